From an optimization exercise on the open Yosys and OpenROAD flow, aimed at small area, a short achievable clock period and few clock cycles per item; shortcuts taken in it are not production practice. At most, simulation tests tie the RTL to the original design; equivalence was not proved. The runs stand in the order in which they began. Some may have run side by side, so a run need not build on the results above it, and the first need not be the original design. Not every run is shown, and edits may drop behaviour that the tests do not exercise. Only the layout flow was run in run 2; the RTL was not checked for function there.

File: design/flow/run.sh
#!/bin/bash
# synth_recipe.tcl (not shown) runs the flow's synth.tcl, then flattens the netlist and writes it again
# the make line also repeats each setting of config.mk as NAME=value (left out here)
make -C /OpenROAD-flow-scripts/flow DESIGN_CONFIG=/design/flow/config.mk WORK_HOME=/design/flow/orfs CLKGATE_MAP_FILE= SYNTH_SCRIPT=/design/flow/synth_recipe.tcl finish
File: design/flow/config.mk
export PLATFORM = sky130hd
export DESIGN_NAME = div_top
export DESIGN_NICKNAME = div_top
export VERILOG_FILES = /design/flow/design.v
export SDC_FILE = /design/flow/constraint.sdc
export NUM_CORES = 4
export LEC_CHECK = 0
export CAP_MARGIN = 20
export CORE_MARGIN = 2
export CORE_UTILIZATION = 40
export SLEW_MARGIN = 20
File: design/flow/constraint.sdc
create_clock -name core_clock -period 8.0 [get_ports {clk}]
set_input_delay 1.6000 -clock core_clock [delete_from_list [all_inputs] [get_ports {clk}]]
set_output_delay 1.6000 -clock core_clock [all_outputs]
set_load 0.01 [all_outputs]
File: design/flow/design.v
package types;
typedef struct packed {
    logic [15:0] opid;
    logic [4:0] fu;
    logic [7:0] funct;
    logic [1:0][63:0] prsv;
} iss_bundle_t;
typedef struct packed {
    logic [15:0] opid;           
    logic [63:0] prdv;           
} exe_bundle_t;
typedef struct packed {
    logic [15:0] opid, topid;      
} red_bundle_t;
typedef struct packed {
    logic remuw, remw, divuw, divw, remu, rem, divu, div;
} div_funct_t;
endpackage
module firstk #(
    parameter width = 64,  
    parameter k     = 4    
)(
    input  logic [width-1:0] bits,
    output logic [k:1][$clog2(width):0] pos  
);
    localparam iw = $clog2(width);  
    logic [iw:0][width-1:0][k:1][iw:0] sel;
    always_comb begin
        sel = 0;
        for (int i = 0; i < width; i++) if (bits[i]) sel[0][i][1] = {1'b1, iw'(i)};
        for (int d = 1; d <= iw; d++)
            for (int i = 0; i < width / 2; i++)
                for (int j = 1; j <= k; j++) begin
                    sel[d][i][j] = sel[d-1][2*i+1][j];
                    for (int l = 1; l < k; l++)
                        if (l < j & sel[d-1][2*i][l][iw])  
                            sel[d][i][j] = sel[d-1][2*i+1][j-l];
                    if (sel[d-1][2*i][j][iw]) sel[d][i][j] = sel[d-1][2*i][j];
                end
    end
    always_comb pos = sel[iw][0];
endmodule
module mwpram #(parameter width = 64, parameter depth = 64,
    parameter rports = 2, parameter wports = 1) (
    input  logic clk,
    input  logic rst,
    input  logic [rports-1:0][$clog2(depth)-1:0] raddr,   
    output logic [rports-1:0]        [width-1:0] rvalue,  
    input  logic [wports-1:0][$clog2(depth)-1:0] waddr,   
    input  logic [wports-1:0]        [width-1:0] wvalue,  
    input  logic [wports-1:0]                    wena     
);
    localparam selwd = wports == 1 ? 1 : $clog2(wports);
    logic [selwd-1:0] sel[depth-1:0];  
    always_ff @(posedge clk)
        for (int i = 0; i < wports; i++) if (wena[i]) sel[waddr[i]] <= (selwd)'(i);
    for (genvar i = 0; i < wports; i++) begin : dupregs
        logic [width-1:0] regs[depth-1:0];  
        always_ff @(posedge clk)
            if (wena[i]) regs[waddr[i]] <= wvalue[i];  
    end
    for (genvar i = 0; i < rports; i++) begin
        logic [width-1:0] dupval[wports-1:0];
        for (genvar j = 0; j < wports; j++)
            always_comb dupval[j] = dupregs[j].regs[raddr[i]];
        always_comb rvalue[i] = dupval[sel[raddr[i]]];  
    end
endmodule
import types::*;
module div #(
    parameter ewd,   
    parameter opsz   
)(
    input  logic clk,
    input  logic rst,
    input  types::red_bundle_t redir,            
    output logic ready,                   
    input  types::iss_bundle_t req,             
    input  logic        claim,            
    output types::exe_bundle_t resp        
);
    function logic succeed(input logic [15:0] opid);
        succeed = redir.opid[15] & opid[15] &
            $clog2(opsz)'(opid)       - $clog2(opsz)'(redir.topid) >=
            $clog2(opsz)'(redir.opid) - $clog2(opsz)'(redir.topid) + $clog2(opsz)'(1);
    endfunction
    localparam eqsz = (1 << $clog2(3 * ewd));
    logic [$clog2(eqsz)-1:0] rr_front;
    logic [$clog2(eqsz):0] rr_num, rr_in, rr_out;
    logic [eqsz-1:0][15:0] rr_opid;
    logic [eqsz-1:0]       rr_bubble;
    types::iss_bundle_t           rr_rvalue;
    logic        [ewd-1:0][$clog2(eqsz)-1:0] rr_waddr;
    types::iss_bundle_t                             rr_wvalue;
    logic        [ewd-1:0]                   rr_wena;
    mwpram #(.width($bits(rr_rvalue)), .depth(eqsz), .rports(1), .wports(ewd))
        rr_inst(.clk(clk), .rst(rst),
            .raddr(rr_front), .rvalue(rr_rvalue),
            .waddr(rr_waddr), .wvalue(rr_wvalue), .wena(rr_wena));
    always_comb begin
        rr_in = 0; rr_wvalue = 0;
        if (req.opid[15] & req.fu[4]) begin  
            rr_wvalue = req;
            rr_in++;
        end
    end
    always_comb for (int i = 0; i < ewd; i++) rr_waddr[i] = rr_front + $clog2(eqsz)'(rr_num) + $clog2(eqsz)'(i);
    always_comb for (int i = 0; i < ewd; i++) rr_wena [i] = i < 32'(rr_in);
    always_ff @(posedge clk) if (rst) rr_opid <= 0;
        else for (int i = 0; i < ewd; i++) if (rr_wena[i]) rr_opid[rr_waddr[i]] <= rr_wvalue.opid;
    always_ff @(posedge clk) if (rst) rr_bubble <= 0; else begin
        for (int i = 0; i < eqsz; i++) if (succeed(rr_opid[i])) rr_bubble[i] <= 1;
        for (int i = 0; i < ewd; i++) if (rr_wena[i]) rr_bubble[rr_waddr[i]] <= 0;
    end
    always_ff @(posedge clk) if (rst) rr_front <= 0; else rr_front <= rr_front + $clog2(eqsz)'(rr_out);
    always_ff @(posedge clk) if (rst) rr_num   <= 0; else rr_num   <= rr_num + rr_in - rr_out;
    types::exe_bundle_t bundle;
    logic [63:0] a, b, r;  
    logic  [6:0] c;        
    logic ov, dz, an, bn;  
    logic d, u, w;         
    logic [1:0][63:0] o;   
    types::div_funct_t f;         
    logic  [6:0] topone;   
    logic [63:0] a_rev;    
    firstk #(.width(64), .k(1)) firstk_inst(.bits(a_rev), .pos(topone));
    always_comb o = rr_rvalue.prsv;
    always_comb f = rr_rvalue.funct[7:0];
    always_comb rr_out = c == 64 & |rr_num ? 1 : 0;
    always_comb for (int i = 0; i < 64; i++) a_rev[i] = a[63 - i];
    always_ff @(posedge clk) if (rst) begin bundle <= 0; a <= 0; b <= 0; r <= 0; c <= 64; end
        else if (|rr_out) begin
            bundle        <= 0;
            bundle.opid   <= rr_rvalue.opid;
            if (f.divw | f.remw | f.divuw | f.remuw) begin
                a[31:0] <= (f.divw | f.remw) & o[0][31] ? -o[0][31:0] : o[0][31:0];
                b[31:0] <= (f.divw | f.remw) & o[1][31] ? -o[1][31:0] : o[1][31:0];
                a[63:32] <= 0;
                b[63:32] <= 0;
                c <= 31;
            end else begin
                a <= (f.div | f.rem) & o[0][63] ? -o[0] : o[0];
                b <= (f.div | f.rem) & o[1][63] ? -o[1] : o[1];
                c <= 63;
            end
            r <= 0;
            if (f.divw | f.remw | f.divuw | f.remuw) begin an <= o[0][31]; bn <= o[1][31]; end
            else                                     begin an <= o[0][63]; bn <= o[1][63]; end
            d <= f.div  | f.divu | f.divw  | f.divuw;
            u <= f.divu | f.remu | f.divuw | f.remuw;
            w <= f.divw | f.remw | f.divuw | f.remuw;
            ov <= 0;
            dz <= 0;
            if ((f.divw | f.remw) & o[0][31:0] == 32'h80000000   & o[1][31:0] == 32'hffffffff |
                (f.div  | f.rem)  & o[0] == 64'h8000000000000000 & o[1] == 64'hffffffffffffffff) begin
                ov <= 1;
                a <= o[0];
                c <= -7'd2;
            end
            if ((f.divw | f.remw | f.divuw | f.remuw) & ~|o[1][31:0] |
               ~(f.divw | f.remw | f.divuw | f.remuw) & ~|o[1][63:0]) begin
                dz <= 1;
                a <= o[0];
                c <= -7'd2;
            end
            if (succeed(rr_opid[rr_front]) | rr_bubble[rr_front]) c <= 64;
        end else if (succeed(bundle.opid)) c <= 64;
        else if (~c[6]) begin
            if      (~topone[6])                       c <= -7'd1;
            else if (c > 0 & 63 - topone[5:0] < c - 1) c <= 63 - topone[5:0];
            else                                       c <= c - 1;
            if ((a >> c[5:0]) >= b) begin
                r[c[5:0]] <= 1;
                a <= a - (b << c[5:0]);
            end
        end else if (c == -7'd1) begin
            case ({w, u, d})
                3'b000: r <= an      ? -a : a;                                             
                3'b001: r <= an ^ bn ? -r : r;                                             
                3'b010: r <= a;                                                            
                3'b011: r <= r;                                                            
                3'b100: r <= an      ? {{32{~a[31]}}, -a[31:0]} : {{32{a[31]}}, a[31:0]};  
                3'b101: r <= an ^ bn ? {{32{~r[31]}}, -r[31:0]} : {{32{r[31]}}, r[31:0]};  
                3'b110: r <= {{32{a[31]}}, a[31:0]};                                       
                3'b111: r <= {{32{r[31]}}, r[31:0]};                                       
            endcase
            c <= -2;
        end else if (c == -7'd2)
            if (claim) c <= 7'd64;
    always_comb ready = ewd <= eqsz - 32'(rr_num);  
    always_comb begin
        resp      = bundle;
        resp.prdv = w ? {{32{r[31]}}, r[31:0]} : r;
        if (ov &  d) resp.prdv = w ? {{32{a[31]}}, a[31:0]} : a;
        if (ov & ~d) resp.prdv = 0;
        if (dz &  d) resp.prdv = -64'd1;
        if (dz & ~d) resp.prdv = w ? {{32{a[31]}}, a[31:0]} : a;
        if (c != -7'd2) resp.opid = 0;
    end
endmodule
import types::*;
module div_top (
    input  logic        clk,
    input  logic        rst,
    input  logic        in_valid,
    output logic        in_ready,
    input  logic  [2:0] in_op,
    input  logic [63:0] in_a,
    input  logic [63:0] in_b,
    output logic        out_valid,
    input  logic        out_ready,
    output logic [63:0] out_result
);
    types::red_bundle_t    redir;
    types::iss_bundle_t    req;
    types::exe_bundle_t    resp;
    logic           ready;
    always_comb redir = 0;  
    always_comb begin
        req          = 0;
        req.opid     = {in_valid & ready, 15'd0};
        req.fu       = 5'b10000;
        req.funct    = 8'd1 << in_op;
        req.prsv[0]  = in_a;
        req.prsv[1]  = in_b;
    end
    div #(.ewd(1), .opsz(64)) div_inst(
        .clk(clk), .rst(rst), .redir(redir), .ready(ready),
        .req(req), .claim(out_ready), .resp(resp));
    always_comb in_ready   = ready;
    always_comb out_valid  = resp.opid[15];
    always_comb out_result = resp.prdv;
endmodule
==> notes.md, run 1 <==
Setup path
STA puts the critical path data required time at 8.55 ns. The worst setup path is captured at a flip-flop. The top fanout value on the critical path is 77. The length in cells of the worst reg-to-reg path is 21. The kind of critical path is flip-flop to flip-flop.

The nature of the critical path startpoint is a flip-flop. The data arrival time of the critical path is around 7.3 ns.

Timing
The tightest hold path in the finished design has a slack of 0.453 ns. Setup slack on the critical path of the routed design comes to 1.26 ns. The number of slew-limit violations in the final report is 0.

Subtracting the final worst setup slack from the clock period gives ~6.7 ns. The worst max-slew margin expressed relative to the limit is 0.254. The clock skew after layout is 0.0404 ns. The final count of hold timing violations was 0.

Setup violations remaining at the end of the flow were counted as 0. Of the available clock period, the critical path in the final layout requires 0.843. Setup repair after global routing left no endpoint under its margin. The actual transition at the worst max-transition pin is 1.11 ns. The highest clock frequency the design can meet is 0.148 GHz.

Synth
For this run, asynchronously set or reset flops after synthesis account for 0. The commonest cells after synthesis are nand2_1, nor2_1, edfxtp_1. The total nets after synthesis is 5665.

Synthesis handed over a netlist of 5376 instances. Sorting the synthesized cells by area gives the leading types as edfxtp_1, mux4_2, dfxtp_1, nand2_1, a21oi_1. The number of enable-type register cells in the synthesized netlist is 555.

The sequential cell area fraction in the yosys report is 0.407. The number of distinct standard cells referenced by the synthesized netlist is about 100. The most frequently used cell type in the post-synthesis netlist is nand2_1. For this run, the number of Yosys warnings is 5. The share of Yosys cell area claimed by the top area cell type is 0.325.

The most used flip-flop cell after synthesis is edfxtp_1. The average instance in the mapped netlist occupies approximately 9.5 µm². Synthesis inferred 764 register bits. The cell area that synthesis handed to floorplanning was 51300 µm².

edfxtp_1 takes more of the synthesized area than any other cell.

Placement
Once detailed placement completed, the half-perimeter wirelength came to 136 mm. The post-placement worst setup slack is about 1.4 ns. Routability-driven placement finished with a final weighted congestion of about 1.0. In this run the tool buffered the top-level ports with 200 buffer cells.

Final layout
Fill cells in the final layout number between 10000 and 15000. At the end of the flow, the number of nets in the layout was 5634. Relative to the synthesized area, the layout overhead comes to 12.1%. Of the cells placed in the final design, the portion with a size suffix greater than 1 is 0.107. The number of antenna diodes in the final layout is 0.

Clock network
The total clock buffers created by CTS is 85. After clock tree synthesis, the repair step resized 0 gates. The H-tree was split into 3 levels. The number of clock sinks seen by CTS is between 700 and 800. The quantity of hold-fixing buffers added after cts is 0. The longest clock path from root to sink contains 3 buffers. Once the clock tree was built, the setup fixing pass inserted 0 buffers. The root buffer cell is clkbuf_16. The clock-pin slew reported for the worst setup and hold paths after clock tree synthesis is around 0.06 ns. TritonCTS built the clock tree. The clock latency reported for the late side of the worst-skew pair is around 0.71 ns.

Global routing
The residual overflow from global routing is 0. The global routing usage summed across all routing layers is 0.278. The first global-routing pass estimated 276 mm of wire. The layer with the highest usage is met2. The met2 track demand over resource in global routing is 0.419. The global routing met1 resource utilization is 0.389. The number of global-route vias before repair is 42100. Entering global routing, the biggest net connects approximately 120 pins. The met3 capacity usage during global routing is 0.0479. The number of antenna violations at the first check in global routing came to 1.

Floorplanning
The number of standard-cell rows in the floorplan is roughly 130. The die footprint is roughly 130000 µm². In this run the vertical extent of the chip is ~360 µm.

The area of the placeable core is 127000 µm². For this configuration, the core starts out at a cell density of 0.403. The number of top-level pins is around 200.

The chip width is 362 µm.

Routing
The routed design has 188 mm of wire. The number of detailed-route iterations in the first pass is 8. In this run the remaining antenna-violating nets after routing total 0. For this run, design rule violations remaining after detail routing come to 0. The routed wire length per instance is 26.6 µm. The number of violations reported at the end of detailed-routing iteration 0 is between 5000 and 6000. In the routed layout, each cell is associated on average with a via count of between 6 and 7. The routed layout has between 40000 and 50000 vias.

Run
Across the run, the number of max-cap violations was 0.

Worst hold path
The number of cells traversed by the worst hold path is 2. The worst min-delay path class is flip-flop to flip-flop.

Run status
The run finished with no timing, DRC or antenna violations.
registers in the layout, summed over array words and instances (netlist names):
register                       cells
div_inst.r                        64
div_inst.w                         1
div_inst.u                         1
div_inst.rr_inst.dupregs.regs    548
div_inst.d                         1
div_inst.c                         7
div_inst.a                        64
div_inst.an                        1
div_inst.bundle                    1
div_inst.dz                        1
div_inst.rr_num                    3
div_inst.rr_front                  2
div_inst.rr_bubble                 4
div_inst.bn                        1
div_inst.b                        64
div_inst.ov                        1
layout make-up:
class | instances | area [µm²] | share of cell area
clock buffer | 115 | 2320 | 0.0404
inverter | 157 | 592 | 0.0103
sequential | 764 | 20900 | 0.363
multi-input combinational | 4014 | 28100 | 0.490
timing repair buffer | 323 | 3000 | 0.0521
tap | 1662 | 2080 | 0.0362
clock inverter | 40 | 479 | 0.00834
cell families after synthesis:
group | Yosys count | share of synthesized area
AOI/OAI and AO/OA | 1385 | 0.169
xor gates and xnor gates | 248 | 0.0424
adders and majority gates | 154 | 0.0379
buffers and inverters | 598 | 0.0462
DFF | 764 | 0.407
muxes | 358 | 0.127
and+or+nand+nor | 1869 | 0.171
stage by stage:
step	utilization	area, µm²	cells	setup TNS, ns
5_1_grt	0.451	57500	7075	0
4_1_cts	0.451	57500	7075	0
6_report	0.451	57500	7075	0
3_3_place_gp	0.429	54700	6920	0
3_5_place_dp	0.429	54700	6920	0
2_1_floorplan	-	51300	5376	-92.27
routing by layer:
layer | part of all wire | vias to the layer above
met1 | 0.42 | 21900
met4 | 0.050 | 2
li1 | - | 20100
met5 | 0.000043 | -
met3 | 0.089 | 462
met2 | 0.44 | 2290
path summary, 6_finish.rpt:
check / from / end / slack, ns
worst max-delay path: div_inst.c[1]$_SDFFE_PP0P_ / div_inst.a[48]$_SDFFE_PP0P_ / 1.26
worst min-delay path: div_inst.bundle[79]$_SDFFE_PP0P_ / div_inst.bundle[79]$_SDFFE_PP0P_ / 0.45
worst max register to register: div_inst.c[1]$_SDFFE_PP0P_ / div_inst.a[48]$_SDFFE_PP0P_ / 1.26
worst min register to register: div_inst.bundle[79]$_SDFFE_PP0P_ / div_inst.bundle[79]$_SDFFE_PP0P_ / 0.45
critical path, stage by stage, from the launching register on:
cell and delay [ns]:
dfxtp_4 0.97, mux2i_1 0.46, a21oi_1 0.18, a21oi_1 0.48, nand2_1 0.09, o21ai_0 0.30, mux2i_1 0.29, and2_1 0.24
ha_1 0.27, nand3_1 0.08, nor3_1 0.24, nand3_1 0.15, a2111oi_0 0.79, a21oi_1 0.17, o211ai_1 0.18, a31oi_4 0.15
buf_4 0.42, buf_4 0.37, nand2_1 0.28, o21ai_0 0.13, a21oi_1 0.15, nor3_1 0.06
placed cells by master (no fill, tap or decap), types with 53 or more instances in the layout:
| master | count |
|---|---|
| nand4_1 | 60 |
| inv_1 | 150 |
| edfxtp_1 | 555 |
| a21oi_1 | 425 |
| ha_1 | 152 |
| nor3_1 | 132 |
| nand3_1 | 53 |
| buf_4 | 119 |
| o21ai_0 | 313 |
| nor2_1 | 563 |
| clkdlybuf4s50_1 | 198 |
| nand2_1 | 597 |
| dfxtp_1 | 200 |
| a21o_1 | 61 |
| xnor2_1 | 155 |
| a31oi_1 | 58 |
| xor2_1 | 93 |
| and3_1 | 144 |
| a211oi_1 | 106 |
| mux4_2 | 232 |
| o22ai_1 | 93 |
| mux2i_1 | 119 |
| clkbuf_16 | 87 |
Testbench counts, summed over its fixed seeds: cycles 65,419, divs 2,048.
Power of run 1 is not shown: the default activity estimate is doubtful for this run.
==> run 2: changes to the inputs <==
==> design/flow/design.v (replaced) <==
module div_top (
    input  logic        clk,
    input  logic        rst,
    input  logic        in_valid,
    output logic        in_ready,
    input  logic  [2:0] in_op,
    input  logic [63:0] in_a,
    input  logic [63:0] in_b,
    output logic        out_valid,
    input  logic        out_ready,
    output logic [63:0] out_result
);
    localparam [2:0] S_IDLE = 3'd0, S_P1 = 3'd1, S_P2 = 3'd2, S_ITER = 3'd3, S_POST = 3'd4;
    logic  [2:0] st;
    logic [64:0] R, V;      
    logic [63:0] Q;         
    logic  [6:0] cnt;       
    logic        w, rm, un;  
    logic        sa;        
    logic        cin;       
    logic        neg;       
    logic        zq;        
    logic        fst;       
    logic        ovld;
    function automatic [6:0] blen(input logic [63:0] x);
        logic [63:0] v [0:6];
        logic [5:0]  p [0:6][0:63];
        for (int i = 0; i < 64; i++) begin v[0][i] = x[i]; p[0][i] = 6'd0; end
        for (int l = 1; l <= 6; l++) begin
            for (int i = 0; i < 64; i++) begin v[l][i] = 1'b0; p[l][i] = 6'd0; end
            for (int i = 0; i < (64 >> l); i++) begin
                v[l][i] = v[l-1][2*i+1] | v[l-1][2*i];
                p[l][i] = v[l-1][2*i+1] ? (p[l-1][2*i+1] | (6'd1 << (l-1))) : p[l-1][2*i];
            end
        end
        blen = v[6][0] ? {1'b0, p[6][0]} + 7'd1 : 7'd0;
    endfunction
    logic [64:0] ea, eb;
    logic        sb, opadd;
    logic  [6:0] ma, mb;
    logic  [7:0] s;
    always_comb begin
        ea = w ? {{33{~un & R[31]}}, R[31:0]} : {~un & R[63], R[63:0]};
        eb = w ? {{33{~un & V[31]}}, V[31:0]} : {~un & V[63], V[63:0]};
        sb = eb[64];
        opadd = ea[64] ^ sb;
        ma = blen(ea[63:0] ^ {64{ea[64]}});
        mb = blen(eb[63:0] ^ {64{sb}});
        s  = {1'b0, ma} + {7'd0, ea[64]} - {1'b0, mb};
    end
    wire dz = (mb == 7'd0) & ~sb;
    logic [64:0] S;
    logic        zs, c;
    always_comb begin
        S  = R + V + {64'd0, cin};
        zs = &((R ^ V) ~^ {R[63:0] | V[63:0], cin});
        c  = sa ? (S[64] | zs) : ~S[64];
    end
    logic [64:0] Vsh;
    always_comb Vsh = (V << cnt) | (cin ? ~({65{1'b1}} << cnt) : 65'd0);
    logic [63:0] qv, r;
    always_comb begin
        qv = zq ? 64'd0 : Q;
        r  = rm ? R[63:0] : (neg ? ~qv : qv);
        if (w) r[63:32] = {32{r[31]}};
    end
    wire take = in_valid & in_ready;
    always_ff @(posedge clk) begin
        if (rst) begin
            st   <= S_IDLE;
            ovld <= 1'b0;
        end else begin
            if (ovld & out_ready) ovld <= 1'b0;
            case (st)
                S_IDLE: if (in_valid) st <= S_P1;
                S_P1: begin
                    if (dz | s[7]) st <= S_POST;
                    else           st <= S_P2;
                end
                S_P2: st <= c ? S_ITER : S_POST;
                S_ITER: if (~ovld && cnt == 7'd0) st <= S_POST;
                S_POST: if (~ovld) begin
                    ovld <= 1'b1;
                    st   <= in_valid ? S_P1 : S_IDLE;
                end
                default: st <= S_IDLE;
            endcase
        end
    end
    always_ff @(posedge clk) begin
        case (st)
            S_IDLE, S_POST: if (in_ready) begin
                R  <= {1'b0, in_a};
                V  <= {1'b0, in_b};
                w  <= in_op[2];
                rm <= in_op[1];
                un <= in_op[0];
            end
            S_P1: begin
                R   <= ea;
                V   <= opadd ? eb : ~eb;
                cin <= ~opadd;
                sa  <= ea[64];
                cnt <= s[6:0];
                neg <= dz | (opadd & ~rm & ~s[7]);
                zq  <= dz | s[7];
                fst <= 1'b1;
            end
            S_P2: begin
                V <= Vsh;
                if (c & neg) R <= S;
                if (~c) begin zq <= 1'b1; neg <= 1'b0; end
            end
            S_ITER: if (~ovld) begin
                if (c) R <= S;
                Q   <= {Q[62:0] & {63{~fst}}, c};
                fst <= 1'b0;
                V   <= {V[64], V[64:1]};
                cnt <= cnt - 7'd1;
            end
            default: ;
        endcase
        if (st == S_POST && ~ovld) Q <= r;
    end
    always_comb in_ready   = (st == S_IDLE) | (st == S_POST & ~ovld);
    always_comb out_valid  = ovld;
    always_comb out_result = Q;
endmodule
==> notes.md, run 2 <==
Synth
The commonest cells after synthesis are nand2_1, o21ai_0, a21oi_1. Summing every instance area after synthesis gives 26900 µm². The number of nets handed over by synthesis was 3781. Synthesis handed over a netlist of 3496 instances. The sequential cell area fraction in the yosys report is 0.236. The synthesized design contains 213 register bits. The most used flip-flop cell after synthesis is edfxtp_1. The library cell occupying the most area in the post-synthesis netlist is edfxtp_1. Counting flops with a built-in enable in the synthesized netlist gives 209.

The share of synthesized registers carrying an async set or reset is 0. The number of warnings issued by yosys is 5. Yosys instantiated no cell more often than nand2_1. After synthesis, the netlist uses 98 different library cells.

By area the synthesized netlist is led by edfxtp_1, o21ai_0, ha_1, nand2_1, a21oi_1. A synthesized cell averages 7.69 µm². The share of Yosys cell area claimed by the top area cell type is 0.233.

Setup path
The critical path in this run is classified as flip-flop to flip-flop. The worst setup path is captured at a flip-flop. The worst setup path is launched from a flip-flop. The worst reg2reg path endpoint is neg$_SDFFCE_PP0P_.

For the worst setup path, the data arrival time is 6.74 ns. The required arrival time at the worst endpoint is between 8 and 9 ns. For the worst flop-to-flop path, the logic depth is 22.

In this run the critical register-to-register path is launched from un$_DFFE_PP_. The top fanout value on the critical path is 22. For flop-to-flop paths, the worst setup slack is around 1.6 ns.

Routing
The antenna violation net count after detailed routing is 0. The number of violations reported at the end of detailed-routing iteration 0 is 3918. After detailed routing, the total wire length is 115 mm. The total DRC errors in the routed layout is 0.

The number of detailed-route iterations in the first pass is 8. The met3 routed wirelength is between 9 and 10 mm. The highest signal layer in the routed design is met4. For this block, wires on met1 add up to 47.5 mm. The routed design uses 51.4 mm of met2 wire. Dividing the detail-routed wire length by the instance count gives around 26 µm. In the routed layout, each cell is associated on average with a via count of 6.48. The routed layout has 28200 vias.

Final layout
Leaving out fill and tap cells, the most frequent cell in the layout is nand2_1. The net count of the finished layout is 3734. Of the cells placed in the final design, the portion with a size suffix greater than 1 is 0.0608. The largest registers in the layout are R (65), V (65), Q (64).

Leaving out fill and tap cells, the most frequent cells in the layout are nand2_1, o21ai_0, a21oi_1. The area growth from synthesis to final layout is 11.8%. The final design instance area without fill is around 30000 µm².

Timing
The final count of hold timing violations is 0. For the finished layout, the period the worst path requires is 6.39 ns. Of the available clock period, the critical path in the final layout requires 0.798. The clock skew after layout is 0.0228 ns. The worst max-slew margin expressed relative to the limit is 0.282.

The actual transition at the worst max-transition pin is 1.07 ns. The setup violation total in the final timing report is 0. Setup repair after global routing left no endpoint under its margin. The sum of negative setup slack is 0 ns. The highest clock frequency the design can meet is 0.157 GHz. The number of slew-limit violations in the final report is 0.

The post-route worst hold slack is 0.603 ns.

Worst hold path
The worst hold path belongs to the class flip-flop to flip-flop. Along the worst hold path, the cell count comes to 2. The critical hold path startpoint is Q[33]$_DFFE_PP_.

The path with the worst hold slack has its endpoint at Q[34]$_DFFE_PP_.

Floorplanning
The die is 263 µm wide. After floorplanning, the core was divided into 95 placement rows. The total area inside the core boundary comes to 66800 µm². The die extent in y is 263 µm. The die covers a little under 70000 µm².

For this configuration, the core starts out at a cell density of 0.402. The number of top-level pins is 201.

Clock network
For this design, the CTS-stage hold fixing added 0 buffers. The number of setup buffers added after CTS is 0. The root buffer cell is clkbuf_16. The clock net in this run drives a total of 213 sinks. The maximum root-to-sink buffer count is 3. CTS built an H-tree with a depth of 1.

After clock tree synthesis, the clock-pin slew on the worst setup and hold paths is 0.06 ns. For the worst-skew pair, the clock arrives at the later sink with an insertion delay of 0.61 ns. The total clock buffers created by CTS is 29. The number of gates resized after CTS was 0. The TritonCTS clock tree is done.

Global routing
For this run the aggregate overflow at the end of global routing stands at 0. The number of global-route vias before repair is 26000. The number of antenna violations at the first check in global routing is 1.

Entering global routing, the biggest net connects 85 pins. The first-pass GRT wire length is 170 mm. The global routing usage summed across all routing layers is 0.317.

Placement
The HPWL after detailed placement is 84.8 mm. Once placement finished, the instance area stood at 29200 µm². The congestion estimate from routability-driven global placement came to 1.00.

Input and output buffers added on the ports amount to 200.

Run status
The run finished with no timing, DRC or antenna violations.

Run
The count of maximum capacitance violations is 0.
-- run 2: cell count changes in the layout (fill, tap and decap cells not counted), sizes merged, moves of 60 or more --
cell / before / now
a211oi: 106 / 45
a21oi: 426 / 283
and3: 144 / 14
buf: 125 / 54
clkbuf: 115 / 34
dfxtp: 209 / 4
edfxtp: 555 / 209
mux4: 232 / 54
nand2: 599 / 422
nand3b: 6 / 66
nor2: 573 / 253
nor3: 140 / 52
-- run 2: worst max path at each step --
stage	slack, ns	endpoint	from
after floorplan	2.17	R[32]$_DFFE_PP_	V[39]$_DFFE_PP_
after global placement	1.88	neg$_SDFFCE_PP0P_	un$_DFFE_PP_
after detailed placement	1.77	neg$_SDFFCE_PP0P_	un$_DFFE_PP_
after CTS	1.74	neg$_SDFFCE_PP0P_	un$_DFFE_PP_
after global routing	1.19	neg$_SDFFCE_PP0P_	un$_DFFE_PP_
final	1.61	neg$_SDFFCE_PP0P_	un$_DFFE_PP_
-- run 2: cell type report --
class / count / area [µm²]
timing repair buffer: 254 / 2410
fill: 6738 / 36800
antenna: 2 / 5.00
multi-input combinational: 2770 / 18600
tap: 873 / 1090
clock buffer: 34 / 744
clock inverter: 20 / 140
sequential: 213 / 6360
inverter: 181 / 679
-- run 2: critical path: stages (launching register included) --
cell and delay, ns:
edfxtp_1 0.80, inv_2 0.25, nand2_2 0.48, inv_2 0.36, nor3_1 0.32, o21ai_0 0.17
or2_2 0.33, nor2_1 0.31, a31oi_1 0.22, o21ai_1 0.26, ha_1 0.27, and2_1 0.14
ha_1 0.32, ha_1 0.28, a21o_1 0.18, a21oi_1 0.25, o21bai_1 0.11, a21oi_1 0.23
o21bai_1 0.10, a21oi_1 0.19, xor2_1 0.29, nor3_1 0.08, o21a_1 0.19
-- run 2: kinds of logic after synthesis --
kind of cell             after synthesis  synth area share
AO/OA/AOI/OAI                       1143             0.269
XOR/XNOR                             220            0.0717
multiplexers                         137            0.0770
buffers and inverters                513            0.0742
AND/OR/NAND/NOR                     1120             0.201
flip-flops                           213             0.236
adder cells (fa/ha/maj)              150            0.0707
-- run 2: metal layers --
metal	GRT usage	vias up
met4	0.143	0
li1	-	12800
met1	0.430	13600
met2	0.503	1581
met3	0.0419	290
met5	0	-
-- run 2: stage by stage --
stage | utilization | instances | setup slack [ns]
after global routing | 0.450 | 4345 | 1.19
after floorplan | - | 3496 | 2.17
after CTS | 0.450 | 4345 | 1.74
final | 0.450 | 4347 | 1.61
after detailed placement | 0.437 | 4291 | 1.77
after global placement | 0.437 | 4291 | 1.88
Power of run 2 is not shown: the default activity estimate is doubtful for this run.
==> run 3: changes to the inputs <==
==> design/flow/design.v (replaced) <==
module div_top (
    input  logic        clk,
    input  logic        rst,
    input  logic        in_valid,
    output logic        in_ready,
    input  logic  [2:0] in_op,
    input  logic [63:0] in_a,
    input  logic [63:0] in_b,
    output logic        out_valid,
    input  logic        out_ready,
    output logic [63:0] out_result
);
    localparam [2:0] S_IDLE = 3'd0, S_P1 = 3'd1, S_P2 = 3'd2, S_ITER = 3'd3, S_POST = 3'd4;
    logic  [2:0] st;
    logic [64:0] R, V;      
    logic [63:0] Q;         
    logic  [5:0] cnt;       
    logic  [6:0] ma, mb;    
    logic        w, rm;     
    logic        sa;        
    logic        cin;       
    logic        neg;       
    logic        zq;        
    logic        fst;       
    logic        ovld;
    function automatic [6:0] blen(input logic [63:0] x);
        logic [63:0] v [0:6];
        logic [5:0]  p [0:6][0:63];
        for (int i = 0; i < 64; i++) begin v[0][i] = x[i]; p[0][i] = 6'd0; end
        for (int l = 1; l <= 6; l++) begin
            for (int i = 0; i < 64; i++) begin v[l][i] = 1'b0; p[l][i] = 6'd0; end
            for (int i = 0; i < (64 >> l); i++) begin
                v[l][i] = v[l-1][2*i+1] | v[l-1][2*i];
                p[l][i] = v[l-1][2*i+1] ? (p[l-1][2*i+1] | (6'd1 << (l-1))) : p[l-1][2*i];
            end
        end
        blen = v[6][0] ? {1'b0, p[6][0]} + 7'd1 : 7'd0;
    endfunction
    logic [64:0] ia, ib;
    logic        iadd;
    always_comb begin
        ia = in_op[2] ? {{33{~in_op[0] & in_a[31]}}, in_a[31:0]} : {~in_op[0] & in_a[63], in_a};
        ib = in_op[2] ? {{33{~in_op[0] & in_b[31]}}, in_b[31:0]} : {~in_op[0] & in_b[63], in_b};
        iadd = ia[64] ^ ib[64];
    end
    logic [65:0] sum;
    logic [64:0] S;
    logic        zs, c;
    always_comb begin
        sum = {R, 1'b1} + {V, cin};
        S   = sum[65:1];
        zs  = &((R ^ V) ~^ {R[63:0] | V[63:0], cin});
        c   = sa ? (S[64] | zs) : ~S[64];
    end
    logic  [6:0] la, lb;
    logic        dz;
    always_comb begin
        la = blen(R[63:0] ^ {64{R[64]}});
        lb = blen(V[63:0] ^ {64{V[64]}});
        dz = (V == {65{cin}});
    end
    logic  [7:0] s;
    logic  [5:0] sh;
    always_comb begin
        s  = {1'b0, ma} + {7'd0, sa} - {1'b0, mb};
        sh = s[6] ? 6'd63 : s[5:0];
    end
    logic [64:0] Vsh;
    always_comb begin
        Vsh = V;
        for (int k = 0; k < 6; k++)
            if (sh[k]) Vsh = (Vsh << (1 << k)) | (cin ? ~({65{1'b1}} << (1 << k)) : 65'd0);
    end
    logic [63:0] qv, r;
    always_comb begin
        qv = zq ? 64'd0 : Q;
        r  = rm ? R[63:0] : (neg ? ~qv : qv);
        if (w) r[63:32] = {32{r[31]}};
    end
    always_ff @(posedge clk) begin
        if (rst) begin
            st   <= S_IDLE;
            ovld <= 1'b0;
        end else begin
            if (ovld & out_ready) ovld <= 1'b0;
            case (st)
                S_IDLE: if (in_valid) st <= S_P1;
                S_P1: begin
                    if (dz | ~c) st <= S_POST;
                    else         st <= S_P2;
                end
                S_P2: st <= S_ITER;
                S_ITER: if (~ovld && cnt == 6'd0) st <= S_POST;
                S_POST: if (~ovld) begin
                    ovld <= 1'b1;
                    st   <= in_valid ? S_P1 : S_IDLE;
                end
                default: st <= S_IDLE;
            endcase
        end
    end
    always_ff @(posedge clk) begin
        case (st)
            S_IDLE, S_POST: if (in_ready) begin
                R   <= ia;
                V   <= iadd ? ib : ~ib;
                cin <= ~iadd;
                sa  <= ia[64];
                neg <= iadd & ~in_op[1];
                w   <= in_op[2];
                rm  <= in_op[1];
            end
            S_P1: begin
                ma  <= la;
                mb  <= lb;
                fst <= 1'b1;
                zq  <= dz | ~c;
                if (dz | ~c) neg <= dz;
                else if (neg) R <= S;
            end
            S_P2: begin
                V   <= Vsh;
                cnt <= sh;
            end
            S_ITER: if (~ovld) begin
                if (c) R <= S;
                Q   <= {Q[62:0] & {63{~fst}}, c};
                fst <= 1'b0;
                V   <= {V[64], V[64:1]};
                cnt <= cnt - 6'd1;
            end
            default: ;
        endcase
        if (st == S_POST && ~ovld) Q <= r;
    end
    always_comb in_ready   = (st == S_IDLE) | (st == S_POST & ~ovld);
    always_comb out_valid  = ovld;
    always_comb out_result = Q;
endmodule
--- a/design/flow/config.mk
+++ b/design/flow/config.mk
@@ -8,4 +8,5 @@
 export CAP_MARGIN = 20
 export CORE_MARGIN = 2
 export CORE_UTILIZATION = 40
+export SETUP_SLACK_MARGIN = 4.0
 export SLEW_MARGIN = 20
==> notes.md, run 3 <==
Synth
The number of warnings issued by yosys is 5. The library cell occupying the most area in the post-synthesis netlist is edfxtp_1. The netlist area before placement is 28500 µm². The sequential cell area fraction in the yosys report is 0.236. The synthesized flop and latch total is 225. Averaged over all synthesized cells, the footprint is 7.76 µm².

The number of enable-type register cells in the synthesized netlist is 221. By count the netlist is led by nor2_1, o21ai_0, nand2_1. The most frequently used cell type in the post-synthesis netlist is nor2_1.

Ranked by total cell area, the synthesized netlist is headed by edfxtp_1, ha_1, o21ai_0, xnor2_1, nor2_1. The total nets after synthesis is 3950. The synthesized instance count is 3670. The share of synthesized registers carrying an async set or reset is 0. The synthesized netlist contains 98 unique library cells. The most used flip-flop cell after synthesis is edfxtp_1. Of the post-synthesis cell area, the dominant cell type holds 0.233.

Final layout
Leaving out fill and tap cells, the most frequent cells in the layout are buf_4, nor2_1, nand2_1. The final layout contains around 4300 nets. Relative to the synthesized area, the layout overhead comes to 32.9%. In the final layout, the registers with the most flip-flops are R (65), V (65), Q (64). The share of layout cells above drive strength 1 is 0.222. The layout filler cell count is 6548. The register area is 6720 µm². The most frequent standard cell in the layout excluding fill and tap cells is buf_4.

The total area of multi-input combinational cells is 22100 µm².

Floorplanning
Pin placement for this block handled approximately 200 I/O pins. The number of standard-cell rows in the floorplan is 97. The area of the placeable core is 70300 µm². The initial utilization of the core area, before any placement, comes to 0.405.

Measured along the y axis, the die boundary spans 271 µm. The chip width is about 270 µm. The die covers 73300 µm².

Timing
The worst max-slew margin expressed relative to the limit is 0.239. Setup repair after global routing could not meet its margin everywhere. The final count of hold timing violations is 0. For this run, the top clock speed supported by timing is 0.229 GHz.

The number of slew-limit violations in the final report is 0. The post-route minimum period is 4.36 ns. The sum of negative setup slack is 0 ns.

In the finished design, the share of the clock period the worst path needs comes to 0.545. The actual transition at the worst max-transition pin is around 1.1 ns. For the final database, setup skew stands at about 0.039 ns. Setup violations remaining at the end of the flow were counted as 0.

Global routing
Entering global routing, the biggest net connects 90 pins. The number of antenna violations at the first check in global routing is 6. The number of global-route vias before repair came to 30200. The first-pass GRT wire length is roughly 210 mm. The global routing usage summed across all routing layers is 0.382. The residual overflow from global routing is 0.

Clock network
Counting the buffers created by CTS gives 31. At the later pin of the worst-skew pair, clock insertion delay measures 0.65 ns. CTS built an H-tree with a depth of 1. The maximum root-to-sink buffer count is 3. The TritonCTS clock tree is done. The clock-pin slew reported for the worst setup and hold paths after clock tree synthesis is 0.07 ns. CTS placed an instance of clkbuf_16 at the clock tree root. The number of clock sinks seen by CTS is 225.

Worst hold path
The worst min-delay path class is flip-flop to flip-flop.

Setup path
The nature of the critical path startpoint is a flip-flop. The kind of critical path is flip-flop to flip-flop. The top fanout value on the critical path is 12. The required arrival time at the worst endpoint is 8.37 ns. The worst setup path is captured at a flip-flop. The maximum cell stage delay along the critical path is 0.82 ns. The cell at the slowest stage of the critical path is o31ai_1. Data on the critical path arrives at its endpoint at around 4.7 ns. The critical path goes through inv_2, ha_4, inv_4, ha_4, inv_2, fa_2, nand2b_4, a21oi_4, o21ai_4, buf_12, nand3_4, buf_12, buf_4, nor2_1, o31ai_1, o21ai_2, o21ai_2, o211ai_1.

Run status
The run finished with no timing, DRC or antenna violations.

Routing
The final layout contains routed wiring with a total length of between 150 and 200 mm. The total DRC errors in the routed layout is 0. For this block, the via count after detailed routing is 34000. The antenna violation net count after detailed routing is 0. The number of violations reported at the end of detailed-routing iteration 0 is 5628. The number of detailed-route iterations in the first pass is 9. Dividing the detail-routed via count by the number of cells gives 6.85. The routed wire length per instance is 30.9 µm.

Placement
The total of buffers placed on input and output ports is 200. Routability-driven placement finished with a final weighted congestion of about 1.1. The wire-length estimate of the detail-placed layout is a little over 100 mm.

Run
The count of maximum capacitance violations is 0.
-- run 3: changes by cell type after synthesis, moves of 53 or more --
| cell | before | now |
|---|---|---|
| a211oi_1 | 43 | 101 |
| a21oi_1 | 283 | 230 |
| a31oi_1 | 33 | 91 |
| nand2_1 | 421 | 263 |
| nand3_1 | 48 | 114 |
| nor2_1 | 252 | 339 |
| o21ai_0 | 369 | 268 |
-- run 3: path summary, 6_finish.rpt --
| kind | end | slack, ns | cells past startpoint | start |
|---|---|---|---|---|
| max | V[59]$_DFFE_PP_ | 3.64 | 18 | sa$_DFFE_PP_ |
| min | Q[17]$_DFFE_PP_ | 0.61 | 2 | Q[16]$_DFFE_PP_ |
| max reg2reg | V[59]$_DFFE_PP_ | 3.64 | 18 | sa$_DFFE_PP_ |
| min reg2reg | Q[17]$_DFFE_PP_ | 0.61 | 2 | Q[16]$_DFFE_PP_ |
-- run 3: cells by family after synthesis --
kind of cell             Yosys count  synth area share
AND/OR/NAND/NOR                 1232             0.218
multiplexers                     117            0.0536
XOR/XNOR                         244            0.0764
buffers and inverters            517            0.0727
flip-flops                       225             0.236
AO/OA/AOI/OAI                   1190             0.280
adder cells (fa/ha/maj)          145            0.0642
-- run 3: area by class of cell --
class / count / share of cell area
multi-input combinational: 2937 / 0.583
sequential: 225 / 0.178
clock inverter: 16 / 0.00410
timing repair inverter: 1 / 0.000132
clock buffer: 41 / 0.0220
tap: 940 / 0.0311
timing repair buffer: 624 / 0.163
antenna: 2 / 0.000132
inverter: 174 / 0.0186
-- run 3: what timing repair did --
item | in CTS | in global routing
endpoints found under the hold margin | 0 | 0
hold buffers | 0 | 0
setup buffers | 148 | 162
resized for setup | 253 | 279
setup endpoints to repair | 170 | 206
gates cloned | 17 | 21
pin swaps | 33 | 89
-- run 3: metal layers --
layer	wire length (µm)	up-vias	part of all wire	GRT usage
met3	20200	766	0.13	0.105
met5	134	-	0.00087	0
met1	58000	16100	0.38	0.501
met2	62100	2750	0.40	0.557
met4	13000	10	0.085	0.225
li1	-	14400	-	-
-- run 3: worst max-delay path, delay by kind of cell (launching register included) --
family | cells | cell delay, ns
compound gates | 6 | 1.77
buf+inv | 6 | 0.78
fa+ha+maj | 3 | 0.69
flops | 1 | 0.40
simple gates | 3 | 0.43
-- run 3: stage by stage --
step | std cells | setup slack [ns] | instance area, µm² | util | hold slack (ns)
after floorplan | 3670 | 2.57 | 28900 | - | 0.569
after global placement | 4553 | 2.57 | 31100 | 0.443 | 0.591
after detailed placement | 4553 | 2.47 | 31100 | 0.443 | 0.597
after CTS | 4775 | 3.83 | 34900 | 0.496 | 0.614
after global routing | 4958 | 3.64 | 37800 | 0.538 | 0.641
final | 4960 | 3.64 | 37800 | 0.538 | 0.605
Testbench counts for the RTL of run 3, summed over its fixed seeds: cycles 22,095, divs 2,048.
Power of run 3 is not shown: default switching activity piles up to over one toggle a cycle in this logic, so the estimate is an artifact.
==> run 4: changes to the inputs <==
--- a/design/flow/config.mk
+++ b/design/flow/config.mk
@@ -5,8 +5,9 @@
 export SDC_FILE = /design/flow/constraint.sdc
 export NUM_CORES = 4
 export LEC_CHECK = 0
+export ABC_AREA = 1
 export CAP_MARGIN = 20
 export CORE_MARGIN = 2
 export CORE_UTILIZATION = 40
-export SETUP_SLACK_MARGIN = 4.0
+export SETUP_SLACK_MARGIN = 4.5
 export SLEW_MARGIN = 20
==> notes.md, run 4 <==
Synth
The number of distinct standard cells referenced by the synthesized netlist is 60. The xor/xnor cell area share of the yosys netlist is 0.0621. The number of nets in the synthesized netlist is about 4500. In the synthesized netlist the dominant register cell turns out to be edfxtp_1. By area the synthesized netlist is led by edfxtp_1, nand2_1, nand3_1, ha_1, o21ai_0. The sequential cell area fraction in the yosys report is 0.252.

Yosys instantiated no cell more often than nand2_1. The share of Yosys cell area claimed by the top area cell type is 0.249. The synthesized design spends more area on one cell type than any other, namely edfxtp_1. Of the post-synthesis cell area, the part taken by muxes is 0. The number of enable-type register cells in the synthesized netlist is 221. Of the total synthesized cell area, the portion taken by AND, OR, NAND and NOR gates is 0.357. A synthesized cell averages ~6.4 µm². Of the total synthesized cell area, the portion taken by full adders, half adders and majority gates is 0.0686. The Yosys step of the flow raised 5 warnings.

The share of synthesized registers carrying an async set or reset is 0. The largest family of logic cells by synthesized area is simple AND/OR/NAND/NOR gates. The synthesized instance count is about 4200. The synthesized flop and latch total is 225. Sorting the synthesized cells by how often they occur yields nand2_1, nand3_1, inv_1. The netlist area before placement is about 27000 µm².

The synthesized-area fraction occupied by ao, oa, aoi and oai cells was 0.167.

Global routing
The number of antenna violations at the first check in global routing is 6. The maximum number of pins on one net before global-route repair is 100. The first-pass GRT wire length is 192 mm.

The number of global-route vias before repair is 29000. The global routing usage summed across all routing layers is 0.369. For this run the aggregate overflow at the end of global routing stands at 0.

Floorplanning
The floorplan step set the die height to ~260 µm. The initial utilization of the core area, before any placement, comes to 0.405. In this run the horizontal extent of the chip is 262 µm. Pin placement for this block handled 201 I/O pins. The area of the placeable core is between 60000 and 70000 µm².

The floorplan has 94 rows. The die covers 68800 µm².

Final layout
The final layout contains 4722 nets. The layout filler cell count is 6322. The largest registers in the layout are R (65), V (65), Q (64). In the layout the commonest cells are nand2_1, nand3_1, inv_1. The finished cells cover 35900 µm². The library cell used most frequently in the layout, excluding fill and tap cells, is nand2_1. The area growth from synthesis to final layout is 34.5%. The multi-input combinational cells in the finished layout cover a total of between 20000 and 25000 µm². Summing all flip-flop and latch instances after layout gives 6720 µm². The share of layout cells above drive strength 1 is 0.219.

Routing
After detailed routing, the number of remaining DRC violations is 0. The first detailed-routing pass took 12 iterations. The routed wire length per instance is 26.7 µm. The ratio of routed vias to standard cells is ~6.3.

Summed over all layers, the routed wires come to 143 mm. The number of violations reported at the end of detailed-routing iteration 0 is 5654. For this block, the via count after detailed routing is 33500. The antenna violation net count after detailed routing is 0.

Setup path
The critical path runs through a total of 21 cells. Among all stages on the critical path, the largest delay is contributed by edfxtp_1. The worst reg2reg path endpoint is V[39]$_DFFE_PP_.

For the worst setup path, the data arrival time is 4.49 ns. The critical path is of the flip-flop to flip-flop type. The length in cells of the worst reg-to-reg path is 21. Following the worst setup path forward leads to its endpoint at V[39]$_DFFE_PP_. The worst register-to-register path begins at sa$_DFFE_PP_. The critical path endpoint category is a flip-flop. The signal on the critical path passes through inv_2, ha_4, inv_4, ha_4, inv_2, fa_2, inv_2, nand4_1, nand2_1, nand2_2, nand2_4, buf_4, bufbuf_16, nand3_1, nand3_1, nand3_1, nand3_1, nand3_1, nand3_1, nand3_2, nand2_1.

For this run, the slowest stage of the critical path takes slightly above 0.5 ns. Counting stages on the worst path, the most repeated cell is nand3_1. In this run the worst path has a maximum fanout of 16. The critical path startpoint is sa$_DFFE_PP_. The kind of cell adding the most delay to the critical path is simple AND/OR/NAND/NOR gates. The nature of the critical path startpoint is a flip-flop. The setup slack on the worst flop-to-flop path is 4.00 ns. The critical path contains buffers and inverters numbering 6 combined. For the worst setup path, the data required time is 8.49 ns.

Timing
The final worst slack is 4.00 ns. The clock arrives with 0.0261 ns of skew. The highest clock frequency the design can meet is 0.250 GHz.

The number of slew-limit violations in the final report is 0. In this run the tightest slew margin relative to its limit is 0.389. The fraction of the cycle the final worst path needs is 0.500.

Setup repair after global routing could not meet its margin everywhere. The final count of hold timing violations is 0. The post-route minimum period is between 4 and 5 ns.

The tightest hold path in the finished design has a slack of 0.597 ns. The sum of negative setup slack is 0 ns. The actual transition at the worst max-transition pin is 0.917 ns. The setup violation total in the final timing report is 0.

Worst hold path
The worst hold path belongs to the class flip-flop to flip-flop.

Placement
Routability-driven placement finished with a final weighted congestion of 0.992. The post-placement worst setup slack is about 2.1 ns. After detailed placement, the total cell area comes to 29300 µm². Input and output buffers added on the ports amount to 200.

The HPWL after detailed placement is 91.9 mm.

Clock network
TritonCTS built the clock tree. The total clock buffers created by CTS is 29. For the worst-skew pair, the clock arrives at the later sink with an insertion delay of 0.63 ns.

The maximum root-to-sink buffer count is 3. The root buffer cell is clkbuf_16. The number of clock sinks seen by CTS is 225. The clock-pin slew reported for the worst setup and hold paths after clock tree synthesis is around 0.070 ns.

In this run the number of H-tree levels came out at 1.

Run status
The flow ran to the end and the layout has no timing, DRC or antenna violations.

Run
Across the run, the number of max-cap violations was 0.
[run 4: cell types whose count changed after synthesis, sizes merged, moves of 51 or more]
cell	delta
nand3	+563
clkbuf	-108
o21ai	+64
nand3b	-57
inv	+214
a31oi	-75
mux2i	-76
a211oi	-96
nand2b	-51
nand4	-57
xnor2	-100
nand2	+848
a21oi	+66
[run 4: kinds of logic (layout without fill, tap and decap cells)]
logic type      after synthesis  count (layout)
xor+xnor                    189             189
flops                       225             225
compound gates              801             802
buf+inv                     625             895
fa+ha+maj                   145             145
other cells                   0               8
simple gates               2206            2208
[run 4: layout make-up]
type | count | area share
tap | 864 | 0.0301
sequential | 225 | 0.187
clock buffer | 30 | 0.0203
inverter | 391 | 0.0465
antenna | 8 | 0.000558
timing repair inverter | 12 | 0.00495
timing repair buffer | 439 | 0.137
multi-input combinational | 3344 | 0.566
clock inverter | 23 | 0.00704
[run 4: what timing repair did]
action | 4_1_cts | 5_1_grt
gates cloned | 25 | 19
setup endpoints to repair | 239 | 214
hold buffers | 0 | 0
gates resized for setup | 278 | 534
pin swaps | 39 | 84
setup buffers | 101 | 62
[run 4: how the worst min path moves through the flow]
stage                        from                 end  slack (ns)  depth (start not counted)
5_1_grt          cnt[0]$_DFFE_PP_    cnt[0]$_DFFE_PP_        0.62                          1
3_5_place_dp      Q[26]$_DFFE_PP_     Q[27]$_DFFE_PP_        0.59                          2
6_report         cnt[0]$_DFFE_PP_    cnt[0]$_DFFE_PP_        0.60                          1
2_1_floorplan  st[0]$_SDFFE_PP0P_  st[0]$_SDFFE_PP0P_        0.55                          3
4_1_cts          cnt[0]$_DFFE_PP_    cnt[0]$_DFFE_PP_        0.60                          1
3_3_place_gp     cnt[0]$_DFFE_PP_    cnt[0]$_DFFE_PP_        0.59                          1
[run 4: routing by layer]
layer / vias up / GRT usage / share of wire
li1: 14700 / - / -
met4: 6 / 0.229 / 0.086
met2: 2541 / 0.518 / 0.39
met5: - / 0.0159 / 0.0015
met1: 15600 / 0.496 / 0.38
met3: 726 / 0.101 / 0.14
[run 4: metrics by stage]
step,utilization,instances
2_1_floorplan,-,4191
3_3_place_gp,0.444,5067
3_5_place_dp,0.444,5067
4_1_cts,0.498,5246
5_1_grt,0.545,5332
6_report,0.545,5336
Power of run 4 is left out for the same reason.
==> run 5: changes to the inputs <==
--- a/design/flow/design.v
+++ b/design/flow/design.v
@@ -15,15 +15,14 @@
     logic [64:0] R, V;      
     logic [63:0] Q;         
     logic  [5:0] cnt;       
-    logic  [6:0] ma, mb;    
+    logic  [5:0] pa, pb;    
     logic        w, rm;     
     logic        sa;        
     logic        cin;       
     logic        neg;       
     logic        zq;        
-    logic        fst;       
     logic        ovld;
-    function automatic [6:0] blen(input logic [63:0] x);
+    function automatic [5:0] hpos(input logic [63:0] x);
         logic [63:0] v [0:6];
         logic [5:0]  p [0:6][0:63];
         for (int i = 0; i < 64; i++) begin v[0][i] = x[i]; p[0][i] = 6'd0; end
@@ -34,7 +33,7 @@
                 p[l][i] = v[l-1][2*i+1] ? (p[l-1][2*i+1] | (6'd1 << (l-1))) : p[l-1][2*i];
             end
         end
-        blen = v[6][0] ? {1'b0, p[6][0]} + 7'd1 : 7'd0;
+        hpos = p[6][0];
     endfunction
     logic [64:0] ia, ib;
     logic        iadd;
@@ -52,19 +51,15 @@
         zs  = &((R ^ V) ~^ {R[63:0] | V[63:0], cin});
         c   = sa ? (S[64] | zs) : ~S[64];
     end
-    logic  [6:0] la, lb;
+    logic  [5:0] ha, hb;
     logic        dz;
     always_comb begin
-        la = blen(R[63:0] ^ {64{R[64]}});
-        lb = blen(V[63:0] ^ {64{V[64]}});
+        ha = hpos(sa ? {~R[62:0], 1'b1} : R[63:0]);
+        hb = hpos(V[63:0] ^ {64{V[64]}});
         dz = (V == {65{cin}});
     end
-    logic  [7:0] s;
     logic  [5:0] sh;
-    always_comb begin
-        s  = {1'b0, ma} + {7'd0, sa} - {1'b0, mb};
-        sh = s[6] ? 6'd63 : s[5:0];
-    end
+    always_comb sh = pa - pb;
     logic [64:0] Vsh;
     always_comb begin
         Vsh = V;
@@ -89,8 +84,8 @@
                     if (dz | ~c) st <= S_POST;
                     else         st <= S_P2;
                 end
-                S_P2: st <= S_ITER;
-                S_ITER: if (~ovld && cnt == 6'd0) st <= S_POST;
+                S_P2: if (~ovld) st <= S_ITER;
+                S_ITER: if (cnt == 6'd0) st <= S_POST;
                 S_POST: if (~ovld) begin
                     ovld <= 1'b1;
                     st   <= in_valid ? S_P1 : S_IDLE;
@@ -111,21 +106,20 @@
                 rm  <= in_op[1];
             end
             S_P1: begin
-                ma  <= la;
-                mb  <= lb;
-                fst <= 1'b1;
+                pa  <= ha;
+                pb  <= hb;
                 zq  <= dz | ~c;
                 if (dz | ~c) neg <= dz;
                 else if (neg) R <= S;
             end
-            S_P2: begin
+            S_P2: if (~ovld) begin
                 V   <= Vsh;
                 cnt <= sh;
+                Q   <= 64'd0;
             end
-            S_ITER: if (~ovld) begin
+            S_ITER: begin
                 if (c) R <= S;
-                Q   <= {Q[62:0] & {63{~fst}}, c};
-                fst <= 1'b0;
+                Q   <= {Q[62:0], c};
                 V   <= {V[64], V[64:1]};
                 cnt <= cnt - 6'd1;
             end
==> notes.md, run 5 <==
Final layout
The largest registers in the layout are R (65), V (65), Q (64). Leaving out fill and tap cells, the most frequent cell in the layout is nand2_1. In the final layout, the share of cells above drive strength 1 is 0.137. The net count of the finished layout is 4231. In the layout the commonest cells are nand2_1, o21ai_0, a21oi_1.

The finished layout holds 4820 standard cells, fillers aside. The area growth from synthesis to final layout is 23.3%.

Routing
Dividing the detail-routed wire length by the instance count gives 24.6 µm. Before antenna repair, the detailed router went through 9 iterations. The antenna violation net count after detailed routing is 0. The ratio of routed vias to standard cells is between 5 and 6. The total DRC errors in the routed layout is 0.

The final wirelength is 118 mm. The vias after detailed routing is 28500. The number of violations reported at the end of detailed-routing iteration 0 is approximately 3600.

Clock network
Clock-pin slew was measured on the worst setup and hold paths at 0.06 ns. TritonCTS built the clock tree. CTS built an H-tree with a depth of 1. The clock net in this run drives a total of 222 sinks. The longest clock path from root to sink contains 3 buffers.

The clock latency reported for the late side of the worst-skew pair is 0.61 ns. The root buffer cell is clkbuf_16. The total clock buffers created by CTS is 30.

Run status
The flow ran to the end and the layout has no timing, DRC or antenna violations.

Timing
The worst pin sits at a relative slew slack of 0.213. Setup violations remaining at the end of the flow were counted as 0. The number of slew-limit violations in the final report is 0. Clock skew on the completed layout was measured at 0.0240 ns.

Dividing the final minimum period by the clock period gives 0.434. The post-route worst hold slack is between 0.5 and 0.6 ns. The clock period could shrink to 3.47 ns. Setup repair after global routing could not meet its margin everywhere. The highest clock frequency the design can meet is 0.288 GHz.

The final count of hold timing violations was 0. The sum of negative setup slack is 0 ns. The actual transition at the worst max-transition pin is 1.17 ns. The final worst slack is 4.53 ns.

Synth
The number of distinct standard cells referenced by the synthesized netlist is 61. The netlist area before placement is between 20000 and 30000 µm². The commonest cells after synthesis are nand2_1, o21ai_0, inv_1. Synthesis produced a netlist with a net count of 4024. The most common cell in the synthesized netlist is nand2_1. The library cell occupying the most area in the post-synthesis netlist is edfxtp_1. By area the synthesized netlist is led by edfxtp_1, nand2_1, o21ai_0, ha_1, a21oi_1.

The share of synthesized area in the top cell type comes to 0.260. Synthesis produced 3752 cells. The share of synthesized registers carrying an async set or reset is 0. The most used flip-flop cell after synthesis is edfxtp_1. During synthesis, Yosys emitted a total of 5 warnings. Synthesis inferred 222 register bits. The sequential cell area fraction in the yosys report is 0.263. The synthesized design contains around 220 enable-type register cells. After synthesis, the mean cell area works out to 6.71 µm².

Placement
Before CTS, the worst setup slack after placement is 2.26 ns. Port buffering added 200 buffers. The last weighted congestion value of the routability-driven placer is 0.994. Summed over all nets, the half-perimeter wirelength after detailed placement is 88.1 mm. Including well taps, the total number of placed cells is 4615.

Worst hold path
The min-delay analysis places its worst path in the category flip-flop to flip-flop. The number of cells traversed by the worst hold path is 2. For hold timing, the worst endpoint is st[1]$_SDFFE_PP0P_.

The critical hold path startpoint is st[1]$_SDFFE_PP0P_.

Setup path
The worst reg2reg path endpoint is R[63]$_DFFE_PP_. The setup slack on the worst flop-to-flop path is about 4.5 ns. The startpoint of the worst register-to-register path is cin$_DFFE_PP_. The setup path with the least slack is of type flip-flop to flip-flop. The nature of the critical path startpoint is a flip-flop.

The data arrival time of the critical path is roughly 3.8 ns. The top fanout value on the critical path is 10. Data on the critical path is required at its endpoint by 8.36 ns. STA classifies the critical path endpoint as a flip-flop. The length in cells of the worst reg-to-reg path is 14.

Global routing
After global routing the overflow that remains totals 0. In the global route stage, overall resource usage came out at 0.347. The first-pass GRT wire length is 166 mm. The number of antenna violations at the first check in global routing came to 0. The maximum number of pins on one net before global-route repair is 85. The number of global-route vias before repair was 25400.

Floorplanning
The floorplan has 91 rows. The area of the placeable core is 61900 µm². The die is 255 µm tall. The number of top-level pins is ~200. The floorplan step defined a die boundary enclosing ~65000 µm². The chip width is 255 µm. For this configuration, the core starts out at a cell density of 0.407.

Run
The count of maximum capacitance violations is 0.
-- run 5: cell families (layout without fill, tap and decap cells) --
group / Yosys count / after routing / share of synthesized area
AO/OA/AOI/OAI: 1058 / 1058 / 0.240
XOR/XNOR: 172 / 172 / 0.0604
AND/OR/NAND/NOR: 1542 / 1542 / 0.253
flip-flops: 222 / 222 / 0.263
buffers and inverters: 563 / 792 / 0.0917
other: 0 / 2 / 0
multiplexers: 58 / 58 / 0.0231
adder cells (fa/ha/maj): 137 / 137 / 0.0687
-- run 5: worst max-delay path by stage --
stage,from,to,cells after the start,slack [ns]
4_1_cts,V[42]$_DFFE_PP_,R[53]$_DFFE_PP_,14,4.50
2_1_floorplan,V[1]$_DFFE_PP_,R[0]$_DFFE_PP_,20,3.95
6_report,cin$_DFFE_PP_,R[63]$_DFFE_PP_,14,4.53
5_1_grt,V[19]$_DFFE_PP_,R[54]$_DFFE_PP_,18,4.47
3_3_place_gp,in_op[2],V[8]$_DFFE_PP_,13,2.33
3_5_place_dp,in_op[2],V[17]$_DFFE_PP_,13,2.26
-- run 5: cell type report --
class | instances | area [µm²]
Antenna cell | 2 | 5.00
Clock buffer | 34 | 787
Clock inverter | 20 | 145
Fill cell | 6444 | 30900
Inverter | 357 | 1420
Multi-Input combinational cell | 2967 | 17300
Sequential cell | 222 | 6630
Tap cell | 837 | 1050
Timing Repair Buffer | 379 | 3740
Timing Repair inverter | 2 | 12.5
-- run 5: what timing repair did --
action,CTS,global route
hold buffers,0,0
endpoints found under the setup margin,156,182
pin swaps,3,15
resized for setup,102,193
setup buffers,57,79
cloned,4,9
-- run 5: per-layer routing --
| layer | GRT usage | routed length (µm) |
|---|---|---|
| met1 | 0.502 | 50800 |
| met2 | 0.520 | 50100 |
| met3 | 0.0431 | 11700 |
| met4 | 0.141 | 5840 |
| met5 | 0 | 0 |
-- run 5: metrics by stage --
step	util	cell area [µm²]
global route	0.501	31000
global placement	0.451	28000
detailed placement	0.451	28000
CTS	0.479	29700
floorplan	-	25600
finish	0.501	31000
-- run 5: critical path, cell delays in order (launching register included) --
cell,delay (ns)
edfxtp_1,0.41
buf_12,0.17
clkinvlp_4,0.09
buf_4,0.25
nand4_1,0.14
o41ai_1,0.95
nand2_1,0.12
nor2_1,0.19
nand2_1,0.12
nand3_2,0.12
nand2_4,0.08
o21ai_2,0.09
nor3_4,0.07
buf_12,0.20
clkbuf_16,0.19
Testbench counts for the RTL of run 5, summed over its fixed seeds: cycles 22,091, divs 2,048.
Power of run 5 is left out for the same reason.
==> run 6: changes to the inputs <==
--- a/design/flow/design.v
+++ b/design/flow/design.v
@@ -72,26 +72,32 @@
         r  = rm ? R[63:0] : (neg ? ~qv : qv);
         if (w) r[63:32] = {32{r[31]}};
     end
+    logic  [2:0] st_n;
+    logic        ovld_n, rdy;
+    always_comb begin
+        st_n   = st;
+        ovld_n = ovld & ~out_ready;
+        case (st)
+            S_IDLE: if (in_valid) st_n = S_P1;
+            S_P1:   st_n = (dz | ~c) ? S_POST : S_P2;
+            S_P2:   if (~ovld) st_n = S_ITER;
+            S_ITER: if (cnt == 6'd0) st_n = S_POST;
+            S_POST: if (~ovld) begin
+                ovld_n = 1'b1;
+                st_n   = in_valid ? S_P1 : S_IDLE;
+            end
+            default: st_n = S_IDLE;
+        endcase
+    end
     always_ff @(posedge clk) begin
         if (rst) begin
             st   <= S_IDLE;
             ovld <= 1'b0;
+            rdy  <= 1'b1;
         end else begin
-            if (ovld & out_ready) ovld <= 1'b0;
-            case (st)
-                S_IDLE: if (in_valid) st <= S_P1;
-                S_P1: begin
-                    if (dz | ~c) st <= S_POST;
-                    else         st <= S_P2;
-                end
-                S_P2: if (~ovld) st <= S_ITER;
-                S_ITER: if (cnt == 6'd0) st <= S_POST;
-                S_POST: if (~ovld) begin
-                    ovld <= 1'b1;
-                    st   <= in_valid ? S_P1 : S_IDLE;
-                end
-                default: st <= S_IDLE;
-            endcase
+            st   <= st_n;
+            ovld <= ovld_n;
+            rdy  <= (st_n == S_IDLE) | (st_n == S_POST & ~ovld_n);
         end
     end
     always_ff @(posedge clk) begin
@@ -127,7 +133,7 @@
         endcase
         if (st == S_POST && ~ovld) Q <= r;
     end
-    always_comb in_ready   = (st == S_IDLE) | (st == S_POST & ~ovld);
+    always_comb in_ready   = rdy;
     always_comb out_valid  = ovld;
     always_comb out_result = Q;
 endmodule
==> design/flow/flow/run.sh (new file) <==
#!/bin/bash
set -euo pipefail
bash standard.sh SETUP_SLACK_MARGIN=4.5 cts > run_cts.log 2>&1
bash standard.sh SETUP_SLACK_MARGIN=4.3 finish > run_finish.log 2>&1
==> design/flow/standard.sh (new file) <==
#!/bin/bash
# synth_recipe.tcl (not shown) runs the flow's synth.tcl, then flattens the netlist and writes it again
# the make line also repeats each setting of config.mk as NAME=value (left out here)
make -C /OpenROAD-flow-scripts/flow DESIGN_CONFIG=/design/flow/config.mk WORK_HOME=/design/flow/orfs CLKGATE_MAP_FILE= SYNTH_SCRIPT=/design/flow/synth_recipe.tcl "${@:-finish}"
--- a/design/flow/config.mk
+++ b/design/flow/config.mk
@@ -9,5 +9,4 @@
 export CAP_MARGIN = 20
 export CORE_MARGIN = 2
 export CORE_UTILIZATION = 40
-export SETUP_SLACK_MARGIN = 4.5
 export SLEW_MARGIN = 20
removed: design/flow/run.sh
==> notes.md, run 6 <==
Global routing
The maximum number of pins on one net before global-route repair is 104. The first-pass GRT wire length is between 150 and 200 mm. The number of global-route vias before repair is about 26000. In the global route stage, overall resource usage came out at 0.350. The residual overflow from global routing is 0.

The number of antenna violations at the first check in global routing came to 1.

Routing
The ratio of routed vias to standard cells is 5.82. The first routing iteration left 3494 violations. In this run the remaining antenna-violating nets after routing total 0. After detailed routing, the number of remaining DRC violations is 0. In this run the top signal layer used is met4. The met2 wire length is just under 50 mm.

The number of detailed-route iterations in the first pass is 7. The vias after detailed routing is about 28000. The final layout contains routed wiring with a total length of 117 mm. In the final routed layout, each cell accounts on average for 24.0 µm.

The met3 routed wirelength is 11.9 mm. The met1 layer wirelength in the final routing is 50.5 mm.

Placement
Prior to clock tree synthesis, the placed netlist has a worst setup slack of 2.44 ns. The HPWL after detailed placement is roughly 84 mm. The total of buffers placed on input and output ports is 200.

The last weighted congestion value of the routability-driven placer is 1.02.

Floorplanning
The starting utilization of the core area is 0.406. The area of the placeable core is 61900 µm². Row generation in the floorplan step produced 91 rows. 201 I/O pins were placed. The chip width is 255 µm. The floorplan step defined a die boundary enclosing 64900 µm².

The die is 255 µm tall.

Setup path
The startpoint identified for the worst register-to-register timing path is V[28]$_DFFE_PP_. Broken down by cell family, the worst path's largest delay share belongs to simple AND/OR/NAND/NOR gates. Traced cell by cell, the critical path runs through inv_1, ha_1, nand2_1, nor2_1, nand2_1, inv_1, a21oi_1, nand2_2, nand2_4, nand2_1, nand2_1, nand3_2, nand2_4, nand2_2, nand2_2, nor3b_4, buf_6, bufbuf_16. Along the worst path, the maximum fanout reaches 16.

The nature of the critical path startpoint is a flip-flop. The maximum cell stage delay along the critical path is 0.48 ns. The cell that appears most often on the critical path is nand2_1.

The worst register-to-register path has a depth of 18. The cell at the slowest stage of the critical path is edfxtp_1. The data arrival time of the critical path is about 3.9 ns. The endpoint identified for the worst register-to-register timing path is R[8]$_DFFE_PP_. The required arrival time at the worst endpoint is 8.29 ns. The combined buffer and inverter count along the critical path is 4.

The setup slack on the worst flop-to-flop path is roughly 4.4 ns. The worst setup path is captured at a flip-flop. The worst setup path is of the flip-flop to flip-flop kind.

Synth
The synthesized flop and latch total is approximately 220. The synthesized design contains 218 enable-type register cells. Of the total synthesized cell area, the portion taken by AND, OR, NAND and NOR gates is 0.263. Ranked by total cell area, the synthesized netlist is headed by edfxtp_1, nand2_1, o21ai_0, ha_1, a21oi_1. The number of distinct standard cells referenced by the synthesized netlist is 66. In the post-synthesis netlist, the cell with the most instances is nand2_1.

By count the netlist is led by nand2_1, o21ai_0, inv_1. The share of the Yosys chip area taken by registers is 0.264. The mux contribution to synthesized area is 0.0199.

The cell area that synthesis handed to floorplanning was 25200 µm². The synthesized instance count is 3805. Of the total synthesized cell area, the portion taken by XOR and XNOR cells is 0.0651. The most used flip-flop cell after synthesis is edfxtp_1.

Yosys printed 5 warnings. The synthesized design spends more area on one cell type than any other, namely edfxtp_1. After synthesis, the largest family of logic cells by area is simple AND/OR/NAND/NOR gates. The number of nets in the synthesized netlist is 4077.

After synthesis, the share of flip-flops with an asynchronous set or reset is 0. The average instance in the mapped netlist occupies 6.61 µm². The share of Yosys cell area claimed by the top area cell type is 0.260. The adder-cell area share of the yosys netlist is 0.0687. The synthesized-area fraction occupied by ao, oa, aoi and oai cells is 0.227.

Timing
The worst max-slew margin expressed relative to the limit is 0.287. The final count of hold timing violations was 0. Clock skew on the completed layout was measured at ~0.041 ns. The smallest clock period supported by the final layout is computed as 3.60 ns. Setup repair after global routing left no endpoint under its margin. Of the available clock period, the critical path in the final layout requires 0.450. The sum of negative setup slack is 0 ns. Once routing completed, OpenROAD measured the worst setup slack at 4.40 ns. For the pin with the worst max-slew slack, the measured transition is 1.07 ns. For this run, the top clock speed supported by timing is 0.278 GHz. The setup violation total in the final timing report is 0. The number of slew-limit violations in the final report was 0.

Worst hold path
The worst hold path terminates at Q[22]$_DFFE_PP_. The critical hold path startpoint is Q[21]$_DFFE_PP_. Counting instances, the worst hold path has a depth of 2.

The worst hold path belongs to the class flip-flop to flip-flop.

Clock network
The clock latency reported for the late side of the worst-skew pair is 0.62 ns. The total clock buffers created by CTS is 29. CTS built an H-tree with a depth of 1. CTS placed an instance of clkbuf_16 at the clock tree root. The quantity of hold-fixing buffers added after cts is 0. The number of clock sinks seen by CTS is 223. TritonCTS built the clock tree. In this run the deepest clock path goes through 3 buffers. Clock-pin slew was measured on the worst setup and hold paths at 0.06 ns.

Final layout
The largest registers in the layout are R (65), V (65), Q (64). The layout filler cell count is 6528. In the final layout, the multi-input gates occupy 16800 µm². The library cells used most frequently in the layout, excluding fill and tap cells, are nand2_1, o21ai_0, inv_1.

The register area is 6650 µm². The net count of the finished layout is between 4000 and 5000. The library cell used most frequently in the layout, excluding fill and tap cells, is nand2_1.

From synthesis to final layout, the design area changed by 21.4%. In the final layout, the share of cells above drive strength 1 is 0.114.

Run status
The run finished with no timing, DRC or antenna violations.

Run
The count of maximum capacitance violations is 0.
[run 6: cell types whose count changed in the layout (fill, tap and decap cells not counted), moves of 14 or more]
| cell | change |
|---|---|
| nand2_1 | +110 |
| a21o_1 | -40 |
| a21oi_1 | -34 |
| o21ai_0 | +25 |
| ha_4 | -21 |
| ha_1 | +16 |
| inv_1 | +16 |
| o21ai_1 | +16 |
| buf_4 | -15 |
| or2_2 | -14 |
| xor2_1 | +14 |
[run 6: cell type report]
| class | count | area share |
|---|---|---|
| well taps | 837 | 0.0343 |
| flip-flops and latches | 223 | 0.217 |
| clock inverters | 20 | 0.00614 |
| multi-input cells | 3005 | 0.550 |
| diodes | 1 | 0.0000819 |
| clock buffers | 34 | 0.0244 |
| repair buffers | 364 | 0.119 |
| inverters | 371 | 0.0490 |
| repair inverters | 2 | 0.000491 |
[run 6: logic make-up (layout without fill, tap and decap cells)]
kind of cell / after synthesis / count (layout)
simple gates: 1621 / 1621
compound gates: 1012 / 1012
buf+inv: 577 / 791
flops: 223 / 223
xor+xnor: 185 / 185
fa+ha+maj: 137 / 137
mux: 50 / 50
other cells: 0 / 1
[run 6: worst max-delay path by stage]
stage / from / endpoint / depth (start not counted)
2_1_floorplan: V[2]$_DFFE_PP_ / R[0]$_DFFE_PP_ / 21
3_3_place_gp: in_op[2] / V[11]$_DFFE_PP_ / 14
3_5_place_dp: in_op[2] / V[11]$_DFFE_PP_ / 14
4_1_cts: pa[2]$_DFFE_PP_ / V[53]$_DFFE_PP_ / 14
5_1_grt: V[48]$_DFFE_PP_ / R[26]$_DFFE_PP_ / 17
6_report: V[28]$_DFFE_PP_ / R[8]$_DFFE_PP_ / 18
[run 6: through the flow]
stage / hold WS [ns] / instances / utilization / instance area (µm²)
3_3_place_gp: 0.566 / 4668 / 0.448 / 27700
4_1_cts: 0.577 / 4840 / 0.489 / 30300
6_report: 0.581 / 4857 / 0.493 / 30600
2_1_floorplan: 0.566 / 3805 / - / 25300
5_1_grt: 0.613 / 4856 / 0.493 / 30600
3_5_place_dp: 0.561 / 4668 / 0.448 / 27700
[run 6: what timing repair did]
item / 4_1_cts / 5_1_grt
endpoints found under the setup margin: 283 / 89
resized for setup: 206 / 38
hold endpoints to repair: 0 / 0
pin swaps: 10 / 3
buffers inserted: 108 / 14
gates cloned: 10 / 2
[run 6: worst reg2reg max path: stages (launching register included)]
cell and delay, ns:
edfxtp_1 0.48, inv_1 0.29, ha_1 0.37, nand2_1 0.14
nor2_1 0.09, nand2_1 0.09, inv_1 0.04, a21oi_1 0.16
nand2_2 0.15, nand2_4 0.15, nand2_1 0.09, nand2_1 0.11
nand3_2 0.09, nand2_4 0.13, nand2_2 0.07, nand2_2 0.10
nor3b_4 0.19, buf_6 0.18, bufbuf_16 0.35
[run 6: per-layer routing]
metal / global-route usage / up-vias
met4: 0.125 / 0
met5: 0 / -
met1: 0.505 / 13400
met3: 0.0545 / 196
met2: 0.528 / 1487
li1: - / 13200
Testbench counts for the RTL of run 6, summed over its fixed seeds: cycles 22,091, divs 2,048.
Power of run 6 is left out for the same reason.
==> run 7: changes to the inputs <==
--- a/design/flow/design.v
+++ b/design/flow/design.v
@@ -15,14 +15,14 @@
     logic [64:0] R, V;      
     logic [63:0] Q;         
     logic  [5:0] cnt;       
-    logic  [5:0] pa, pb;    
+    logic  [5:0] pb;        
     logic        w, rm;     
     logic        sa;        
     logic        cin;       
     logic        neg;       
     logic        zq;        
     logic        ovld;
-    function automatic [5:0] hpos(input logic [63:0] x);
+    function automatic [6:0] hpos(input logic [63:0] x);
         logic [63:0] v [0:6];
         logic [5:0]  p [0:6][0:63];
         for (int i = 0; i < 64; i++) begin v[0][i] = x[i]; p[0][i] = 6'd0; end
@@ -33,7 +33,7 @@
                 p[l][i] = v[l-1][2*i+1] ? (p[l-1][2*i+1] | (6'd1 << (l-1))) : p[l-1][2*i];
             end
         end
-        hpos = p[6][0];
+        hpos = {v[6][0], p[6][0]};    
     endfunction
     logic [64:0] ia, ib;
     logic        iadd;
@@ -51,15 +51,19 @@
         zs  = &((R ^ V) ~^ {R[63:0] | V[63:0], cin});
         c   = sa ? (S[64] | zs) : ~S[64];
     end
-    logic  [5:0] ha, hb;
+    logic  [6:0] ha, hb;
     logic        dz;
     always_comb begin
         ha = hpos(sa ? {~R[62:0], 1'b1} : R[63:0]);
         hb = hpos(V[63:0] ^ {64{V[64]}});
-        dz = (V == {65{cin}});
+        dz = ~hb[6] & (V[64] == cin);
     end
     logic  [5:0] sh;
-    always_comb sh = pa - pb;
+    logic        sh0;       
+    always_comb begin
+        sh  = cnt - pb;
+        sh0 = cnt == pb;
+    end
     logic [64:0] Vsh;
     always_comb begin
         Vsh = V;
@@ -80,7 +84,7 @@
         case (st)
             S_IDLE: if (in_valid) st_n = S_P1;
             S_P1:   st_n = (dz | ~c) ? S_POST : S_P2;
-            S_P2:   if (~ovld) st_n = S_ITER;
+            S_P2:   if (~ovld) st_n = sh0 ? S_POST : S_ITER;
             S_ITER: if (cnt == 6'd0) st_n = S_POST;
             S_POST: if (~ovld) begin
                 ovld_n = 1'b1;
@@ -112,16 +116,21 @@
                 rm  <= in_op[1];
             end
             S_P1: begin
-                pa  <= ha;
-                pb  <= hb;
+                cnt <= ha[5:0];
+                pb  <= hb[5:0];
                 zq  <= dz | ~c;
                 if (dz | ~c) neg <= dz;
                 else if (neg) R <= S;
             end
             S_P2: if (~ovld) begin
-                V   <= Vsh;
-                cnt <= sh;
-                Q   <= 64'd0;
+                if (sh0) begin
+                    if (c) R <= S;
+                    Q <= {63'd0, c};
+                end else begin
+                    V   <= Vsh;
+                    cnt <= sh;
+                    Q   <= 64'd0;
+                end
             end
             S_ITER: begin
                 if (c) R <= S;
==> design/flow/run.sh (new file) <==
#!/bin/bash
# synth_recipe.tcl (not shown) runs the flow's synth.tcl, then flattens the netlist and writes it again
# the make line also repeats each setting of config.mk as NAME=value (left out here)
make -C /OpenROAD-flow-scripts/flow DESIGN_CONFIG=/design/flow/config.mk WORK_HOME=/design/flow/orfs CLKGATE_MAP_FILE= SYNTH_SCRIPT=/design/flow/synth_recipe.tcl finish
--- a/design/flow/config.mk
+++ b/design/flow/config.mk
@@ -9,4 +9,5 @@
 export CAP_MARGIN = 20
 export CORE_MARGIN = 2
 export CORE_UTILIZATION = 40
+export SETUP_SLACK_MARGIN = 4.5
 export SLEW_MARGIN = 20
removed: design/flow/flow/run.sh
removed: design/flow/standard.sh
==> notes.md, run 7 <==
Placement
At the end of routability-driven placement, the weighted congestion stood at 1.08. The HPWL after detailed placement is slightly above 90 mm. The total of buffers placed on input and output ports is 200.

Final layout
Leaving out fill and tap cells, the most frequent cells in the layout are nand2_1, o21ai_0, a21oi_1. Relative to the synthesized area, the layout overhead comes to 21.6%. At the end of the flow, the number of nets in the layout was 4185.

Leaving out fill and tap cells, the most frequent cell in the layout is nand2_1. The share of layout cells above drive strength 1 is 0.121. The largest registers in the layout are R (65), V (65), Q (64).

Worst hold path
The number of cells traversed by the worst hold path is 1. The worst hold path terminates at Q[58]$_DFFE_PP_. The critical hold path startpoint is Q[57]$_DFFE_PP_.

The tightest min-delay check is of the flip-flop to flip-flop type.

Global routing
The maximum number of pins on one net before global-route repair is 78. Global routing finished with a remaining overflow of 0. The global routing met1 resource utilization is 0.506. The number of global-route vias before repair was 25200. The met2 track demand over resource in global routing is 0.576.

The number of antenna violations at the first check in global routing is 11. The met3 capacity usage during global routing is 0.0728. The global routing usage summed across all routing layers is 0.378. The layer flagged by global routing as most heavily used is met2. The first global-routing pass estimated 176 mm of wire.

Timing
Setup repair after global routing could not meet its margin everywhere. The setup violation total in the final timing report is 0. The sum of negative setup slack is 0 ns. The highest clock frequency the design can meet is between 0.2 and 0.3 GHz. The worst max-slew margin expressed relative to the limit is 0.254. The clock skew after layout is 0.0170 ns. The final count of hold timing violations is 0. The worst path needs about 3.6 ns of the cycle, external delays included. The fraction of the cycle the final worst path needs is 0.449.

The number of slew-limit violations in the final report is 0. The actual transition at the worst max-transition pin is 1.12 ns.

Setup path
The cell at the slowest stage of the critical path is edfxtp_1. STA classifies the critical path startpoint as a flip-flop. The length in cells of the worst reg-to-reg path is 15. The setup slack on the worst flop-to-flop path is 4.41 ns. The worst reg2reg path endpoint is R[55]$_DFFE_PP_.

The signal on the critical path passes through inv_4, ha_2, nand2_2, nand4_1, nor2_1, nand2_1, nor2_1, nand3_1, nor2_1, nor2_1, nand3_2, nand2_1, nand2_2, and3_4, buf_12. For this run, the slowest stage of the critical path takes between 0.4 and 0.5 ns. The data arrival time of the critical path is 3.91 ns.

The critical path endpoint category is a flip-flop. The worst register-to-register path begins at R[61]$_DFFE_PP_. The kind of critical path is flip-flop to flip-flop. The top fanout value on the critical path is 14. In this design, the critical path's most frequently occurring cell is nor2_1. Data on the critical path is required at its endpoint by 8.31 ns.

Routing
Using the TritonRoute via totals, the vias-per-cell ratio works out to 5.89. The number of violations reported at the end of detailed-routing iteration 0 is 3869. The routed design has around 130 mm of wire. The total DRC errors in the routed layout is 0. The routed wire length per instance is 26.4 µm. The vias after detailed routing is 28200. The number of detailed-route iterations in the first pass is 10. Once detail routing completed, the nets flagged for antenna violations numbered 0.

Run
The count of maximum capacitance violations is 0.

Synth
Ranked by instance count, the synthesized netlist is headed by nand2_1, o21ai_0, inv_1. The most used flip-flop cell after synthesis is edfxtp_1. Of all flip-flops after synthesis, the portion carrying an async set or reset was 0. The total nets after synthesis is 3988. After synthesis, the cell types taking the most area are edfxtp_1, nand2_1, o21ai_0, ha_1, a21oi_1.

The synthesized design contains 212 enable-type register cells. The most frequently used cell type in the post-synthesis netlist is nand2_1. The library cell occupying the most area in the post-synthesis netlist is edfxtp_1. The sequential cell area fraction in the yosys report is 0.260. The share of synthesized area in the top cell type comes to 0.256. Yosys printed 5 warnings. The netlist area before placement is 24900 µm². The number of distinct standard cells referenced by the synthesized netlist is 65. The mean post-synth cell area is 6.70 µm². The synthesized instance count is 3716. The synthesized flop and latch total is between 200 and 250.

Clock network
The number of clock sinks seen by CTS is 217. The maximum root-to-sink buffer count is 3. After clock tree synthesis, the clock-pin slew on the worst setup and hold paths is 0.06 ns. In this run the clock root is driven by a clkbuf_16.

The clock latency reported for the late side of the worst-skew pair is 0.63 ns. The H-tree depth reported by CTS is 1. The total clock buffers created by CTS is 30. TritonCTS built the clock tree.

Floorplanning
From bottom edge to top edge, the die measures 253 µm. From left edge to right edge, the die measures roughly 250 µm. The floorplan step defined a die boundary enclosing 64200 µm². The number of standard-cell rows in the floorplan is a little over 90. The starting utilization of the core area is 0.404. The area of the placeable core is approximately 62000 µm². The number of top-level pins is about 200.

Run status
The run finished with no timing, DRC or antenna violations.
[run 7: changes by cell type after synthesis, moves of 11 or more]
cell / before / now
nand2_1: 1087 / 979
a21o_1: 11 / 45
or2_2: 35 / 46
o22ai_1: 14 / 33
a21oi_1: 271 / 319
or2_1: 14 / 3
nor4_1: 16 / 2
nor2_1: 259 / 229
nand3_1: 148 / 116
o211ai_1: 61 / 49
o21ai_0: 475 / 506
[run 7: stage by stage]
| step | area [µm²] | util | hold slack (ns) | setup WS [ns] | std cells |
|---|---|---|---|---|---|
| detailed placement | 27300 | 0.443 | 0.571 | 2.98 | 4583 |
| floorplan | 24900 | - | 0.606 | 4.54 | 3716 |
| CTS | 29400 | 0.477 | 0.585 | 4.46 | 4715 |
| finish | 30300 | 0.492 | 0.584 | 4.41 | 4776 |
| global placement | 27300 | 0.443 | 0.570 | 3.02 | 4583 |
| global route | 30300 | 0.492 | 0.605 | 4.42 | 4774 |
[run 7: how the worst max path moves through the flow]
stage	startpoint	end	slack, ns
global placement	in_op[2]	V[62]$_DFFE_PP_	3.02
CTS	cnt[2]$_DFFE_PP_	V[64]$_DFFE_PP_	4.46
detailed placement	in_op[2]	V[62]$_DFFE_PP_	2.98
global route	pb[0]$_DFFE_PP_	V[24]$_DFFE_PP_	4.42
floorplan	cnt[0]$_DFFE_PP_	V[0]$_DFFE_PP_	4.54
finish	R[61]$_DFFE_PP_	R[55]$_DFFE_PP_	4.41
[run 7: final cells by class]
| type | count | area (µm²) |
|---|---|---|
| diodes | 2 | 5.00 |
| clock buffers | 35 | 769 |
| clock inverters | 21 | 145 |
| fillers | 6370 | 31300 |
| inverters | 360 | 1450 |
| multi-input cells | 2940 | 16800 |
| flip-flops and latches | 217 | 6470 |
| well taps | 837 | 1050 |
| repair buffers | 362 | 3560 |
| repair inverters | 2 | 15.0 |
[run 7: what timing repair did]
item                       4_1_cts  5_1_grt
cloned                          11        2
buffers inserted                65       57
resized for setup              153      125
hold buffers                     0        0
pin swaps                        7       12
setup endpoints to repair      172      161
[run 7: cells by family after synthesis]
group	share of synthesized area
simple gates	0.239
buf+inv	0.0934
compound gates	0.251
xor+xnor	0.0682
flops	0.260
fa+ha+maj	0.0695
mux	0.0189
[run 7: worst max-delay path, delay by kind of cell, from the launching register on]
kind	cells	cell delay (ns)
adder cells (fa/ha/maj)	1	0.37
buffers and inverters	2	0.36
AND/OR/NAND/NOR	12	2.05
flip-flops	1	0.47
[run 7: routing by layer]
metal  routed length (µm)  vias up
met4                 8060       10
met3                14600      374
met1                49600    13000
met5                   76        -
met2                53900     1766
li1                     -    13000
Testbench counts for the RTL of run 7, summed over its fixed seeds: cycles 22,018, divs 2,048.
Power of run 7 is left out for the same reason.
==> run 8: changes to the inputs <==
--- a/design/flow/design.v
+++ b/design/flow/design.v
@@ -70,10 +70,9 @@
         for (int k = 0; k < 6; k++)
             if (sh[k]) Vsh = (Vsh << (1 << k)) | (cin ? ~({65{1'b1}} << (1 << k)) : 65'd0);
     end
-    logic [63:0] qv, r;
+    logic [63:0] r;
     always_comb begin
-        qv = zq ? 64'd0 : Q;
-        r  = rm ? R[63:0] : (neg ? ~qv : qv);
+        r = rm ? R[63:0] : (zq ? {64{neg}} : Q);
         if (w) r[63:32] = {32{r[31]}};
     end
     logic  [2:0] st_n;
@@ -125,16 +124,16 @@
             S_P2: if (~ovld) begin
                 if (sh0) begin
                     if (c) R <= S;
-                    Q <= {63'd0, c};
+                    Q <= {{63{neg}}, c ^ neg};
                 end else begin
                     V   <= Vsh;
                     cnt <= sh;
-                    Q   <= 64'd0;
+                    Q   <= {64{neg}};
                 end
             end
             S_ITER: begin
                 if (c) R <= S;
-                Q   <= {Q[62:0], c};
+                Q   <= {Q[62:0], c ^ neg};
                 V   <= {V[64], V[64:1]};
                 cnt <= cnt - 6'd1;
             end
==> notes.md, run 8 <==
Setup path
In this design, the stage delay of the slowest critical-path cell is 0.57 ns. STA classifies the critical path startpoint as a flip-flop. The critical path goes through buf_6, inv_4, nor3_1, o21ai_0, nor2_1, nand2_1, or2_2, o2111ai_1, o21ai_1, nand2_1. For the worst setup path, the data arrival time is about 3.9 ns. The number of cells on the worst reg-to-reg path is 10.

The worst setup path is captured at a flip-flop. Among all stages on the critical path, the largest delay is contributed by o21ai_1. Counting stages on the worst path, the most repeated cell is nand2_1. The critical path is of the flip-flop to flip-flop type. Data on the critical path is required at its endpoint by 8.32 ns. Along the worst path, the maximum fanout reaches 59.

Routing
The antenna violation net count after detailed routing is 0. In the routed design, unresolved DRC markers number 0. The final wirelength is 118 mm. The ratio of routed vias to standard cells is around 6.

The number of violations reported at the end of detailed-routing iteration 0 is 4083. The number of detailed-route iterations in the first pass is 9. Dividing the detail-routed wire length by the instance count gives 25.7 µm. The final route contains 27400 vias.

Timing
The setup violation total in the final timing report is 0. The sum of negative setup slack is 0 ns. In the finished design, the share of the clock period the worst path needs comes to 0.441.

In this run the tightest slew margin relative to its limit is 0.328. The actual transition at the worst max-transition pin is 1.00 ns. The highest clock frequency the design can meet is 0.283 GHz. The clock skew after layout is between 0.015 and 0.02 ns. The final count of hold timing violations was 0. Setup repair after global routing could not meet its margin everywhere. The post-route minimum period is 3.53 ns. The number of slew-limit violations in the final report is 0.

Floorplanning
For this configuration, the core starts out at a cell density of 0.402. The die footprint is slightly above 60000 µm². The core region is 58700 µm². The die is 247 µm wide.

The floorplan has 89 rows. From bottom edge to top edge, the die measures 247 µm. During I/O placement, the number of pins put on the boundary was 201.

Run status
The flow ran to the end and the layout has no timing, DRC or antenna violations.

Synth
The share of Yosys cell area claimed by the top area cell type is 0.270. Synthesis handed over a netlist of 3526 instances. For this run, the leading register cell type out of synthesis is edfxtp_1. The most frequently used cell type in the post-synthesis netlist is nand2_1. After synthesis, the share of flip-flops with an asynchronous set or reset is 0. Dividing the synthesized area by the synthesized cell count gives ~6.7 µm². The number of warnings issued by yosys is 5. Counting distinct cell types in the post-synthesis netlist gives slightly above 60. The share of the Yosys chip area taken by registers is 0.274. Counting flops with a built-in enable in the synthesized netlist gives around 210. The number of nets handed over by synthesis was 3798.

In the synthesized netlist, the cells that appear most often are nand2_1, o21ai_0, a21oi_1. The synthesized flop and latch total is 217. Ranked by total cell area, the synthesized netlist is headed by edfxtp_1, nand2_1, o21ai_0, a21oi_1, ha_1. edfxtp_1 takes more of the synthesized area than any other cell. The netlist area before placement is between 20000 and 25000 µm².

Final layout
The area growth from synthesis to final layout is 26.5%. In the layout the commonest cells are nand2_1, o21ai_0, a21oi_1. The most frequent standard cell in the layout excluding fill and tap cells is nand2_1.

Of the cells placed in the final design, the portion with a size suffix greater than 1 is 0.141. The largest registers in the layout are R (65), V (65), Q (64). The net count of the finished layout is roughly 4100.

Fill cells in the final layout number about 6000.

Clock network
The maximum root-to-sink buffer count is 3. The clock latency reported for the late side of the worst-skew pair is 0.61 ns. The tree is rooted in a clkbuf_16.

The H-tree depth reported by CTS is 1. The clock-pin slew reported for the worst setup and hold paths after clock tree synthesis is 0.06 ns. The number of clock sinks seen by CTS is 217. Counting the buffers created by CTS gives 29. The TritonCTS clock tree is done. The quantity of hold-fixing buffers added after cts is 0.

Worst hold path
Along the worst hold path, the cell count comes to 2. The worst hold path belongs to the class flip-flop to flip-flop.

Placement
The last weighted congestion value of the routability-driven placer is ~1.0. Input and output buffers added on the ports amount to 200. The HPWL after detailed placement is 85.1 mm.

Global routing
The first-pass GRT wire length is roughly 160 mm. The number of global-route vias before repair is ~25000. The global routing usage summed across all routing layers is 0.369.

The number of antenna violations at the first check in global routing is 9. The maximum number of pins on one net before global-route repair is 76. Summed over all layers, the global routing overflow is 0.

Run
The count of maximum capacitance violations is 0.
[run 8: worst paths after layout]
kind | start | endpoint | slack [ns]
worst max register to register | sa$_DFFE_PP_ | cnt[1]$_DFFE_PP_ | 4.47
worst min register to register | Q[58]$_DFFE_PP_ | Q[59]$_DFFE_PP_ | 0.62
worst min-delay path | Q[58]$_DFFE_PP_ | Q[59]$_DFFE_PP_ | 0.62
worst max-delay path | sa$_DFFE_PP_ | cnt[1]$_DFFE_PP_ | 4.47
[run 8: final cells by class]
cell class                 instances  area [µm²]  area share
tap                              773         967      0.0324
inverter                         347        1380      0.0463
clock buffer                      33         741      0.0248
sequential                       217        6470       0.217
timing repair inverter             2        15.0    0.000503
multi-input combinational       2775       15900       0.533
timing repair buffer             419        4190       0.140
antenna                            2        5.00    0.000168
clock inverter                    20         189     0.00633
[run 8: critical path, delay by kind of cell (launching register included)]
kind / cells / cell delay [ns]
simple gates: 5 / 0.87
buf+inv: 2 / 0.64
compound gates: 3 / 1.30
flops: 1 / 0.38
[run 8: what timing repair did]
action	4_1_cts	5_1_grt
gates cloned	12	4
setup endpoints to repair	203	274
resized for setup	190	166
pin swaps	5	11
setup buffers	83	89
[run 8: cells by family after synthesis]
group	synth area share
simple gates	0.232
compound gates	0.255
buf+inv	0.0910
flops	0.274
xor+xnor	0.0537
fa+ha+maj	0.0732
mux	0.0212
[run 8: metrics by stage]
stage	instance area, µm²	hold slack (ns)	utilization	cells	setup WS [ns]
3_3_place_gp	26200	0.604	0.446	4345	2.72
4_1_cts	28500	0.619	0.486	4493	4.50
6_report	29900	0.623	0.509	4588	4.47
2_1_floorplan	23700	0.616	-	3526	4.50
5_1_grt	29900	0.648	0.509	4586	4.46
3_5_place_dp	26200	0.603	0.446	4345	2.66
[run 8: layer usage]
layer	part of all wire	vias up	GRT usage	wire, µm
met4	0.068	2	0.201	8010
li1	-	12600	-	-
met5	0.000093	-	0	11
met2	0.43	1933	0.570	51000
met1	0.38	12600	0.487	45300
met3	0.12	381	0.0650	13800
Testbench counts for the RTL of run 8, summed over its fixed seeds: cycles 22,018, divs 2,048.
Power of run 8 is left out for the same reason.
==> run 9: changes to the inputs <==
==> design/flow/flow/run.sh (new file) <==
#!/bin/bash
# Layout: the standard flow (standard.sh) with one change: the port
# buffers that global placement inserts on every input and output are
# sky130_fd_sc_hd__buf_2 cells instead of the default pick,
# sky130_fd_sc_hd__clkdlybuf4s50_1 (a delay buffer: larger and about 0.4 ns
# slower on every path from an input or to an output).  Timing repair aims
# at 4.5 ns of setup slack, as SETUP_SLACK_MARGIN does in config.mk.
# The whole make output goes to run_flow.log in this folder; ORFS keeps each
# step's own log under orfs/logs/.
set -euo pipefail
bash standard.sh SETUP_SLACK_MARGIN=4.5 "BUFFER_PORTS_ARGS=-buffer_cell sky130_fd_sc_hd__buf_2" finish > run_flow.log 2>&1
==> design/flow/standard.sh (new file) <==
#!/bin/bash
# synth_recipe.tcl (not shown) runs the flow's synth.tcl, then flattens the netlist and writes it again
# the make line also repeats each setting of config.mk as NAME=value (left out here)
make -C /OpenROAD-flow-scripts/flow DESIGN_CONFIG=/design/flow/config.mk WORK_HOME=/design/flow/orfs CLKGATE_MAP_FILE= SYNTH_SCRIPT=/design/flow/synth_recipe.tcl "${@:-finish}"
--- a/design/flow/config.mk
+++ b/design/flow/config.mk
@@ -9,5 +9,4 @@
 export CAP_MARGIN = 20
 export CORE_MARGIN = 2
 export CORE_UTILIZATION = 40
-export SETUP_SLACK_MARGIN = 4.5
 export SLEW_MARGIN = 20
removed: design/flow/run.sh
==> notes.md, run 9 <==
Global routing
The number of antenna violations at the first check in global routing is 8. The number of global-route vias before repair came to 24600. The maximum number of pins on one net before global-route repair is 76. The residual overflow from global routing is 0. The global routing usage summed across all routing layers is 0.363. The layer with the highest usage is met2. For met3 alone, demand over resource in global routing was 0.0672. The global routing met1 resource utilization is 0.464. For met2 alone, demand over resource in global routing was 0.566. The first-pass GRT wire length is roughly 160 mm.

Final layout
The final non-filler cell total is roughly 4600. The final cell utilization of the core is 0.487. The top cell types in the final layout, fill and taps aside, are nand2_1, o21ai_0, a21oi_1.

The largest registers in the layout are R (65), V (65), Q (64). The library cell used most frequently in the layout, excluding fill and tap cells, is nand2_1. The area growth from synthesis to final layout is 21.1%. The share of layout cells above drive strength 1 is 0.189. After the last flow step, the layout net total stands at 4034.

Setup path
The signal on the critical path passes through inv_2, ha_4, inv_1, fa_2, buf_12, clkinvlp_4, buf_12, or2_1, o21ai_0, mux2i_1, nand2_1, o21ai_0, o21ai_1, nand2_1, nand2_1, o211ai_1. The startpoint of the worst register-to-register path is cnt[0]$_DFFE_PP_. The most prevalent standard cell on the critical path is nand2_1. The worst register-to-register path has a depth of 16. The largest individual stage delay along the critical path comes from the cell fa_2. STA classifies the critical path endpoint as a flip-flop. The kind of cell adding the most delay to the critical path is compound AO/OA/AOI/OAI gates.

In this design, the stage delay of the slowest critical-path cell is 0.57 ns. For the worst setup path, the data required time is 8.34 ns. The kind of critical path is flip-flop to flip-flop. The critical path contains buffers and inverters numbering 5 combined. The setup slack on the worst flop-to-flop path is roughly 4.5 ns. The data arrival time of the critical path is 3.85 ns. The worst reg2reg path endpoint is V[15]$_DFFE_PP_. The nature of the critical path startpoint is a flip-flop. The critical path starts at cnt[0]$_DFFE_PP_.

The top fanout value on the critical path is 25.

Run status
The flow ran to the end and the layout has no timing, DRC or antenna violations.

Timing
For the pin with the worst max-slew slack, the measured transition is 1.06 ns. The setup violation total in the final timing report is 0. The final worst slack is 4.50 ns.

The final count of hold timing violations is 0. The post-route minimum period is around 3.5 ns. The clock skew after layout is 0.0233 ns. The sum of negative setup slack is 0 ns. The highest clock frequency the design can meet is 0.285 GHz.

Dividing the final minimum period by the clock period gives 0.438. The number of slew-limit violations in the final report is 0. The worst pin sits at a relative slew slack of 0.293. Setup repair after global routing left no endpoint under its margin.

Routing
The number of violations reported at the end of detailed-routing iteration 0 is between 3000 and 4000. The routed wire length per instance is 25.5 µm. The antenna violation net count after detailed routing is 0.

In the routed layout, each cell is associated on average with a via count of 6.00. The pre-antenna-repair detailed-routing pass consisted of 9 iterations. In the routed design, unresolved DRC markers number 0.

The vias after detailed routing is 27400. The final wirelength is 116 mm.

Synth
The most common cell in the synthesized netlist is nand2_1. Counting instances in the post-synthesis netlist gives the leading cell types as nand2_1, o21ai_0, a21oi_1. The number of warnings issued by yosys is 5. By area the synthesized netlist is led by edfxtp_1, nand2_1, o21ai_0, a21oi_1, ha_1. The netlist area before placement is approximately 24000 µm². Counting every net in the synthesized netlist gives 3798. The share of synthesized registers carrying an async set or reset is 0. Summed over all instances, the cell type with the most area after synthesis is edfxtp_1. The share of synthesized area in the top cell type comes to 0.270. The sequential cell area fraction in the yosys report is 0.274. Synthesis produced a netlist whose cell count is 3526. The number of enable-type register cells in the synthesized netlist is 212. The most used flip-flop cell after synthesis is edfxtp_1. The synthesized flop and latch total is 217.

The mean post-synth cell area is 6.70 µm². The synthesized netlist contains 61 unique library cells.

Floorplanning
The core region is 58700 µm². 201 I/O pins were placed. The die extent in y is 247 µm. The floorplan has 89 rows. The chip width is 247 µm.

The die footprint is 61000 µm². The starting utilization of the core area is 0.402.

Placement
The last weighted congestion value of the routability-driven placer is 1.08. Input and output buffers added on the ports amount to 200. The post-placement worst setup slack is 2.76 ns. The number of cells after detailed placement is ~4300. The wire-length estimate of the detail-placed layout is 84.9 mm.

Clock network
In this run, CTS created clock tree buffers numbering 28. Clock latency on the worst-skew pair, taken at its later pin, is around 0.62 ns. Clock-pin slew was measured on the worst setup and hold paths at ~0.07 ns. TritonCTS built the clock tree. CTS saw 217 sinks. The maximum root-to-sink buffer count is 3. In this run the clock root is driven by a clkbuf_16. The number of hold buffers added after CTS was 0. The H-tree depth reported by CTS is 1.

Worst hold path
The critical hold path startpoint is Q[57]$_DFFE_PP_. Counting instances, the worst hold path has a depth of 2. For hold timing, the worst endpoint is Q[58]$_DFFE_PP_. The worst min-delay path class is flip-flop to flip-flop.

Run
The count of maximum capacitance violations is 0.
==> run 9: tightest hold or removal path, delay by kind of cell, from the launching register on <==
kind | cells | cell delay [ns]
DFF | 1 | 0.33
AOI/OAI and AO/OA | 2 | 0.16
==> run 9: logic make-up after synthesis <==
kind of cell | synth area share
DFF | 0.274
xor gates and xnor gates | 0.0537
and+or+nand+nor | 0.232
AOI/OAI and AO/OA | 0.255
buffers and inverters | 0.0910
muxes | 0.0212
adders and majority gates | 0.0732
==> run 9: timing repair <==
action | 4_1_cts | 5_1_grt
setup endpoints to repair | 204 | 180
pin swaps | 4 | 9
gates cloned | 9 | 4
buffers inserted | 84 | 66
resized for setup | 178 | 156
endpoints found under the hold margin | 0 | 0
==> run 9: layout make-up <==
cell class,instances,area [µm²]
antenna,2,5.00
clock buffer,32,716
clock inverter,19,255
fill,6083,30100
inverter,347,1410
multi-input combinational,2773,15900
sequential,217,6470
tap,773,967
timing repair buffer,392,2850
timing repair inverter,3,20.0
==> run 9: worst max-delay path by stage <==
stage                                  to  slack, ns  depth (start not counted)
after floorplan            R[0]$_DFFE_PP_       4.50                         16
after global placement    V[35]$_DFFE_PP_       2.88                         15
after detailed placement  V[49]$_DFFE_PP_       2.76                         15
after CTS                 V[53]$_DFFE_PP_       4.49                         14
after global routing      V[15]$_DFFE_PP_       4.47                         16
final                     V[15]$_DFFE_PP_       4.50                         16
==> run 9: layer usage <==
layer  wire length [µm]  vias up
met5                  0        -
met4               8900        0
met3              12700      378
met2              50000     1825
met1              44900    12700
li1                   -    12500
==> run 9: stage by stage <==
step,instance area [µm²],hold WS (ns)
2_1_floorplan,23700,0.616
3_3_place_gp,25100,0.595
3_5_place_dp,25100,0.597
4_1_cts,27400,0.616
5_1_grt,28600,0.652
6_report,28600,0.615
Power of run 9 is left out for the same reason.
==> run 10: changes to the inputs <==
==> design/flow/flow/run.sh (replaced) <==
#!/bin/bash
# Layout: the standard flow (standard.sh) with one change: the port
# buffers that global placement inserts on every input and output are
# sky130_fd_sc_hd__buf_2 cells instead of the default pick,
# sky130_fd_sc_hd__clkdlybuf4s50_1 (a delay buffer: larger and about 0.4 ns
# slower on every path from an input or to an output).  Timing repair aims
# at 4.75 ns of setup slack, as SETUP_SLACK_MARGIN does in config.mk.
# The whole make output goes to run_flow.log in this folder; ORFS keeps each
# step's own log under orfs/logs/.
set -euo pipefail
bash standard.sh SETUP_SLACK_MARGIN=4.75 "BUFFER_PORTS_ARGS=-buffer_cell sky130_fd_sc_hd__buf_2" finish > run_flow.log 2>&1
==> notes.md, run 10 <==
Run status
The run finished with no timing, DRC or antenna violations.

Global routing
The number of antenna violations at the first check in global routing was 9. In the global route stage, overall resource usage came out at 0.368. The residual overflow from global routing is 0. The maximum number of pins on one net before global-route repair is 67. The number of global-route vias before repair is ~24000. The first global-routing pass estimated 165 mm of wire.

Floorplanning
The core region is around 59000 µm². The number of top-level pins is 201. The starting utilization of the core area is 0.402. The number of standard-cell rows in the floorplan is 89.

The chip width is 247 µm. The die footprint is 61000 µm². The die is 247 µm tall.

Final layout
Leaving out fill and tap cells, the most frequent cell in the layout is nand2_1. Leaving out fill and tap cells, the most frequent cells in the layout are nand2_1, o21ai_0, a21oi_1. The layout filler cell count is about 5900. In the final layout, the share of cells above drive strength 1 is 0.233. The largest registers in the layout are R (65), V (65), Q (64). The net count of the finished layout is 4084. The area growth from synthesis to final layout is 26.9%.

Run
The count of maximum capacitance violations is 0.

Timing
The actual transition at the worst max-transition pin is a little over 1 ns. The post-route minimum period is 3.57 ns. Derived from the worst setup path, the maximum achievable clock frequency is approximately 0.28 GHz. Setup repair after global routing could not meet its margin everywhere. The fraction of the cycle the final worst path needs is 0.446. The final worst slack is roughly 4.4 ns. The final count of hold timing violations is 0. The worst max-slew margin expressed relative to the limit is 0.307.

Across the routed clock network, the largest skew measured is 0.0414 ns. The setup violation total in the final timing report is 0. The sum of negative setup slack is 0 ns. The number of slew-limit violations in the final report is 0.

Setup path
The critical path goes through inv_1, ha_2, a21oi_2, o21ai_0, a21oi_1, nand2_1, a21oi_4, nand2_1, nand2_1, nand3b_1, nand2_4, o21ai_2, a21oi_4, buf_12, buf_12, clkbuf_16. The kind of critical path is flip-flop to flip-flop. The combined buffer and inverter count along the critical path is 4. The data arrival time of the critical path is 3.91 ns. The most prevalent standard cell on the critical path is nand2_1. The critical path endpoint category is a flip-flop.

Broken down by cell family, the worst path's largest delay share belongs to compound AO/OA/AOI/OAI gates. The nature of the critical path startpoint is a flip-flop. On the worst path, the slowest cell contributes a delay of 0.47 ns.

The cell at the slowest stage of the critical path is edfxtp_1. The top fanout value on the critical path is 8. The required arrival time at the worst endpoint is 8.34 ns.

Routing
The detailed router placed 27700 vias in this run. After detailed routing, the number of vias per cell comes to 6.02. The number of detailed-route iterations in the first pass is 7.

The routed wire length per instance is 26.2 µm. Once detail routing completed, the nets flagged for antenna violations numbered 0. The final wirelength is 121 mm. After detailed routing, the number of remaining DRC violations is 0. The number of violations reported at the end of detailed-routing iteration 0 is 4034.

Clock network
The clock latency reported for the late side of the worst-skew pair is 0.63 ns. The H-tree depth reported by CTS is 1. The TritonCTS clock tree is done. For this design, the sink count on the clock tree is 217. The number of hold buffers added after CTS was 0. The clock-pin slew reported for the worst setup and hold paths after clock tree synthesis is around 0.060 ns.

Buffers inserted during clock tree synthesis total 28. The cell sitting at the root of the clock tree is a clkbuf_16. The clock passes through at most 3 buffers.

Synth
Counting every instance in the synthesized netlist gives 3526. The share of the Yosys chip area taken by registers is 0.274. The total nets after synthesis is 3798. The mean post-synth cell area is between 6 and 7 µm².

The synthesized flop and latch total is between 200 and 250. In the synthesized netlist, the cells that appear most often are nand2_1, o21ai_0, a21oi_1. Among all flip-flop cells after synthesis, the most frequent one is edfxtp_1. Sorting the synthesized cells by area gives the leading types as edfxtp_1, nand2_1, o21ai_0, a21oi_1, ha_1. The most frequently used cell type in the post-synthesis netlist is nand2_1. The number of distinct standard cells referenced by the synthesized netlist is 61. The netlist area before placement is 23600 µm². The library cell occupying the most area in the post-synthesis netlist is edfxtp_1. The number of warnings issued by yosys is 5. Of the post-synthesis cell area, the dominant cell type holds 0.270.

The number of enable-type register cells in the synthesized netlist is 212. After synthesis, the share of flip-flops with an asynchronous set or reset is 0.

Placement
The last weighted congestion value of the routability-driven placer is 1.06. At the placement stage, the worst setup path has a slack of 2.67 ns. Summed over all nets, the half-perimeter wirelength after detailed placement is about 86 mm. The count of buffers added on input and output ports is 200.

Worst hold path
The tightest min-delay check is of the flip-flop to flip-flop type.
==> run 10: cell counts after synthesis <==
Identical to the previous run, type by type.
==> run 10: per-layer routing <==
metal / wire (µm) / track usage / vias to the layer above
li1: - / - / 12600
met1: 46200 / 0.482 / 12800
met2: 51800 / 0.568 / 1888
met3: 14600 / 0.0814 / 406
met4: 8020 / 0.189 / 8
met5: 49 / 0 / -
==> run 10: what timing repair did <==
action                                  4_1_cts  5_1_grt
buffers inserted                             86      102
endpoints found under the setup margin      236      232
gates cloned                                 13       10
resized for setup                           216      329
pin swaps                                    10       74
==> run 10: layout make-up <==
class / count / area [µm²] / share of cell area
sequential: 217 / 6470 / 0.216
inverter: 347 / 1400 / 0.0469
multi-input combinational: 2773 / 16500 / 0.552
clock inverter: 19 / 258 / 0.00860
timing repair inverter: 5 / 38.8 / 0.00129
clock buffer: 32 / 716 / 0.0239
timing repair buffer: 440 / 3550 / 0.119
tap: 773 / 967 / 0.0323
antenna: 1 / 2.50 / 0.0000835
==> run 10: logic make-up after synthesis <==
logic type | Yosys count | share of synthesized area
adders and majority gates | 137 | 0.0732
and+or+nand+nor | 1357 | 0.232
DFF | 217 | 0.274
muxes | 50 | 0.0212
AOI/OAI and AO/OA | 1086 | 0.255
xor gates and xnor gates | 143 | 0.0537
buffers and inverters | 536 | 0.0910
==> run 10: through the flow <==
| step | utilization | instance area (µm²) | hold WS, ns | instances |
|---|---|---|---|---|
| global placement | 0.431 | 25300 | 0.599 | 4344 |
| detailed placement | 0.431 | 25300 | 0.605 | 4344 |
| CTS | 0.474 | 27800 | 0.592 | 4494 |
| floorplan | - | 23900 | 0.616 | 3526 |
| finish | 0.510 | 30000 | 0.611 | 4607 |
| global route | 0.510 | 30000 | 0.647 | 4606 |
==> run 10: worst paths after layout <==
check | startpoint | endpoint | slack [ns] | cells past startpoint
hold / removal | Q[48]$_DFFE_PP_ | Q[49]$_DFFE_PP_ | 0.61 | 2
setup / recovery | V[57]$_DFFE_PP_ | R[4]$_DFFE_PP_ | 4.43 | 16
hold reg to reg | Q[48]$_DFFE_PP_ | Q[49]$_DFFE_PP_ | 0.61 | 2
setup reg to reg | V[57]$_DFFE_PP_ | R[4]$_DFFE_PP_ | 4.43 | 16
==> run 10: worst min-delay path: cells and delay by family (launching register included) <==
family,cells,cell delay [ns]
compound gates,2,0.18
flops,1,0.35
Power of run 10 is left out for the same reason.
==> run 11: changes to the inputs <==
--- a/design/flow/design.v
+++ b/design/flow/design.v
@@ -35,12 +35,14 @@
         end
         hpos = {v[6][0], p[6][0]};    
     endfunction
-    logic [64:0] ia, ib;
-    logic        iadd;
+    logic [64:0] ia, ib;    
+    logic        isa, isb, iinv;
     always_comb begin
-        ia = in_op[2] ? {{33{~in_op[0] & in_a[31]}}, in_a[31:0]} : {~in_op[0] & in_a[63], in_a};
-        ib = in_op[2] ? {{33{~in_op[0] & in_b[31]}}, in_b[31:0]} : {~in_op[0] & in_b[63], in_b};
-        iadd = ia[64] ^ ib[64];
+        isa  = ~in_op[0] & (in_op[2] ? in_a[31] : in_a[63]);
+        isb  = ~in_op[0] & (in_op[2] ? in_b[31] : in_b[63]);
+        iinv = ~(isa ^ isb);
+        ia   = {isa, in_op[2] ? {32{isa}} : in_a[63:32], in_a[31:0]};
+        ib   = {~isa, in_op[2] ? {32{~isa}} : in_b[63:32] ^ {32{iinv}}, in_b[31:0] ^ {32{iinv}}};
     end
     logic [65:0] sum;
     logic [64:0] S;
@@ -107,10 +109,10 @@
         case (st)
             S_IDLE, S_POST: if (in_ready) begin
                 R   <= ia;
-                V   <= iadd ? ib : ~ib;
-                cin <= ~iadd;
-                sa  <= ia[64];
-                neg <= iadd & ~in_op[1];
+                V   <= ib;
+                cin <= iinv;
+                sa  <= isa;
+                neg <= ~iinv & ~in_op[1];
                 w   <= in_op[2];
                 rm  <= in_op[1];
             end
==> design/flow/flow/run.sh (replaced) <==
#!/bin/bash
# Layout: the standard flow (standard.sh) with one change: the port
# buffers that global placement inserts on every input and output are
# sky130_fd_sc_hd__buf_2 cells instead of the default pick,
# sky130_fd_sc_hd__clkdlybuf4s50_1 (a delay buffer: larger and about 0.4 ns
# slower on every path from an input or to an output).  Timing repair aims
# at 4.5 ns of setup slack, as SETUP_SLACK_MARGIN does in config.mk.
# The whole make output goes to run_flow.log in this folder; ORFS keeps each
# step's own log under orfs/logs/.
set -euo pipefail
bash standard.sh SETUP_SLACK_MARGIN=4.5 "BUFFER_PORTS_ARGS=-buffer_cell sky130_fd_sc_hd__buf_2" finish > run_flow.log 2>&1
==> notes.md, run 11 <==
Run status
The flow ran to the end and the layout has no timing, DRC or antenna violations.

Clock network
CTS placed an instance of clkbuf_16 at the clock tree root. In this run the deepest clock path goes through 3 buffers. The clock-pin slew reported for the worst setup and hold paths after clock tree synthesis is 0.06 ns. The H-tree depth reported by CTS is 1. CTS saw 217 sinks.

In this run, CTS created clock tree buffers numbering 29. TritonCTS built the clock tree. For the worst-skew pair, the clock arrives at the later sink with an insertion delay of about 0.62 ns.

Worst hold path
The worst min-delay path class is flip-flop to flip-flop.

Synth
By count the netlist is led by nand2_1, o21ai_0, a21oi_1. The biggest area contributor in the post-synthesis netlist is edfxtp_1. When the netlist entered floorplanning its net count stood at between 3000 and 4000. Synthesis inferred 217 register bits. The number of enable-type register cells in the synthesized netlist is roughly 210. The number of distinct standard cells referenced by the synthesized netlist is 62. Ranked by total cell area, the synthesized netlist is headed by edfxtp_1, nand2_1, o21ai_0, a21oi_1, ha_1. The sequential cell area fraction in the yosys report is 0.273.

The number of warnings issued by yosys is 5. The most frequently used cell type in the post-synthesis netlist is nand2_1. The share of synthesized registers carrying an async set or reset is 0. In the synthesized netlist, the number of instances is roughly 3500. The netlist area before placement is 23700 µm².

The mean post-synth cell area is 6.74 µm². The share of Yosys cell area claimed by the top area cell type is 0.269. The most used flip-flop cell after synthesis is edfxtp_1.

Placement
Detailed placement ended at an HPWL of ~88 mm. Before CTS, the worst setup slack after placement is 3.00 ns. The total of buffers placed on input and output ports is 200. In this run the cell area measured after placement is 25100 µm². The last weighted congestion value of the routability-driven placer is 1.10.

Setup path
STA classifies the critical path endpoint as a flip-flop. For the worst setup path, the data required time is around 8.3 ns. Walking the worst path, the cells encountered are clkbuf_8, clkinvlp_4, buf_4, buf_4, nand2_1, o22ai_1, o21ai_0, nor3_2, nand2_1, inv_2, o211ai_1, nand3_1, o221ai_1.

The critical path is of the flip-flop to flip-flop type. The data arrival time of the critical path is 3.86 ns. The setup slack on the worst flop-to-flop path is 4.46 ns. Along the worst path, the maximum fanout reaches 70. For this run, the slowest stage of the critical path takes 0.46 ns. For this design, the slowest cell found on the critical path is nor3_2. The nature of the critical path startpoint is a flip-flop.

Final layout
The most frequent standard cell in the layout excluding fill and tap cells is nand2_1. Of the cells placed in the final design, the portion with a size suffix greater than 1 is 0.185. For this run, the post-layout net count is between 4000 and 5000. Measured on the finished design, the core utilization comes to 0.481. Relative to the synthesized area, the layout overhead comes to 19.3%. With fillers left out, the area of the finished cells amounts to 28300 µm². The top cell types in the final layout, fill and taps aside, are nand2_1, o21ai_0, a21oi_1. In the final layout, the registers with the most flip-flops are R (65), V (65), Q (64).

Run
The count of maximum capacitance violations is 0.

Timing
The clock skew after layout is 0.0245 ns. The number of slew-limit violations in the final report is 0. The post-route minimum period is 3.54 ns.

Setup slack on the critical path of the routed design comes to 4.46 ns. The highest clock frequency the design can meet is 0.283 GHz. Of the available clock period, the critical path in the final layout requires 0.442. Setup repair after global routing left no endpoint under its margin. The actual transition at the worst max-transition pin is 1.01 ns. The worst pin sits at a relative slew slack of 0.327.

The sum of negative setup slack is 0 ns. Setup violations remaining at the end of the flow were counted as 0. The final count of hold timing violations is 0.

Global routing
The first-pass GRT wire length is 165 mm. Entering global routing, the biggest net connects 130 pins. The number of antenna violations at the first check in global routing is 8.

After global routing the overflow that remains totals 0. The global routing usage summed across all routing layers is 0.370. The number of global-route vias before repair is approximately 24000.

Floorplanning
The number of standard-cell rows in the floorplan is 89. The area of the placeable core is 58800 µm². The chip width is 247 µm. The die covers 61200 µm².

The number of top-level pins is 201. The die extent in y is 247 µm. The starting utilization of the core area is 0.403.

Routing
Dividing the detail-routed via count by the number of cells gives between 5 and 6. The total DRC errors in the routed layout is 0. The final wirelength is ~120 mm.

The number of detailed-route iterations in the first pass is 6. The number of violations reported at the end of detailed-routing iteration 0 is a little under 4000. The vias after detailed routing is between 20000 and 30000.

Dividing the detail-routed wire length by the instance count gives 26.0 µm. The antenna violation net count after detailed routing is 0.
==> run 11: cell count changes after synthesis, moves of 14 or more <==
| cell | previous run | this run |
|---|---|---|
| o22ai_1 | 29 | 15 |
| buf_2 | 50 | 71 |
| o21ai_0 | 459 | 440 |
| nor2_1 | 244 | 212 |
| a21oi_1 | 381 | 412 |
| xnor2_1 | 45 | 30 |
| clkbuf_1 | 119 | 94 |
==> run 11: what timing repair did <==
item | 4_1_cts | 5_1_grt
pin swaps | 3 | 9
gates cloned | 4 | 1
endpoints found under the hold margin | 0 | 0
hold buffers | 0 | 0
resized for setup | 131 | 160
setup buffers | 65 | 93
setup endpoints to repair | 205 | 255
==> run 11: through the flow <==
| stage | hold slack [ns] | cells |
|---|---|---|
| global placement | 0.598 | 4324 |
| global route | 0.651 | 4539 |
| CTS | 0.625 | 4445 |
| finish | 0.621 | 4541 |
| floorplan | 0.593 | 3516 |
| detailed placement | 0.606 | 4324 |
==> run 11: final cells by class <==
type	count	area, µm²
sequential	217	6470
clock buffer	35	748
fill	6211	30500
multi-input combinational	2769	16000
inverter	336	1340
timing repair buffer	391	2650
antenna	2	5.00
clock inverter	17	133
tap	773	967
timing repair inverter	1	7.51
==> run 11: worst paths after layout <==
path	from	end	cells past startpoint
max	sa$_DFFE_PP_	cnt[2]$_DFFE_PP_	13
min	Q[40]$_DFFE_PP_	Q[41]$_DFFE_PP_	2
max reg2reg	sa$_DFFE_PP_	cnt[2]$_DFFE_PP_	13
min reg2reg	Q[40]$_DFFE_PP_	Q[41]$_DFFE_PP_	2
==> run 11: cell families after synthesis <==
logic type                 synth area share
and+or+nand+nor                       0.231
AOI/OAI and AO/OA                     0.264
buffers and inverters                0.0921
DFF                                   0.273
adders and majority gates            0.0730
xor gates and xnor gates             0.0484
muxes                                0.0190
==> run 11: layer usage <==
metal	wire (µm)	part of all wire	up-vias	track usage
met1	46600	0.40	12500	0.492
li1	-	-	12400	-
met4	8170	0.069	4	0.198
met5	23	0.00019	-	0
met3	13600	0.11	382	0.0819
met2	49600	0.42	1824	0.558
==> run 11: critical path, delay by kind of cell (launching register included) <==
family / cells / cell delay, ns
buffers and inverters: 5 / 1.03
AND/OR/NAND/NOR: 4 / 0.98
AO/OA/AOI/OAI: 4 / 0.77
flip-flops: 1 / 0.37
Testbench counts for the RTL of run 11, summed over its fixed seeds: cycles 22,018, divs 2,048.
Power of run 11 is left out for the same reason.
==> run 12: changes to the inputs <==
--- a/design/flow/config.mk
+++ b/design/flow/config.mk
@@ -8,5 +8,5 @@
 export ABC_AREA = 1
 export CAP_MARGIN = 20
 export CORE_MARGIN = 2
-export CORE_UTILIZATION = 40
+export CORE_UTILIZATION = 55
 export SLEW_MARGIN = 20
==> notes.md, run 12 <==
Clock network
After clock tree synthesis, the clock-pin slew on the worst setup and hold paths is 0.06 ns. Counting the buffers created by CTS gives 27. The maximum root-to-sink buffer count is 3.

The root buffer cell is clkbuf_16. Buffers inserted to repair hold after CTS numbered 0. The H-tree depth reported by CTS is 1. At the later pin of the worst-skew pair, clock insertion delay measures 0.60 ns.

The number of clock sinks seen by CTS is about 220. TritonCTS built the clock tree.

Synth
Synthesis produced 3516 cells. Yosys mapped the design onto 62 distinct sky130hd cell types. The number of warnings issued by yosys is 5. The number of nets in the synthesized netlist is around 3800. The adder-cell area share of the yosys netlist is 0.0730.

The share of Yosys cell area claimed by the top area cell type is 0.269. In this run, synthesis inferred 212 flip-flops with an integrated enable. By count the netlist is led by nand2_1, o21ai_0, a21oi_1.

Ranked by total cell area, the synthesized netlist is headed by edfxtp_1, nand2_1, o21ai_0, a21oi_1, ha_1. The synthesized design contains 217 register bits. The xor/xnor cell area share of the yosys netlist is 0.0484. Of the total synthesized cell area, the portion taken by AND, OR, NAND and NOR gates is 0.231. The mapped netlist covers between 20000 and 25000 µm². The most used flip-flop cell after synthesis is edfxtp_1. The synthesized-area fraction occupied by ao, oa, aoi and oai cells is 0.264. The mean post-synth cell area is ~6.7 µm². Summed over all instances, the cell type with the most area after synthesis is edfxtp_1.

In the post-synthesis netlist, the cell with the most instances is nand2_1. After synthesis, the largest family of logic cells by area is compound AO/OA/AOI/OAI gates. The sequential cell area fraction in the yosys report is 0.273. The share of synthesized registers carrying an async set or reset is 0.

Of the post-synthesis cell area, the part taken by muxes is 0.0190.

Setup path
For this design, the slowest cell found on the critical path is nor3_1. Traced cell by cell, the critical path runs through ha_1, nand2_1, nand2_1, a31oi_1, or2_1, nand2_1, a21oi_4, xor2_4, buf_4, nand2_1, nor3_1, nor3_1. Counting stages on the worst path, the most repeated cell is nand2_1.

The critical path is of the flip-flop to flip-flop type. The data arrival time of the critical path is 3.95 ns. STA classifies the critical path startpoint as a flip-flop. The worst setup path is captured at a flip-flop. STA puts the critical path data required time at 8.21 ns. For this run, the slowest stage of the critical path takes 0.85 ns.

In this run the worst path has a maximum fanout of 12.

Timing
The setup violation total in the final timing report is 0. At the pin with the least slew margin, the transition time is 1.09 ns. The final count of hold timing violations is 0. Counting I/O delays and the setup requirement, the final critical path takes approximately 3.7 ns. The clock skew after layout is 0.0165 ns. The highest clock frequency the design can meet is 0.268 GHz. After routing, the total negative slack on setup checks comes to 0 ns. The worst max-slew margin expressed relative to the limit is 0.267. Setup repair after global routing could not meet its margin everywhere.

Setup slack closes at 4.26 ns. Dividing the final minimum period by the clock period gives 0.467. The number of slew-limit violations in the final report came to 0.

Floorplanning
After floorplanning, the core was divided into 76 placement rows. The area of the placeable core is about 43000 µm². The die footprint is ~45000 µm². The die is 212 µm wide. The die extent in y is 212 µm.

The number of top-level pins is 201. The starting utilization of the core area is 0.554.

Final layout
The register area is 6470 µm². The largest registers in the layout are R (65), V (65), Q (64). The final cell utilization of the core is 0.660. The top cell types in the final layout, fill and taps aside, are nand2_1, o21ai_0, a21oi_1.

Leaving out filler cells and counting taps, the final layout contains around 4300. The area growth from synthesis to final layout is 19.2%. The layout filler cell count is 3677. In the final layout, the multi-input gates occupy 16100 µm². At the end of the flow, the number of nets in the layout was 4006. The most frequent standard cell in the layout excluding fill and tap cells is nand2_1. In the final layout, the share of cells above drive strength 1 is 0.186.

Placement
The congestion estimate from routability-driven global placement came to 1.12. Including well taps, the total number of placed cells is 4088. Buffers placed on the I/O ports in this run total 200. At the placement stage, the worst setup path has a slack of approximately 2.5 ns. Detailed placement finished with a half-perimeter wire length of approximately 85 mm.

Routing
The antenna violation net count after detailed routing is 0. For this block, the routed nets add up to 119 mm of wire. The number of detailed-route iterations in the first pass is 12. The routed wire length per instance is 27.7 µm. The ratio of routed vias to standard cells is 6.71. The total DRC errors in the routed layout is 0. The vias after detailed routing is 28900. In this run, the number of DRC markers left after iteration 0 of detailed routing was 5166.

Global routing
For met2 alone, demand over resource in global routing was 0.756. After global routing, the most crowded layer is met2. The number of antenna violations at the first check in global routing is 14. The residual overflow from global routing is 0. The number of global-route vias before repair is 25600. The first global-routing pass estimated 166 mm of wire. For met3 alone, demand over resource in global routing was 0.182.

The maximum number of pins on one net before global-route repair is 71. The global routing usage summed across all routing layers is 0.509. For this run, global-route usage on met1 was measured as 0.617.

Run
The count of maximum capacitance violations is 0.

Run status
The flow ran to the end and the layout has no timing, DRC or antenna violations.

Worst hold path
The worst min-delay path class is flip-flop to flip-flop.
-- run 12: final timing paths --
kind	start	end	slack, ns	depth (start not counted)
hold / removal	Q[60]$_DFFE_PP_	Q[61]$_DFFE_PP_	0.62	2
setup reg to reg	cnt[2]$_DFFE_PP_	V[63]$_DFFE_PP_	4.26	12
hold reg to reg	Q[60]$_DFFE_PP_	Q[61]$_DFFE_PP_	0.62	2
setup / recovery	cnt[2]$_DFFE_PP_	V[63]$_DFFE_PP_	4.26	12
-- run 12: routing by layer --
metal | routed length (µm) | vias up
li1 | - | 12500
met1 | 41000 | 13100
met2 | 48400 | 2641
met3 | 18600 | 671
met4 | 11000 | 14
met5 | 210 | -
-- run 12: cell families after synthesis --
group	after synthesis
buf+inv	531
xor+xnor	127
fa+ha+maj	137
compound gates	1121
mux	45
simple gates	1338
flops	217
-- run 12: layout make-up --
class                      count  share of cell area
clock inverter                18             0.00797
clock buffer                  31              0.0244
timing repair buffer         380              0.0957
sequential                   217               0.229
timing repair inverter         2            0.000443
tap                          546              0.0242
inverter                     336              0.0482
antenna                        3            0.000266
multi-input combinational   2770               0.570
-- run 12: through the flow --
| step | area [µm²] | hold WS [ns] |
|---|---|---|
| floorplan | 23700 | 0.593 |
| global placement | 24700 | 0.598 |
| detailed placement | 24700 | 0.604 |
| CTS | 27300 | 0.621 |
| global route | 28300 | 0.647 |
| finish | 28300 | 0.617 |
-- run 12: worst max-delay path, delay by kind of cell, from the launching register on --
family	cells	cell delay, ns
buffers and inverters	1	0.24
AOI/OAI and AO/OA	2	0.53
and+or+nand+nor	7	1.48
DFF	1	0.46
xor gates and xnor gates	1	0.18
adders and majority gates	1	0.47
-- run 12: repair_timing --
action	in CTS	in global routing
resized for setup	208	109
setup buffers	98	49
pin swaps	6	12
gates cloned	8	6
setup endpoints to repair	256	184
Power of run 12 is left out for the same reason.
==> run 13: changes to the inputs <==
--- a/design/flow/design.v
+++ b/design/flow/design.v
@@ -14,7 +14,7 @@
     logic  [2:0] st;
     logic [64:0] R, V;      
     logic [63:0] Q;         
-    logic  [5:0] cnt;       
+    logic  [6:0] cnt;       
     logic  [5:0] pb;        
     logic        w, rm;     
     logic        sa;        
@@ -53,18 +53,23 @@
         zs  = &((R ^ V) ~^ {R[63:0] | V[63:0], cin});
         c   = sa ? (S[64] | zs) : ~S[64];
     end
-    logic  [6:0] ha, hb;
+    logic  [6:0] ha, hb, ht;
+    logic [64:0] ta;
     logic        dz;
     always_comb begin
-        ha = hpos(sa ? {~R[62:0], 1'b1} : R[63:0]);
-        hb = hpos(V[63:0] ^ {64{V[64]}});
+        ta = R ^ {R[63:0], 1'b0};
+        ht = hpos(ta[63:0]);
+        ha = ta[64] ? 7'd64 : {1'b0, ht[5:0]};
+        hb = hpos(V[64:1] ^ V[63:0]);
         dz = ~hb[6] & (V[64] == cin);
     end
+    logic  [6:0] s7;
     logic  [5:0] sh;
     logic        sh0;       
     always_comb begin
-        sh  = cnt - pb;
-        sh0 = cnt == pb;
+        s7  = cnt + {1'b1, ~pb} + {6'd0, sa};
+        sh  = s7[5:0];
+        sh0 = sh == 6'd0;
     end
     logic [64:0] Vsh;
     always_comb begin
@@ -86,7 +91,7 @@
             S_IDLE: if (in_valid) st_n = S_P1;
             S_P1:   st_n = (dz | ~c) ? S_POST : S_P2;
             S_P2:   if (~ovld) st_n = sh0 ? S_POST : S_ITER;
-            S_ITER: if (cnt == 6'd0) st_n = S_POST;
+            S_ITER: if (cnt == 7'd0) st_n = S_POST;
             S_POST: if (~ovld) begin
                 ovld_n = 1'b1;
                 st_n   = in_valid ? S_P1 : S_IDLE;
@@ -117,7 +122,7 @@
                 rm  <= in_op[1];
             end
             S_P1: begin
-                cnt <= ha[5:0];
+                cnt <= ha;
                 pb  <= hb[5:0];
                 zq  <= dz | ~c;
                 if (dz | ~c) neg <= dz;
@@ -129,7 +134,7 @@
                     Q <= {{63{neg}}, c ^ neg};
                 end else begin
                     V   <= Vsh;
-                    cnt <= sh;
+                    cnt <= {1'b0, sh};
                     Q   <= {64{neg}};
                 end
             end
@@ -137,7 +142,7 @@
                 if (c) R <= S;
                 Q   <= {Q[62:0], c ^ neg};
                 V   <= {V[64], V[64:1]};
-                cnt <= cnt - 6'd1;
+                cnt <= cnt - 7'd1;
             end
             default: ;
         endcase
--- a/design/flow/config.mk
+++ b/design/flow/config.mk
@@ -8,5 +8,5 @@
 export ABC_AREA = 1
 export CAP_MARGIN = 20
 export CORE_MARGIN = 2
-export CORE_UTILIZATION = 55
+export CORE_UTILIZATION = 40
 export SLEW_MARGIN = 20
==> notes.md, run 13 <==
Run status
The run finished with no timing, DRC or antenna violations.

Timing
Setup violations remaining at the end of the flow were counted as 0. The worst pin sits at a relative slew slack of 0.232. The actual transition at the worst max-transition pin is around 1.2 ns. The clock skew after layout is 0.0132 ns.

The final count of hold timing violations is 0. The fraction of the cycle the final worst path needs is 0.429. The final worst slack is 4.57 ns. Timing would allow up to 0.291 GHz. The number of slew-limit violations in the final report was 0. Setup repair after global routing could not meet its margin everywhere. After routing, the total negative slack on setup checks comes to 0 ns.

The post-route minimum period is 3.43 ns.

Setup path
In this design, the stage delay of the slowest critical-path cell is just over 0.5 ns. The worst register-to-register path has a setup slack of roughly 4.6 ns. Traced cell by cell, the critical path runs through inv_1, fa_4, inv_2, fa_2, buf_12, buf_4, mux2i_1, mux2i_1, o21ai_0, nand2_1, o21ai_4, nand2_1, nand2_1, o211ai_1. The kind of cell adding the most delay to the critical path is adder cells. The most prevalent standard cell on the critical path is nand2_1. The required arrival time at the worst endpoint is 8.33 ns. Together, buffers and inverters on the worst path number 4. STA classifies the critical path endpoint as a flip-flop. The largest individual stage delay along the critical path comes from the cell fa_2. The critical path is of the flip-flop to flip-flop type. The data arrival time of the critical path is 3.77 ns.

Of all nets on the critical path, the largest fanout is 6. STA classifies the critical path startpoint as a flip-flop.

Global routing
The first global-routing pass estimated 154 mm of wire. Entering global routing, the biggest net connects between 80 and 90 pins. The residual overflow from global routing is 0. In the global route stage, met2 resource usage came out at 0.524.

In this run the most used layer during global routing was met2. The met3 capacity usage during global routing is 0.0587. In the global route stage, met1 resource usage came out at 0.452.

The number of global-route vias before repair came to approximately 25000. The number of antenna violations at the first check in global routing is 1. The global routing usage summed across all routing layers is 0.335.

Synth
The average instance in the mapped netlist occupies roughly 6.7 µm². By instance count, the leading cell after synthesis is nand2_1. The library cell occupying the most area in the post-synthesis netlist is edfxtp_1.

The number of enable-type register cells in the synthesized netlist is 213. For this run, the register share of the synthesized area comes to 0.273. The share of synthesized registers carrying an async set or reset is 0.

For this run, the leading register cell type out of synthesis is edfxtp_1. The cell count after synthesis came out at 3548. Sorting the synthesized cells by how often they occur yields nand2_1, o21ai_0, a21oi_1. The cell area that synthesis handed to floorplanning was 23800 µm².

By area the synthesized netlist is led by edfxtp_1, nand2_1, o21ai_0, a21oi_1, ha_1. The number of nets in the synthesized netlist is 3820. The number of warnings issued by yosys is 5. The number of distinct standard cells referenced by the synthesized netlist is 68. The synthesized flop and latch total is 218. Of the post-synthesis cell area, the dominant cell type holds 0.269.

Floorplanning
The chip width is around 250 µm. The die extent in y is 248 µm. In this run the standard cell core region covers slightly below 60000 µm².

Row generation in the floorplan step produced 89 rows. The number of top-level pins is 201. The starting utilization of the core area is 0.404. The die covers about 61000 µm².

Placement
The number of cells after detailed placement is around 4400. The total of buffers placed on input and output ports is 200. The HPWL after detailed placement is 79.4 mm. The last weighted congestion value of the routability-driven placer is 1.03. The post-placement worst setup slack is around 2.7 ns.

Final layout
After the last flow step, the layout net total stands at about 4000. The library cell used most frequently in the layout, excluding fill and tap cells, is nand2_1. Of the cells placed in the final design, the portion with a size suffix greater than 1 is 0.205. In the final layout, the multi-input gates occupy between 15000 and 20000 µm².

For this run, the number of standard cells in the final layout without fillers is 4644. Measured on the finished design, the core utilization comes to 0.495. The count of inserted antenna diode cells is 0. The register area is 6500 µm². In the final layout, the registers with the most flip-flops are R (65), V (65), Q (64).

The layout has 6094 filler cells. Compared with the post-synthesis result, the final layout area differs by 22.6%. The library cells used most frequently in the layout, excluding fill and tap cells, are nand2_1, o21ai_0, a21oi_1.

Worst hold path
The tightest min-delay check is of the flip-flop to flip-flop type.

Routing
The first routing iteration left 3535 violations. In the final routed layout, each cell accounts on average for roughly 24 µm. The detail route stage leaves a number of antenna-violating nets equal to 0. After detailed routing, the number of vias per cell comes to ~5.9.

After detailed routing, the number of remaining DRC violations is 0. The final wirelength is 109 mm. The first TritonRoute pass finished after 6 iterations. The vias after detailed routing is 27200.

Clock network
The root buffer cell is clkbuf_16. The total clock buffers created by CTS is 29. The TritonCTS clock tree is done. In this run the number of H-tree levels came out at 1. The maximum root-to-sink buffer count is 3. The clock latency reported for the late side of the worst-skew pair is 0.61 ns. After clock tree synthesis, the clock-pin slew on the worst setup and hold paths is 0.06 ns. The number of clock sinks seen by CTS is 218.

Run
The count of maximum capacitance violations is 0.
==> run 13: per-layer routing <==
metal | share of wire | vias up
met5 | 0.00012 | -
met4 | 0.055 | 2
met3 | 0.11 | 274
met2 | 0.43 | 1467
met1 | 0.40 | 12800
li1 | - | 12700
==> run 13: what timing repair did <==
| action | CTS | global route |
|---|---|---|
| setup endpoints to repair | 306 | 267 |
| buffers inserted | 63 | 149 |
| gates resized for setup | 98 | 248 |
| pin swaps | 6 | 23 |
| gates cloned | 7 | 6 |
| hold buffers | 0 | 0 |
| endpoints found under the hold margin | 0 | 0 |
==> run 13: logic make-up after synthesis <==
family | count (synthesis) | synth area share
XOR/XNOR | 149 | 0.0560
multiplexers | 47 | 0.0198
adder cells (fa/ha/maj) | 137 | 0.0730
AND/OR/NAND/NOR | 1388 | 0.238
AO/OA/AOI/OAI | 1081 | 0.253
flip-flops | 218 | 0.273
buffers and inverters | 528 | 0.0877
==> run 13: layout make-up <==
class                   count  share of cell area
well taps                 773              0.0331
repair inverters            4             0.00111
flip-flops and latches    218               0.223
repair buffers            445               0.110
clock buffers              31              0.0251
inverters                 348              0.0482
multi-input cells        2804               0.555
clock inverters            21             0.00476
==> run 13: path summary, 6_finish.rpt <==
path	from	to	cells past startpoint
worst max-delay path	sa$_DFFE_PP_	V[21]$_DFFE_PP_	14
worst min-delay path	Q[30]$_DFFE_PP_	Q[31]$_DFFE_PP_	2
worst max register to register	sa$_DFFE_PP_	V[21]$_DFFE_PP_	14
worst min register to register	Q[30]$_DFFE_PP_	Q[31]$_DFFE_PP_	2
==> run 13: metrics by stage <==
stage | cell area [µm²] | hold WS [ns]
3_3_place_gp | 25400 | 0.594
3_5_place_dp | 25400 | 0.599
6_report | 29200 | 0.613
4_1_cts | 27200 | 0.614
5_1_grt | 29200 | 0.644
2_1_floorplan | 24000 | 0.618
==> run 13: tightest hold or removal path, cell delays in order (launching register included) <==
cell	delay (ns)
edfxtp_1	0.34
a21oi_1	0.08
nor2_1	0.08
Testbench counts for the RTL of run 13, summed over its fixed seeds: cycles 22,018, divs 2,048.
Power of run 13 is left out for the same reason.
==> run 14: changes to the inputs <==
--- a/design/flow/design.v
+++ b/design/flow/design.v
@@ -63,12 +63,12 @@
         hb = hpos(V[64:1] ^ V[63:0]);
         dz = ~hb[6] & (V[64] == cin);
     end
-    logic  [6:0] s7;
-    logic  [5:0] sh;
+    logic  [5:0] sh, d0, d1;
     logic        sh0;       
     always_comb begin
-        s7  = cnt + {1'b1, ~pb} + {6'd0, sa};
-        sh  = s7[5:0];
+        d0  = cnt[5:0] + ~pb;   
+        d1  = cnt[5:0] - pb;
+        sh  = sa ? d1 : d0;
         sh0 = sh == 6'd0;
     end
     logic [64:0] Vsh;
==> notes.md, run 14 <==
Setup path
The worst setup path is captured at a flip-flop. Of all nets on the critical path, the largest fanout is 8. The slowest stage of the critical path belongs to the cell edfxtp_1.

For this run, the slowest stage of the critical path takes between 0.4 and 0.5 ns. Together, buffers and inverters on the worst path number 4. The most prevalent standard cell on the critical path is nor2_1. The critical path is of the flip-flop to flip-flop type. The critical path goes through inv_2, ha_2, nand2_1, o21ai_0, nor2_1, nand4_1, nor2_1, nand3_1, nor2_1, nor2_1, nand3_1, nand3_2, a21oi_4, buf_6, buf_6, clkbuf_16.

The data arrival time of the critical path is 3.98 ns. Grouping stages by cell kind, the critical path spends the most delay in simple AND/OR/NAND/NOR gates. STA classifies the critical path startpoint as a flip-flop. At the worst endpoint, the required time is 8.32 ns.

Final layout
In the final layout, the share of cells above drive strength 1 is 0.186. The most frequent standard cell in the layout excluding fill and tap cells is nand2_1. The total area of multi-input combinational cells is 16200 µm². Relative to the synthesized area, the layout overhead comes to 25.1%.

The layout filler cell count is 5951. The finished layout holds 4604 standard cells, fillers aside. The net count of the finished layout is 4088. Leaving out fill and tap cells, the most frequent cells in the layout are nand2_1, o21ai_0, a21oi_1. The final cell utilization of the core is 0.508.

Across the whole layout, storage elements account for ~6500 µm². The largest registers in the layout are R (65), V (65), Q (64).

Clock network
The number of hold buffers added after CTS was 0. Counting along the longest clock path gives a buffer depth of 3. In this run the number of H-tree levels came out at 1.

The number of clock sinks seen by CTS is 218. The root buffer cell is clkbuf_16. The total clock buffers created by CTS is 29. Clock-pin slew was measured on the worst setup and hold paths at ~0.06 ns. The TritonCTS clock tree is done. For the worst-skew pair, the clock arrives at the later sink with an insertion delay of approximately 0.61 ns.

Global routing
The number of antenna violations at the first check in global routing is 4. The maximum number of pins on one net before global-route repair is 83. For this run the aggregate overflow at the end of global routing stands at 0. The number of global-route vias before repair came to 24700. The first global-routing pass estimated around 160 mm of wire. The global routing usage summed across all routing layers is 0.361.

Synth
Counting flops with a built-in enable in the synthesized netlist gives between 200 and 250. The sequential cell area fraction in the yosys report is 0.276. The most frequently used cell type in the post-synthesis netlist is nand2_1. After synthesis the cells add up to ~24000 µm². The share of synthesized registers carrying an async set or reset is 0.

Among all flip-flop cells after synthesis, the most frequent one is edfxtp_1. Sorting the synthesized cells by area gives the leading types as edfxtp_1, nand2_1, o21ai_0, a21oi_1, ha_1. When the netlist entered floorplanning its net count stood at 3794. The share of Yosys cell area claimed by the top area cell type is 0.271. The mean post-synth cell area is 6.70 µm². The number of distinct standard cells referenced by the synthesized netlist is 59. The synthesized instance count is roughly 3500. Ranked by instance count, the synthesized netlist is headed by nand2_1, o21ai_0, a21oi_1.

Yosys printed 5 warnings. The synthesized flop and latch total is 218. The largest total area in the synthesized netlist belongs to edfxtp_1.

Placement
In this run the tool buffered the top-level ports with 200 buffer cells. The last weighted congestion value of the routability-driven placer is 1.01. Including well taps, the total number of placed cells is 4343. The HPWL after detailed placement is about 84 mm. The post-placement worst setup slack is 2.78 ns.

Routing
For this block, the via count after detailed routing is around 28000. The number of detailed-route iterations in the first pass is 9. The number of violations reported at the end of detailed-routing iteration 0 is approximately 3700. The total DRC errors in the routed layout is 0. Dividing the detail-routed via count by the number of cells gives 6.02. The final wirelength is 118 mm. The routed wire length per instance is 25.7 µm. The antenna violation net count after detailed routing is 0.

Floorplanning
The die extent in y is 247 µm. The initial utilization of the core area, before any placement, comes to 0.406. For this design the top-level I/O count stands at 201.

After floorplanning, the core was divided into 88 placement rows. The die is around 250 µm wide. The die footprint is 60900 µm². The area of the placeable core is a little under 60000 µm².

Run status
The flow ran to the end and the layout has no timing, DRC or antenna violations.

Run
The tool flagged a number of max-cap violations equal to 0.

Timing
The worst max-slew margin expressed relative to the limit is 0.257. The sum of negative setup slack is 0 ns. The final worst slack is 4.34 ns. The actual transition at the worst max-transition pin is 1.11 ns.

The fraction of the cycle the final worst path needs is 0.458. Setup violations remaining at the end of the flow were counted as 0. The post-route minimum period is 3.66 ns.

Setup repair after global routing could not meet its margin everywhere. The final count of hold timing violations is 0. The number of slew-limit violations in the final report was 0. Derived from the worst setup path, the maximum achievable clock frequency is 0.273 GHz. For the final database, setup skew stands at 0.0206 ns.

Worst hold path
The worst min-delay path class is flip-flop to flip-flop.
## run 14: cell types whose count changed in the layout (fill, tap and decap cells not counted), moves of 12 or more
| cell | change |
|---|---|
| nor2_1 | +47 |
| buf_4 | -46 |
| o311ai_1 | -16 |
| o211ai_1 | -14 |
| inv_1 | +33 |
| nand2_1 | -32 |
| o21ai_0 | -12 |
| o221ai_1 | +29 |
| inv_2 | -35 |
## run 14: logic make-up (layout without fill, tap and decap cells)
family                     count (synthesis)  after routing  synth area share
and+or+nand+nor                         1380           1383             0.236
AOI/OAI and AO/OA                       1088           1089             0.256
adders and majority gates                138            138            0.0739
other                                      0              1                 0
buffers and inverters                    503            816            0.0828
DFF                                      218            218             0.276
muxes                                     46             46            0.0195
xor gates and xnor gates                 148            148            0.0567
## run 14: what timing repair did
| action | CTS | global route |
|---|---|---|
| gates resized for setup | 146 | 198 |
| gates cloned | 14 | 19 |
| setup endpoints to repair | 298 | 274 |
| pin swaps | 7 | 30 |
| setup buffers | 91 | 82 |
## run 14: cell type report
| type | count | share of cell area |
|---|---|---|
| timing repair inverter | 3 | 0.00123 |
| tap | 765 | 0.0325 |
| antenna | 1 | 0.0000849 |
| multi-input combinational | 2804 | 0.551 |
| inverter | 337 | 0.0457 |
| clock buffer | 33 | 0.0251 |
| sequential | 218 | 0.220 |
| timing repair buffer | 422 | 0.117 |
| clock inverter | 21 | 0.00755 |
## run 14: worst register-to-register path: stages (launching register included)
cell       delay (ns)
edfxtp_1         0.49
inv_2            0.18
ha_2             0.35
nand2_1          0.18
o21ai_0          0.15
nor2_1           0.12
nand4_1          0.13
nor2_1           0.21
nand3_1          0.10
nor2_1           0.22
nor2_1           0.11
nand3_1          0.20
nand3_2          0.18
a21oi_4          0.30
buf_6            0.17
buf_6            0.13
clkbuf_16        0.16
## run 14: path summary, 6_finish.rpt
check / start / endpoint / slack, ns / cells past startpoint
max: V[25]$_DFFE_PP_ / R[16]$_DFFE_PP_ / 4.34 / 16
min: Q[10]$_DFFE_PP_ / Q[11]$_DFFE_PP_ / 0.62 / 2
max reg2reg: V[25]$_DFFE_PP_ / R[16]$_DFFE_PP_ / 4.34 / 16
min reg2reg: Q[10]$_DFFE_PP_ / Q[11]$_DFFE_PP_ / 0.62 / 2
## run 14: metal layers
layer / vias up / track usage / share of wire
met5: - / 0 / 0.00014
met2: 1716 / 0.581 / 0.44
met3: 368 / 0.0509 / 0.099
met4: 4 / 0.188 / 0.067
li1: 12600 / - / -
met1: 13000 / 0.469 / 0.39
## run 14: stage by stage
step / hold WS, ns / area (µm²)
floorplan: 0.605 / 23600
global placement: 0.601 / 25200
detailed placement: 0.606 / 25200
CTS: 0.619 / 27600
global route: 0.655 / 29500
finish: 0.616 / 29500
Testbench counts for the RTL of run 14, summed over its fixed seeds: cycles 22,018, divs 2,048.
Power of run 14 is left out for the same reason.
==> run 15: changes to the inputs <==
==> design/flow/flow/run.sh (replaced) <==
#!/bin/bash
# Layout: the standard flow (standard.sh) with one change: the port
# buffers that global placement inserts on every input and output are
# sky130_fd_sc_hd__buf_2 cells instead of the default pick,
# sky130_fd_sc_hd__clkdlybuf4s50_1 (a delay buffer: larger and about 0.4 ns
# slower on every path from an input or to an output).  Timing repair aims
# at 4.75 ns of setup slack, as SETUP_SLACK_MARGIN does in config.mk.
# The whole make output goes to run_flow.log in this folder; ORFS keeps each
# step's own log under orfs/logs/.
set -euo pipefail
bash standard.sh SETUP_SLACK_MARGIN=4.75 "BUFFER_PORTS_ARGS=-buffer_cell sky130_fd_sc_hd__buf_2" finish > run_flow.log 2>&1
==> notes.md, run 15 <==
Synth
After synthesis the netlist holds a flip-flop and latch count of 218. When the netlist entered floorplanning its net count stood at 3794. Counting instances in the post-synthesis netlist gives the leading cell types as nand2_1, o21ai_0, a21oi_1. The number of enable-type register cells in the synthesized netlist is 213. The number of distinct standard cells referenced by the synthesized netlist is 59.

A synthesized cell averages approximately 6.7 µm². Ranked by total cell area, the synthesized netlist is headed by edfxtp_1, nand2_1, o21ai_0, a21oi_1, ha_1. The most used flip-flop cell after synthesis is edfxtp_1. Yosys printed 5 warnings. Summed over all instances, the cell type with the most area after synthesis is edfxtp_1.

Counting flops with an async set or reset pin after synthesis yields a share of 0. Summing every instance area after synthesis gives 23600 µm². The share of Yosys cell area claimed by the top area cell type is 0.271. The synthesized instance count is 3521. In the post-synthesis netlist, the cell with the most instances is nand2_1. The sequential cell area fraction in the yosys report is 0.276.

Clock network
The total clock buffers created by CTS is 29. The H-tree depth reported by CTS is 1. The quantity of hold-fixing buffers added after cts is 0. After clock tree synthesis, the clock-pin slew on the worst setup and hold paths is 0.06 ns. The cell sitting at the root of the clock tree is a clkbuf_16.

The clock latency reported for the late side of the worst-skew pair is 0.60 ns. For this design, the sink count on the clock tree is 218. The TritonCTS clock tree is done. The maximum root-to-sink buffer count is 3.

Placement
Input and output buffers added on the ports amount to 200. The congestion estimate from routability-driven global placement came to 1.03. Once detailed placement completed, the half-perimeter wirelength came to 84.3 mm.

Routing
The antenna violation net count after detailed routing is 0. After detailed routing, the total wire length is 121 mm. The first detailed-routing pass ran for 6 iterations. Dividing the detail-routed wire length by the instance count gives ~26 µm. In the routed design, unresolved DRC markers number 0.

For this block, the via count after detailed routing is between 20000 and 30000. For this block, the initial DRC count from the detailed router was about 3700. The ratio of routed vias to standard cells is roughly 6.

Final layout
Counting the fill cells in the layout gives between 5000 and 6000. The final cell utilization of the core is 0.538. Compared with the post-synthesis result, the final layout area differs by 32.5%. The share of layout cells above drive strength 1 is 0.237. The largest registers in the layout are R (65), V (65), Q (64). The count of inserted antenna diode cells is 0. The library cells used most frequently in the layout, excluding fill and tap cells, are nand2_1, o21ai_0, a21oi_1. The most frequent standard cell in the layout excluding fill and tap cells is nand2_1. The register area is 6500 µm². For this run, the post-layout net count is 4157. The multi-input combinational cells in the finished layout cover a total of 17000 µm².

Floorplanning
From left edge to right edge, the die measures 247 µm. The area of the placeable core is 58000 µm². The number of top-level pins is 201. The floorplan step set the die height to 247 µm. The number of standard-cell rows in the floorplan is 88. The starting utilization of the core area is 0.406. The die footprint is 60900 µm².

Timing
The post-route minimum period is around 3.6 ns. The number of slew-limit violations in the final report is 0. After routing, the total negative slack on setup checks comes to 0 ns. For this run, the top clock speed supported by timing is 0.278 GHz. The final count of hold timing violations came to 0. The setup violation total in the final timing report is 0.

At the pin with the least slew margin, the transition time is 1.07 ns. Of the available clock period, the critical path in the final layout requires 0.450. Measured against its own limit, the worst slew margin works out to 0.288. Setup repair after global routing could not meet its margin everywhere. The clock skew after layout is 0.0221 ns.

Worst hold path
The path class of the tightest hold or removal check is flip-flop to flip-flop. In this run the most critical hold path is launched from Q[6]$_DFFE_PP_. The number of cells traversed by the worst hold path is 2.

Setup path
The critical path goes through inv_2, ha_1, nand2_1, o21ai_0, nor2_1, nand4_1, nor2_1, nand3_1, nor2_1, nor2_1, nand3_1, nand3_4, a21oi_4, buf_6, buf_8, buf_6, buf_12. The cell at the slowest stage of the critical path is edfxtp_1. For the worst flop-to-flop path, the logic depth is 17.

Counting buffers and inverters, the worst setup path is 17 cells deep. In this design, the critical path's most frequently occurring cell is nor2_1. Counting both buffers and inverters, the worst setup path holds a total of 5.

The startpoint of the worst register-to-register path is V[25]$_DFFE_PP_. STA classifies the critical path startpoint as a flip-flop. The worst setup path is captured at a flip-flop.

On the worst path, the slowest cell contributes a delay of around 0.47 ns. The kind of cell adding the most delay to the critical path is simple AND/OR/NAND/NOR gates. The kind of critical path is flip-flop to flip-flop.

The critical path startpoint is V[25]$_DFFE_PP_. STA puts the critical path data required time at ~8.3 ns. The data arrival time of the critical path is 3.90 ns. The top fanout value on the critical path is 6.

Global routing
The maximum number of pins on one net before global-route repair is 71. The number of global-route vias before repair was 25800. The first global-routing pass estimated 171 mm of wire. In the global route stage, overall resource usage came out at 0.381. The number of antenna violations at the first check in global routing was 2.

The residual overflow from global routing is 0.

Run status
The run finished with no timing, DRC or antenna violations.

Run
Max-cap violations in this run came to 0.
[run 15: cell counts after synthesis]
No cell type changed its count.
[run 15: routing by layer]
| layer | part of all wire | global-route usage | vias up | routed length, µm |
|---|---|---|---|---|
| li1 | - | - | 12800 | - |
| met1 | 0.38 | 0.479 | 13100 | 46000 |
| met2 | 0.43 | 0.585 | 1886 | 52200 |
| met3 | 0.11 | 0.0912 | 478 | 13500 |
| met4 | 0.079 | 0.245 | 2 | 9610 |
| met5 | 0.00011 | 0 | - | 13 |
[run 15: worst reg2reg max path: cells and delay by family (launching register included)]
family / cells / cell delay [ns]
AO/OA/AOI/OAI: 2 / 0.39
adder cells (fa/ha/maj): 1 / 0.35
buffers and inverters: 5 / 0.69
flip-flops: 1 / 0.47
AND/OR/NAND/NOR: 9 / 1.41
[run 15: kinds of logic (layout without fill, tap and decap cells)]
family,Yosys count,after routing,synth area share
buffers and inverters,503,881,0.0828
DFF,218,218,0.276
adders and majority gates,138,138,0.0739
and+or+nand+nor,1380,1383,0.236
AOI/OAI and AO/OA,1088,1090,0.256
xor gates and xnor gates,148,148,0.0567
muxes,46,46,0.0195
[run 15: repair_timing]
action	in CTS	in global routing
setup buffers	164	68
setup endpoints to repair	308	306
gates cloned	40	1
pin swaps	41	76
gates resized for setup	334	282
[run 15: final cells by class]
type / count / share of cell area
Clock buffer: 31 / 0.0235
Clock inverter: 20 / 0.00673
Inverter: 337 / 0.0423
Multi-Input combinational cell: 2805 / 0.543
Sequential cell: 218 / 0.208
Tap cell: 765 / 0.0306
Timing Repair Buffer: 490 / 0.144
Timing Repair inverter: 3 / 0.00156
[run 15: path summary, 6_finish.rpt]
check | end | slack [ns]
worst min register to register | Q[7]$_DFFE_PP_ | 0.62
worst min-delay path | Q[7]$_DFFE_PP_ | 0.62
worst max-delay path | R[4]$_DFFE_PP_ | 4.40
worst max register to register | R[4]$_DFFE_PP_ | 4.40
[run 15: through the flow]
step                setup slack [ns]  cells  instance area (µm²)  hold slack (ns)
global route                    4.37   4669                31200            0.647
floorplan                       4.22   3521                23600            0.605
global placement                2.84   4345                25200            0.605
detailed placement              2.74   4345                25200            0.602
CTS                             4.47   4600                29600            0.618
finish                          4.40   4669                31200            0.621
Power of run 15 is left out for the same reason.

## static timing again, ports no longer ideal
Ports are ideal in the flow. The routed layouts listed here were re-timed in OpenROAD.
Step 1: set_driving_cell puts a clkbuf_16 on clk and a buf_2 on each other input, an assumption about the parent block.
Step 2, shift: input delay + t, output delay - t, t = (earliest + latest rising clock arrival at the registers) / 2. This alone moves slack from input paths to output paths.
a / b / c = ideal ports / drivers / drivers and shift; a / b = the first two.
| run | shift t [ns] | setup slack, ns | worst setup path at the end | worst data-port slew with drivers (ns) |
|---|---|---|---|---|
| run 1 | 0.766 | 1.255 / 1.255 / 1.255 | register to register | 0.09 |
| run 2 | 0.657 | 1.614 / 1.614 / 1.614 | register to register | 0.06 |
| run 3 | 0.694 | 3.638 / 3.638 / 3.277 | input to register | 0.05 |
| run 4 | 0.684 | 4.000 / 4.000 / 3.868 | input to register | 0.07 |
| run 5 | 0.659 | 4.526 / 4.513 / 4.001 | input to register | 0.07 |
| run 6 | 0.663 | 4.397 / 4.397 / 3.802 | input to register | 0.05 |
| run 7 | 0.682 | 4.408 / 4.408 / 4.003 | input to register | 0.05 |
| run 8 | 0.655 | 4.469 / 4.469 / 3.915 | input to register | 0.05 |
| run 9 | 0.661 | 4.496 / 4.496 / 3.972 | input to register | 0.06 |
| run 10 | 0.671 | 4.433 / 4.433 / 3.948 | input to register | 0.34 |
| run 11 | 0.663 | 4.461 / 4.461 / 4.113 | input to register | 0.06 |
| run 12 | 0.658 | 4.262 / 4.262 / 3.991 | input to register | 0.06 |
| run 13 | 0.660 | 4.568 / 4.568 / 4.066 | input to register | 0.08 |
| run 14 | 0.667 | 4.338 / 4.338 / 4.008 | input to register | 0.07 |
| run 15 | 0.659 | 4.400 / 4.400 / 4.133 | input to register | 0.06 |
After both steps every run listed still meets setup and hold. For run 6, which loses most, drivers alone change the setup slack by 0.000 ns; drivers and shift together by -0.595 ns.
